From an optimization exercise on the open Yosys and OpenROAD flow, aimed at small area; shortcuts taken in it are not production practice.
At most, simulation tests tie the RTL to the original design; equivalence was not proved.
Runs are listed by start time; runs that overlapped did not see each other's results, and the first one shown may already differ from the original design.
Some runs may be left out. An edit can pass the tests and still lose a function that they never use.
For runs 5 and 6, only the layout was checked, not whether the RTL still works.
No activity file was given, so power comes from the tool's default toggle rates.

[flow/config.mk]
export PLATFORM = sky130hd
export DESIGN_NAME = top_final
export DESIGN_NICKNAME = top_final
export VERILOG_FILES = /design/flow/design.v
export SDC_FILE = /design/flow/constraint.sdc
export NUM_CORES = 4
export LEC_CHECK = 0
export CAP_MARGIN = 20
export CORE_MARGIN = 2
export CORE_UTILIZATION = 30
export PLACE_DENSITY = 0.5
export SLEW_MARGIN = 20
export SYNTH_MEMORY_MAX_BITS = 16384
[flow/constraint.sdc]
create_clock -name core_clock -period 10.0 [get_ports {CLK100MHZ}]
set_input_delay 2.0000 -clock core_clock [delete_from_list [all_inputs] [get_ports {CLK100MHZ}]]
set_output_delay 2.0000 -clock core_clock [all_outputs]
set_load 0.01 [all_outputs]
[flow/design.v]
`timescale 1ns / 1ps
module charROM(
    input [6:0] addr,
    output reg [63:0] data
);
    always @(*) begin
        case (addr)
            7'd0: data = 64'h0000000000000000;
            7'd1: data = 64'h0000000000000000;
            7'd2: data = 64'h0000000000000000;
            7'd3: data = 64'h0000000000000000;
            7'd4: data = 64'h0000000000000000;
            7'd5: data = 64'h0000000000000000;
            7'd6: data = 64'h0000000000000000;
            7'd7: data = 64'h0000000000000000;
            7'd8: data = 64'h0000000000000000;
            7'd9: data = 64'h0000000000000000;
            7'd10: data = 64'h0000000000000000;
            7'd11: data = 64'h0000000000000000;
            7'd12: data = 64'h0000000000000000;
            7'd13: data = 64'h0000000000000000;
            7'd14: data = 64'h0000000000000000;
            7'd15: data = 64'h0000000000000000;
            7'd16: data = 64'h0000000000000000;
            7'd17: data = 64'h0000000000000000;
            7'd18: data = 64'h0000000000000000;
            7'd19: data = 64'h0000000000000000;
            7'd20: data = 64'h0000000000000000;
            7'd21: data = 64'h0000000000000000;
            7'd22: data = 64'h0000000000000000;
            7'd23: data = 64'h0000000000000000;
            7'd24: data = 64'h0000000000000000;
            7'd25: data = 64'h0000000000000000;
            7'd26: data = 64'h0000000000000000;
            7'd27: data = 64'h0000000000000000;
            7'd28: data = 64'h0000000000000000;
            7'd29: data = 64'h0000000000000000;
            7'd30: data = 64'h0000000000000000;
            7'd31: data = 64'h0000000000000000;
            7'd32: data = 64'h0000000000000000;
            7'd33: data = 64'h0000005f00000000;
            7'd34: data = 64'h0000030003000000;
            7'd35: data = 64'h643c26643c262400;
            7'd36: data = 64'h2649497f49493200;
            7'd37: data = 64'h4225120824522100;
            7'd38: data = 64'h20504e5522582800;
            7'd39: data = 64'h0000000300000000;
            7'd40: data = 64'h00001c2241000000;
            7'd41: data = 64'h00000041221c0000;
            7'd42: data = 64'h0015150e0e151500;
            7'd43: data = 64'h0008083e08080000;
            7'd44: data = 64'h0000005030000000;
            7'd45: data = 64'h0008080808080000;
            7'd46: data = 64'h0000004000000000;
            7'd47: data = 64'h4020100804020100;
            7'd48: data = 64'h003e4141413e0000;
            7'd49: data = 64'h0000417f40000000;
            7'd50: data = 64'h00426151496e0000;
            7'd51: data = 64'h0022414949360000;
            7'd52: data = 64'h001814127f100000;
            7'd53: data = 64'h0027494949710000;
            7'd54: data = 64'h003c4a4948700000;
            7'd55: data = 64'h004321110d030000;
            7'd56: data = 64'h0036494949360000;
            7'd57: data = 64'h00060949291e0000;
            7'd58: data = 64'h0000001200000000;
            7'd59: data = 64'h0000005230000000;
            7'd60: data = 64'h0000081414220000;
            7'd61: data = 64'h0014141414141400;
            7'd62: data = 64'h0000221414080000;
            7'd63: data = 64'h0002015905020000;
            7'd64: data = 64'h3e415d554d512e00;
            7'd65: data = 64'h407c4a094a7c4000;
            7'd66: data = 64'h417f494949493600;
            7'd67: data = 64'h1c22414141412200;
            7'd68: data = 64'h417f414141221c00;
            7'd69: data = 64'h417f49495d416300;
            7'd70: data = 64'h417f49091d010300;
            7'd71: data = 64'h1c224149493a0800;
            7'd72: data = 64'h417f0808087f4100;
            7'd73: data = 64'h0041417f41410000;
            7'd74: data = 64'h304041413f010100;
            7'd75: data = 64'h417f080c12614100;
            7'd76: data = 64'h417f414040406000;
            7'd77: data = 64'h417f420c427f4100;
            7'd78: data = 64'h417f420c117f0100;
            7'd79: data = 64'h1c22414141221c00;
            7'd80: data = 64'h417f490909090600;
            7'd81: data = 64'h0c12212161524c00;
            7'd82: data = 64'h417f090919694600;
            7'd83: data = 64'h6649494949493300;
            7'd84: data = 64'h0301417f41010300;
            7'd85: data = 64'h013f4140413f0100;
            7'd86: data = 64'h010f3140310f0100;
            7'd87: data = 64'h011f6114611f0100;
            7'd88: data = 64'h4141360836414100;
            7'd89: data = 64'h0103447844030100;
            7'd90: data = 64'h4361514945436100;
            7'd91: data = 64'h00007f4141000000;
            7'd92: data = 64'h0102040810204000;
            7'd93: data = 64'h000041417f000000;
            7'd94: data = 64'h0004020101020400;
            7'd95: data = 64'h0040404040404000;
            7'd96: data = 64'h0001020000000000;
            7'd97: data = 64'h00344a4a4a3c4000;
            7'd98: data = 64'h00413f4848483000;
            7'd99: data = 64'h003c424242240000;
            7'd100: data = 64'h00304848493f4000;
            7'd101: data = 64'h003c4a4a4a2c0000;
            7'd102: data = 64'h0000487e49090000;
            7'd103: data = 64'h00264949493f0100;
            7'd104: data = 64'h417f480444784000;
            7'd105: data = 64'h0000447d40000000;
            7'd106: data = 64'h000040443d000000;
            7'd107: data = 64'h417f101824424200;
            7'd108: data = 64'h0040417f40400000;
            7'd109: data = 64'h427e027c027e4000;
            7'd110: data = 64'h427e4402427c4000;
            7'd111: data = 64'h003c4242423c0000;
            7'd112: data = 64'h00417f4909090600;
            7'd113: data = 64'h00060909497f4100;
            7'd114: data = 64'h00427e4402020400;
            7'd115: data = 64'h00644a4a4a360000;
            7'd116: data = 64'h00043f4444200000;
            7'd117: data = 64'h00023e4040227e40;
            7'd118: data = 64'h020e3240320e0200;
            7'd119: data = 64'h021e6218621e0200;
            7'd120: data = 64'h4262140814624200;
            7'd121: data = 64'h0143453805030100;
            7'd122: data = 64'h004662524a466200;
            7'd123: data = 64'h0000083641000000;
            7'd124: data = 64'h0000007f00000000;
            7'd125: data = 64'h0000004136080000;
            7'd126: data = 64'h0018080810101800;
            7'd127: data = 64'haa55aa55aa55aa55;
            default: data = 64'h0000000000000000;
        endcase
    end
endmodule
`timescale 1ns / 1ps
module delayGen(
    input clock,
    input reset,
    input delayEn,
    output reg delayDone
    );
    reg [17:0]  counter;
    always @(posedge clock)
    begin
        if(reset)
            counter <= 0;
        else if(delayEn & counter != 20000)
            counter <= counter + 1;
        else
            counter <= 0;
    end
    always @(posedge clock)
    begin
        if(reset)
            delayDone <= 1'b0;
        else if(delayEn & counter == 20000)
            delayDone <= 1'b1;
        else
            delayDone <= 1'b0;
    end
endmodule
`timescale 1ns / 1ps
module spiControl(
input  clock,  
input  reset,
input [7:0] data_in,
input  load_data,  
output reg done_send, 
output     spi_clock, 
output reg spi_data
);
reg [2:0] counter;
reg [2:0] dataCount;
reg [7:0] shiftReg;
reg [1:0] state;
reg clock_10;
reg CE;
assign spi_clock = (CE == 1) ? clock_10 : 1'b1;
always @(posedge clock)
begin
    if(reset)
        counter <= 0;
    else if(counter != 4)
        counter <= counter + 1;
    else
        counter <= 0;
end
always @(posedge clock)
begin
    if(reset)
        clock_10 <= 0;
    else if(counter == 4)
        clock_10 <= ~clock_10;
end
localparam IDLE = 'd0,
           SEND = 'd1,
           DONE = 'd2;
wire clock_10_fall = (counter == 4) & clock_10;
always @(posedge clock)
begin
    if(reset)
    begin
        state <= IDLE;
        dataCount <= 0;
        done_send <= 1'b0;
        CE <= 0;
        spi_data <= 1'b1;
        shiftReg <= 8'd0;
    end
    else if(clock_10_fall)
    begin
        case(state)
            IDLE:begin
                if(load_data)
                begin
                    shiftReg <= data_in;
                    state <= SEND;
                     dataCount <= 0;
                end
            end
            SEND:begin
                spi_data <= shiftReg[7];
                shiftReg <= {shiftReg[6:0],1'b0};
                CE <= 1;
                if(dataCount != 7)
                    dataCount <= dataCount + 1;
                else
                begin
                    state <= DONE;
                end
            end
            DONE:begin
                CE <= 0;
                done_send <= 1'b1;
                if(!load_data)
                begin
                    done_send <= 1'b0;
                    state <= IDLE;
                end
            end
        endcase
    end
end
endmodule
`timescale 1ns / 1ps
module oledControl(
    input clock,  
    input reset,
    output wire oled_spi_clk,
    output wire oled_spi_data,
    output reg  oled_vdd,
    output reg  oled_vbat,
    output reg  oled_reset_n,
    output reg  oled_dc_n,
    input [6:0] sendData,
    input       sendDataValid,
    input       updateString,
    output reg  sendDone
    );
    reg [4:0] state;
    reg [4:0] nextState;
    reg startDelay;
    reg [7:0] spiData;
    reg spiLoadData;
    reg [1:0] currPage;
    wire delayDone;
    wire spiDone;
    wire [63:0] charBitMap;
    reg [7:0] columnAddr;
    reg [3:0] byteCounter;
    localparam IDLE = 'd0,
               DELAY = 'd1,
               INIT = 'd2,
               RESET = 'd3,
               CHARG_PUMP = 'd4,
               WAIT_SPI = 'd5,
               CHARG_PUMP1 = 'd6,
               PRE_CHARG = 'd7,
               PRE_CHARG1 = 'd8,
               VBAT_ON = 'd9,
               CONTRAST = 'd10,
               CONTRAST1 = 'd11,
               SEG_REMAP = 'd12,
               SCAN_DIR = 'd13,
               COM_PIN = 'd14,
               COM_PIN1 = 'd15,
               DISPLAY_ON = 'd16,
               FULL_DISPLAY = 'd17,
               DONE = 'd18,
               PAGE_ADDR = 'd19,
               PAGE_ADDR1 = 'd20,
               PAGE_ADDR2 = 'd21,
               COLUMN_ADDR = 'd22,
               SEND_DATA = 'd23;
    always @(posedge clock)
    begin
        if(reset)
        begin
            state <= IDLE;
            nextState <= IDLE;
            oled_vdd <= 1'b1;
            oled_vbat <= 1'b1;
            oled_reset_n <= 1'b1;
            oled_dc_n <= 1'b1;
            startDelay <= 1'b0;
            spiData <= 8'd0;
            spiLoadData <= 1'b0;
            currPage <= 0;
            sendDone <= 0;
            columnAddr <= 0;
            byteCounter <= 0;
        end
        else
        begin
            case(state)
                IDLE: begin
                    oled_vbat <= 1'b1;
                    oled_reset_n <= 1'b1;
                    oled_dc_n <= 1'b0;
                    oled_vdd <= 1'b0;
                    state <= DELAY;
                    nextState <= INIT;
                end
                DELAY: begin
                    startDelay <= 1'b1;
                    if(delayDone)
                    begin
                        state <= nextState;
                        startDelay <= 1'b0;
                    end
                end
                INIT: begin
                    spiData <= 'hAE;
                    spiLoadData <= 1'b1;
                    if(spiDone)
                    begin
                        spiLoadData <= 1'b0;
                        oled_reset_n <= 1'b0;
                        state <= DELAY;
                        nextState <= RESET;
                    end
                end
                RESET: begin
                    oled_reset_n <= 1'b1;
                    state <= DELAY;
                    nextState <= CHARG_PUMP;
                end
                CHARG_PUMP: begin
                    spiData <= 'h8D;
                    spiLoadData <= 1'b1;
                    if(spiDone)
                    begin
                        spiLoadData <= 1'b0;
                        state <= WAIT_SPI;
                        nextState <= CHARG_PUMP1;
                    end
                end
                WAIT_SPI: begin
                    if(!spiDone)
                    begin    
                        state <= nextState;
                    end
                end
                CHARG_PUMP1: begin
                    spiData <= 'h14;
                    spiLoadData <= 1'b1;
                    if(spiDone)
                    begin
                        spiLoadData <= 1'b0;
                        state <= WAIT_SPI;
                        nextState <= PRE_CHARG;
                    end
                end
                PRE_CHARG: begin
                    spiData <= 'hD9;
                    spiLoadData <= 1'b1;
                    if(spiDone)
                    begin
                        spiLoadData <= 1'b0;
                        state <= WAIT_SPI;
                        nextState <= PRE_CHARG1;
                    end
                end
                PRE_CHARG1: begin
                    spiData <= 'hF1;
                    spiLoadData <= 1'b1;
                    if(spiDone)
                    begin
                        spiLoadData <= 1'b0;
                        state <= WAIT_SPI;
                        nextState <= VBAT_ON;
                    end
                end
                VBAT_ON: begin
                    oled_vbat <= 1'b0;
                    state <= DELAY;
                    nextState <= CONTRAST;
                end
                CONTRAST: begin
                    spiData <= 'h81;
                    spiLoadData <= 1'b1;
                    if(spiDone)
                    begin
                        spiLoadData <= 1'b0;
                        state <= WAIT_SPI;
                        nextState <= CONTRAST1;
                    end
                end
                CONTRAST1: begin
                    spiData <= 'hFF;
                    spiLoadData <= 1'b1;
                    if(spiDone)
                    begin
                        spiLoadData <= 1'b0;
                        state <= WAIT_SPI;
                        nextState <= SEG_REMAP;
                    end
                end
                SEG_REMAP: begin
                    spiData <= 'hA0;
                    spiLoadData <= 1'b1;
                    if(spiDone)
                    begin
                        spiLoadData <= 1'b0;
                        state <= WAIT_SPI;
                        nextState <= SCAN_DIR;
                    end
                end
                SCAN_DIR: begin
                    spiData <= 'hC0;
                    spiLoadData <= 1'b1;
                    if(spiDone)
                    begin
                        spiLoadData <= 1'b0;
                        state <= WAIT_SPI;
                        nextState <= COM_PIN;
                    end
                end
                COM_PIN: begin
                    spiData <= 'hDA;
                    spiLoadData <= 1'b1;
                    if(spiDone)
                    begin
                        spiLoadData <= 1'b0;
                        state <= WAIT_SPI;
                        nextState <= COM_PIN1;
                    end
                end
                COM_PIN1: begin
                    spiData <= 'h00;
                    spiLoadData <= 1'b1;
                    if(spiDone)
                    begin
                        spiLoadData <= 1'b0;
                        state <= WAIT_SPI;
                        nextState <= DISPLAY_ON;
                    end
                end
                DISPLAY_ON: begin
                    spiData <= 'hAF;
                    spiLoadData <= 1'b1;
                    if(spiDone)
                    begin
                        spiLoadData <= 1'b0;
                        state <= WAIT_SPI;
                        nextState <= PAGE_ADDR;  
                    end
                end
                PAGE_ADDR: begin
                    spiData <= 'h22;
                    spiLoadData <= 1'b1;
                    oled_dc_n <= 1'b0;
                    if(spiDone)
                    begin
                        spiLoadData <= 1'b0;
                        state <= WAIT_SPI;
                        nextState <= PAGE_ADDR1;
                    end
                end
                PAGE_ADDR1: begin
                    spiData <= currPage;  
                    spiLoadData <= 1'b1;
                    oled_dc_n <= 1'b0;
                    if(spiDone)
                    begin
                        spiLoadData <= 1'b0;
                        state <= WAIT_SPI;
                        currPage <= currPage + 1;
                        nextState <= PAGE_ADDR2;
                    end
                end
                PAGE_ADDR2: begin
                    spiData <= currPage;  
                    spiLoadData <= 1'b1;
                    oled_dc_n <= 1'b0;
                    if(spiDone)
                    begin
                        spiLoadData <= 1'b0;
                        state <= WAIT_SPI;
                        nextState <= COLUMN_ADDR;
                    end
                end
                COLUMN_ADDR: begin
                    spiData <= 'h10;  
                    spiLoadData <= 1'b1;
                    if(spiDone)
                    begin
                        spiLoadData <= 1'b0;
                        state <= WAIT_SPI;
                        nextState <= DONE;
                    end
                end
                DONE: begin
                    sendDone <= 1'b0;
                    if (updateString) begin
                        columnAddr <= 0;
                        currPage   <= 0;
                        state      <= PAGE_ADDR;    
                        nextState  <= PAGE_ADDR;
                    end
                    if(sendDataValid & columnAddr != 128 & !sendDone)
                    begin
                        state <= SEND_DATA;
                        byteCounter <= 8;
                    end
                    else if(sendDataValid & columnAddr == 128 & !sendDone)
                    begin
                        state <= PAGE_ADDR;
                        columnAddr <= 0;
                        byteCounter <= 8;
                    end
                end
                SEND_DATA: begin
                    spiData <= charBitMap[(byteCounter*8-1)-:8];
                    spiLoadData <= 1'b1;
                    oled_dc_n <= 1'b1;
                    if(spiDone)
                    begin
                        columnAddr <= columnAddr - 1;
                        spiLoadData <= 1'b0;
                        state <= WAIT_SPI;
                        if(byteCounter != 1)
                        begin
                            byteCounter <= byteCounter - 1;
                            nextState <= SEND_DATA;
                        end
                        else
                        begin
                            nextState <= DONE;
                            sendDone <= 1'b1;
                        end
                    end
                end
            endcase
        end
    end
    delayGen DG(
        .clock(clock),
        .reset(reset),
        .delayEn(startDelay),
        .delayDone(delayDone)
    );
    spiControl SC(
        .clock(clock),  
    .reset(reset),
    .data_in(spiData),
    .load_data(spiLoadData),  
    .done_send(spiDone),  
    .spi_clock(oled_spi_clk),  
    .spi_data(oled_spi_data)
    );
    charROM CR(
        .addr(sendData),
        .data(charBitMap)
    );
endmodule
`timescale 1ns / 1ps
module main_control (
    input wire clk,
    input wire reset,
    input wire signed [15:0] data_x,
    input wire signed [15:0] data_y,
    input wire signed [15:0] data_z,
    output reg [3:0] direction  
);
    localparam signed [15:0] x_threshold = 500;   
    localparam signed [15:0] y_threshold = 500;   
    localparam signed [15:0] z_threshold = 500;   
    always @(posedge clk) begin
        if (reset) begin
            direction <= 4'b0000;  
        end else begin
            direction <= 4'b0000;  
            if (data_x > x_threshold) begin
                direction <= 4'b1000;  
            end
            else if (data_x < -x_threshold) begin
                direction <= 4'b0100;  
            end
            if (data_y > y_threshold) begin
                direction <= 4'b0001;  
            end
            else if (data_y < -y_threshold) begin
                direction <= 4'b0010;  
            end
            if (data_z > z_threshold) begin
                direction <= 4'b0011;  
            end
            else if (data_z < -z_threshold) begin
                direction <= 4'b0110;  
            end
        end
    end
endmodule
`timescale 1ns / 1ps
module spi_master(
    input iclk,                  
    input reset,                 
    input tick,                  
    input miso,                  
	output sclk,				 
    output reg mosi,              
    output reg cs,               
    output [44:0] acl_data      
    );
	reg sclk_control;		
	reg clk_counter;
	reg clk_reg;	
	always @(posedge iclk) begin
		if(reset) begin
			clk_counter <= 1'b0;
			clk_reg <= 1'b1;
		end
		else if(tick) begin
		clk_counter <= clk_counter + 1;
		if(clk_counter == 1'b1)
			clk_reg <= ~clk_reg;          
		end
	end
	localparam [7:0] write_instr = 8'h0A;			 
	localparam [7:0] mode_reg_addr = 8'h2D;			 
	localparam [7:0] mode_wr_data = 8'h02;			 
    localparam [7:0] read_instr = 8'h0B;			 
    localparam [7:0] x_LSB_addr = 8'h0E;			 
    reg [44:0] temp_DATA;			 
    reg [15:0] X;						 
    reg [15:0] Y;					     
    reg [15:0] Z;						 
    reg [31:0] counter;         		 
    wire latch_data;
    localparam [6:0] POWER_UP    = 7'h00,		 
					 BEGIN_SPIW  = 7'h01,		
					 SEND_WCMD7   = 7'h02,		 
					 SEND_WCMD6   = 7'h03,
					 SEND_WCMD5   = 7'h04,
					 SEND_WCMD4   = 7'h05,
					 SEND_WCMD3   = 7'h06,
					 SEND_WCMD2   = 7'h07,
					 SEND_WCMD1   = 7'h08,
					 SEND_WCMD0   = 7'h09,
					 SEND_WADDR7  = 7'h0A,		
					 SEND_WADDR6  = 7'h0B,
					 SEND_WADDR5  = 7'h0C,
					 SEND_WADDR4  = 7'h0D,
					 SEND_WADDR3  = 7'h0E,
					 SEND_WADDR2  = 7'h0F,
					 SEND_WADDR1  = 7'h10,
					 SEND_WADDR0  = 7'h11,
					 SEND_BYTE7  = 7'h12,		
					 SEND_BYTE6  = 7'h13,
					 SEND_BYTE5  = 7'h14,
					 SEND_BYTE4  = 7'h15,
					 SEND_BYTE3  = 7'h16,
					 SEND_BYTE2  = 7'h17,
					 SEND_BYTE1  = 7'h18,
					 SEND_BYTE0  = 7'h19,
					 WAIT        = 7'h1A,
					 BEGIN_SPIR  = 7'h1B,
					 SEND_RCMD7  = 7'h1C,		
					 SEND_RCMD6  = 7'h1D,
					 SEND_RCMD5  = 7'h1E,
					 SEND_RCMD4  = 7'h1F,
					 SEND_RCMD3  = 7'h20,
					 SEND_RCMD2  = 7'h21,
                     SEND_RCMD1  = 7'h22,
					 SEND_RCMD0  = 7'h23,
					 SEND_RADDR7 = 7'h24,		
					 SEND_RADDR6 = 7'h25,
					 SEND_RADDR5 = 7'h26,
					 SEND_RADDR4 = 7'h27,
					 SEND_RADDR3 = 7'h28,
					 SEND_RADDR2 = 7'h29,
                     SEND_RADDR1 = 7'h2A,
                     SEND_RADDR0 = 7'h2B,
					 REC_XLSB7	 = 7'h2C,
					 REC_XLSB6	 = 7'h2D,
					 REC_XLSB5	 = 7'h2E,
					 REC_XLSB4	 = 7'h2F,
					 REC_XLSB3	 = 7'h30,
					 REC_XLSB2	 = 7'h31,
					 REC_XLSB1	 = 7'h32,
					 REC_XLSB0	 = 7'h33,
					 REC_XMSB7	 = 7'h34,
					 REC_XMSB6	 = 7'h35,
					 REC_XMSB5	 = 7'h36,
					 REC_XMSB4	 = 7'h37,
					 REC_XMSB3	 = 7'h38,
					 REC_XMSB2	 = 7'h39,
					 REC_XMSB1	 = 7'h3A,
					 REC_XMSB0	 = 7'h3B,
					 REC_YLSB7	 = 7'h3C,
					 REC_YLSB6	 = 7'h3D,
					 REC_YLSB5	 = 7'h3E,
					 REC_YLSB4	 = 7'h3F,
					 REC_YLSB3	 = 7'h40,
					 REC_YLSB2	 = 7'h41,
					 REC_YLSB1	 = 7'h42,
					 REC_YLSB0	 = 7'h43,
					 REC_YMSB7	 = 7'h44,
					 REC_YMSB6	 = 7'h45,
					 REC_YMSB5	 = 7'h46,
					 REC_YMSB4	 = 7'h47,
					 REC_YMSB3	 = 7'h48,
					 REC_YMSB2	 = 7'h49,
					 REC_YMSB1	 = 7'h4A,
					 REC_YMSB0	 = 7'h4B,
					 REC_ZLSB7	 = 7'h4C,
					 REC_ZLSB6	 = 7'h4D,
					 REC_ZLSB5	 = 7'h4E,
					 REC_ZLSB4	 = 7'h4F,
					 REC_ZLSB3	 = 7'h50,
					 REC_ZLSB2	 = 7'h51,
					 REC_ZLSB1	 = 7'h52,
					 REC_ZLSB0	 = 7'h53,
					 REC_ZMSB7	 = 7'h54,
					 REC_ZMSB6	 = 7'h55,
					 REC_ZMSB5	 = 7'h56,
					 REC_ZMSB4	 = 7'h57,
					 REC_ZMSB3	 = 7'h58,
					 REC_ZMSB2	 = 7'h59,
					 REC_ZMSB1	 = 7'h5A,
					 REC_ZMSB0	 = 7'h5B,
					 END_SPI	 = 7'h5C;	 
    reg [6:0] state_reg;          
    always @(posedge iclk) begin   
      if(reset) begin
        counter <= 32'd0;
        state_reg <= POWER_UP;
        cs <= 1'b1;
        mosi <= 1'b0;
        sclk_control <= 1'b0;
        X <= 16'd0;
        Y <= 16'd0;
        Z <= 16'd0;
      end
      else if(tick) begin
        counter <= counter + 1;                              
        case(state_reg)
            POWER_UP    : begin
                            if(counter == 32'd2399)		 
                                state_reg <= BEGIN_SPIW;
			end
			BEGIN_SPIW	: begin						 
							if(counter == 32'd2401) begin
								state_reg <= SEND_WCMD7;
								cs <= 1'b0;			 
							end	
			end
            SEND_WCMD7    : begin					 
							sclk_control <= 1'b1;	 
							mosi <= write_instr[7];	 
							if(counter == 32'd2405)
								state_reg <= SEND_WCMD6;
            end
			SEND_WCMD6    : begin					 
							mosi <= write_instr[6];	 
							if(counter == 32'd2409)
								state_reg <= SEND_WCMD5;
            end
			SEND_WCMD5    : begin					 
							mosi <= write_instr[5];	 
							if(counter == 32'd2413)
								state_reg <= SEND_WCMD4;
            end
			SEND_WCMD4    : begin					 
							mosi <= write_instr[4];	 
							if(counter == 32'd2417)
								state_reg <= SEND_WCMD3;
            end
			SEND_WCMD3    : begin					 
							mosi <= write_instr[3];	 
							if(counter == 32'd2421)
								state_reg <= SEND_WCMD2;
            end
			SEND_WCMD2    : begin					 
							mosi <= write_instr[2];	 
							if(counter == 32'd2425)
								state_reg <= SEND_WCMD1;
            end
			SEND_WCMD1    : begin					 
							mosi <= write_instr[1];	 
							if(counter == 32'd2429)
								state_reg <= SEND_WCMD0;
            end
			SEND_WCMD0    : begin					 
							mosi <= write_instr[0];	 
							if(counter == 32'd2433)
								state_reg <= SEND_WADDR7;
            end
            SEND_WADDR7   : begin						 
							mosi <= mode_reg_addr[7];	 
							if(counter == 32'd2437)
								state_reg <= SEND_WADDR6;							
            end
			SEND_WADDR6   : begin						 
							mosi <= mode_reg_addr[6];	 
							if(counter == 32'd2441)
								state_reg <= SEND_WADDR5;
            end
			SEND_WADDR5   : begin						 
							mosi <= mode_reg_addr[5];	 
							if(counter == 32'd2445)
								state_reg <= SEND_WADDR4;
            end
			SEND_WADDR4   : begin						 
							mosi <= mode_reg_addr[4];	 
							if(counter == 32'd2449)
								state_reg <= SEND_WADDR3;
            end
			SEND_WADDR3   : begin						 
							mosi <= mode_reg_addr[3];	 
							if(counter == 32'd2453)
								state_reg <= SEND_WADDR2;
            end
			SEND_WADDR2   : begin						 
							mosi <= mode_reg_addr[2];	 
							if(counter == 32'd2457)
								state_reg <= SEND_WADDR1;
            end
			SEND_WADDR1   : begin						 
							mosi <= mode_reg_addr[1];	 
							if(counter == 32'd2461)
								state_reg <= SEND_WADDR0;
            end
			SEND_WADDR0   : begin						 
							mosi <= mode_reg_addr[0];	 
							if(counter == 32'd2465)
								state_reg <= SEND_BYTE7;
            end
			SEND_BYTE7	: begin							 
							mosi <= mode_wr_data[7];	 
							if(counter == 32'd2469)
								state_reg <= SEND_BYTE6;
			end
			SEND_BYTE6	: begin							 
							mosi <= mode_wr_data[6];	 
							if(counter == 32'd2473)
								state_reg <= SEND_BYTE5;
			end
			SEND_BYTE5	: begin							 
							mosi <= mode_wr_data[5];	 
							if(counter == 32'd2477)
								state_reg <= SEND_BYTE4;
			end
            SEND_BYTE4	: begin							 
							mosi <= mode_wr_data[4];	 
							if(counter == 32'd2481)
								state_reg <= SEND_BYTE3;
			end
            SEND_BYTE3	: begin							 
							mosi <= mode_wr_data[3];	 
							if(counter == 32'd2485)
								state_reg <= SEND_BYTE2;
			end
            SEND_BYTE2	: begin							 
							mosi <= mode_wr_data[2];	 
							if(counter == 32'd2489)
								state_reg <= SEND_BYTE1;
			end
			SEND_BYTE1	: begin							 
							mosi <= mode_wr_data[1];	 
							if(counter == 32'd2493)
								state_reg <= SEND_BYTE0;
			end
            SEND_BYTE0	: begin							 
							mosi <= mode_wr_data[0];	 
							if(counter == 32'd2497) begin
								state_reg <= WAIT;
								counter <= 32'd0;
								cs <= 1'b1;			 
								sclk_control <= 1'b0;	 
							end
			end
			WAIT		: begin							 
							if(counter == 32'd4002) begin
								counter <= 32'd0;
								state_reg <= BEGIN_SPIR;
								end
			end
			BEGIN_SPIR	: begin							 
							if(counter == 32'd1) begin
								state_reg <= SEND_RCMD7;
								cs <= 1'b0;				 
								sclk_control <= 1'b1;	 
							end
			end
			SEND_RCMD7 	: begin							 
							mosi <= read_instr[7];		 
							if(counter == 32'd4)
								state_reg <= SEND_RCMD6;
			end
			SEND_RCMD6 	: begin							 
							mosi <= read_instr[6];		 
							if(counter == 32'd8)
								state_reg <= SEND_RCMD5;
			end 
			SEND_RCMD5 	: begin							 
							mosi <= read_instr[5];		 
							if(counter == 32'd12)
								state_reg <= SEND_RCMD4;
			end 
			SEND_RCMD4 	: begin							 
							mosi <= read_instr[4];		 
							if(counter == 32'd16)
								state_reg <= SEND_RCMD3;
			end 
			SEND_RCMD3 	: begin							 
							mosi <= read_instr[3];		 
							if(counter == 32'd20)
								state_reg <= SEND_RCMD2;
			end 
			SEND_RCMD2 	: begin							 
							mosi <= read_instr[2];		 
							if(counter == 32'd24)
								state_reg <= SEND_RCMD1;
			end 
			SEND_RCMD1 	: begin							 
							mosi <= read_instr[1];		 
							if(counter == 32'd28)
								state_reg <= SEND_RCMD0;
			end 
			SEND_RCMD0 	: begin							 
							mosi <= read_instr[0];		 
							if(counter == 32'd32)
								state_reg <= SEND_RADDR7;
			end 
			SEND_RADDR7 : begin							 
							mosi <= x_LSB_addr[7];		 
							if(counter == 32'd36)
								state_reg <= SEND_RADDR6;
			end
			SEND_RADDR6 : begin							 
							mosi <= x_LSB_addr[6];		 
							if(counter == 32'd40)
								state_reg <= SEND_RADDR5;
			end
			SEND_RADDR5 : begin							 
							mosi <= x_LSB_addr[5];		 
							if(counter == 32'd44)
								state_reg <= SEND_RADDR4;
			end
			SEND_RADDR4 : begin							 
							mosi <= x_LSB_addr[4];		 
							if(counter == 32'd48)
								state_reg <= SEND_RADDR3;
			end
			SEND_RADDR3 : begin							 
							mosi <= x_LSB_addr[3];		 
							if(counter == 32'd52)
								state_reg <= SEND_RADDR2;
			end
			SEND_RADDR2 : begin							 
							mosi <= x_LSB_addr[2];		 
							if(counter == 32'd56)
								state_reg <= SEND_RADDR1;
			end
			SEND_RADDR1 : begin							 
							mosi <= x_LSB_addr[1];		 
							if(counter == 32'd60)
								state_reg <= SEND_RADDR0;
			end
			SEND_RADDR0 : begin							 
							mosi <= x_LSB_addr[0];		 
							if(counter == 32'd64)
								state_reg <= REC_XLSB7;
			end
			REC_XLSB7 	: begin							 
							X[7] <= miso;				 
							if(counter == 32'd68)
								state_reg <= REC_XLSB6;
			end	
			REC_XLSB6 	: begin							 
							X[6] <= miso;				 
							if(counter == 32'd72)
								state_reg <= REC_XLSB5;
			end	
			REC_XLSB5 	: begin							 
							X[5] <= miso;				 
							if(counter == 32'd76)
								state_reg <= REC_XLSB4;
			end	
			REC_XLSB4 	: begin							 
							X[4] <= miso;				 
							if(counter == 32'd80)
								state_reg <= REC_XLSB3;
			end	
			REC_XLSB3 	: begin							 
							X[3] <= miso;				 
							if(counter == 32'd84)
								state_reg <= REC_XLSB2;
			end	
			REC_XLSB2 	: begin							 
							X[2] <= miso;				 
							if(counter == 32'd88)
								state_reg <= REC_XLSB1;
			end	
			REC_XLSB1 	: begin							 
							X[1] <= miso;				 
							if(counter == 32'd92)
								state_reg <= REC_XLSB0;
			end	
			REC_XLSB0 	: begin							 
							X[0] <= miso;				 
							if(counter == 32'd96)
								state_reg <= REC_XMSB7;
			end	
			REC_XMSB7 	: begin							 
							X[15] <= miso;				 
							if(counter == 32'd100)
								state_reg <= REC_XMSB6;
			end	
			REC_XMSB6 	: begin							 
							X[14] <= miso;				 
							if(counter == 32'd104)
								state_reg <= REC_XMSB5;
			end	
			REC_XMSB5 	: begin							 
							X[13] <= miso;				 
							if(counter == 32'd108)
								state_reg <= REC_XMSB4;
			end	
			REC_XMSB4 	: begin							 
							X[12] <= miso;				 
							if(counter == 32'd112)
								state_reg <= REC_XMSB3;
			end	
			REC_XMSB3 	: begin							 
							X[11] <= miso;				 
							if(counter == 32'd116)
								state_reg <= REC_XMSB2;
			end	
			REC_XMSB2 	: begin							 
							X[10] <= miso;				 
							if(counter == 32'd120)
								state_reg <= REC_XMSB1;
			end	
			REC_XMSB1 	: begin							 
							X[9] <= miso;				 
							if(counter == 32'd124)
								state_reg <= REC_XMSB0;
			end	
			REC_XMSB0 	: begin							 
							X[8] <= miso;				 
							if(counter == 32'd128)
								state_reg <= REC_YLSB7;
			end	
			REC_YLSB7 	: begin							 
							Y[7] <= miso;				 
							if(counter == 32'd132)
								state_reg <= REC_YLSB6;
			end	
			REC_YLSB6 	: begin							 
							Y[6] <= miso;				 
							if(counter == 32'd136)
								state_reg <= REC_YLSB5;
			end	
			REC_YLSB5 	: begin							 
							Y[5] <= miso;				 
							if(counter == 32'd140)
								state_reg <= REC_YLSB4;
			end	
			REC_YLSB4 	: begin							 
							Y[4] <= miso;				 
							if(counter == 32'd144)
								state_reg <= REC_YLSB3;
			end	
			REC_YLSB3 	: begin							 
							Y[3] <= miso;				 
							if(counter == 32'd148)
								state_reg <= REC_YLSB2;
			end	
			REC_YLSB2 	: begin							 
							Y[2] <= miso;				 
							if(counter == 32'd152)
								state_reg <= REC_YLSB1;
			end	
			REC_YLSB1 	: begin							 
							Y[1] <= miso;				 
							if(counter == 32'd156)
								state_reg <= REC_YLSB0;
			end	
			REC_YLSB0 	: begin							 
							Y[0] <= miso;				 
							if(counter == 32'd160)
								state_reg <= REC_YMSB7;
			end	
			REC_YMSB7 	: begin							 
							Y[15] <= miso;				 
							if(counter == 32'd164)
								state_reg <= REC_YMSB6;
			end	
			REC_YMSB6 	: begin							 
							Y[14] <= miso;				 
							if(counter == 32'd168)
								state_reg <= REC_YMSB5;
			end	
			REC_YMSB5 	: begin							 
							Y[13] <= miso;				 
							if(counter == 32'd172)
								state_reg <= REC_YMSB4;
			end	
			REC_YMSB4 	: begin							 
							Y[12] <= miso;				 
							if(counter == 32'd176)
								state_reg <= REC_YMSB3;
			end	
			REC_YMSB3 	: begin							 
							Y[11] <= miso;				 
							if(counter == 32'd180)
								state_reg <= REC_YMSB2;
			end	
			REC_YMSB2 	: begin							 
							Y[10] <= miso;				 
							if(counter == 32'd184)
								state_reg <= REC_YMSB1;
			end	
			REC_YMSB1 	: begin							 
							Y[9] <= miso;				 
							if(counter == 32'd188)
								state_reg <= REC_YMSB0;
			end	
			REC_YMSB0 	: begin							 
							Y[8] <= miso;				 
							if(counter == 32'd192)
								state_reg <= REC_ZLSB7;
			end	
			REC_ZLSB7 	: begin							 
							Z[7] <= miso;				 
							if(counter == 32'd196)
								state_reg <= REC_ZLSB6;
			end	
			REC_ZLSB6 	: begin							 
							Z[6] <= miso;				 
							if(counter == 32'd200)
								state_reg <= REC_ZLSB5;			
			end	
			REC_ZLSB5 	: begin							 
							Z[5] <= miso;				 
							if(counter == 32'd204)
								state_reg <= REC_ZLSB4;			
			end	
			REC_ZLSB4 	: begin							 
							Z[4] <= miso;				 
							if(counter == 32'd208)
								state_reg <= REC_ZLSB3;		
			end	
			REC_ZLSB3 	: begin							 
							Z[3] <= miso;				 
							if(counter == 32'd212)
								state_reg <= REC_ZLSB2;			
			end	
			REC_ZLSB2 	: begin							 
							Z[2] <= miso;				 
							if(counter == 32'd216)
								state_reg <= REC_ZLSB1;			
			end	
			REC_ZLSB1 	: begin							 
							Z[1] <= miso;				 
							if(counter == 32'd220)
								state_reg <= REC_ZLSB0;			
			end	
			REC_ZLSB0 	: begin							 
							Z[0] <= miso;				 
							if(counter == 32'd224)
								state_reg <= REC_ZMSB7;			
			end	
			REC_ZMSB7 	: begin							 
							Z[15] <= miso;				 
							if(counter == 32'd228)
								state_reg <= REC_ZMSB6;
			end	
			REC_ZMSB6 	: begin							 
							Z[14] <= miso;				 
							if(counter == 32'd232)
								state_reg <= REC_ZMSB5;		
			end	
			REC_ZMSB5 	: begin							 
							Z[13] <= miso;				 
							if(counter == 32'd236)
								state_reg <= REC_ZMSB4;			
			end	
			REC_ZMSB4 	: begin							 
							Z[12] <= miso;				 
							if(counter == 32'd240)
								state_reg <= REC_ZMSB3;			
			end	
			REC_ZMSB3 	: begin							 
							Z[11] <= miso;				 
							if(counter == 32'd244)
								state_reg <= REC_ZMSB2;			
			end	
			REC_ZMSB2 	: begin							 
							Z[10] <= miso;				 
							if(counter == 32'd248)
								state_reg <= REC_ZMSB1;
			end	
			REC_ZMSB1 	: begin							 
							Z[9] <= miso;				 
							if(counter == 32'd252)
								state_reg <= REC_ZMSB0;
			end	
			REC_ZMSB0 	: begin							 
							Z[8] <= miso;				 
							if(counter == 32'd256) begin
								cs <= 1'b1;				 
								sclk_control <= 1'b0;	 
								state_reg <= END_SPI;
							end
			end	
			END_SPI 	: begin							 
							if(counter == 32'd4259) begin
								counter <= 32'd0;				 
								state_reg <= BEGIN_SPIR;		 
							end
			end		
        endcase
      end
    end
    always @(posedge iclk)
        if(reset)
            temp_DATA <= 45'b0;
        else if(tick & latch_data) begin		 
            temp_DATA <= { X[14:0], Y[14:0], Z[14:0] };    
		end
    assign acl_data = temp_DATA;
	assign latch_data = ((state_reg == END_SPI) && (counter == 32'd258)) ? 1 : 0;
	assign sclk = (sclk_control) ? clk_reg : 0;
endmodule
`timescale 1ns / 1ps
module iclk_gen (
    input CLK100MHZ,
    input reset,
    output clk_4MHz_en
);
    reg [4:0] div;
    always @(posedge CLK100MHZ) begin
        if (reset)
            div <= 5'd0;
        else if (div == 5'd24)
            div <= 5'd0;
        else
            div <= div + 5'd1;
    end
    assign clk_4MHz_en = (div == 5'd24);
endmodule
`timescale 1ns / 1ps
module top_final (
    input CLK100MHZ,             
    input reset,                 
    input ACL_MISO,              
    output ACL_MOSI,             
    output ACL_SCLK,             
    output ACL_CSN,              
    output oled_spi_clk,         
    output oled_spi_data,        
    output oled_vdd,             
    output oled_vbat,            
    output oled_reset_n,         
    output oled_dc_n             
);
    wire clk_4MHz_en;
    iclk_gen clock_generation (
        .CLK100MHZ(CLK100MHZ),
        .reset(reset),
        .clk_4MHz_en(clk_4MHz_en)
    );
    wire [44:0] acl_data;
    spi_master master (
        .iclk(CLK100MHZ),
        .reset(reset),
        .tick(clk_4MHz_en),
        .miso(ACL_MISO),
        .sclk(ACL_SCLK),
        .mosi(ACL_MOSI),
        .cs(ACL_CSN),
        .acl_data(acl_data)
    );
    wire signed [14:0] data_x =  acl_data[14:0];   
    wire signed [14:0] data_y =  acl_data[29:15];  
    wire signed [14:0] data_z =  acl_data[44:30];  
    wire [3:0] direction;
    main_control main_control_inst (
        .clk(CLK100MHZ),
        .reset(reset),
        .data_x(data_x),
        .data_y(data_y),
        .data_z(data_z),
        .direction(direction)
    );
    integer byteCounter;
    localparam IDLE = 'd0,
               SEND = 'd1,
               DONE = 'd2;
    reg [1:0] state;
    integer stringCount;
    reg [7:0] sendData;
    reg sendDataValid;
    wire sendDone;
    localparam stringLen = 64; 
    reg [(8*stringLen)-1:0] message;
    reg updateString;
    reg [26:0] refresh_timer; 
    always @(posedge CLK100MHZ) begin
      if(reset) begin
        stringCount <= 0;
        updateString <= 1'b0;
        message <= "                                                                ";
      end
      else begin
        stringCount <= stringCount + 1;
        if(stringCount == 100000)
        begin
        updateString <= 1'b1;
        case (direction)
            4'b1000: message <= "---------------------FLAT---------------------------------------";
            4'b0100: message <= "UNFLAT";
            4'b0001: message <= "       ^               |               |               UP       ";
            4'b0010: message <= "       |               |               v              DOWN      ";
            4'b0011: message <= "                      ---->                           RIGHT     ";
            4'b0110: message <= "                      <----                           LEFT      ";
            default: message <= "                                                                ";
        endcase
        stringCount <= 0;
        end
        else begin
            updateString <= 1'b0;
        end
      end
    end
    always @(posedge CLK100MHZ)
    begin
        if(reset)
        begin
            state <= IDLE;
            byteCounter <= stringLen;
            sendDataValid <= 1'b0;
            sendData <= 8'd0;
        end
        else
        begin
            case(state)
                IDLE: begin
                    if(!sendDone)
                    begin
                        sendData <= message[(byteCounter*8-1)-:8];
                        sendDataValid <= 1'b1;
                        state <= SEND;
                    end
                end
                SEND: begin
                    if(sendDone)
                    begin
                        sendDataValid <= 1'b0;
                        byteCounter <= byteCounter - 1;
                        if(byteCounter != 1)
                            state <= IDLE;
                        else
                            state <= DONE;
                    end
                end
                DONE: begin
                    if(updateString)
                    begin
                        byteCounter <= stringLen;
                        state <= IDLE;
                    end
                    else
                        state <= DONE;
                end
            endcase
        end
        end
    oledControl oled_control_inst (
        .clock(CLK100MHZ),
        .reset(reset),
        .oled_spi_clk(oled_spi_clk),
        .oled_spi_data(oled_spi_data),
        .oled_vdd(oled_vdd),
        .oled_vbat(oled_vbat),
        .oled_reset_n(oled_reset_n),
        .oled_dc_n(oled_dc_n),
        .sendData(sendData),
        .sendDataValid(sendDataValid),
        .sendDone(sendDone),
        .updateString(updateString)
    );
endmodule
[flow/run.sh]
#!/bin/bash
# synth_recipe.tcl (not shown) runs the flow's synth.tcl, then flattens the netlist and writes it again
# the make line also repeats each setting of config.mk as NAME=value (left out here)
make -C /OpenROAD-flow-scripts/flow DESIGN_CONFIG=/design/flow/config.mk WORK_HOME=/design/flow/orfs CLKGATE_MAP_FILE= SYNTH_SCRIPT=/design/flow/synth_recipe.tcl finish
==> impl_metrics.py, run 1 <==
metrics = {
    "routing": {
        "firstDrtPassIters": 10,
        "wl_met1_um": 47000,
        "drt_iter0_markers": 3794,
        "drc_errors": 0,
        "highest_layer": "met4",
        "met3WireLength_um": 12800,
        "drt_wl_total_um": 113000,
        "dr_wl_met2_um": 46100,
        "vias": 28700,
        "via_per_inst": 6.21,
        "ant_nets": 0,
        "wl_per_cell_um": 24.6,
    },
    "floorplanning": {
        "row_count": 108,
        "dieArea_mm2": 0.0895,
        "ioPinCount": 12,
        "initial_core_util_pct": 30.2,
        "die_w_um": 299,
        "fp.coreArea_mm2": 0.0866,
        "die_y_um": 299,
    },
    "synth": {
        "synth_ff_type": "dfxtp_1",
        "yosys_warnings": 12,
        "netlist-cell-type-count": 106,
        "synthCells": 3598,
        "synth_seq_cells": 375,
        "synth_edf_count": 0,
        "syn_nets": 3648,
        "yosysSeqAreaShare_pct": 28.7,
        "synth_area_mm2": 0.0262,
        "async_flop_share_pct": 0,
        "syn_avg_cell_area_um2": 7.27,
    },
    "placed_design": {
        "dp.final_hpwl_um": 77000,
        "gp_congestion": 1.05,
        "portBuffers": 11,
    },
    "timing": {
        "hold_violations": 0,
        "setup_tns_ns": 0,
        "rsz0062_at_grt": "no",
        "setup_violations": 0,
        "tightest_slew_ns": 1.15,
        "drv_slew": 0,
        "holdWs_ns": 0.433,
        "fmax_mhz": 139,
        "min_period_ns": 7.20,
        "skew_ns": 0.0452,
        "period_share_pct": 72.0,
        "max-slew-margin-rel_pct": 23.2,
    },
    "critical_path": {
        "reg2regPathDepth": 15,
        "cp_top_family": "compound AO/OA/AOI/OAI gates",
        "worstPathBufferInverterCount": 4,
        "cp.required_ns": 10.47,
        "cp_common_cell": "inv_1",
        "critPathSlowestCell": "a311oi_1",
        "r2r-end": "oled_control_inst.charBitMap[16]",
        "worst-path-stages": 15,
        "critPathMaxStageDelay_ns": 0.82,
        "crit_type": "flop to flop",
        "timing.rr.start": "byteCounter[0]",
        "cp_max_fo": 46,
        "crit_chain": "buf_4, inv_1, ha_1, nor3b_1, nand4_1, and2_1, a21oi_1, nand2_1, inv_1, ha_1, inv_1, a311oi_1, o21ai_0, a32oi_1, nand3_1",
        "arrival_ns": 7.67,
        "r2r_slack_ns": 2.80,
        "worstSetupStartpointType": "flop",
        "endpoint_kind": "flop",
    },
    "grt": {
        "antenna_found_initial": 0,
        "grt_overflow": 0,
        "grt_pass1_vias": 27100,
        "grt_pass1_wl_um": 172000,
        "track_usage_pct": 24.4,
        "grt_start_max_net_pins": 78,
    },
    "cts": {
        "htree_levels": 2,
        "cts_setup_buffers": 0,
        "root_buffer": "clkbuf_16",
        "clock-sinks": 375,
        "cts_tree": "yes",
        "clk_pin_slew_ns": 0.06,
        "postCtsResizedCells": 0,
        "clkLatencyLatePin_ns": 0.62,
        "hold_buffers": 0,
        "cts.path.max_buffers": 3,
        "cts_inserted_buffers": 47,
    },
    "hold_path": {
        "worstHoldStart": "master.Y[9]",
        "worstHoldPathCells": 2,
        "min_to": "master.temp_DATA[24]",
        "min_path_type": "flop to flop",
    },
    "status": {
        "status": "timing/DRC/antenna clean",
    },
    "power_and_ir_drop": {
        "cellPowerDensity_mw_per_mm2": 132,
        "p_leak_nw": 9.82,
        "max-vdd-ir-drop_v": 0.000129,
    },
    "layout": {
        "layout_commonest_cell": "nor2_1",
        "final_util_pct": 33.1,
        "largest_reg_flops": 51,
        "synthToLayoutAreaGrowth_pct": 9.63,
        "layout_common_cells": "nor2_1, nand2_1, dfxtp_1",
        "final_nets": 3474,
        "drive_above_1_share_pct": 7.06,
    },
    "flow_run": {
        "maxCapViolCount": 0,
    },
}
-- worst min-delay path, cell delays in order, from the launching register on --
cell and delay (ns):
dfxtp_1 0.30, nand2_1 0.05, a21oi_1 0.05
-- metal layers --
layer	GRT usage (%)	vias to the layer above
met2	35.2	1771
met1	32.1	13400
met4	14.3	0
met3	7.22	509
li1	-	13000
met5	0	-
-- power by group --
group          switching (W)  leakage, nW  internal, W
registers          0.0000346         3.03      0.00154
logic               0.000311         6.01     0.000140
clock network       0.000710        0.779      0.00106
total                0.00106         9.82      0.00274
-- cells in the mapped netlist (34+ instances only) --
cell type / instances / area share, %
a31oi_1: 51 / 1.2
nor2_1: 400 / 5.7
ha_1: 47 / 2.2
a211oi_1: 53 / 1.5
dfxtp_1: 375 / 29
and3_1: 43 / 1.0
mux2i_1: 41 / 1.6
inv_1: 68 / 0.98
nor3_1: 109 / 2.1
nand2_1: 377 / 5.4
o31ai_1: 34 / 0.98
clkbuf_1: 212 / 3.0
o22ai_1: 35 / 0.84
nand3_1: 159 / 3.0
nand2b_1: 42 / 1.0
o211ai_1: 47 / 1.3
xor2_1: 60 / 2.0
nor4_1: 53 / 1.3
xnor2_1: 51 / 1.7
nor2b_1: 34 / 0.81
a21oi_1: 318 / 6.1
o21ai_0: 249 / 4.8
buf_2: 58 / 1.1
nand4_1: 60 / 1.4
-- cells by family (layout without fill, tap and decap cells) --
group	count (synthesis)	count (layout)	synth area share, %
other	0	1	0
multiplexers	62	62	3.00
adder cells (fa/ha/maj)	47	47	2.25
XOR/XNOR	111	111	3.72
AO/OA/AOI/OAI	1150	1150	28.8
flip-flops	375	375	28.7
buffers and inverters	381	241	5.95
AND/OR/NAND/NOR	1472	1472	27.6
-- through the flow --
step                      setup WS (ns)  power [W]  instances  area (µm²)
after floorplan                    4.65    0.00191       3598       26200
after global placement             3.44    0.00205       4530       27100
after detailed placement           3.14    0.00204       4530       27100
after CTS                          3.15    0.00384       4613       28700
after global routing               2.63    0.00396       4613       28700
final                              2.80    0.00380       4614       28700
-- area by class of cell --
class / instances / area [µm²]
Clock inverter: 19 / 275
Tap cell: 1155 / 1450
Antenna cell: 1 / 2.50
Fill cell: 9279 / 57900
Sequential cell: 375 / 7510
Timing Repair Buffer: 85 / 679
Clock buffer: 64 / 1330
Inverter: 73 / 274
Multi-Input combinational cell: 2842 / 17100
-- how the worst max path moves through the flow --
| stage | endpoint | slack [ns] | startpoint |
|---|---|---|---|
| after floorplan | oled_control_inst.charBitMap[18] | 4.65 | byteCounter[1] |
| after global placement | oled_control_inst.charBitMap[16] | 3.44 | byteCounter[0] |
| after detailed placement | oled_control_inst.charBitMap[16] | 3.14 | byteCounter[0] |
| after CTS | oled_control_inst.charBitMap[16] | 3.15 | byteCounter[0] |
| after global routing | oled_control_inst.charBitMap[16] | 2.63 | byteCounter[0] |
| final | oled_control_inst.charBitMap[16] | 2.80 | byteCounter[0] |
==> inputs of run 2 (changes only) <==
==> flow/design.v (replaced) <==
`timescale 1ns / 1ps
module charROM(
    input [4:0] code,
    input [2:0] col,
    output reg [7:0] data
);
    always @(*) begin
        case ({code, col})
            8'd10: data = 8'h08;
            8'd11: data = 8'h08;
            8'd12: data = 8'h08;
            8'd13: data = 8'h08;
            8'd14: data = 8'h08;
            8'd18: data = 8'h22;
            8'd19: data = 8'h14;
            8'd20: data = 8'h14;
            8'd21: data = 8'h08;
            8'd26: data = 8'h08;
            8'd27: data = 8'h14;
            8'd28: data = 8'h14;
            8'd29: data = 8'h22;
            8'd33: data = 8'h40;
            8'd34: data = 8'h7c;
            8'd35: data = 8'h4a;
            8'd36: data = 8'h09;
            8'd37: data = 8'h4a;
            8'd38: data = 8'h7c;
            8'd39: data = 8'h40;
            8'd41: data = 8'h1c;
            8'd42: data = 8'h22;
            8'd43: data = 8'h41;
            8'd44: data = 8'h41;
            8'd45: data = 8'h41;
            8'd46: data = 8'h7f;
            8'd47: data = 8'h41;
            8'd49: data = 8'h63;
            8'd50: data = 8'h41;
            8'd51: data = 8'h5d;
            8'd52: data = 8'h49;
            8'd53: data = 8'h49;
            8'd54: data = 8'h7f;
            8'd55: data = 8'h41;
            8'd57: data = 8'h03;
            8'd58: data = 8'h01;
            8'd59: data = 8'h1d;
            8'd60: data = 8'h09;
            8'd61: data = 8'h49;
            8'd62: data = 8'h7f;
            8'd63: data = 8'h41;
            8'd65: data = 8'h08;
            8'd66: data = 8'h3a;
            8'd67: data = 8'h49;
            8'd68: data = 8'h49;
            8'd69: data = 8'h41;
            8'd70: data = 8'h22;
            8'd71: data = 8'h1c;
            8'd73: data = 8'h41;
            8'd74: data = 8'h7f;
            8'd75: data = 8'h08;
            8'd76: data = 8'h08;
            8'd77: data = 8'h08;
            8'd78: data = 8'h7f;
            8'd79: data = 8'h41;
            8'd82: data = 8'h41;
            8'd83: data = 8'h41;
            8'd84: data = 8'h7f;
            8'd85: data = 8'h41;
            8'd86: data = 8'h41;
            8'd89: data = 8'h60;
            8'd90: data = 8'h40;
            8'd91: data = 8'h40;
            8'd92: data = 8'h40;
            8'd93: data = 8'h41;
            8'd94: data = 8'h7f;
            8'd95: data = 8'h41;
            8'd97: data = 8'h01;
            8'd98: data = 8'h7f;
            8'd99: data = 8'h11;
            8'd100: data = 8'h0c;
            8'd101: data = 8'h42;
            8'd102: data = 8'h7f;
            8'd103: data = 8'h41;
            8'd105: data = 8'h1c;
            8'd106: data = 8'h22;
            8'd107: data = 8'h41;
            8'd108: data = 8'h41;
            8'd109: data = 8'h41;
            8'd110: data = 8'h22;
            8'd111: data = 8'h1c;
            8'd113: data = 8'h06;
            8'd114: data = 8'h09;
            8'd115: data = 8'h09;
            8'd116: data = 8'h09;
            8'd117: data = 8'h49;
            8'd118: data = 8'h7f;
            8'd119: data = 8'h41;
            8'd121: data = 8'h46;
            8'd122: data = 8'h69;
            8'd123: data = 8'h19;
            8'd124: data = 8'h09;
            8'd125: data = 8'h09;
            8'd126: data = 8'h7f;
            8'd127: data = 8'h41;
            8'd129: data = 8'h03;
            8'd130: data = 8'h01;
            8'd131: data = 8'h41;
            8'd132: data = 8'h7f;
            8'd133: data = 8'h41;
            8'd134: data = 8'h01;
            8'd135: data = 8'h03;
            8'd137: data = 8'h01;
            8'd138: data = 8'h3f;
            8'd139: data = 8'h41;
            8'd140: data = 8'h40;
            8'd141: data = 8'h41;
            8'd142: data = 8'h3f;
            8'd143: data = 8'h01;
            8'd145: data = 8'h01;
            8'd146: data = 8'h1f;
            8'd147: data = 8'h61;
            8'd148: data = 8'h14;
            8'd149: data = 8'h61;
            8'd150: data = 8'h1f;
            8'd151: data = 8'h01;
            8'd153: data = 8'h04;
            8'd154: data = 8'h02;
            8'd155: data = 8'h01;
            8'd156: data = 8'h01;
            8'd157: data = 8'h02;
            8'd158: data = 8'h04;
            8'd161: data = 8'h02;
            8'd162: data = 8'h0e;
            8'd163: data = 8'h32;
            8'd164: data = 8'h40;
            8'd165: data = 8'h32;
            8'd166: data = 8'h0e;
            8'd167: data = 8'h02;
            8'd172: data = 8'h7f;
            default: data = 8'h00;
        endcase
    end
endmodule
module msgROM(
    input [2:0] sel,
    input [5:0] pos,
    output reg [4:0] code
);
    always @(*) begin
        case ({sel, pos})
            9'd127: code = 5'd1;
            9'd126: code = 5'd1;
            9'd125: code = 5'd1;
            9'd124: code = 5'd1;
            9'd123: code = 5'd1;
            9'd122: code = 5'd1;
            9'd121: code = 5'd1;
            9'd120: code = 5'd1;
            9'd119: code = 5'd1;
            9'd118: code = 5'd1;
            9'd117: code = 5'd1;
            9'd116: code = 5'd1;
            9'd115: code = 5'd1;
            9'd114: code = 5'd1;
            9'd113: code = 5'd1;
            9'd112: code = 5'd1;
            9'd111: code = 5'd1;
            9'd110: code = 5'd1;
            9'd109: code = 5'd1;
            9'd108: code = 5'd1;
            9'd107: code = 5'd1;
            9'd106: code = 5'd7;
            9'd105: code = 5'd11;
            9'd104: code = 5'd4;
            9'd103: code = 5'd16;
            9'd102: code = 5'd1;
            9'd101: code = 5'd1;
            9'd100: code = 5'd1;
            9'd99: code = 5'd1;
            9'd98: code = 5'd1;
            9'd97: code = 5'd1;
            9'd96: code = 5'd1;
            9'd95: code = 5'd1;
            9'd94: code = 5'd1;
            9'd93: code = 5'd1;
            9'd92: code = 5'd1;
            9'd91: code = 5'd1;
            9'd90: code = 5'd1;
            9'd89: code = 5'd1;
            9'd88: code = 5'd1;
            9'd87: code = 5'd1;
            9'd86: code = 5'd1;
            9'd85: code = 5'd1;
            9'd84: code = 5'd1;
            9'd83: code = 5'd1;
            9'd82: code = 5'd1;
            9'd81: code = 5'd1;
            9'd80: code = 5'd1;
            9'd79: code = 5'd1;
            9'd78: code = 5'd1;
            9'd77: code = 5'd1;
            9'd76: code = 5'd1;
            9'd75: code = 5'd1;
            9'd74: code = 5'd1;
            9'd73: code = 5'd1;
            9'd72: code = 5'd1;
            9'd71: code = 5'd1;
            9'd70: code = 5'd1;
            9'd69: code = 5'd1;
            9'd68: code = 5'd1;
            9'd67: code = 5'd1;
            9'd66: code = 5'd1;
            9'd65: code = 5'd1;
            9'd64: code = 5'd1;
            9'd133: code = 5'd17;
            9'd132: code = 5'd12;
            9'd131: code = 5'd7;
            9'd130: code = 5'd11;
            9'd129: code = 5'd4;
            9'd128: code = 5'd16;
            9'd248: code = 5'd19;
            9'd232: code = 5'd21;
            9'd216: code = 5'd21;
            9'd200: code = 5'd17;
            9'd199: code = 5'd14;
            9'd312: code = 5'd21;
            9'd296: code = 5'd21;
            9'd280: code = 5'd20;
            9'd265: code = 5'd5;
            9'd264: code = 5'd13;
            9'd263: code = 5'd18;
            9'd262: code = 5'd12;
            9'd361: code = 5'd1;
            9'd360: code = 5'd1;
            9'd359: code = 5'd1;
            9'd358: code = 5'd1;
            9'd357: code = 5'd3;
            9'd329: code = 5'd15;
            9'd328: code = 5'd10;
            9'd327: code = 5'd8;
            9'd326: code = 5'd9;
            9'd325: code = 5'd16;
            9'd425: code = 5'd2;
            9'd424: code = 5'd1;
            9'd423: code = 5'd1;
            9'd422: code = 5'd1;
            9'd421: code = 5'd1;
            9'd393: code = 5'd11;
            9'd392: code = 5'd6;
            9'd391: code = 5'd7;
            9'd390: code = 5'd16;
            default: code = 5'd0;
        endcase
    end
endmodule
`timescale 1ns / 1ps
module delayGen(
    input clock,
    input reset,
    input delayEn,
    output reg delayDone
    );
    always @(posedge clock)
    begin
        if(reset)
            delayDone <= 1'b0;
        else
            delayDone <= delayEn;
    end
endmodule
`timescale 1ns / 1ps
module spiControl(
    input  clock,
    input  reset,
    input [7:0] data_in,
    input  load_data,
    output reg done_send,
    output     spi_clock,
    output reg spi_data
);
reg [2:0] counter;
reg [2:0] dataCount;
reg [1:0] state;
reg clock_10;
reg CE;
assign spi_clock = CE ? clock_10 : 1'b1;
always @(posedge clock)
begin
    if(reset | counter == 3'd4)
        counter <= 0;
    else
        counter <= counter + 1;
end
always @(posedge clock)
begin
    if(reset)
        clock_10 <= 0;
    else if(counter == 3'd4)
        clock_10 <= ~clock_10;
end
localparam IDLE = 2'd0,
           SEND = 2'd1,
           DONE = 2'd2;
wire clock_10_fall = (counter == 3'd4) & clock_10;
always @(posedge clock)
begin
    if(reset)
    begin
        state <= IDLE;
        dataCount <= 0;
        done_send <= 1'b0;
        CE <= 0;
        spi_data <= 1'b1;
    end
    else if(clock_10_fall)
    begin
        case(state)
            IDLE:begin
                if(load_data)
                begin
                    state <= SEND;
                    dataCount <= 0;
                end
            end
            SEND:begin
                spi_data <= data_in[3'd7 - dataCount];
                CE <= 1;
                if(dataCount != 7)
                    dataCount <= dataCount + 1;
                else
                    state <= DONE;
            end
            default:begin
                CE <= 0;
                done_send <= 1'b1;
                if(!load_data)
                begin
                    done_send <= 1'b0;
                    state <= IDLE;
                end
            end
        endcase
    end
end
endmodule
`timescale 1ns / 1ps
module oledControl(
    input clock,
    input reset,
    output wire oled_spi_clk,
    output wire oled_spi_data,
    output wire oled_vdd,
    output wire oled_vbat,
    output wire oled_reset_n,
    output reg  oled_dc_n,
    input [4:0] charCode,
    input       sendDataValid,
    input       updateString,
    input [16:0] timer,
    output reg  sendDone
    );
    localparam [4:0] IDLE = 5'd0,
                     INIT = 5'd1,
                     RESET = 5'd2,
                     CHARG_PUMP = 5'd3,
                     CHARG_PUMP1 = 5'd4,
                     PRE_CHARG = 5'd5,
                     PRE_CHARG1 = 5'd6,
                     VBAT_ON = 5'd7,
                     CONTRAST = 5'd8,
                     CONTRAST1 = 5'd9,
                     SEG_REMAP = 5'd10,
                     SCAN_DIR = 5'd11,
                     COM_PIN = 5'd12,
                     COM_PIN1 = 5'd13,
                     DISPLAY_ON = 5'd14,
                     PAGE_ADDR = 5'd15,
                     PAGE_ADDR1 = 5'd16,
                     PAGE_ADDR2 = 5'd17,
                     COLUMN_ADDR = 5'd18,
                     DONE = 5'd19,
                     SEND_DATA = 5'd20;
    localparam [16:0] D1 = 17'd20003, D2 = 17'd40103, D3 = 17'd60107, D4 = 17'd80544;
    reg [4:0] cmd;
    reg pend;
    reg spiLoadData;
    reg [1:0] currPage;
    reg [4:0] charCount;         
    reg [2:0] byteCounter;       
    wire spiDone;
    wire [7:0] fontByte;
    wire isDelay = (cmd == INIT) | (cmd == RESET) | (cmd == CHARG_PUMP) | (cmd == CONTRAST);
    wire delayEnd = (cmd == INIT       & ((timer & D1) == D1)) |
                    (cmd == RESET      & ((timer & D2) == D2)) |
                    (cmd == CHARG_PUMP & ((timer & D3) == D3)) |
                    (cmd == CONTRAST   & ((timer & D4) == D4));
    wire sending = ~(cmd == IDLE | cmd == RESET | cmd == VBAT_ON | cmd == DONE);
    reg [7:0] spiData;
    always @(*) begin
        case (cmd)
            INIT:        spiData = 8'hAE;
            CHARG_PUMP:  spiData = 8'h8D;
            CHARG_PUMP1: spiData = 8'h14;
            PRE_CHARG:   spiData = 8'hD9;
            PRE_CHARG1:  spiData = 8'hF1;
            CONTRAST:    spiData = 8'h81;
            CONTRAST1:   spiData = 8'hFF;
            SEG_REMAP:   spiData = 8'hA0;
            SCAN_DIR:    spiData = 8'hC0;
            COM_PIN:     spiData = 8'hDA;
            DISPLAY_ON:  spiData = 8'hAF;
            PAGE_ADDR:   spiData = 8'h22;
            PAGE_ADDR1:  spiData = {6'd0, currPage};
            PAGE_ADDR2:  spiData = {6'd0, currPage};
            COLUMN_ADDR: spiData = 8'h10;
            SEND_DATA:   spiData = fontByte;
            default:     spiData = 8'h00;
        endcase
    end
    assign oled_vdd = (cmd == IDLE);
    assign oled_vbat = (cmd < CONTRAST);
    assign oled_reset_n = (cmd != RESET);
    always @(posedge clock)
    begin
        if(reset)
        begin
            cmd <= IDLE;
            pend <= 1'b0;
            oled_dc_n <= 1'b1;
            spiLoadData <= 1'b0;
            currPage <= 0;
            sendDone <= 0;
            charCount <= 0;
            byteCounter <= 0;
        end
        else if(pend)
        begin
            if(isDelay ? delayEnd : !spiDone)
                pend <= 1'b0;
        end
        else if(cmd == DONE)
        begin
            sendDone <= 1'b0;
            if (updateString) begin
                charCount <= 0;
                currPage <= 0;
                cmd <= PAGE_ADDR;
            end
            if(sendDataValid & !charCount[4] & !sendDone)
            begin
                cmd <= SEND_DATA;
                byteCounter <= 3'd7;
            end
            else if(sendDataValid & charCount[4] & !sendDone)
            begin
                cmd <= PAGE_ADDR;
                charCount <= 0;
                byteCounter <= 3'd7;
            end
        end
        else if(!sending)
        begin
            if(cmd == IDLE)
                oled_dc_n <= 1'b0;
            cmd <= cmd + 5'd1;
            pend <= 1'b1;
        end
        else
        begin
            spiLoadData <= 1'b1;
            if(cmd == PAGE_ADDR | cmd == PAGE_ADDR1 | cmd == PAGE_ADDR2)
                oled_dc_n <= 1'b0;
            if(cmd == SEND_DATA)
                oled_dc_n <= 1'b1;
            if(spiDone)
            begin
                spiLoadData <= 1'b0;
                pend <= 1'b1;
                if(cmd == PAGE_ADDR1)
                    currPage <= currPage + 1;
                if(cmd != SEND_DATA)
                    cmd <= cmd + 5'd1;
                else if(byteCounter != 3'd0)
                    byteCounter <= byteCounter - 3'd1;
                else
                begin
                    cmd <= DONE;
                    sendDone <= 1'b1;
                    charCount <= charCount + 5'd1;
                end
            end
        end
    end
    spiControl SC(
        .clock(clock),
        .reset(reset),
        .data_in(spiData),
        .load_data(spiLoadData),
        .done_send(spiDone),
        .spi_clock(oled_spi_clk),
        .spi_data(oled_spi_data)
    );
    charROM CR(
        .code(charCode),
        .col(byteCounter),
        .data(fontByte)
    );
endmodule
`timescale 1ns / 1ps
module main_control (
    input wire clk,
    input wire reset,
    input wire bit_en,
    input wire [3:0] bit_q,
    input wire [1:0] bit_axis,
    input wire b,
    input wire latch,
    output reg [2:0] direction
);
    localparam [7:0] K1 = 8'hF4, K2 = 8'h0C;
    reg e1, g1, e2, l2;      
    reg [2:0] code;          
    wire k1 = K1[3'd7 - bit_q[2:0]];
    wire k2 = K2[3'd7 - bit_q[2:0]];
    wire gt = ~e1 & (~e2 | (b & g1));
    wire lt =  e1 & (~e2 | (~b & l2));
    always @(posedge clk) begin
        if (reset) begin
            e1 <= 1'b0; g1 <= 1'b0; e2 <= 1'b0; l2 <= 1'b0;
            code <= 3'd0;
        end else if (bit_en) begin
            if (!bit_q[3]) begin
                if (bit_q[2:0] == 3'd0) begin
                    e1 <= (b == k1); g1 <= b & ~k1;
                    e2 <= (b == k2); l2 <= ~b & k2;
                end else begin
                    e1 <= e1 & (b == k1); g1 <= g1 | (e1 & b & ~k1);
                    e2 <= e2 & (b == k2); l2 <= l2 | (e2 & ~b & k2);
                end
            end else if (bit_q == 4'd9) begin
                e1 <= b;
                e2 <= 1'b1;
            end else if (bit_q != 4'd8 && bit_q != 4'd15) begin
                e2 <= e2 & (b == e1);
            end else if (bit_q == 4'd15) begin
                case (bit_axis)
                    2'd0: code <= gt ? 3'd5 : lt ? 3'd6 : 3'd0;
                    2'd1: if (code == 3'd0) code <= gt ? 3'd3 : lt ? 3'd4 : 3'd0;
                    default: if (code == 3'd0) code <= gt ? 3'd1 : lt ? 3'd2 : 3'd0;
                endcase
            end
        end
    end
    always @(posedge clk) begin
        if (reset)
            direction <= 3'd0;
        else if (latch)
            direction <= code;
    end
endmodule
`timescale 1ns / 1ps
module spi_master(
    input iclk,
    input reset,
    input tick,
    input tick0,
    input miso,
    output sclk,
    output reg mosi,
    output reg cs,
    output bit_en,           
    output [3:0] bit_q,      
    output [1:0] bit_axis,   
    output latch             
    );
    localparam [1:0] PU = 2'd0, WT = 2'd1, RD = 2'd2;
    localparam [23:0] wseq = 24'h0A2D02;
    localparam [15:0] rseq = 16'h0B0E;
    reg [12:0] c;
    reg [1:0] ph;
    reg sctl;
    wire [12:0] cw = c - 13'd2402;
    wire [12:0] cr = c - 13'd1;
    wire [12:0] cb = c - 13'd68;
    always @(posedge iclk) begin
        if (reset) begin
            c <= 13'd0;
            ph <= PU;
            cs <= 1'b1;
            mosi <= 1'b0;
            sctl <= 1'b0;
        end else if (tick) begin
            c <= c + 13'd1;
            case (ph)
                PU: begin
                    if (c == 13'd2401)
                        cs <= 1'b0;
                    if (c >= 13'd2402) begin
                        sctl <= 1'b1;
                        mosi <= wseq[5'd23 - cw[6:2]];
                    end
                    if (c == 13'd2497) begin
                        c <= 13'd0;
                        ph <= WT;
                        cs <= 1'b1;
                        sctl <= 1'b0;
                    end
                end
                WT: begin
                    if (c == 13'd4002) begin
                        c <= 13'd0;
                        ph <= RD;
                    end
                end
                default: begin
                    if (c == 13'd1) begin
                        cs <= 1'b0;
                        sctl <= 1'b1;
                    end
                    if (c >= 13'd2 && c <= 13'd64)
                        mosi <= rseq[4'd15 - cr[5:2]];
                    if (c == 13'd256) begin
                        cs <= 1'b1;
                        sctl <= 1'b0;
                    end
                    if (c == 13'd4259)
                        c <= 13'd0;
                end
            endcase
        end
    end
    assign sclk = sctl & ~(ph == PU ? c[1] : (c[1] ^ c[0]));
    assign bit_en = tick & (ph == RD) & (c[1:0] == 2'd0) & (c >= 13'd68) & (c <= 13'd256);
    assign bit_q = cb[5:2];
    assign bit_axis = cb[7:6];
    assign latch = tick0 & (ph == RD) & (c == 13'd259);
endmodule
`timescale 1ns / 1ps
module iclk_gen (
    input CLK100MHZ,
    input reset,
    output clk_4MHz_en,
    output tick0
);
    reg [4:0] div;
    always @(posedge CLK100MHZ) begin
        if (reset | clk_4MHz_en)
            div <= 5'd0;
        else
            div <= div + 5'd1;
    end
    assign clk_4MHz_en = (div == 5'd24);
    assign tick0 = (div == 5'd0);
endmodule
`timescale 1ns / 1ps
module top_final (
    input CLK100MHZ,
    input reset,
    input ACL_MISO,
    output ACL_MOSI,
    output ACL_SCLK,
    output ACL_CSN,
    output oled_spi_clk,
    output oled_spi_data,
    output oled_vdd,
    output oled_vbat,
    output oled_reset_n,
    output oled_dc_n
);
    wire clk_4MHz_en, tick0;
    iclk_gen clock_generation (
        .CLK100MHZ(CLK100MHZ),
        .reset(reset),
        .clk_4MHz_en(clk_4MHz_en),
        .tick0(tick0)
    );
    wire bit_en, latch;
    wire [3:0] bit_q;
    wire [1:0] bit_axis;
    spi_master master (
        .iclk(CLK100MHZ),
        .reset(reset),
        .tick(clk_4MHz_en),
        .tick0(tick0),
        .miso(ACL_MISO),
        .sclk(ACL_SCLK),
        .mosi(ACL_MOSI),
        .cs(ACL_CSN),
        .bit_en(bit_en),
        .bit_q(bit_q),
        .bit_axis(bit_axis),
        .latch(latch)
    );
    wire [2:0] direction;
    main_control main_control_inst (
        .clk(CLK100MHZ),
        .reset(reset),
        .bit_en(bit_en),
        .bit_q(bit_q),
        .bit_axis(bit_axis),
        .b(ACL_MISO),
        .latch(latch),
        .direction(direction)
    );
    reg [16:0] stringCount;
    reg updateString;
    reg [2:0] message;           
    wire refresh = stringCount[16] & stringCount[15] & stringCount[10] &
                   stringCount[9] & stringCount[7] & stringCount[5];
    always @(posedge CLK100MHZ) begin
        if (reset) begin
            stringCount <= 17'd0;
            updateString <= 1'b0;
            message <= 3'd0;
        end else begin
            stringCount <= refresh ? 17'd0 : stringCount + 17'd1;
            updateString <= refresh;
            if (refresh)
                message <= direction;
        end
    end
    localparam [1:0] IDLE = 2'd0, SEND = 2'd1, DONE = 2'd2;
    reg [1:0] state;
    reg [5:0] byteCounter;
    reg [2:0] sendSel;
    wire sendDone;
    wire sendDataValid = (state == SEND);
    always @(posedge CLK100MHZ) begin
        if (reset) begin
            state <= IDLE;
            byteCounter <= 6'd63;
            sendSel <= 3'd0;
        end else begin
            case (state)
                IDLE: if (!sendDone) begin
                    sendSel <= message;
                    state <= SEND;
                end
                SEND: if (sendDone) begin
                    byteCounter <= byteCounter - 6'd1;    
                    state <= (byteCounter != 6'd0) ? IDLE : DONE;
                end
                default: if (updateString)
                    state <= IDLE;
            endcase
        end
    end
    wire [4:0] charCode;
    msgROM message_rom (
        .sel(sendSel),
        .pos(byteCounter),
        .code(charCode)
    );
    oledControl oled_control_inst (
        .clock(CLK100MHZ),
        .reset(reset),
        .oled_spi_clk(oled_spi_clk),
        .oled_spi_data(oled_spi_data),
        .oled_vdd(oled_vdd),
        .oled_vbat(oled_vbat),
        .oled_reset_n(oled_reset_n),
        .oled_dc_n(oled_dc_n),
        .charCode(charCode),
        .sendDataValid(sendDataValid),
        .updateString(updateString),
        .timer(stringCount),
        .sendDone(sendDone)
    );
endmodule
--- a/flow/config.mk
+++ b/flow/config.mk
@@ -5,6 +5,7 @@
 export SDC_FILE = /design/flow/constraint.sdc
 export NUM_CORES = 4
 export LEC_CHECK = 0
+export ABC_AREA = 1
 export CAP_MARGIN = 20
 export CORE_MARGIN = 2
 export CORE_UTILIZATION = 30
==> impl_metrics.py, run 2 <==
metrics = {
    "synth": {
        "synth_edf_count": 0,
        "synth_ff_type": "dfxtp_1",
        "synthTopCellsByArea": "dfxtp_1, nand2_1, nor2_1, inv_1, ha_1",
        "synth_common_cells": "nand2_1, nor2_1, inv_1",
        "syn_nets": 1272,
        "yosys.area.top_type_share_pct": 25.7,
        "synth_seq_cells": 96,
        "yosys.cell_count.top_type": "nand2_1",
        "async_flop_share_pct": 0,
        "yosys_warnings": 8,
        "yosysSeqAreaShare_pct": 25.7,
        "synth_area_mm2": 0.00749,
        "synthCells": 1226,
        "synth_area_leader_cell": "dfxtp_1",
        "netlist-cell-type-count": 47,
        "syn_avg_cell_area_um2": 6.11,
    },
    "routing": {
        "ant_nets": 0,
        "drc_errors": 0,
        "wl_per_cell_um": 13.5,
        "via_per_inst": 4.97,
        "drt_iter0_markers": 331,
        "vias": 7715,
        "firstDrtPassIters": 5,
        "drt_wl_total_um": 20900,
    },
    "critical_path": {
        "worstPathBufferInverterCount": 5,
        "cp_max_fo": 4,
        "critPathSlowestCell": "clkdlybuf4s50_1",
        "cp_top_family": "buffers and inverters",
        "arrival_ns": 2.12,
        "endpoint_kind": "primary output",
        "cp_common_cell": "inv_1",
        "reg2regPathDepth": 21,
        "crit_type": "flop to primary output",
        "crit_chain": "inv_1, ha_1, inv_1, nor2_1, inv_1, nor2_1, inv_1, clkdlybuf4s50_1",
        "worstSetupStartpointType": "flop",
        "critPathMaxStageDelay_ns": 0.50,
        "r2r_slack_ns": 6.56,
        "cp.required_ns": 8.00,
        "r2r-end": "oled_control_inst.SC.spi_data",
        "timing.rr.start": "sendSel[2]",
    },
    "flow_run": {
        "maxCapViolCount": 0,
    },
    "power_and_ir_drop": {
        "max-vdd-ir-drop_v": 0.0000704,
        "pwr-share-seq_pct": 40.1,
        "p_leak_nw": 3.67,
        "power_frac_comb_pct": 24.9,
        "clkPwrFrac_pct": 35.0,
        "swShare_pct": 33.3,
        "p_sw_w": 0.000350,
        "cellPowerDensity_mw_per_mm2": 128,
        "intPower_w": 0.000700,
    },
    "hold_path": {
        "worstHoldPathCells": 1,
        "worstHoldStart": "stringCount[0]",
        "min_path_type": "flop to flop",
        "min_to": "stringCount[0]",
    },
    "timing": {
        "skew_ns": 0.00804,
        "setup_violations": 0,
        "fin_ws_ns": 5.88,
        "period_share_pct": 41.2,
        "hold_violations": 0,
        "tightest_slew_ns": 0.863,
        "rsz0062_at_grt": "no",
        "min_period_ns": 4.12,
        "holdWs_ns": 0.445,
        "max-slew-margin-rel_pct": 42.3,
        "setup_tns_ns": 0,
        "drv_slew": 0,
        "fmax_mhz": 243,
    },
    "grt": {
        "antenna_found_initial": 0,
        "grt_pass1_wl_um": 35700,
        "grt_pass1_vias": 7399,
        "grt_overflow": 0,
        "grt_start_max_net_pins": 37,
        "track_usage_pct": 16.3,
    },
    "floorplanning": {
        "ioPinCount": 12,
        "initial_core_util_pct": 30.7,
        "row_count": 57,
        "die_w_um": 162,
        "fp.coreArea_mm2": 0.0244,
        "die_y_um": 162,
        "dieArea_mm2": 0.0262,
    },
    "cts": {
        "htree_levels": 3,
        "cts_setup_buffers": 0,
        "clk_pin_slew_ns": 0.07,
        "cts_tree": "yes",
        "clkLatencyLatePin_ns": 0.35,
        "cts_inserted_buffers": 9,
        "root_buffer": "clkbuf_16",
        "clock-sinks": 96,
        "cts.path.max_buffers": 2,
        "hold_buffers": 0,
        "postCtsResizedCells": 0,
    },
    "layout": {
        "fill_cells": 2733,
        "synthToLayoutAreaGrowth_pct": 9.54,
        "drive_above_1_share_pct": 4.89,
        "final_nets": 1268,
        "layout_common_cells": "nand2_1, nor2_1, inv_1",
        "largest_reg_flops": 17,
        "diodes": 0,
        "layout_commonest_cell": "nand2_1",
    },
    "placed_design": {
        "portBuffers": 11,
        "gp_congestion": 0.890,
        "dp_slack_ns": 6.24,
        "dp.final_hpwl_um": 15700,
    },
    "status": {
        "status": "timing/DRC/antenna clean",
    },
}
[run 2: logic make-up (layout without fill, tap and decap cells)]
kind of cell	Yosys count	count (layout)	synth area share, %
AO/OA/AOI/OAI	207	207	16.4
XOR/XNOR	17	17	1.99
adder cells (fa/ha/maj)	43	43	7.19
flip-flops	96	96	25.7
buffers and inverters	213	214	11.1
AND/OR/NAND/NOR	650	650	37.7
[run 2: cell type report]
class	count	area (µm²)	area share, %
Sequential cell	96	1920	23.4
Multi-Input combinational cell	917	4740	57.7
Tap cell	324	405	4.94
Clock buffer	11	253	3.08
Timing Repair Buffer	14	133	1.62
Clock inverter	5	62.6	0.763
Inverter	184	691	8.42
[run 2: how the worst max path moves through the flow]
stage                                  to                     start  cells past startpoint  slack (ns)
after floorplan                  ACL_SCLK               master.c[1]                      3        6.93
after global placement    stringCount[11]                     reset                      6        6.20
after detailed placement  stringCount[11]                     reset                      6        6.24
after CTS                    oled_reset_n  oled_control_inst.cmd[0]                      8        5.90
after global routing         oled_reset_n  oled_control_inst.cmd[0]                      8        5.76
final                        oled_reset_n  oled_control_inst.cmd[0]                      8        5.88
[run 2: per-stage QoR]
stage	utilization (%)	cells	cell area, µm²	total power (W)
2_1_floorplan	-	1226	7490	0.000614
3_3_place_gp	32.3	1535	7890	0.000688
3_5_place_dp	32.3	1535	7890	0.000689
4_1_cts	33.6	1551	8200	0.00106
5_1_grt	33.6	1551	8200	0.00112
6_report	33.6	1551	8200	0.00105
[run 2: metal layers]
layer / vias up / wire (µm) / track usage, %
li1: 4027 / - / -
met1: 3529 / 10500 / 22.2
met2: 125 / 9480 / 27.0
met3: 34 / 539 / 1.99
met4: 0 / 334 / 4.71
met5: - / 0 / 0
[run 2: power groups by stage]
stage / Clock [W] / Sequential (W) / Combinational [W]
final: 0.000368 / 0.000421 / 0.000261
after global routing: 0.000394 / 0.000424 / 0.000304
after CTS: 0.000379 / 0.000421 / 0.000260
after detailed placement: 0 / 0.000430 / 0.000259
after global placement: 0 / 0.000430 / 0.000259
after floorplan: 0 / 0.000422 / 0.000192
==> inputs of run 3 (changes only) <==
--- a/flow/design.v
+++ b/flow/design.v
@@ -273,7 +273,7 @@
     input  reset,
     input [7:0] data_in,
     input  load_data,
-    output reg done_send,
+    output done_send,
     output     spi_clock,
     output reg spi_data
 );
@@ -281,7 +281,12 @@
 reg [2:0] dataCount;
 reg [1:0] state;
 reg clock_10;
-reg CE;
+localparam IDLE = 2'd0,
+           SEND = 2'd1,
+           DONE0 = 2'd2,
+           DONE1 = 2'd3;
+wire CE = (state == DONE0) | ((state == SEND) & (dataCount != 3'd0));
+assign done_send = (state == DONE1);
 assign spi_clock = CE ? clock_10 : 1'b1;
 always @(posedge clock)
 begin
@@ -297,18 +302,12 @@
     else if(counter == 3'd4)
         clock_10 <= ~clock_10;
 end
-localparam IDLE = 2'd0,
-           SEND = 2'd1,
-           DONE = 2'd2;
 wire clock_10_fall = (counter == 3'd4) & clock_10;
 always @(posedge clock)
 begin
     if(reset)
     begin
         state <= IDLE;
-        dataCount <= 0;
-        done_send <= 1'b0;
-        CE <= 0;
         spi_data <= 1'b1;
     end
     else if(clock_10_fall)
@@ -316,27 +315,17 @@
         case(state)
             IDLE:begin
                 if(load_data)
-                begin
                     state <= SEND;
-                    dataCount <= 0;
-                end
+                dataCount <= 0;
             end
             SEND:begin
                 spi_data <= data_in[3'd7 - dataCount];
-                CE <= 1;
-                if(dataCount != 7)
-                    dataCount <= dataCount + 1;
-                else
-                    state <= DONE;
+                dataCount <= dataCount + 1;
+                if(dataCount == 7)
+                    state <= DONE0;
             end
             default:begin
-                CE <= 0;
-                done_send <= 1'b1;
-                if(!load_data)
-                begin
-                    done_send <= 1'b0;
-                    state <= IDLE;
-                end
+                state <= load_data ? DONE1 : IDLE;
             end
         endcase
     end
@@ -430,7 +419,6 @@
             currPage <= 0;
             sendDone <= 0;
             charCount <= 0;
-            byteCounter <= 0;
         end
         else if(pend)
         begin
@@ -516,35 +504,36 @@
     input wire latch,
     output reg [2:0] direction
 );
-    localparam [7:0] K1 = 8'hF4, K2 = 8'h0C;
-    reg e1, g1, e2, l2;      
+    reg t, e, d;
     reg [2:0] code;          
-    wire k1 = K1[3'd7 - bit_q[2:0]];
-    wire k2 = K2[3'd7 - bit_q[2:0]];
-    wire gt = ~e1 & (~e2 | (b & g1));
-    wire lt =  e1 & (~e2 | (~b & l2));
+    reg k;
+    always @(*) begin
+        case (bit_q[2:0])
+            3'd1, 3'd2, 3'd3: k = t;
+            3'd4:             k = ~t;
+            3'd5:             k = 1'b1;
+            default:          k = 1'b0;
+        endcase
+    end
+    wire gt = ~t & (~e | (b & d));
+    wire lt =  t & (~e | (~b & d));
     always @(posedge clk) begin
-        if (reset) begin
-            e1 <= 1'b0; g1 <= 1'b0; e2 <= 1'b0; l2 <= 1'b0;
-            code <= 3'd0;
-        end else if (bit_en) begin
-            if (!bit_q[3]) begin
-                if (bit_q[2:0] == 3'd0) begin
-                    e1 <= (b == k1); g1 <= b & ~k1;
-                    e2 <= (b == k2); l2 <= ~b & k2;
-                end else begin
-                    e1 <= e1 & (b == k1); g1 <= g1 | (e1 & b & ~k1);
-                    e2 <= e2 & (b == k2); l2 <= l2 | (e2 & ~b & k2);
-                end
+        if (bit_en) begin
+            if (bit_q == 4'd0) begin
+                t <= b; e <= 1'b1; d <= 1'b0;
+            end else if (!bit_q[3]) begin
+                e <= e & (b == k);
+                d <= d | (e & (b != k) & (b == t));
             end else if (bit_q == 4'd9) begin
-                e1 <= b;
-                e2 <= 1'b1;
+                t <= b;
+                d <= d & (b ^ t);
+                e <= 1'b1;
             end else if (bit_q != 4'd8 && bit_q != 4'd15) begin
-                e2 <= e2 & (b == e1);
+                e <= e & (b == t);
             end else if (bit_q == 4'd15) begin
                 case (bit_axis)
-                    2'd0: code <= gt ? 3'd5 : lt ? 3'd6 : 3'd0;
-                    2'd1: if (code == 3'd0) code <= gt ? 3'd3 : lt ? 3'd4 : 3'd0;
+                    2'd1: code <= gt ? 3'd5 : lt ? 3'd6 : 3'd0;
+                    2'd2: if (code == 3'd0) code <= gt ? 3'd3 : lt ? 3'd4 : 3'd0;
                     default: if (code == 3'd0) code <= gt ? 3'd1 : lt ? 3'd2 : 3'd0;
                 endcase
             end
@@ -572,67 +561,50 @@
     output [1:0] bit_axis,   
     output latch             
     );
-    localparam [1:0] PU = 2'd0, WT = 2'd1, RD = 2'd2;
     localparam [23:0] wseq = 24'h0A2D02;
     localparam [15:0] rseq = 16'h0B0E;
-    reg [12:0] c;
-    reg [1:0] ph;
-    reg sctl;
-    wire [12:0] cw = c - 13'd2402;
-    wire [12:0] cr = c - 13'd1;
-    wire [12:0] cb = c - 13'd68;
+    reg [1:0] q;
+    reg [11:0] s;
+    wire rd = s[11];
+    wire [10:0] r = s[10:0];
+    wire r_lo = rd & (r[10:6] == 5'd0);             
+    wire slot_end = tick & (q == 2'd1);
+    wire slot_bit = tick & (q == 2'd2);             
+    wire [4:0] k = s[4:0] + 5'd1;                   
     always @(posedge iclk) begin
         if (reset) begin
-            c <= 13'd0;
-            ph <= PU;
+            q <= 2'd0;
+            s <= 12'd422;
             cs <= 1'b1;
             mosi <= 1'b0;
-            sctl <= 1'b0;
-        end else if (tick) begin
-            c <= c + 13'd1;
-            case (ph)
-                PU: begin
-                    if (c == 13'd2401)
-                        cs <= 1'b0;
-                    if (c >= 13'd2402) begin
-                        sctl <= 1'b1;
-                        mosi <= wseq[5'd23 - cw[6:2]];
-                    end
-                    if (c == 13'd2497) begin
-                        c <= 13'd0;
-                        ph <= WT;
-                        cs <= 1'b1;
-                        sctl <= 1'b0;
-                    end
-                end
-                WT: begin
-                    if (c == 13'd4002) begin
-                        c <= 13'd0;
-                        ph <= RD;
-                    end
-                end
-                default: begin
-                    if (c == 13'd1) begin
-                        cs <= 1'b0;
-                        sctl <= 1'b1;
-                    end
-                    if (c >= 13'd2 && c <= 13'd64)
-                        mosi <= rseq[4'd15 - cr[5:2]];
-                    if (c == 13'd256) begin
-                        cs <= 1'b1;
-                        sctl <= 1'b0;
-                    end
-                    if (c == 13'd4259)
-                        c <= 13'd0;
-                end
-            endcase
+        end else begin
+            if (tick)
+                q <= q + 2'd1;
+            if (slot_end)
+                s <= (rd & (r == 11'd1064)) ? 12'd2048 : s + 12'd1;
+            if (slot_end & (s == 12'd1022))
+                cs <= 1'b0;
+            if (slot_bit & rd & (r == 11'd0))
+                cs <= 1'b0;
+            if (slot_end & ((s == 12'd1046) | (rd & (r == 11'd63))))
+                cs <= 1'b1;
+            if (slot_bit) begin
+                if (s == 12'd1023)
+                    mosi <= wseq[23];
+                else if (s[11:5] == 7'b0100000 && s[4:0] <= 5'd22)
+                    mosi <= wseq[5'd23 - k];
+                else if (r_lo && r[5:4] == 2'd0)
+                    mosi <= rseq[4'd15 - r[3:0]];
+                else
+                    mosi <= 1'b0;
+            end
         end
     end
-    assign sclk = sctl & ~(ph == PU ? c[1] : (c[1] ^ c[0]));
-    assign bit_en = tick & (ph == RD) & (c[1:0] == 2'd0) & (c >= 13'd68) & (c <= 13'd256);
-    assign bit_q = cb[5:2];
-    assign bit_axis = cb[7:6];
-    assign latch = tick0 & (ph == RD) & (c == 13'd259);
+    assign sclk = ~cs & ~q[1];
+    assign bit_en = slot_end & r_lo & (r[5:4] != 2'd0);
+    assign bit_q = r[3:0];
+    assign bit_axis = r[5:4];
+    assign latch = tick0 & (q == 2'd0) & rd & (r == 11'd64);
 endmodule
 `timescale 1ns / 1ps
 module iclk_gen (
@@ -701,19 +673,17 @@
         .latch(latch),
         .direction(direction)
     );
-    reg [16:0] stringCount;
-    reg updateString;
+    reg [16:0] timer;
     reg [2:0] message;           
-    wire refresh = stringCount[16] & stringCount[15] & stringCount[10] &
-                   stringCount[9] & stringCount[7] & stringCount[5];
+    wire top100k = timer[16] & timer[15] & timer[10] & timer[9] & timer[7] & timer[5];
+    wire refresh = top100k & ~timer[0];
+    wire updateString = top100k & timer[0];
     always @(posedge CLK100MHZ) begin
         if (reset) begin
-            stringCount <= 17'd0;
-            updateString <= 1'b0;
+            timer <= 17'd0;
             message <= 3'd0;
         end else begin
-            stringCount <= refresh ? 17'd0 : stringCount + 17'd1;
-            updateString <= refresh;
+            timer <= updateString ? 17'd1 : timer + 17'd1;
             if (refresh)
                 message <= direction;
         end
@@ -728,7 +698,6 @@
         if (reset) begin
             state <= IDLE;
             byteCounter <= 6'd63;
-            sendSel <= 3'd0;
         end else begin
             case (state)
                 IDLE: if (!sendDone) begin
@@ -762,7 +731,7 @@
         .charCode(charCode),
         .sendDataValid(sendDataValid),
         .updateString(updateString),
-        .timer(stringCount),
+        .timer(timer),
         .sendDone(sendDone)
     );
 endmodule
==> impl_metrics.py, run 3 <==
metrics = {
    "status": {
        "status": "timing/DRC/antenna clean",
    },
    "routing": {
        "via_per_inst": 5.02,
        "drt_iter0_markers": 476,
        "wl_per_cell_um": 13.1,
        "ant_nets": 0,
        "drt_wl_total_um": 18100,
        "firstDrtPassIters": 5,
        "drc_errors": 0,
        "vias": 6944,
    },
    "grt": {
        "track_usage_pct": 15.4,
        "grt_overflow": 0,
        "grt_start_max_net_pins": 30,
        "grt_pass1_vias": 6565,
        "grt_pass1_wl_um": 31400,
        "antenna_found_initial": 0,
    },
    "cts": {
        "root_buffer": "clkbuf_16",
        "clock-sinks": 90,
        "cts_tree": "yes",
        "postCtsResizedCells": 0,
        "htree_levels": 3,
        "clk_pin_slew_ns": 0.07,
        "cts.path.max_buffers": 2,
        "hold_buffers": 0,
        "clkLatencyLatePin_ns": 0.34,
        "cts_inserted_buffers": 9,
        "cts_setup_buffers": 0,
    },
    "hold_path": {
        "min_path_type": "flop to flop",
    },
    "critical_path": {
        "crit_chain": "inv_1, ha_1, inv_1, nor2_1, inv_1, nor2_1, clkdlybuf4s50_1",
        "arrival_ns": 2.04,
        "endpoint_kind": "primary output",
        "cp_common_cell": "inv_1",
        "critPathSlowestCell": "clkdlybuf4s50_1",
        "cp.required_ns": 8.00,
        "cp_max_fo": 5,
        "critPathMaxStageDelay_ns": 0.58,
        "worstSetupStartpointType": "flop",
        "crit_type": "flop to primary output",
    },
    "power_and_ir_drop": {
        "cellPowerDensity_mw_per_mm2": 133,
        "p_leak_nw": 3.38,
        "power.total_w": 0.00100,
        "max-vdd-ir-drop_v": 0.0000650,
    },
    "synth": {
        "synth_edf_count": 15,
        "syn_nets": 1138,
        "yosys.area.top_type_share_pct": 21.7,
        "synthCells": 1093,
        "synthTopCellsByArea": "dfxtp_1, nand2_1, inv_1, nor2_1, ha_1",
        "yosys_warnings": 8,
        "netlist-cell-type-count": 53,
        "synth_ff_type": "dfxtp_1",
        "syn_avg_cell_area_um2": 6.33,
        "yosysSeqAreaShare_pct": 28.2,
        "synth_seq_cells": 90,
        "synth_common_cells": "nand2_1, inv_1, nor2_1",
        "async_flop_share_pct": 0,
        "synth_area_mm2": 0.00692,
        "synth_area_leader_cell": "dfxtp_1",
        "yosys.cell_count.top_type": "nand2_1",
    },
    "placed_design": {
        "dp_slack_ns": 6.29,
        "dp.final_hpwl_um": 13700,
        "place_inst": 1366,
        "portBuffers": 11,
        "dpl-instance-area_mm2": 0.00728,
        "gp_congestion": 0.874,
    },
    "layout": {
        "diodes": 0,
        "layout_common_cells": "nand2_1, inv_1, nor2_1",
        "drive_above_1_share_pct": 4.74,
        "stdcell_area_mm2": 0.00756,
        "stdcell_count": 1382,
        "layout_commonest_cell": "nand2_1",
        "final_nets": 1137,
        "largest_reg_flops": 17,
        "synthToLayoutAreaGrowth_pct": 9.22,
        "fill_cells": 2484,
    },
    "timing": {
        "setup_violations": 0,
        "fmax_mhz": 247,
        "hold_violations": 0,
        "fin_ws_ns": 5.96,
        "rsz0062_at_grt": "no",
        "period_share_pct": 40.4,
        "tightest_slew_ns": 0.995,
        "min_period_ns": 4.04,
        "setup_tns_ns": 0,
        "max-slew-margin-rel_pct": 33.0,
        "drv_slew": 0,
        "skew_ns": 0.00866,
    },
    "floorplanning": {
        "ioPinCount": 12,
        "initial_core_util_pct": 30.6,
        "fp.coreArea_mm2": 0.0226,
        "dieArea_mm2": 0.0243,
        "die_y_um": 156,
        "row_count": 55,
        "die_w_um": 156,
    },
    "flow_run": {
        "maxCapViolCount": 0,
    },
}
-- run 3: cell type report --
type | instances | area [µm²] | share of cell area (%)
multi-input combinational | 809 | 4210 | 55.7
sequential | 90 | 1950 | 25.8
inverter | 168 | 631 | 8.34
tap | 285 | 357 | 4.72
clock buffer | 12 | 256 | 3.39
timing repair buffer | 14 | 133 | 1.75
clock inverter | 4 | 25.0 | 0.331
-- run 3: per-stage QoR --
step / utilization, % / hold slack, ns
2_1_floorplan: - / 0.403
3_3_place_gp: 32.2 / 0.408
3_5_place_dp: 32.2 / 0.410
4_1_cts: 33.4 / 0.426
5_1_grt: 33.4 / 0.437
6_report: 33.4 / 0.427
-- run 3: where the power goes --
part | switching (W) | internal (W)
Clock | 0.000145 | 0.000183
Sequential | 0.0000242 | 0.000388
Combinational | 0.000172 | 0.0000921
-- run 3: kinds of logic (layout without fill, tap and decap cells) --
group,Yosys count,count (layout),share of synthesized area (%)
simple gates,575,575,36.5
buf+inv,194,198,11.0
compound gates,179,179,15.0
flops,90,90,28.2
fa+ha+maj,42,42,7.59
xor+xnor,13,13,1.64
-- run 3: worst max-delay path: cells and delay by family, from the launching register on --
kind / cells / cell delay (ns)
adder cells (fa/ha/maj): 1 / 0.18
buffers and inverters: 4 / 0.87
flip-flops: 1 / 0.35
AND/OR/NAND/NOR: 2 / 0.33
-- run 3: worst paths after layout --
path                                                from                            end  slack (ns)  depth (start not counted)
worst max register to register            byteCounter[1]  oled_control_inst.SC.spi_data        6.21                         23
worst min-delay path                          message[0]                     sendSel[0]        0.43                          0
worst min register to register                message[0]                     sendSel[0]        0.43                          0
worst max-delay path            oled_control_inst.cmd[0]                       oled_vdd        5.96                          7
-- run 3: metal layers --
layer	up-vias	wire length, µm	track usage, %	part of all wire (%)
met5	-	0	0	0
met3	17	832	1.83	4.6
met4	0	240	4.33	1.3
li1	3597	-	-	-
met2	186	8010	24.6	44
met1	3144	8970	21.8	50
==> inputs of run 4 (changes only) <==
==> flow/flow/run.sh (new file) <==
#!/bin/bash
# Layout flow: the standard synthesis, then its combinational logic mapped
# again for area (registers, their names and cells untouched), then the standard flow's
# standard layout from floorplan to finish.
set -euo pipefail
WORK=$(pwd)
F=$WORK/flow
R=$WORK/orfs/results/$FLOW_PLATFORM/top_final/base
LIB=$FLOW_HOME/platforms/$FLOW_PLATFORM/lib/sky130_fd_sc_hd__tt_025C_1v80.lib

# 1. standard synthesis
bash standard.sh synth > synth_standard.log 2>&1

# 2. remap the combinational logic
cp $R/1_2_yosys.v $WORK/standard_1_2_yosys.v
python3 $F/mkmap.py $LIB $WORK/combmap.v > mkmap.log 2>&1
DU=$(sed -n '/^export DONT_USE_CELLS/,/^$/p' $FLOW_HOME/platforms/$FLOW_PLATFORM/config.mk \
     | grep -o 'sky130_fd_sc_hd__[a-z0-9_]*' | sort -u | sed 's/^/-dont_use /' | tr '\n' ' ')
cat > $WORK/remap.ys <<EOT
read_liberty -lib $LIB
read_verilog $WORK/standard_1_2_yosys.v
hierarchy -top $FLOW_TOP
techmap -map $WORK/combmap.v
techmap
opt -fast
opt -purge
abc -liberty $LIB $DU -script $F/area.abc
opt_clean -purge
hilomap -singleton -hicell sky130_fd_sc_hd__conb_1 HI -locell sky130_fd_sc_hd__conb_1 LO
insbuf -buf sky130_fd_sc_hd__buf_4 A X
opt_clean -purge
tee -o $WORK/remap_stat.txt stat -liberty $LIB
check -assert -mapped
write_verilog -noattr -nohex -nodec $WORK/remap_1_2_yosys.v
EOT
yosys -s $WORK/remap.ys > remap.log 2>&1
cp $WORK/remap_1_2_yosys.v $R/1_2_yosys.v
rm -f $R/1_synth.odb

# 3. standard layout from the remapped netlist
bash standard.sh finish > layout_standard.log 2>&1
==> flow/flow/area.abc (new file) <==
strash
dc2
balance -l; resub -K 6 -l; rewrite -l; resub -K 6 -N 2 -l; refactor -l; resub -K 8 -l; balance -l; resub -K 8 -N 2 -l; rewrite -l; resub -K 10 -l; rewrite -z -l; resub -K 10 -N 2 -l; balance -l; resub -K 12 -l; refactor -z -l; resub -K 12 -N 2 -l; rewrite -z -l; balance -l
balance -l; resub -K 6 -l; rewrite -l; resub -K 6 -N 2 -l; refactor -l; resub -K 8 -l; balance -l; resub -K 8 -N 2 -l; rewrite -l; resub -K 10 -l; rewrite -z -l; resub -K 10 -N 2 -l; balance -l; resub -K 12 -l; refactor -z -l; resub -K 12 -N 2 -l; rewrite -z -l; balance -l
strash
&get -n
&dch -f
&nf -R 1000
&put
==> flow/flow/mkmap.py (new file) <==
#!/usr/bin/env python3
"""Write a Yosys techmap file that turns each combinational sky130 cell back into logic,
from the liberty 'function' of each output pin.  Sequential cells are left out."""
import re, sys
lib = open(sys.argv[1]).read()
out = open(sys.argv[2], 'w')
# split into cells
cells = re.split(r'\n\s*cell\s*\(\s*"?([A-Za-z0-9_]+)"?\s*\)\s*\{', lib)
n = 0
for i in range(1, len(cells), 2):
    name, body = cells[i], cells[i + 1]
    if re.search(r'\b(ff|latch|statetable)\s*\(', body):
        continue
    pins = re.findall(r'pin\s*\(\s*"?([A-Za-z0-9_]+)"?\s*\)\s*\{(.*?)\n\s{8}\}', body, re.S)
    ins, outs = [], []
    for pn, pb in pins:
        d = re.search(r'direction\s*:\s*"?(\w+)"?', pb)
        if not d: continue
        if d.group(1) == 'input': ins.append(pn)
        elif d.group(1) == 'output':
            f = re.search(r'function\s*:\s*"([^"]*)"', pb)
            if not f: break
            outs.append((pn, f.group(1)))
    else:
        if not outs: continue
        def conv(f):
            f = f.replace('!', '~').replace('+', '|').replace('*', '&').replace('^', '^')
            # implicit AND: "A B" -> "A&B"
            f = re.sub(r'([A-Za-z0-9_\)])\s+(?=[A-Za-z0-9_~\(])', r'\1&', f)
            return f
        out.write('module %s(%s);\n' % (name, ', '.join(ins + [o for o, _ in outs])))
        for p in ins: out.write('  input %s;\n' % p)
        for o, f in outs: out.write('  output %s;\n  assign %s = %s;\n' % (o, o, conv(f)))
        out.write('endmodule\n')
        n += 1
print(n, 'cells')
==> flow/standard.sh (new file) <==
#!/bin/bash
# synth_recipe.tcl (not shown) runs the flow's synth.tcl, then flattens the netlist and writes it again
# the make line also repeats each setting of config.mk as NAME=value (left out here)
make -C /OpenROAD-flow-scripts/flow DESIGN_CONFIG=/design/flow/config.mk WORK_HOME=/design/flow/orfs CLKGATE_MAP_FILE= SYNTH_SCRIPT=/design/flow/synth_recipe.tcl "${@:-finish}"
removed: flow/run.sh
==> impl_metrics.py, run 4 <==
metrics = {
    "power_and_ir_drop": {
        "max-vdd-ir-drop_v": 0.0000864,
        "p_leak_nw": 2.11,
        "power.total_w": 0.000893,
        "cellPowerDensity_mw_per_mm2": 147,
    },
    "critical_path": {
        "r2r-end": "oled_control_inst.SC.spi_data",
        "arrival_ns": 5.88,
        "cp_common_cell": "nor2_1",
        "crit_type": "flop to flop",
        "cp_top_family": "simple AND/OR/NAND/NOR gates",
        "critPathMaxStageDelay_ns": 0.54,
        "worstSetupStartpointType": "flop",
        "cp.required_ns": 10.19,
        "reg2regPathDepth": 24,
        "cp_max_fo": 21,
        "r2r_slack_ns": 4.31,
        "endpoint_kind": "flop",
        "critPathSlowestCell": "or4_1",
        "crit_chain": "or2_0, nor2_1, a21oi_1, o22ai_1, or3_1, or4_1, or2_0, buf_4, nor2_1, nand3_1, and2_0, nand3_1, nand2_1, a21oi_1, nor2_1, a2111oi_0, nor3_1, a21boi_0, o21ai_0, nand3_1, a31oi_1, nor2_1, a21oi_1, o211ai_1",
        "timing.rr.start": "byteCounter[4]",
        "worstPathBufferInverterCount": 1,
    },
    "cts": {
        "cts.path.max_buffers": 2,
        "root_buffer": "clkbuf_16",
        "clkLatencyLatePin_ns": 0.33,
        "cts_tree": "yes",
        "clk_pin_slew_ns": 0.06,
        "cts_setup_buffers": 0,
        "htree_levels": 3,
        "postCtsResizedCells": 0,
        "clock-sinks": 90,
        "cts_inserted_buffers": 9,
        "hold_buffers": 0,
    },
    "flow_run": {
        "maxCapViolCount": 0,
    },
    "routing": {
        "ant_nets": 0,
        "via_per_inst": 5.83,
        "firstDrtPassIters": 5,
        "drc_errors": 0,
        "drt_wl_total_um": 15700,
        "vias": 5728,
        "drt_iter0_markers": 697,
        "wl_per_cell_um": 16.0,
    },
    "timing": {
        "drv_slew": 0,
        "max-slew-margin-rel_pct": 37.9,
        "fmax_mhz": 176,
        "period_share_pct": 56.9,
        "hold_violations": 0,
        "holdWs_ns": 0.435,
        "setup_violations": 0,
        "skew_ns": 0.00402,
        "tightest_slew_ns": 0.932,
        "rsz0062_at_grt": "no",
        "fin_ws_ns": 4.31,
        "setup_tns_ns": 0,
        "min_period_ns": 5.69,
    },
    "layout": {
        "diodes": 0,
        "stdcell_area_mm2": 0.00608,
        "synthToLayoutAreaGrowth_pct": 13.4,
        "layout_common_cells": "nor2_1, a21oi_1, nand2_1",
        "final_nets": 755,
        "drive_above_1_share_pct": 2.11,
        "fill_cells": 1877,
        "largest_reg_flops": 17,
        "layout_commonest_cell": "nor2_1",
    },
    "grt": {
        "grt_pass1_vias": 5087,
        "grt_pass1_wl_um": 25500,
        "antenna_found_initial": 0,
        "grt_overflow": 0,
        "grt_start_max_net_pins": 39,
        "track_usage_pct": 16.7,
    },
    "floorplanning": {
        "die_w_um": 138,
        "initial_core_util_pct": 30.8,
        "ioPinCount": 12,
        "dieArea_mm2": 0.0190,
        "die_y_um": 138,
        "fp.coreArea_mm2": 0.0174,
        "row_count": 48,
    },
    "synth": {
        "syn_avg_cell_area_um2": 7.38,
        "syn_nets": 730,
        "yosys_warnings": 8,
        "synth_area_mm2": 0.00536,
        "synthCells": 727,
    },
    "placed_design": {
        "portBuffers": 11,
        "gp_congestion": 0.912,
        "dp_slack_ns": 4.42,
        "dpl-instance-area_mm2": 0.00578,
        "dp.final_hpwl_um": 11400,
    },
    "hold_path": {
        "min_path_type": "flop to flop",
        "min_to": "sendSel[1]",
        "worstHoldPathCells": 0,
        "worstHoldStart": "message[1]",
    },
    "status": {
        "status": "timing/DRC/antenna clean",
    },
}
## run 4: layout make-up
type | count | area [µm²] | share of cell area [%]
clock buffer | 14 | 287 | 4.71
timing repair buffer | 14 | 133 | 2.18
inverter | 8 | 30.0 | 0.494
sequential | 90 | 1950 | 32.1
tap | 225 | 282 | 4.63
clock inverter | 2 | 15.0 | 0.247
multi-input combinational | 629 | 3380 | 55.6
## run 4: worst max-delay path by stage
stage                         from                             to  cells past startpoint
CTS                 byteCounter[4]  oled_control_inst.SC.spi_data                     24
floorplan               sendSel[1]  oled_control_inst.SC.spi_data                     24
global route        byteCounter[4]  oled_control_inst.SC.spi_data                     24
detailed placement  byteCounter[4]  oled_control_inst.SC.spi_data                     24
global placement    byteCounter[4]  oled_control_inst.SC.spi_data                     24
finish              byteCounter[4]  oled_control_inst.SC.spi_data                     24
## run 4: through the flow
stage,utilization (%),std cells
final,34.9,982
after global placement,33.2,966
after floorplan,-,727
after detailed placement,33.2,966
after CTS,34.9,982
after global routing,34.9,982
## run 4: per-layer routing
metal	part of all wire (%)	global-route usage, %	wire [µm]
met5	0	0	0
met4	2.6	7.14	412
met3	5.2	2.24	823
met2	45	26.2	7000
met1	48	23.0	7450
## run 4: report_power, final
part	total [W]	switching (W)	internal (W)
logic	0.000151	0.0000931	0.0000578
registers	0.000407	0.0000249	0.000382
clock network	0.000335	0.000136	0.000200
==> inputs of run 5 (changes only) <==
--- a/flow/design.v
+++ b/flow/design.v
@@ -271,13 +271,13 @@
 module spiControl(
     input  clock,
     input  reset,
+    input  p5,               
     input [7:0] data_in,
     input  load_data,
     output done_send,
     output     spi_clock,
     output reg spi_data
 );
-reg [2:0] counter;
 reg [2:0] dataCount;
 reg [1:0] state;
 reg clock_10;
@@ -290,19 +290,12 @@
 assign spi_clock = CE ? clock_10 : 1'b1;
 always @(posedge clock)
 begin
-    if(reset | counter == 3'd4)
-        counter <= 0;
-    else
-        counter <= counter + 1;
-end
-always @(posedge clock)
-begin
     if(reset)
         clock_10 <= 0;
-    else if(counter == 3'd4)
+    else if(p5)
         clock_10 <= ~clock_10;
 end
-wire clock_10_fall = (counter == 3'd4) & clock_10;
+wire clock_10_fall = p5 & clock_10;
 always @(posedge clock)
 begin
     if(reset)
@@ -335,6 +328,7 @@
 module oledControl(
     input clock,
     input reset,
+    input p5,
     output wire oled_spi_clk,
     output wire oled_spi_data,
     output wire oled_vdd,
@@ -481,6 +475,7 @@
     spiControl SC(
         .clock(clock),
         .reset(reset),
+        .p5(p5),
         .data_in(spiData),
         .load_data(spiLoadData),
         .done_send(spiDone),
@@ -504,8 +499,9 @@
     input wire latch,
     output reg [2:0] direction
 );
+    localparam [2:0] X_GT = 3'd1, X_LT = 3'd2, Y_GT = 3'd3, Y_LT = 3'd4, Z_GT = 3'd5, Z_LT = 3'd6;
     reg t, e, d;
-    reg [2:0] code;          
+    reg found;
     reg k;
     always @(*) begin
         case (bit_q[2:0])
@@ -517,10 +513,20 @@
     end
     wire gt = ~t & (~e | (b & d));
     wire lt =  t & (~e | (~b & d));
+    reg [2:0] res;
+    always @(*) begin
+        case (bit_axis)
+            2'd1:    res = gt ? Z_GT : Z_LT;
+            2'd2:    res = gt ? Y_GT : Y_LT;
+            default: res = gt ? X_GT : X_LT;
+        endcase
+    end
+    wire first = (bit_axis == 2'd1) & (bit_q == 4'd0);
     always @(posedge clk) begin
-        if (bit_en) begin
+        if (bit_en & (first | ~found)) begin
             if (bit_q == 4'd0) begin
                 t <= b; e <= 1'b1; d <= 1'b0;
+                found <= 1'b0;
             end else if (!bit_q[3]) begin
                 e <= e & (b == k);
                 d <= d | (e & (b != k) & (b == t));
@@ -531,11 +537,10 @@
             end else if (bit_q != 4'd8 && bit_q != 4'd15) begin
                 e <= e & (b == t);
             end else if (bit_q == 4'd15) begin
-                case (bit_axis)
-                    2'd1: code <= gt ? 3'd5 : lt ? 3'd6 : 3'd0;
-                    2'd2: if (code == 3'd0) code <= gt ? 3'd3 : lt ? 3'd4 : 3'd0;
-                    default: if (code == 3'd0) code <= gt ? 3'd1 : lt ? 3'd2 : 3'd0;
-                endcase
+                if (gt | lt) begin
+                    {t, e, d} <= res;
+                    found <= 1'b1;
+                end
             end
         end
     end
@@ -543,7 +548,7 @@
         if (reset)
             direction <= 3'd0;
         else if (latch)
-            direction <= code;
+            direction <= found ? {t, e, d} : 3'd0;
     end
 endmodule
 `timescale 1ns / 1ps
@@ -610,18 +615,26 @@
 module iclk_gen (
     input CLK100MHZ,
     input reset,
+    output p5,
     output clk_4MHz_en,
     output tick0
 );
-    reg [4:0] div;
+    reg [2:0] lo, hi;
+    assign p5 = (lo == 3'd4);
     always @(posedge CLK100MHZ) begin
-        if (reset | clk_4MHz_en)
-            div <= 5'd0;
+        if (reset | p5)
+            lo <= 3'd0;
         else
-            div <= div + 5'd1;
+            lo <= lo + 3'd1;
+    end
+    always @(posedge CLK100MHZ) begin
+        if (reset | clk_4MHz_en)
+            hi <= 3'd0;
+        else if (p5)
+            hi <= hi + 3'd1;
     end
-    assign clk_4MHz_en = (div == 5'd24);
-    assign tick0 = (div == 5'd0);
+    assign clk_4MHz_en = p5 & (hi == 3'd4);
+    assign tick0 = (lo == 3'd0) & (hi == 3'd0);
 endmodule
 `timescale 1ns / 1ps
 module top_final (
@@ -638,10 +651,11 @@
     output oled_reset_n,
     output oled_dc_n
 );
-    wire clk_4MHz_en, tick0;
+    wire clk_4MHz_en, tick0, p5;
     iclk_gen clock_generation (
         .CLK100MHZ(CLK100MHZ),
         .reset(reset),
+        .p5(p5),
         .clk_4MHz_en(clk_4MHz_en),
         .tick0(tick0)
     );
@@ -722,6 +736,7 @@
     oledControl oled_control_inst (
         .clock(CLK100MHZ),
         .reset(reset),
+        .p5(p5),
         .oled_spi_clk(oled_spi_clk),
         .oled_spi_data(oled_spi_data),
         .oled_vdd(oled_vdd),
--- a/flow/flow/run.sh
+++ b/flow/flow/run.sh
@@ -37,5 +37,6 @@
 cp $WORK/remap_1_2_yosys.v $R/1_2_yosys.v
 rm -f $R/1_synth.odb
 
-# 3. standard layout from the remapped netlist
+# 3. standard layout from the remapped netlist; the port buffers are buf_1
+export BUFFER_PORTS_ARGS="-buffer_cell sky130_fd_sc_hd__buf_1"
 bash standard.sh finish > layout_standard.log 2>&1
==> flow/flow/area.abc (replaced) <==
strash
&get -n
&deepsyn -T 20
&put
strash
&get -n
&dch -f
&nf -p -R 1000
&put
mfs3 -a
--- a/flow/config.mk
+++ b/flow/config.mk
@@ -9,6 +9,7 @@
 export CAP_MARGIN = 20
 export CORE_MARGIN = 2
 export CORE_UTILIZATION = 30
+export CTS_BUF_LIST = sky130_fd_sc_hd__clkbuf_8
 export PLACE_DENSITY = 0.5
 export SLEW_MARGIN = 20
 export SYNTH_MEMORY_MAX_BITS = 16384
==> impl_metrics.py, run 5 <==
metrics = {
    "timing": {
        "max-slew-margin-rel_pct": 43.1,
        "tightest_slew_ns": 0.850,
        "rsz0062_at_grt": "no",
        "setup_violations": 0,
        "period_share_pct": 53.2,
        "holdWs_ns": 0.438,
        "min_period_ns": 5.32,
        "fin_ws_ns": 4.68,
        "drv_slew": 0,
        "setup_tns_ns": 0,
        "fmax_mhz": 188,
        "hold_violations": 0,
        "skew_ns": 0.00969,
    },
    "routing": {
        "ant_nets": 0,
        "wl_per_cell_um": 15.3,
        "firstDrtPassIters": 5,
        "vias": 5329,
        "via_per_inst": 5.62,
        "drt_iter0_markers": 477,
        "drc_errors": 0,
        "drt_wl_total_um": 14500,
    },
    "layout": {
        "fill_cells": 1774,
        "layout_commonest_cell": "nor2_1",
        "final_nets": 726,
        "stdcell_area_mm2": 0.00566,
        "synthToLayoutAreaGrowth_pct": 10.6,
        "diodes": 0,
        "layout_common_cells": "nor2_1, nand2_1, a21oi_1",
        "largest_reg_flops": 17,
        "drive_above_1_share_pct": 2.20,
    },
    "grt": {
        "antenna_found_initial": 0,
        "grt_overflow": 0,
        "grt_pass1_wl_um": 24100,
        "grt_pass1_vias": 4913,
        "grt_start_max_net_pins": 62,
        "track_usage_pct": 16.1,
    },
    "critical_path": {
        "r2r-end": "oled_control_inst.SC.spi_data",
        "cp-startpoint": "byteCounter[4]",
        "timing.rr.start": "byteCounter[4]",
        "cp_max_fo": 13,
        "cp.required_ns": 10.26,
        "worstSetupStartpointType": "flop",
        "endpoint_kind": "flop",
        "r2r_slack_ns": 4.68,
        "endpoint": "oled_control_inst.SC.spi_data",
        "crit_type": "flop to flop",
        "reg2regPathDepth": 22,
        "arrival_ns": 5.58,
    },
    "floorplanning": {
        "die_w_um": 135,
        "initial_core_util_pct": 30.7,
        "fp.coreArea_mm2": 0.0166,
        "die_y_um": 135,
        "ioPinCount": 12,
        "row_count": 47,
        "dieArea_mm2": 0.0181,
    },
    "cts": {
        "clkLatencyLatePin_ns": 0.35,
        "cts.path.max_buffers": 2,
        "hold_buffers": 0,
        "root_buffer": "clkbuf_8",
        "htree_levels": 3,
        "cts_setup_buffers": 0,
        "cts_inserted_buffers": 9,
        "postCtsResizedCells": 0,
        "clock-sinks": 86,
        "cts_tree": "yes",
        "clk_pin_slew_ns": 0.08,
    },
    "hold_path": {
        "worstHoldStart": "clock_generation.lo[0]",
        "min_path_type": "flop to flop",
    },
    "placed_design": {
        "dp.final_hpwl_um": 10900,
        "dpl-instance-area_mm2": 0.00544,
        "dp_slack_ns": 4.79,
        "gp_congestion": 0.902,
        "portBuffers": 11,
    },
    "power_and_ir_drop": {
        "p_leak_nw": 1.93,
        "cellPowerDensity_mw_per_mm2": 135,
        "max-vdd-ir-drop_v": 0.0000852,
    },
    "synth": {
        "yosys_warnings": 8,
        "syn_avg_cell_area_um2": 7.31,
        "synthCells": 700,
        "synth_area_mm2": 0.00511,
        "syn_nets": 703,
    },
    "flow_run": {
        "maxCapViolCount": 0,
    },
    "status": {
        "status": "timing/DRC/antenna clean",
    },
}
==> run 5: how the worst min path moves through the flow <==
stage / depth (start not counted) / to / slack (ns)
2_1_floorplan: 0 / sendSel[0] / 0.41
6_report: 1 / clock_generation.lo[0] / 0.44
5_1_grt: 0 / sendSel[0] / 0.46
3_5_place_dp: 0 / sendSel[0] / 0.42
4_1_cts: 1 / clock_generation.lo[0] / 0.44
3_3_place_gp: 1 / clock_generation.lo[0] / 0.42
==> run 5: final cells by class <==
type                    instances  area, µm²  area share [%]
clock inverters                 6       77.6            1.37
repair buffers                 12       50.0           0.885
flip-flops and latches         86       1850            32.7
clock buffers                  10        138            2.43
well taps                     220        275            4.87
inverters                      23       86.3            1.53
multi-input cells             591       3180            56.2
==> run 5: critical path: stages, from the launching register on <==
cell and delay [ns]:
dfxtp_1 0.36, or2_0 0.39, nor4b_1 0.53, nor3b_1 0.43, a22o_1 0.21, and2_0 0.14
or4_1 0.14, a2111o_1 0.37, clkinv_1 0.29, nand2_1 0.17, clkinv_1 0.14, nand2_1 0.13
nand3_1 0.08, nor3b_1 0.30, o21ai_0 0.14, nand2_1 0.11, a21oi_1 0.08, a211oi_1 0.31
o311a_1 0.24, o311ai_0 0.15, a21oi_1 0.14, a41oi_1 0.06, o41ai_1 0.31
==> run 5: per-layer routing <==
layer  part of all wire [%]  vias to the layer above  routed length [µm]  GRT usage (%)
li1                       -                     2650                   -              -
met1                     47                     2449                6830           20.8
met2                     46                      182                6640           26.8
met3                    3.7                       48                 536           2.03
met4                    3.5                        0                 512           7.49
met5                      0                        -                   0              0
==> run 5: power by group <==
group	internal (W)	total, W	switching (W)
clock network	0.000145	0.000265	0.000120
registers	0.000363	0.000384	0.0000209
logic	0.0000395	0.000114	0.0000746
==> run 5: per-stage QoR <==
step                power, W  std cells  util, %
floorplan           0.000466        700        -
global placement    0.000503        932     32.7
detailed placement  0.000504        932     32.7
CTS                 0.000771        948     34.0
global route        0.000801        948     34.0
finish              0.000763        948     34.0
==> inputs of run 6 (changes only) <==
==> flow/flow/area.abc (replaced) <==
strash
&get -n
&deepsyn -T 60
&put
strash
&get -n
&dch -f
&nf -p -R 1000
&put
mfs3 -a
--- a/flow/config.mk
+++ b/flow/config.mk
@@ -8,8 +8,8 @@
 export ABC_AREA = 1
 export CAP_MARGIN = 20
 export CORE_MARGIN = 2
-export CORE_UTILIZATION = 30
+export CORE_UTILIZATION = 60
 export CTS_BUF_LIST = sky130_fd_sc_hd__clkbuf_8
-export PLACE_DENSITY = 0.5
+export PLACE_DENSITY = 0.75
 export SLEW_MARGIN = 20
 export SYNTH_MEMORY_MAX_BITS = 16384
==> impl_metrics.py, run 6 <==
metrics = {
    "grt": {
        "grt_start_max_net_pins": 51,
        "grt_overflow": 0,
        "track_usage_pct": 30.5,
        "grt_pass1_vias": 4728,
        "grt_pass1_wl_um": 21900,
        "antenna_found_initial": 0,
    },
    "critical_path": {
        "timing.rr.start": "byteCounter[0]",
        "cp_max_fo": 12,
        "cp.required_ns": 10.29,
        "critPathSlowestCell": "dfxtp_1",
        "endpoint_kind": "flop",
        "critPathMaxStageDelay_ns": 0.54,
        "arrival_ns": 7.25,
        "cp_top_family": "compound AO/OA/AOI/OAI gates",
        "crit_type": "flop to flop",
        "worstSetupStartpointType": "flop",
        "cp-startpoint": "byteCounter[0]",
        "worstPathBufferInverterCount": 2,
    },
    "routing": {
        "drt_wl_total_um": 13300,
        "vias": 5263,
        "drt_iter0_markers": 577,
        "via_per_inst": 6.61,
        "drc_errors": 0,
        "firstDrtPassIters": 5,
        "ant_nets": 0,
        "wl_per_cell_um": 16.7,
    },
    "cts": {
        "cts_tree": "yes",
        "root_buffer": "clkbuf_8",
        "postCtsResizedCells": 0,
        "cts.path.max_buffers": 2,
        "htree_levels": 3,
        "cts_setup_buffers": 0,
        "hold_buffers": 0,
        "clk_pin_slew_ns": 0.09,
        "clock-sinks": 86,
        "clkLatencyLatePin_ns": 0.36,
        "cts_inserted_buffers": 9,
    },
    "power_and_ir_drop": {
        "p_leak_nw": 1.82,
        "power.total_w": 0.000738,
        "max-vdd-ir-drop_v": 0.0000980,
        "cellPowerDensity_mw_per_mm2": 137,
    },
    "hold_path": {
        "worstHoldStart": "message[0]",
        "min_path_type": "flop to flop",
    },
    "placed_design": {
        "portBuffers": 11,
        "dp.final_hpwl_um": 9720,
        "dpl-instance-area_mm2": 0.00516,
        "gp_congestion": 0.972,
    },
    "synth": {
        "syn_avg_cell_area_um2": 7.51,
        "syn_nets": 665,
        "synthCells": 662,
        "synth_area_mm2": 0.00497,
        "yosys_warnings": 8,
    },
    "layout": {
        "diodes": 0,
        "synthToLayoutAreaGrowth_pct": 7.90,
        "final_util_pct": 66.0,
        "stdcell_area_mm2": 0.00537,
        "layout_common_cells": "nor2_1, dfxtp_1, a21oi_1",
        "fill_cells": 683,
        "final_nets": 689,
        "drive_above_1_share_pct": 2.75,
        "largest_reg_flops": 17,
        "layout_commonest_cell": "nor2_1",
    },
    "floorplanning": {
        "ioPinCount": 12,
        "fp.coreArea_mm2": 0.00813,
        "die_w_um": 95.1,
        "die_y_um": 95.1,
        "dieArea_mm2": 0.00904,
        "initial_core_util_pct": 61.2,
        "row_count": 33,
    },
    "timing": {
        "skew_ns": 0.0109,
        "max-slew-margin-rel_pct": 43.0,
        "setup_violations": 0,
        "period_share_pct": 69.6,
        "min_period_ns": 6.96,
        "rsz0062_at_grt": "no",
        "tightest_slew_ns": 0.856,
        "setup_tns_ns": 0,
        "drv_slew": 0,
        "hold_violations": 0,
        "fmax_mhz": 144,
    },
    "status": {
        "status": "timing/DRC/antenna clean",
    },
    "flow_run": {
        "maxCapViolCount": 0,
    },
}
## run 6: final timing paths
check                                                      to  slack [ns]  cells after the start
worst max-delay path            oled_control_inst.SC.spi_data        3.04                     27
worst min-delay path                               sendSel[0]        0.45                      0
worst max register to register  oled_control_inst.SC.spi_data        3.04                     27
worst min register to register                     sendSel[0]        0.45                      0
## run 6: through the flow
step / setup slack, ns / instances / hold slack (ns)
after floorplan: 4.60 / 662 / 0.409
after global placement: 3.53 / 780 / 0.426
after detailed placement: 3.28 / 780 / 0.435
after CTS: 3.22 / 796 / 0.461
after global routing: 2.31 / 796 / 0.472
final: 3.04 / 796 / 0.452
## run 6: cell type report
class	instances	area, µm²	area share [%]
clock buffers	10	138	2.56
well taps	105	131	2.45
repair buffers	13	57.6	1.07
inverters	21	78.8	1.47
multi-input cells	555	3040	56.7
clock inverters	6	66.3	1.24
flip-flops and latches	86	1850	34.5
## run 6: power by group
part	switching [W]	leakage (nW)	internal, W
Sequential	0.0000212	0.716	0.000361
Combinational	0.0000623	1.01	0.0000406
Clock	0.000129	0.104	0.000124
## run 6: worst reg2reg max path, delay by kind of cell, from the launching register on
| family | cells | cell delay (ns) |
|---|---|---|
| AOI/OAI and AO/OA | 13 | 3.11 |
| buffers and inverters | 2 | 0.34 |
| DFF | 1 | 0.54 |
| and+or+nand+nor | 12 | 2.88 |
## run 6: routing by layer
layer | routed length [µm] | share of wire (%) | GRT usage (%)
met2 | 6150 | 46 | 48.9
met5 | 0 | 0 | 0
met1 | 5650 | 43 | 39.8
met4 | 535 | 4.0 | 15.1
met3 | 950 | 7.2 | 5.14
==> inputs of run 7 (changes only) <==
--- a/flow/design.v
+++ b/flow/design.v
@@ -568,25 +568,23 @@
     );
     localparam [23:0] wseq = 24'h0A2D02;
     localparam [15:0] rseq = 16'h0B0E;
-    reg [1:0] q;
-    reg [11:0] s;
+    reg [13:0] n;
+    wire [11:0] s = n[13:2];
+    wire [1:0] u = n[1:0];
     wire rd = s[11];
     wire [10:0] r = s[10:0];
     wire r_lo = rd & (r[10:6] == 5'd0);             
-    wire slot_end = tick & (q == 2'd1);
-    wire slot_bit = tick & (q == 2'd2);             
+    wire slot_end = tick & (u == 2'd3);
+    wire slot_bit = tick & (u == 2'd0);             
     wire [4:0] k = s[4:0] + 5'd1;                   
     always @(posedge iclk) begin
         if (reset) begin
-            q <= 2'd0;
-            s <= 12'd422;
+            n <= {12'd422, 2'd2};
             cs <= 1'b1;
             mosi <= 1'b0;
         end else begin
             if (tick)
-                q <= q + 2'd1;
-            if (slot_end)
-                s <= (rd & (r == 11'd1064)) ? 12'd2048 : s + 12'd1;
+                n <= (slot_end & rd & (r == 11'd1064)) ? {12'd2048, 2'd0} : n + 14'd1;
             if (slot_end & (s == 12'd1022))
                 cs <= 1'b0;
             if (slot_bit & rd & (r == 11'd0))
@@ -605,11 +603,11 @@
             end
         end
     end
-    assign sclk = ~cs & ~q[1];
+    assign sclk = ~cs & u[1];
     assign bit_en = slot_end & r_lo & (r[5:4] != 2'd0);
     assign bit_q = r[3:0];
     assign bit_axis = r[5:4];
-    assign latch = tick0 & (q == 2'd0) & rd & (r == 11'd64);
+    assign latch = tick0 & (u == 2'd2) & rd & (r == 11'd64);
 endmodule
 `timescale 1ns / 1ps
 module iclk_gen (
--- a/flow/flow/run.sh
+++ b/flow/flow/run.sh
@@ -39,4 +39,6 @@
 
 # 3. standard layout from the remapped netlist; the port buffers are buf_1
 export BUFFER_PORTS_ARGS="-buffer_cell sky130_fd_sc_hd__buf_1"
+# clock tree of clkbuf_8, without the dummy loads CTS adds to balance leaves
+export CTS_ARGS="-sink_clustering_enable -repair_clock_nets -buf_list sky130_fd_sc_hd__clkbuf_8 -dont_use_dummy_load"
 bash standard.sh finish > layout_standard.log 2>&1
--- a/flow/config.mk
+++ b/flow/config.mk
@@ -9,7 +9,6 @@
 export CAP_MARGIN = 20
 export CORE_MARGIN = 2
 export CORE_UTILIZATION = 60
-export CTS_BUF_LIST = sky130_fd_sc_hd__clkbuf_8
 export PLACE_DENSITY = 0.75
 export SLEW_MARGIN = 20
 export SYNTH_MEMORY_MAX_BITS = 16384
==> impl_metrics.py, run 7 <==
metrics = {
    "layout": {
        "drive_above_1_share_pct": 1.78,
        "layout_common_cells": "nor2_1, a21oi_1, dfxtp_1",
        "fill_cells": 743,
        "stdcell_count": 778,
        "final_util_pct": 64.7,
        "largest_reg_flops": 17,
        "synthToLayoutAreaGrowth_pct": 6.49,
        "regArea_mm2": 0.00185,
        "final_nets": 678,
        "multi_input_area_mm2": 0.00300,
        "diodes": 0,
    },
    "placed_design": {
        "gp_congestion": 1.02,
        "place_inst": 769,
        "dp.final_hpwl_um": 9930,
        "portBuffers": 11,
    },
    "timing": {
        "holdWs_ns": 0.440,
        "skew_ns": 0.0356,
        "min_period_ns": 7.31,
        "setup_violations": 0,
        "setup_tns_ns": 0,
        "period_share_pct": 73.1,
        "hold_violations": 0,
        "drv_slew": 0,
        "max-slew-margin-rel_pct": 45.5,
        "rsz0062_at_grt": "no",
        "fmax_mhz": 137,
        "tightest_slew_ns": 0.809,
    },
    "power_and_ir_drop": {
        "swShare_pct": 28.8,
        "max-vdd-ir-drop_v": 0.000107,
        "power_frac_comb_pct": 15.5,
        "p_sw_w": 0.000196,
        "intPower_w": 0.000485,
        "cellPowerDensity_mw_per_mm2": 130,
        "p_leak_nw": 1.84,
        "clkPwrFrac_pct": 27.0,
        "power.total_w": 0.000681,
        "pwr-share-seq_pct": 57.5,
    },
    "floorplanning": {
        "dieArea_mm2": 0.00894,
        "ioPinCount": 12,
        "die_y_um": 94.5,
        "die_w_um": 94.5,
        "row_count": 33,
        "fp.coreArea_mm2": 0.00809,
        "initial_core_util_pct": 60.8,
    },
    "critical_path": {
        "cp_common_cell": "o21ai_0",
        "critPathSlowestCell": "nor4_1",
        "cp_max_fo": 12,
        "arrival_ns": 7.56,
        "crit_type": "flop to flop",
        "worstSetupStartpointType": "flop",
        "critPathMaxStageDelay_ns": 0.49,
        "cp.required_ns": 10.25,
        "endpoint_kind": "flop",
    },
    "routing": {
        "vias": 5200,
        "drc_errors": 0,
        "firstDrtPassIters": 5,
        "ant_nets": 0,
        "drt_iter0_markers": 381,
        "wl_per_cell_um": 17.0,
        "via_per_inst": 6.68,
        "drt_wl_total_um": 13200,
    },
    "cts": {
        "clkLatencyLatePin_ns": 0.36,
        "cts_tree": "yes",
        "postCtsResizedCells": 0,
        "htree_levels": 3,
        "cts_setup_buffers": 0,
        "clk_pin_slew_ns": 0.08,
        "cts.path.max_buffers": 2,
        "hold_buffers": 0,
        "root_buffer": "clkbuf_8",
        "clock-sinks": 86,
        "cts_inserted_buffers": 9,
    },
    "synth": {
        "yosys_warnings": 8,
        "synth_area_mm2": 0.00492,
        "syn_avg_cell_area_um2": 7.56,
        "synthCells": 650,
        "syn_nets": 653,
    },
    "flow_run": {
        "maxCapViolCount": 0,
    },
    "grt": {
        "antenna_found_initial": 0,
        "grt_start_max_net_pins": 35,
        "grt_pass1_wl_um": 22000,
        "grt_pass1_vias": 4659,
        "grt_overflow": 0,
        "track_usage_pct": 30.7,
    },
    "hold_path": {
        "min_path_type": "flop to flop",
    },
    "status": {
        "status": "timing/DRC/antenna clean",
    },
}
==> run 7: cell count changes in the layout (fill, tap and decap cells not counted), sizes merged, moves of 4 or more <==
cell    previous run  this run
nor3b              1         9
clkinv            22        18
and2              17         9
o21ai             62        56
nor3              36        47
nand3             19        31
nand2b            26        16
nor2b             21        13
nand3b             7         2
nand2             61        69
nor2              93        73
==> run 7: path summary, 6_finish.rpt <==
kind	startpoint	end	slack, ns	cells past startpoint
worst max-delay path	byteCounter[4]	oled_control_inst.SC.spi_data	2.69	30
worst min-delay path	message[2]	sendSel[2]	0.44	0
worst max register to register	byteCounter[4]	oled_control_inst.SC.spi_data	2.69	30
worst min register to register	message[2]	sendSel[2]	0.44	0
==> run 7: worst max-delay path: cells and delay by family (launching register included) <==
| kind | cells | cell delay (ns) |
|---|---|---|
| buf+inv | 3 | 0.62 |
| simple gates | 10 | 2.65 |
| flops | 1 | 0.35 |
| compound gates | 17 | 3.60 |
==> run 7: metrics by stage <==
stage / area, µm² / setup slack (ns)
finish: 5240 / 2.69
detailed placement: 5110 / 3.07
floorplan: 4920 / 4.18
global route: 5240 / 1.99
global placement: 5110 / 3.37
CTS: 5240 / 3.00
==> run 7: metal layers <==
layer | track usage [%] | wire [µm]
met5 | 0 | 0
met4 | 12.6 | 484
met3 | 5.11 | 933
met2 | 48.9 | 5990
met1 | 41.6 | 5840
==> run 7: layout make-up <==
cell class / instances / share of cell area (%)
inverters: 18 / 1.29
flip-flops and latches: 86 / 35.4
clock buffers: 9 / 2.37
multi-input cells: 546 / 57.3
repair buffers: 14 / 1.22
well taps: 105 / 2.51
==> run 7: power groups by stage <==
| stage | clock, W | combinational [W] | sequential [W] |
|---|---|---|---|
| 6_report | 0.000184 | 0.000105 | 0.000392 |
| 5_1_grt | 0.000199 | 0.000119 | 0.000394 |
| 4_1_cts | 0.000187 | 0.000104 | 0.000390 |
| 3_5_place_dp | 0 | 0.000103 | 0.000398 |
| 3_3_place_gp | 0 | 0.000102 | 0.000398 |
| 2_1_floorplan | 0 | 0.0000777 | 0.000391 |
==> inputs of run 8 (changes only) <==
--- a/flow/config.mk
+++ b/flow/config.mk
@@ -8,7 +8,7 @@
 export ABC_AREA = 1
 export CAP_MARGIN = 20
 export CORE_MARGIN = 2
-export CORE_UTILIZATION = 60
-export PLACE_DENSITY = 0.75
+export CORE_UTILIZATION = 30
+export PLACE_DENSITY = 0.5
 export SLEW_MARGIN = 20
 export SYNTH_MEMORY_MAX_BITS = 16384
==> impl_metrics.py, run 8 <==
metrics = {
    "routing": {
        "drc_errors": 0,
        "drt_wl_total_um": 14400,
        "via_per_inst": 5.68,
        "wl_per_cell_um": 16.2,
        "drt_iter0_markers": 532,
        "firstDrtPassIters": 5,
        "ant_nets": 0,
        "vias": 5051,
    },
    "cts": {
        "hold_buffers": 0,
        "clk_pin_slew_ns": 0.08,
        "clkLatencyLatePin_ns": 0.36,
        "postCtsResizedCells": 0,
        "cts_setup_buffers": 0,
        "htree_levels": 3,
        "cts_inserted_buffers": 9,
        "cts_tree": "yes",
        "root_buffer": "clkbuf_8",
        "cts.path.max_buffers": 2,
        "clock-sinks": 86,
    },
    "timing": {
        "tightest_slew_ns": 0.790,
        "rsz0062_at_grt": "no",
        "holdWs_ns": 0.441,
        "setup_violations": 0,
        "fmax_mhz": 142,
        "min_period_ns": 7.06,
        "hold_violations": 0,
        "setup_tns_ns": 0,
        "max-slew-margin-rel_pct": 47.3,
        "skew_ns": 0.0236,
        "drv_slew": 0,
        "period_share_pct": 70.6,
    },
    "grt": {
        "grt_start_max_net_pins": 35,
        "grt_pass1_vias": 4840,
        "track_usage_pct": 16.8,
        "antenna_found_initial": 0,
        "grt_pass1_wl_um": 24400,
        "grt_overflow": 0,
    },
    "hold_path": {
        "min_to": "sendSel[2]",
        "worstHoldPathCells": 0,
        "min_path_type": "flop to flop",
        "worstHoldStart": "message[2]",
    },
    "critical_path": {
        "timing.rr.start": "byteCounter[4]",
        "cp_top_family": "compound AO/OA/AOI/OAI gates",
        "cp.required_ns": 10.28,
        "endpoint_kind": "flop",
        "crit_type": "flop to flop",
        "arrival_ns": 7.34,
        "cp-startpoint": "byteCounter[4]",
        "worstPathBufferInverterCount": 3,
        "critPathMaxStageDelay_ns": 0.39,
        "r2r_slack_ns": 2.94,
        "cp_common_cell": "o21ai_0",
        "worstSetupStartpointType": "flop",
        "r2r-end": "oled_control_inst.SC.spi_data",
        "critPathSlowestCell": "nor2_1",
        "cp_max_fo": 12,
        "reg2regPathDepth": 30,
    },
    "power_and_ir_drop": {
        "cellPowerDensity_mw_per_mm2": 128,
        "p_leak_nw": 1.84,
        "max-vdd-ir-drop_v": 0.0000881,
    },
    "synth": {
        "synthCells": 650,
        "syn_nets": 653,
        "synth_area_mm2": 0.00492,
        "syn_avg_cell_area_um2": 7.56,
        "yosys_warnings": 8,
    },
    "flow_run": {
        "maxCapViolCount": 0,
    },
    "layout": {
        "synthToLayoutAreaGrowth_pct": 9.31,
        "stdcell_area_mm2": 0.00538,
        "largest_reg_flops": 17,
        "final_nets": 678,
        "drive_above_1_share_pct": 1.78,
        "layout_common_cells": "nor2_1, a21oi_1, dfxtp_1",
        "diodes": 0,
    },
    "floorplanning": {
        "dieArea_mm2": 0.0174,
        "fp.coreArea_mm2": 0.0159,
        "row_count": 46,
        "die_y_um": 132,
        "die_w_um": 132,
        "initial_core_util_pct": 30.8,
        "ioPinCount": 12,
    },
    "placed_design": {
        "dpl-instance-area_mm2": 0.00525,
        "gp_congestion": 0.868,
        "dp.final_hpwl_um": 10800,
        "portBuffers": 11,
    },
    "status": {
        "status": "timing/DRC/antenna clean",
    },
}
## run 8: cell counts in the layout (fill, tap and decap cells not counted)
Identical to the previous run, type by type.
## run 8: cell type report
class                           count  area, µm²
Inverter                           18       67.6
Clock buffer                        9        124
Multi-Input combinational cell    546       3000
Fill cell                        1697      10600
Timing Repair Buffer               14       63.8
Tap cell                          216        270
Sequential cell                    86       1850
## run 8: worst reg2reg max path: cells and delay by family (launching register included)
family | cells | cell delay, ns
buf+inv | 3 | 0.63
compound gates | 17 | 3.57
flops | 1 | 0.36
simple gates | 10 | 2.45
## run 8: report_power, final
group          total, W  internal [W]  switching, W
logic          0.000108     0.0000407     0.0000669
clock network  0.000189     0.0000806      0.000109
registers      0.000392      0.000363     0.0000290
## run 8: worst max-delay path by stage
stage | endpoint | depth (start not counted)
CTS | oled_control_inst.SC.spi_data | 30
finish | oled_control_inst.SC.spi_data | 30
global placement | oled_control_inst.SC.spi_data | 30
floorplan | oled_control_inst.SC.spi_data | 29
detailed placement | oled_control_inst.SC.spi_data | 30
global route | oled_control_inst.SC.spi_data | 30
## run 8: metal layers
metal,up-vias,routed length [µm],global-route usage [%]
li1,2490,-,-
met1,2383,6730,22.2
met5,-,0,0
met2,142,6750,27.3
met4,0,416,8.09
met3,36,523,1.81
## run 8: per-stage QoR
step / utilization (%) / worst slack (ns) / total power (W) / std cells
final: 33.7 / 2.94 / 0.000689 / 889
after global routing: 33.7 / 1.98 / 0.000729 / 889
after CTS: 33.7 / 2.98 / 0.000697 / 889
after detailed placement: 32.9 / 3.02 / 0.000506 / 880
after global placement: 32.9 / 3.18 / 0.000506 / 880
after floorplan: - / 4.18 / 0.000468 / 650
==> inputs of run 9 (changes only) <==
--- a/flow/flow/run.sh
+++ b/flow/flow/run.sh
@@ -16,7 +16,11 @@
 python3 $F/mkmap.py $LIB $WORK/combmap.v > mkmap.log 2>&1
 DU=$(sed -n '/^export DONT_USE_CELLS/,/^$/p' $FLOW_HOME/platforms/$FLOW_PLATFORM/config.mk \
      | grep -o 'sky130_fd_sc_hd__[a-z0-9_]*' | sort -u | sed 's/^/-dont_use /' | tr '\n' ' ')
-cat > $WORK/remap.ys <<EOT
+# ABC's deepsyn is randomised: map with a few seeds at once, keep the smallest.
+SEEDS="1 2 3 4"
+for S in $SEEDS; do
+  sed "s/@SEED@/$S/" $F/area.abc.in > $WORK/area_$S.abc
+  cat > $WORK/remap_$S.ys <<EOT
 read_liberty -lib $LIB
 read_verilog $WORK/standard_1_2_yosys.v
 hierarchy -top $FLOW_TOP
@@ -24,16 +28,26 @@
 techmap
 opt -fast
 opt -purge
-abc -liberty $LIB $DU -script $F/area.abc
+abc -liberty $LIB $DU -script $WORK/area_$S.abc
 opt_clean -purge
 hilomap -singleton -hicell sky130_fd_sc_hd__conb_1 HI -locell sky130_fd_sc_hd__conb_1 LO
 insbuf -buf sky130_fd_sc_hd__buf_4 A X
 opt_clean -purge
-tee -o $WORK/remap_stat.txt stat -liberty $LIB
+tee -o $WORK/remap_stat_$S.txt stat -liberty $LIB
 check -assert -mapped
-write_verilog -noattr -nohex -nodec $WORK/remap_1_2_yosys.v
+write_verilog -noattr -nohex -nodec $WORK/remap_1_2_yosys_$S.v
 EOT
-yosys -s $WORK/remap.ys > remap.log 2>&1
+  yosys -s $WORK/remap_$S.ys > remap_$S.log 2>&1 &
+done
+wait
+BEST=""; BESTA=""
+for S in $SEEDS; do
+  [ -s $WORK/remap_1_2_yosys_$S.v ] || continue
+  A=$(grep "Chip area for module" $WORK/remap_stat_$S.txt | grep -o "[0-9.]*$")
+  if [ -z "$BEST" ] || awk "BEGIN{exit !($A < $BESTA)}"; then BEST=$S; BESTA=$A; fi
+done
+echo "seed $BEST area $BESTA" > remap_choice.log
+cp $WORK/remap_1_2_yosys_$BEST.v $WORK/remap_1_2_yosys.v
 cp $WORK/remap_1_2_yosys.v $R/1_2_yosys.v
 rm -f $R/1_synth.odb
 
==> flow/flow/area.abc.in (new file) <==
strash
&get -n
&deepsyn -T 120 -S @SEED@
&put
strash
&get -n
&dch -f
&nf -p -R 1000
&put
mfs3 -a
removed: flow/flow/area.abc
==> impl_metrics.py, run 9 <==
metrics = {
    "status": {
        "status": "timing/DRC/antenna clean",
    },
    "grt": {
        "grt_pass1_wl_um": 23700,
        "grt_pass1_vias": 4767,
        "grt_overflow": 0,
        "track_usage_pct": 16.5,
        "antenna_found_initial": 0,
        "grt_start_max_net_pins": 37,
    },
    "layout": {
        "largest_reg_flops": 17,
        "layout_common_cells": "nand2_1, nor2_1, dfxtp_1",
        "diodes": 0,
        "synthToLayoutAreaGrowth_pct": 9.16,
        "stdcell_area_mm2": 0.00538,
        "final_nets": 696,
        "layout_commonest_cell": "nand2_1",
        "multi_input_area_mm2": 0.00300,
        "fill_cells": 1749,
        "stdcell_count": 907,
        "regArea_mm2": 0.00185,
        "drive_above_1_share_pct": 1.74,
    },
    "timing": {
        "min_period_ns": 6.90,
        "max-slew-margin-rel_pct": 52.4,
        "drv_slew": 0,
        "hold_violations": 0,
        "setup_violations": 0,
        "skew_ns": 0.0245,
        "period_share_pct": 69.0,
        "setup_tns_ns": 0,
        "rsz0062_at_grt": "no",
        "tightest_slew_ns": 0.713,
        "fmax_mhz": 145,
    },
    "routing": {
        "via_per_inst": 5.60,
        "wl_per_cell_um": 15.7,
        "drt_wl_total_um": 14300,
        "ant_nets": 0,
        "vias": 5081,
        "drc_errors": 0,
        "firstDrtPassIters": 5,
        "drt_iter0_markers": 395,
    },
    "placed_design": {
        "gp_congestion": 0.906,
        "dpl-instance-area_mm2": 0.00526,
        "dp.final_hpwl_um": 10700,
        "portBuffers": 11,
        "place_inst": 898,
    },
    "synth": {
        "syn_nets": 672,
        "syn_avg_cell_area_um2": 7.37,
        "synth_area_mm2": 0.00493,
        "yosys_warnings": 8,
        "synthCells": 669,
    },
    "critical_path": {
        "r2r_slack_ns": 3.10,
        "endpoint_kind": "flop",
        "crit_type": "flop to flop",
        "cp_common_cell": "o21ai_0",
        "critPathMaxStageDelay_ns": 0.58,
        "worstSetupStartpointType": "flop",
        "cp_max_fo": 9,
        "critPathSlowestCell": "nor2b_1",
        "arrival_ns": 7.16,
        "cp.required_ns": 10.26,
    },
    "cts": {
        "clock-sinks": 86,
        "cts_tree": "yes",
        "cts_inserted_buffers": 9,
        "cts_setup_buffers": 0,
        "root_buffer": "clkbuf_8",
        "clk_pin_slew_ns": 0.09,
        "clkLatencyLatePin_ns": 0.37,
        "postCtsResizedCells": 0,
        "htree_levels": 3,
        "cts.path.max_buffers": 2,
        "hold_buffers": 0,
    },
    "floorplanning": {
        "initial_core_util_pct": 30.9,
        "die_y_um": 132,
        "row_count": 46,
        "die_w_um": 132,
        "ioPinCount": 12,
        "fp.coreArea_mm2": 0.0159,
        "dieArea_mm2": 0.0175,
    },
    "flow_run": {
        "maxCapViolCount": 0,
    },
    "power_and_ir_drop": {
        "power.total_w": 0.000668,
        "max-vdd-ir-drop_v": 0.0000634,
        "p_leak_nw": 1.81,
        "cellPowerDensity_mw_per_mm2": 124,
    },
    "hold_path": {
        "min_path_type": "flop to flop",
    },
}
-- run 9: changes by cell type in the layout (fill, tap and decap cells not counted), moves of 5 or more --
cell	delta
nand2_1	+17
nand4_1	-5
nor2_1	+8
nor3_1	-8
nor3b_1	-6
o21ai_0	+11
-- run 9: layout make-up --
class,count,area share (%)
repair buffers,13,1.07
well taps,216,5.02
inverters,21,1.47
flip-flops and latches,86,34.4
multi-input cells,562,55.7
clock buffers,9,2.30
-- run 9: final timing paths --
| kind | start | endpoint | cells after the start |
|---|---|---|---|
| setup / recovery | sendSel[1] | oled_control_inst.SC.spi_data | 32 |
| hold / removal | message[0] | sendSel[0] | 0 |
| setup reg to reg | sendSel[1] | oled_control_inst.SC.spi_data | 32 |
| hold reg to reg | message[0] | sendSel[0] | 0 |
-- run 9: critical path: cells and delay by family (launching register included) --
kind	cells	cell delay, ns
flip-flops	1	0.53
AND/OR/NAND/NOR	14	2.42
AO/OA/AOI/OAI	18	3.86
-- run 9: routing by layer --
layer / part of all wire [%] / track usage [%] / vias to the layer above / wire (µm)
met5: 0 / 0 / - / 0
met2: 46 / 26.2 / 152 / 6530
met1: 47 / 21.8 / 2376 / 6740
li1: - / - / 2514 / -
met3: 3.8 / 2.04 / 39 / 548
met4: 3.1 / 8.78 / 0 / 440
-- run 9: power breakdown --
group / switching, W / total (W) / internal, W
logic: 0.0000585 / 0.0000902 / 0.0000317
clock network: 0.000110 / 0.000191 / 0.0000806
registers: 0.0000254 / 0.000387 / 0.000361
-- run 9: per-stage QoR --
step | worst slack [ns] | utilization (%) | hold WS, ns
6_report | 3.10 | 33.7 | 0.444
5_1_grt | 2.46 | 33.7 | 0.459
4_1_cts | 3.21 | 33.7 | 0.447
3_5_place_dp | 3.21 | 33.0 | 0.432
3_3_place_gp | 3.19 | 33.0 | 0.422
2_1_floorplan | 4.35 | - | 0.409
==> inputs of run 10 (changes only) <==
--- a/flow/design.v
+++ b/flow/design.v
@@ -362,20 +362,24 @@
                      COLUMN_ADDR = 5'd18,
                      DONE = 5'd19,
                      SEND_DATA = 5'd20;
-    localparam [16:0] D1 = 17'd20003, D2 = 17'd40103, D3 = 17'd60107, D4 = 17'd80544;
+    localparam [16:0] D1 = 17'b01000111000001001,   
+                      D2 = 17'b11101110011110010,   
+                      D3 = 17'b11001010111101000,   
+                      D4 = 17'b00001101100110000;   
     reg [4:0] cmd;
     reg pend;
     reg spiLoadData;
     reg [1:0] currPage;
     reg [4:0] charCount;         
+    wire col128 = charCount[4];
     reg [2:0] byteCounter;       
     wire spiDone;
     wire [7:0] fontByte;
     wire isDelay = (cmd == INIT) | (cmd == RESET) | (cmd == CHARG_PUMP) | (cmd == CONTRAST);
-    wire delayEnd = (cmd == INIT       & ((timer & D1) == D1)) |
-                    (cmd == RESET      & ((timer & D2) == D2)) |
-                    (cmd == CHARG_PUMP & ((timer & D3) == D3)) |
-                    (cmd == CONTRAST   & ((timer & D4) == D4));
+    wire delayEnd = (cmd == INIT       & (timer == D1)) |
+                    (cmd == RESET      & (timer == D2)) |
+                    (cmd == CHARG_PUMP & (timer == D3)) |
+                    (cmd == CONTRAST   & (timer == D4));
     wire sending = ~(cmd == IDLE | cmd == RESET | cmd == VBAT_ON | cmd == DONE);
     reg [7:0] spiData;
     always @(*) begin
@@ -427,12 +431,12 @@
                 currPage <= 0;
                 cmd <= PAGE_ADDR;
             end
-            if(sendDataValid & !charCount[4] & !sendDone)
+            if(sendDataValid & !col128 & !sendDone)
             begin
                 cmd <= SEND_DATA;
                 byteCounter <= 3'd7;
             end
-            else if(sendDataValid & charCount[4] & !sendDone)
+            else if(sendDataValid & col128 & !sendDone)
             begin
                 cmd <= PAGE_ADDR;
                 charCount <= 0;
@@ -685,17 +689,23 @@
         .latch(latch),
         .direction(direction)
     );
+    localparam [16:0] T_REFRESH = 17'b01010100011010111;     
     reg [16:0] timer;
+    reg updateString;
     reg [2:0] message;           
-    wire top100k = timer[16] & timer[15] & timer[10] & timer[9] & timer[7] & timer[5];
-    wire refresh = top100k & ~timer[0];
-    wire updateString = top100k & timer[0];
+    wire refresh = (timer == T_REFRESH);
     always @(posedge CLK100MHZ) begin
-        if (reset) begin
+        if (reset | refresh)
             timer <= 17'd0;
+        else
+            timer <= {timer[15:0], ~(timer[16] ^ timer[13])};
+    end
+    always @(posedge CLK100MHZ) begin
+        if (reset) begin
+            updateString <= 1'b0;
             message <= 3'd0;
         end else begin
-            timer <= updateString ? 17'd1 : timer + 17'd1;
+            updateString <= refresh;
             if (refresh)
                 message <= direction;
         end
==> impl_metrics.py, run 10 <==
metrics = {
    "layout": {
        "fill_cells": 1698,
        "final_nets": 665,
        "diodes": 0,
        "layout_commonest_cell": "nand2_1",
        "drive_above_1_share_pct": 1.67,
        "synthToLayoutAreaGrowth_pct": 9.19,
        "largest_reg_flops": 17,
        "layout_common_cells": "nand2_1, dfxtp_1, nor2_1",
    },
    "power_and_ir_drop": {
        "max-vdd-ir-drop_v": 0.0000810,
        "power.total_w": 0.000772,
        "cellPowerDensity_mw_per_mm2": 144,
        "p_leak_nw": 1.76,
    },
    "timing": {
        "max-slew-margin-rel_pct": 38.1,
        "fmax_mhz": 137,
        "setup_tns_ns": 0,
        "period_share_pct": 72.8,
        "drv_slew": 0,
        "rsz0062_at_grt": "no",
        "tightest_slew_ns": 0.924,
        "setup_violations": 0,
        "hold_violations": 0,
        "skew_ns": 0.0392,
        "min_period_ns": 7.28,
    },
    "grt": {
        "antenna_found_initial": 0,
        "grt_pass1_vias": 4610,
        "grtUsageMet1_pct": 21.4,
        "grt_pass1_wl_um": 23300,
        "grt_overflow": 0,
        "grt_util_met3_pct": 3.11,
        "track_usage_pct": 16.5,
        "top_usage_layer": "met2",
        "grt_start_max_net_pins": 30,
        "use_met2_pct": 26.4,
    },
    "critical_path": {
        "reg2regPathDepth": 31,
        "timing.rr.start": "byteCounter[4]",
        "r2r-end": "oled_control_inst.SC.spi_data",
        "cp.required_ns": 10.27,
        "r2r_slack_ns": 2.72,
        "cp_common_cell": "a31oi_1",
        "arrival_ns": 7.56,
        "critPathSlowestCell": "a21oi_1",
        "crit_type": "flop to flop",
        "endpoint_kind": "flop",
        "critPathMaxStageDelay_ns": 0.59,
        "cp_max_fo": 12,
        "worstSetupStartpointType": "flop",
    },
    "hold_path": {
        "worstHoldPathCells": 0,
        "worstHoldStart": "message[2]",
        "min_path_type": "flop to flop",
        "min_to": "sendSel[2]",
    },
    "synth": {
        "synthCells": 638,
        "yosys_warnings": 8,
        "synth_area_mm2": 0.00490,
        "syn_avg_cell_area_um2": 7.68,
        "syn_nets": 641,
    },
    "routing": {
        "firstDrtPassIters": 5,
        "ant_nets": 0,
        "drt_wl_total_um": 14300,
        "drc_errors": 0,
        "drt_iter0_markers": 521,
        "wl_per_cell_um": 16.3,
        "via_per_inst": 5.64,
        "vias": 4944,
    },
    "placed_design": {
        "dp.final_hpwl_um": 10600,
        "gp_congestion": 0.920,
        "portBuffers": 11,
    },
    "cts": {
        "htree_levels": 3,
        "postCtsResizedCells": 0,
        "cts_setup_buffers": 0,
        "cts_tree": "yes",
        "clock-sinks": 87,
        "clk_pin_slew_ns": 0.08,
        "root_buffer": "clkbuf_8",
        "cts.path.max_buffers": 2,
        "hold_buffers": 0,
        "cts_inserted_buffers": 9,
        "clkLatencyLatePin_ns": 0.38,
    },
    "floorplanning": {
        "row_count": 46,
        "fp.coreArea_mm2": 0.0159,
        "dieArea_mm2": 0.0174,
        "die_w_um": 132,
        "ioPinCount": 12,
        "initial_core_util_pct": 30.7,
        "die_y_um": 132,
    },
    "status": {
        "status": "timing/DRC/antenna clean",
    },
    "flow_run": {
        "maxCapViolCount": 0,
    },
}
==> run 10: area by class of cell <==
type                       count  area [µm²]  share of cell area (%)
multi-input combinational    530        2950                    55.1
sequential                    87        1870                    35.0
tap                          216         270                    5.05
clock buffer                   9         124                    2.32
inverter                      21        78.8                    1.47
timing repair buffer          13        56.3                    1.05
==> run 10: worst max path at each step <==
stage | slack, ns | cells past startpoint | end | start
after detailed placement | 3.01 | 31 | oled_control_inst.SC.spi_data | byteCounter[4]
after CTS | 2.96 | 31 | oled_control_inst.SC.spi_data | byteCounter[4]
after global routing | 2.13 | 31 | oled_control_inst.SC.spi_data | byteCounter[4]
after floorplan | 4.63 | 31 | oled_control_inst.SC.spi_data | sendSel[1]
final | 2.72 | 31 | oled_control_inst.SC.spi_data | byteCounter[4]
after global placement | 2.75 | 32 | oled_control_inst.SC.spi_data | byteCounter[0]
==> run 10: worst max-delay path, delay by kind of cell (launching register included) <==
| kind | cells | cell delay [ns] |
|---|---|---|
| DFF | 1 | 0.54 |
| AOI/OAI and AO/OA | 20 | 4.57 |
| and+or+nand+nor | 11 | 2.10 |
==> run 10: metal layers <==
metal	wire length [µm]	vias to the layer above
li1	-	2428
met1	6550	2292
met2	6590	185
met3	783	39
met4	386	0
met5	0	-
==> run 10: power by group <==
part           internal [W]  switching [W]  total [W]
logic             0.0000578       0.000112   0.000170
clock network     0.0000806       0.000111   0.000192
registers          0.000372      0.0000373   0.000410
total              0.000511       0.000261   0.000772
==> run 10: stage by stage <==
step                cells  utilization, %  cell area, µm²  setup slack (ns)  hold WS (ns)
floorplan             638               -            4900              4.63         0.409
global placement      867            32.8            5230              2.75         0.428
detailed placement    867            32.8            5230              3.01         0.424
CTS                   876            33.6            5350              2.96         0.447
global route          876            33.6            5350              2.13         0.469
finish                876            33.6            5350              2.72         0.444
==> inputs of run 11 (changes only) <==
==> flow/design.v: back to that of run 7 <==
==> flow/flow/run.sh (replaced) <==
#!/bin/bash
# Layout flow: the standard synthesis, then its combinational logic mapped
# again for area (registers, their names and cells untouched), then the standard flow's
# standard layout from floorplan to finish.
set -euo pipefail
WORK=$(pwd)
F=$WORK/flow
R=$WORK/orfs/results/$FLOW_PLATFORM/top_final/base
LIB=$FLOW_HOME/platforms/$FLOW_PLATFORM/lib/sky130_fd_sc_hd__tt_025C_1v80.lib

# 1. standard synthesis
bash standard.sh synth > synth_standard.log 2>&1

# 2. remap the combinational logic
cp $R/1_2_yosys.v $WORK/standard_1_2_yosys.v
python3 $F/mkmap.py $LIB $WORK/combmap.v > mkmap.log 2>&1
DU=$(sed -n '/^export DONT_USE_CELLS/,/^$/p' $FLOW_HOME/platforms/$FLOW_PLATFORM/config.mk \
     | grep -o 'sky130_fd_sc_hd__[a-z0-9_]*' | sort -u | sed 's/^/-dont_use /' | tr '\n' ' ')
cat > $WORK/remap.ys <<EOT
read_liberty -lib $LIB
read_verilog $WORK/standard_1_2_yosys.v
hierarchy -top $FLOW_TOP
techmap -map $WORK/combmap.v
techmap
opt -fast
opt -purge
abc -liberty $LIB $DU -script $F/area.abc
opt_clean -purge
hilomap -singleton -hicell sky130_fd_sc_hd__conb_1 HI -locell sky130_fd_sc_hd__conb_1 LO
insbuf -buf sky130_fd_sc_hd__buf_4 A X
opt_clean -purge
tee -o $WORK/remap_stat.txt stat -liberty $LIB
check -assert -mapped
write_verilog -noattr -nohex -nodec $WORK/remap_1_2_yosys.v
EOT
yosys -s $WORK/remap.ys > remap.log 2>&1
cp $WORK/remap_1_2_yosys.v $R/1_2_yosys.v
rm -f $R/1_synth.odb

# 3. standard layout from the remapped netlist; the port buffers are buf_1
export BUFFER_PORTS_ARGS="-buffer_cell sky130_fd_sc_hd__buf_1"
# clock tree of clkbuf_8, without the dummy loads CTS adds to balance leaves
export CTS_ARGS="-sink_clustering_enable -repair_clock_nets -sink_clustering_size 20 -sink_clustering_max_diameter 200 -buf_list sky130_fd_sc_hd__clkbuf_8 -dont_use_dummy_load"
bash standard.sh finish > layout_standard.log 2>&1
==> flow/flow/area.abc (new file) <==
strash
&get -n
&deepsyn -T 60
&put
strash
&get -n
&dch -f
&nf -p -R 1000
&put
mfs3 -a
removed: flow/flow/area.abc.in
==> impl_metrics.py, run 11 <==
metrics = {
    "status": {
        "status": "timing/DRC/antenna clean",
    },
    "layout": {
        "synthToLayoutAreaGrowth_pct": 9.32,
        "layout_common_cells": "nand2_1, nor2_1, dfxtp_1",
        "largest_reg_flops": 17,
        "fill_cells": 1737,
        "final_nets": 697,
        "layout_commonest_cell": "nand2_1",
        "drive_above_1_share_pct": 1.88,
        "diodes": 0,
    },
    "critical_path": {
        "crit_type": "flop to flop",
        "timing.rr.start": "byteCounter[2]",
        "cp.required_ns": 10.24,
        "worst-path-stages": 27,
        "r2r_slack_ns": 3.98,
        "critPathSlowestCell": "o41ai_1",
        "endpoint_kind": "flop",
        "worstSetupStartpointType": "flop",
        "r2r-end": "oled_control_inst.SC.spi_data",
        "critPathMaxStageDelay_ns": 0.78,
        "cp_max_fo": 10,
        "cp_top_family": "compound AO/OA/AOI/OAI gates",
        "reg2regPathDepth": 27,
        "cp_common_cell": "o21ai_0",
        "cp-startpoint": "byteCounter[2]",
        "arrival_ns": 6.26,
        "worstPathBufferInverterCount": 2,
    },
    "floorplanning": {
        "die_y_um": 133,
        "ioPinCount": 12,
        "initial_core_util_pct": 30.3,
        "die_w_um": 133,
        "fp.coreArea_mm2": 0.0164,
        "dieArea_mm2": 0.0176,
        "row_count": 47,
    },
    "hold_path": {
        "min_path_type": "flop to flop",
        "worstHoldPathCells": 0,
        "worstHoldStart": "message[1]",
        "min_to": "sendSel[1]",
    },
    "timing": {
        "tightest_slew_ns": 0.905,
        "period_share_pct": 60.2,
        "skew_ns": 0.0308,
        "max-slew-margin-rel_pct": 38.9,
        "hold_violations": 0,
        "setup_violations": 0,
        "fmax_mhz": 166,
        "fin_ws_ns": 3.98,
        "drv_slew": 0,
        "rsz0062_at_grt": "no",
        "setup_tns_ns": 0,
        "min_period_ns": 6.02,
    },
    "placed_design": {
        "portBuffers": 11,
        "gp_congestion": 0.926,
        "dp.final_hpwl_um": 11000,
        "dp_slack_ns": 4.28,
    },
    "synth": {
        "synthCells": 670,
        "syn_nets": 673,
        "synth_area_mm2": 0.00497,
        "yosys_warnings": 8,
        "syn_avg_cell_area_um2": 7.42,
    },
    "cts": {
        "htree_levels": 3,
        "clk_pin_slew_ns": 0.09,
        "cts_setup_buffers": 0,
        "hold_buffers": 0,
        "clkLatencyLatePin_ns": 0.37,
        "cts_tree": "yes",
        "cts.path.max_buffers": 2,
        "root_buffer": "clkbuf_8",
        "cts_inserted_buffers": 9,
        "postCtsResizedCells": 0,
        "clock-sinks": 86,
    },
    "flow_run": {
        "maxCapViolCount": 0,
    },
    "routing": {
        "ant_nets": 0,
        "via_per_inst": 5.62,
        "drt_iter0_markers": 502,
        "vias": 5126,
        "firstDrtPassIters": 5,
        "met3WireLength_um": 516,
        "drt_wl_total_um": 14700,
        "wl_met1_um": 6970,
        "wl_per_cell_um": 16.1,
        "drc_errors": 0,
        "highest_layer": "met4",
        "dr_wl_met2_um": 6780,
    },
    "grt": {
        "grt_start_max_net_pins": 35,
        "grt_overflow": 0,
        "antenna_found_initial": 0,
        "grt_pass1_vias": 4674,
        "track_usage_pct": 16.5,
        "grt_pass1_wl_um": 23600,
    },
    "power_and_ir_drop": {
        "p_leak_nw": 1.81,
        "cellPowerDensity_mw_per_mm2": 128,
        "max-vdd-ir-drop_v": 0.0000843,
    },
}
==> run 11: metal layers <==
layer	track usage, %	vias up
met5	0	-
met4	7.41	0
met3	2.38	30
met2	26.9	138
met1	21.7	2409
li1	-	2549
==> run 11: metrics by stage <==
step	cells	util (%)	instance area, µm²	hold slack (ns)	total power (W)
2_1_floorplan	670	-	4970	0.409	0.000472
3_3_place_gp	903	32.3	5310	0.429	0.000511
3_5_place_dp	903	32.3	5310	0.420	0.000512
4_1_cts	912	33.1	5430	0.412	0.000703
5_1_grt	912	33.1	5430	0.438	0.000732
6_report	912	33.1	5430	0.412	0.000696
==> run 11: how the worst max path moves through the flow <==
stage | to | slack (ns)
final | oled_control_inst.SC.spi_data | 3.98
after global routing | oled_control_inst.SC.spi_data | 3.54
after CTS | oled_control_inst.SC.spi_data | 4.17
after detailed placement | oled_control_inst.SC.spi_data | 4.28
after global placement | oled_control_inst.SC.spi_data | 4.25
after floorplan | oled_control_inst.SC.spi_data | 4.65
==> run 11: area by class of cell <==
| class | count | area [µm²] | share of cell area [%] |
|---|---|---|---|
| sequential | 86 | 1850 | 34.1 |
| timing repair buffer | 13 | 57.6 | 1.06 |
| tap | 220 | 275 | 5.07 |
| inverter | 20 | 75.1 | 1.38 |
| multi-input combinational | 564 | 3050 | 56.1 |
| clock buffer | 9 | 124 | 2.28 |
==> run 11: where the power goes <==
| group | internal, W | switching, W | total (W) | leakage (nW) |
|---|---|---|---|---|
| Combinational | 0.0000422 | 0.0000691 | 0.000111 | 1.04 |
| Sequential | 0.000363 | 0.0000312 | 0.000394 | 0.708 |
| Clock | 0.0000806 | 0.000111 | 0.000191 | 0.0647 |
==> inputs of run 12 (changes only) <==
--- a/flow/flow/run.sh
+++ b/flow/flow/run.sh
@@ -40,5 +40,5 @@
 # 3. standard layout from the remapped netlist; the port buffers are buf_1
 export BUFFER_PORTS_ARGS="-buffer_cell sky130_fd_sc_hd__buf_1"
 # clock tree of clkbuf_8, without the dummy loads CTS adds to balance leaves
-export CTS_ARGS="-sink_clustering_enable -repair_clock_nets -sink_clustering_size 20 -sink_clustering_max_diameter 200 -buf_list sky130_fd_sc_hd__clkbuf_8 -dont_use_dummy_load"
+export CTS_ARGS="-sink_clustering_enable -repair_clock_nets -sink_clustering_size 25 -sink_clustering_max_diameter 200 -buf_list sky130_fd_sc_hd__clkbuf_16 -dont_use_dummy_load"
 bash standard.sh finish > layout_standard.log 2>&1
==> impl_metrics.py, run 12 <==
metrics = {
    "cts": {
        "cts.path.max_buffers": 2,
        "htree_levels": 3,
        "root_buffer": "clkbuf_16",
        "clkLatencyLatePin_ns": 0.34,
        "clk_pin_slew_ns": 0.06,
        "hold_buffers": 0,
        "postCtsResizedCells": 0,
        "cts_setup_buffers": 0,
        "cts_tree": "yes",
        "clock-sinks": 86,
        "cts_inserted_buffers": 9,
    },
    "status": {
        "status": "timing/DRC/antenna clean",
    },
    "floorplanning": {
        "die_y_um": 133,
        "initial_core_util_pct": 30.3,
        "fp.coreArea_mm2": 0.0164,
        "dieArea_mm2": 0.0176,
        "die_w_um": 133,
        "row_count": 47,
        "ioPinCount": 12,
    },
    "layout": {
        "final_nets": 697,
        "layout_common_cells": "nand2_1, nor2_1, dfxtp_1",
        "diodes": 0,
        "layout_commonest_cell": "nand2_1",
        "stdcell_count": 912,
        "synthToLayoutAreaGrowth_pct": 11.4,
        "largest_reg_flops": 17,
        "fill_cells": 1726,
        "stdcell_area_mm2": 0.00553,
        "drive_above_1_share_pct": 1.88,
    },
    "critical_path": {
        "cp_top_family": "compound AO/OA/AOI/OAI gates",
        "cp_common_cell": "o21ai_0",
        "critPathSlowestCell": "o41ai_1",
        "endpoint_kind": "flop",
        "arrival_ns": 6.18,
        "cp.required_ns": 10.22,
        "crit_type": "flop to flop",
        "worstSetupStartpointType": "flop",
        "critPathMaxStageDelay_ns": 0.75,
        "cp_max_fo": 10,
        "worstPathBufferInverterCount": 2,
    },
    "routing": {
        "wl_per_cell_um": 16.1,
        "firstDrtPassIters": 5,
        "drc_errors": 0,
        "vias": 5165,
        "drt_wl_total_um": 14700,
        "ant_nets": 0,
        "drt_iter0_markers": 496,
        "via_per_inst": 5.66,
    },
    "power_and_ir_drop": {
        "cellPowerDensity_mw_per_mm2": 141,
        "p_leak_nw": 1.86,
        "max-vdd-ir-drop_v": 0.0000837,
    },
    "timing": {
        "period_share_pct": 59.6,
        "holdWs_ns": 0.419,
        "max-slew-margin-rel_pct": 42.2,
        "hold_violations": 0,
        "tightest_slew_ns": 0.855,
        "rsz0062_at_grt": "no",
        "setup_violations": 0,
        "setup_tns_ns": 0,
        "fin_ws_ns": 4.04,
        "skew_ns": 0.0209,
        "min_period_ns": 5.96,
        "fmax_mhz": 168,
        "drv_slew": 0,
    },
    "placed_design": {
        "gp_congestion": 0.926,
        "dp.final_hpwl_um": 11000,
        "place_inst": 903,
        "dp_slack_ns": 4.28,
        "dpl-instance-area_mm2": 0.00531,
        "portBuffers": 11,
    },
    "synth": {
        "syn_avg_cell_area_um2": 7.42,
        "synthCells": 670,
        "syn_nets": 673,
        "yosys_warnings": 8,
        "synth_area_mm2": 0.00497,
    },
    "grt": {
        "grt_pass1_vias": 4658,
        "grt_start_max_net_pins": 35,
        "antenna_found_initial": 0,
        "track_usage_pct": 16.6,
        "grt_pass1_wl_um": 23800,
        "grt_overflow": 0,
    },
    "hold_path": {
        "min_path_type": "flop to flop",
    },
    "flow_run": {
        "maxCapViolCount": 0,
    },
}
## run 12: worst reg2reg max path: cells and delay by family (launching register included)
| kind | cells | cell delay [ns] |
|---|---|---|
| compound gates | 13 | 2.88 |
| buf+inv | 2 | 0.40 |
| flops | 1 | 0.50 |
| simple gates | 12 | 2.06 |
## run 12: final timing paths
check	from	cells past startpoint	end	slack, ns
min reg2reg	message[1]	0	sendSel[1]	0.42
min	message[1]	0	sendSel[1]	0.42
max	byteCounter[2]	27	oled_control_inst.SC.spi_data	4.04
max reg2reg	byteCounter[2]	27	oled_control_inst.SC.spi_data	4.04
## run 12: area by class of cell
type	count	area (µm²)	area share, %
inverters	20	75.1	1.36
well taps	220	275	4.98
clock buffers	9	225	4.07
flip-flops and latches	86	1850	33.5
multi-input cells	564	3050	55.1
repair buffers	13	57.6	1.04
## run 12: layer usage
layer | track usage [%] | routed length [µm] | vias up | share of wire [%]
met5 | 0 | 0 | - | 0
met4 | 7.29 | 456 | 0 | 3.1
met3 | 2.38 | 599 | 37 | 4.1
met2 | 27.1 | 6830 | 158 | 47
met1 | 22.0 | 6790 | 2423 | 46
li1 | - | - | 2547 | -
## run 12: power breakdown
group	leakage (nW)	total, W	internal [W]	switching [W]
Clock	0.111	0.000276	0.000158	0.000118
Combinational	1.04	0.000112	0.0000422	0.0000697
Sequential	0.708	0.000394	0.000363	0.0000306
Total	1.86	0.000782	0.000563	0.000218
## run 12: through the flow
| stage | utilization, % | total power, W |
|---|---|---|
| 2_1_floorplan | - | 0.000472 |
| 3_3_place_gp | 32.3 | 0.000511 |
| 3_5_place_dp | 32.3 | 0.000512 |
| 4_1_cts | 33.7 | 0.000792 |
| 5_1_grt | 33.7 | 0.000823 |
| 6_report | 33.7 | 0.000782 |
==> inputs of run 13 (changes only) <==
--- a/flow/design.v
+++ b/flow/design.v
@@ -362,20 +362,24 @@
                      COLUMN_ADDR = 5'd18,
                      DONE = 5'd19,
                      SEND_DATA = 5'd20;
-    localparam [16:0] D1 = 17'd20003, D2 = 17'd40103, D3 = 17'd60107, D4 = 17'd80544;
+    localparam [16:0] D1 = 17'b01000111000001001,   
+                      D2 = 17'b11101110011110010,   
+                      D3 = 17'b11001010111101000,   
+                      D4 = 17'b00001101100110000;   
     reg [4:0] cmd;
     reg pend;
     reg spiLoadData;
     reg [1:0] currPage;
     reg [4:0] charCount;         
+    wire col128 = charCount[4];
     reg [2:0] byteCounter;       
     wire spiDone;
     wire [7:0] fontByte;
     wire isDelay = (cmd == INIT) | (cmd == RESET) | (cmd == CHARG_PUMP) | (cmd == CONTRAST);
-    wire delayEnd = (cmd == INIT       & ((timer & D1) == D1)) |
-                    (cmd == RESET      & ((timer & D2) == D2)) |
-                    (cmd == CHARG_PUMP & ((timer & D3) == D3)) |
-                    (cmd == CONTRAST   & ((timer & D4) == D4));
+    wire delayEnd = (cmd == INIT       & (timer == D1)) |
+                    (cmd == RESET      & (timer == D2)) |
+                    (cmd == CHARG_PUMP & (timer == D3)) |
+                    (cmd == CONTRAST   & (timer == D4));
     wire sending = ~(cmd == IDLE | cmd == RESET | cmd == VBAT_ON | cmd == DONE);
     reg [7:0] spiData;
     always @(*) begin
@@ -427,12 +431,12 @@
                 currPage <= 0;
                 cmd <= PAGE_ADDR;
             end
-            if(sendDataValid & !charCount[4] & !sendDone)
+            if(sendDataValid & !col128 & !sendDone)
             begin
                 cmd <= SEND_DATA;
                 byteCounter <= 3'd7;
             end
-            else if(sendDataValid & charCount[4] & !sendDone)
+            else if(sendDataValid & col128 & !sendDone)
             begin
                 cmd <= PAGE_ADDR;
                 charCount <= 0;
@@ -559,8 +563,8 @@
     input tick0,
     input miso,
     output sclk,
-    output reg mosi,
-    output reg cs,
+    output reg mosi,      
+    output cs,
     output bit_en,           
     output [3:0] bit_q,      
     output [1:0] bit_axis,   
@@ -574,40 +578,30 @@
     wire rd = s[11];
     wire [10:0] r = s[10:0];
     wire r_lo = rd & (r[10:6] == 5'd0);             
-    wire slot_end = tick & (u == 2'd3);
-    wire slot_bit = tick & (u == 2'd0);             
+    wire slot_end = tick & (u == 2'd2);
     wire [4:0] k = s[4:0] + 5'd1;                   
     always @(posedge iclk) begin
-        if (reset) begin
-            n <= {12'd422, 2'd2};
-            cs <= 1'b1;
-            mosi <= 1'b0;
-        end else begin
-            if (tick)
-                n <= (slot_end & rd & (r == 11'd1064)) ? {12'd2048, 2'd0} : n + 14'd1;
-            if (slot_end & (s == 12'd1022))
-                cs <= 1'b0;
-            if (slot_bit & rd & (r == 11'd0))
-                cs <= 1'b0;
-            if (slot_end & ((s == 12'd1046) | (rd & (r == 11'd63))))
-                cs <= 1'b1;
-            if (slot_bit) begin
-                if (s == 12'd1023)
-                    mosi <= wseq[23];
-                else if (s[11:5] == 7'b0100000 && s[4:0] <= 5'd22)
-                    mosi <= wseq[5'd23 - k];
-                else if (r_lo && r[5:4] == 2'd0)
-                    mosi <= rseq[4'd15 - r[3:0]];
-                else
-                    mosi <= 1'b0;
-            end
-        end
+        if (reset)
+            n <= {12'd422, 2'd1};
+        else if (tick)
+            n <= (slot_end & rd & (r == 11'd1064)) ? 14'd8191 : n + 14'd1;
+    end
+    always @(*) begin
+        if (s == 12'd1023)
+            mosi = wseq[23];
+        else if (s[11:5] == 7'b0100000 && s[4:0] <= 5'd22)
+            mosi = wseq[5'd23 - k];
+        else if (r_lo && r[5:4] == 2'd0)
+            mosi = rseq[4'd15 - r[3:0]];
+        else
+            mosi = 1'b0;
     end
-    assign sclk = ~cs & u[1];
+    assign cs = ~(((n >= 14'd4091) & (n <= 14'd4186)) | (rd & (n[12:8] == 5'd0) & (n[7:0] != 8'd255)));
+    assign sclk = ~cs & (n[1] ^ n[0]);
     assign bit_en = slot_end & r_lo & (r[5:4] != 2'd0);
     assign bit_q = r[3:0];
     assign bit_axis = r[5:4];
-    assign latch = tick0 & (u == 2'd2) & rd & (r == 11'd64);
+    assign latch = tick0 & (u == 2'd1) & rd & (r == 11'd64);
 endmodule
 `timescale 1ns / 1ps
 module iclk_gen (
@@ -685,17 +679,23 @@
         .latch(latch),
         .direction(direction)
     );
+    localparam [16:0] T_REFRESH = 17'b01010100011010111;     
     reg [16:0] timer;
+    reg updateString;
     reg [2:0] message;           
-    wire top100k = timer[16] & timer[15] & timer[10] & timer[9] & timer[7] & timer[5];
-    wire refresh = top100k & ~timer[0];
-    wire updateString = top100k & timer[0];
+    wire refresh = (timer == T_REFRESH);
     always @(posedge CLK100MHZ) begin
-        if (reset) begin
+        if (reset | refresh)
             timer <= 17'd0;
+        else
+            timer <= {timer[15:0], ~(timer[16] ^ timer[13])};
+    end
+    always @(posedge CLK100MHZ) begin
+        if (reset) begin
+            updateString <= 1'b0;
             message <= 3'd0;
         end else begin
-            timer <= updateString ? 17'd1 : timer + 17'd1;
+            updateString <= refresh;
             if (refresh)
                 message <= direction;
         end
--- a/flow/flow/run.sh
+++ b/flow/flow/run.sh
@@ -16,7 +16,11 @@
 python3 $F/mkmap.py $LIB $WORK/combmap.v > mkmap.log 2>&1
 DU=$(sed -n '/^export DONT_USE_CELLS/,/^$/p' $FLOW_HOME/platforms/$FLOW_PLATFORM/config.mk \
      | grep -o 'sky130_fd_sc_hd__[a-z0-9_]*' | sort -u | sed 's/^/-dont_use /' | tr '\n' ' ')
-cat > $WORK/remap.ys <<EOT
+# ABC's deepsyn is randomised: map with a few seeds at once, keep the smallest.
+SEEDS="1 2 3 4"
+for S in $SEEDS; do
+  sed "s/@SEED@/$S/" $F/area.abc.in > $WORK/area_$S.abc
+  cat > $WORK/remap_$S.ys <<EOT
 read_liberty -lib $LIB
 read_verilog $WORK/standard_1_2_yosys.v
 hierarchy -top $FLOW_TOP
@@ -24,21 +28,31 @@
 techmap
 opt -fast
 opt -purge
-abc -liberty $LIB $DU -script $F/area.abc
+abc -liberty $LIB $DU -script $WORK/area_$S.abc
 opt_clean -purge
 hilomap -singleton -hicell sky130_fd_sc_hd__conb_1 HI -locell sky130_fd_sc_hd__conb_1 LO
 insbuf -buf sky130_fd_sc_hd__buf_4 A X
 opt_clean -purge
-tee -o $WORK/remap_stat.txt stat -liberty $LIB
+tee -o $WORK/remap_stat_$S.txt stat -liberty $LIB
 check -assert -mapped
-write_verilog -noattr -nohex -nodec $WORK/remap_1_2_yosys.v
+write_verilog -noattr -nohex -nodec $WORK/remap_1_2_yosys_$S.v
 EOT
-yosys -s $WORK/remap.ys > remap.log 2>&1
+  yosys -s $WORK/remap_$S.ys > remap_$S.log 2>&1 &
+done
+wait
+BEST=""; BESTA=""
+for S in $SEEDS; do
+  [ -s $WORK/remap_1_2_yosys_$S.v ] || continue
+  A=$(grep "Chip area for module" $WORK/remap_stat_$S.txt | grep -o "[0-9.]*$")
+  if [ -z "$BEST" ] || awk "BEGIN{exit !($A < $BESTA)}"; then BEST=$S; BESTA=$A; fi
+done
+echo "seed $BEST area $BESTA" > remap_choice.log
+cp $WORK/remap_1_2_yosys_$BEST.v $WORK/remap_1_2_yosys.v
 cp $WORK/remap_1_2_yosys.v $R/1_2_yosys.v
 rm -f $R/1_synth.odb
 
 # 3. standard layout from the remapped netlist; the port buffers are buf_1
 export BUFFER_PORTS_ARGS="-buffer_cell sky130_fd_sc_hd__buf_1"
 # clock tree of clkbuf_8, without the dummy loads CTS adds to balance leaves
-export CTS_ARGS="-sink_clustering_enable -repair_clock_nets -sink_clustering_size 25 -sink_clustering_max_diameter 200 -buf_list sky130_fd_sc_hd__clkbuf_16 -dont_use_dummy_load"
+export CTS_ARGS="-sink_clustering_enable -repair_clock_nets -buf_list sky130_fd_sc_hd__clkbuf_8 -dont_use_dummy_load"
 bash standard.sh finish > layout_standard.log 2>&1
==> flow/flow/area.abc.in (new file) <==
strash
&get -n
&deepsyn -T 300 -S @SEED@
&put
strash
&get -n
&dch -f
&nf -p -R 1000
&put
mfs3 -a
removed: flow/flow/area.abc
==> impl_metrics.py, run 13 <==
metrics = {
    "timing": {
        "rsz0062_at_grt": "no",
        "drv_slew": 0,
        "setup_violations": 0,
        "fin_ws_ns": 1.56,
        "period_share_pct": 84.4,
        "holdWs_ns": 0.454,
        "tightest_slew_ns": 1.05,
        "setup_tns_ns": 0,
        "hold_violations": 0,
        "fmax_mhz": 118,
        "skew_ns": 0.0182,
        "min_period_ns": 8.44,
        "max-slew-margin-rel_pct": 28.0,
    },
    "critical_path": {
        "r2r_slack_ns": 1.56,
        "worstSetupStartpointType": "flop",
        "critPathSlowestCell": "a211oi_1",
        "cp_max_fo": 11,
        "arrival_ns": 8.69,
        "crit_type": "flop to flop",
        "cp_common_cell": "a21oi_1",
        "critPathMaxStageDelay_ns": 0.64,
        "cp.required_ns": 10.25,
        "reg2regPathDepth": 39,
        "endpoint_kind": "flop",
    },
    "layout": {
        "layout_common_cells": "dfxtp_1, nor2_1, nand2_1",
        "final_nets": 649,
        "drive_above_1_share_pct": 1.86,
        "regArea_mm2": 0.00183,
        "multi_input_area_mm2": 0.00296,
        "fill_cells": 1689,
        "largest_reg_flops": 17,
        "synthToLayoutAreaGrowth_pct": 9.31,
        "layout_commonest_cell": "dfxtp_1",
        "diodes": 0,
        "stdcell_count": 860,
    },
    "grt": {
        "track_usage_pct": 16.4,
        "top_usage_layer": "met2",
        "grt_util_met3_pct": 3.47,
        "use_met2_pct": 29.0,
        "grt_start_max_net_pins": 50,
        "grtUsageMet1_pct": 18.9,
        "grt_pass1_vias": 4592,
        "antenna_found_initial": 0,
        "grt_pass1_wl_um": 23000,
        "grt_overflow": 0,
    },
    "cts": {
        "cts_setup_buffers": 0,
        "htree_levels": 3,
        "cts_inserted_buffers": 9,
        "clkLatencyLatePin_ns": 0.38,
        "postCtsResizedCells": 0,
        "clk_pin_slew_ns": 0.07,
        "cts.path.max_buffers": 2,
        "root_buffer": "clkbuf_8",
        "hold_buffers": 0,
        "cts_tree": "yes",
        "clock-sinks": 85,
    },
    "placed_design": {
        "dp_slack_ns": 1.79,
        "dp.final_hpwl_um": 10500,
        "gp_congestion": 0.913,
        "portBuffers": 11,
        "place_inst": 851,
    },
    "routing": {
        "drt_wl_total_um": 14100,
        "wl_per_cell_um": 16.4,
        "vias": 4871,
        "ant_nets": 0,
        "drt_iter0_markers": 570,
        "drc_errors": 0,
        "via_per_inst": 5.66,
        "firstDrtPassIters": 5,
    },
    "floorplanning": {
        "die_y_um": 131,
        "initial_core_util_pct": 30.6,
        "row_count": 46,
        "dieArea_mm2": 0.0172,
        "fp.coreArea_mm2": 0.0158,
        "ioPinCount": 12,
        "die_w_um": 131,
    },
    "synth": {
        "yosys_warnings": 8,
        "syn_nets": 625,
        "syn_avg_cell_area_um2": 7.80,
        "synth_area_mm2": 0.00485,
        "synthCells": 622,
    },
    "power_and_ir_drop": {
        "max-vdd-ir-drop_v": 0.0000617,
        "p_leak_nw": 1.71,
        "cellPowerDensity_mw_per_mm2": 127,
    },
    "status": {
        "status": "timing/DRC/antenna clean",
    },
    "hold_path": {
        "worstHoldPathCells": 0,
        "min_path_type": "flop to flop",
    },
    "flow_run": {
        "maxCapViolCount": 0,
    },
}
run 13: critical path, delay by kind of cell (launching register included):
kind | cells | cell delay, ns
mux | 1 | 0.16
flops | 1 | 0.49
compound gates | 21 | 4.79
simple gates | 15 | 2.57
buf+inv | 2 | 0.31
run 13: final cells by class:
type,instances,area share [%]
Tap cell,216,5.10
Sequential cell,85,34.5
Clock buffer,9,2.34
Timing Repair Buffer,13,1.09
Multi-Input combinational cell,521,55.8
Inverter,16,1.13
run 13: path summary, 6_finish.rpt:
kind	start	endpoint
setup reg to reg	byteCounter[2]	oled_control_inst.SC.spi_data
hold reg to reg	message[0]	sendSel[0]
hold / removal	message[0]	sendSel[0]
setup / recovery	byteCounter[2]	oled_control_inst.SC.spi_data
run 13: where the power goes:
group          leakage, nW  internal [W]  total [W]  switching [W]
sequential           0.702      0.000358   0.000379      0.0000212
combinational        0.940     0.0000347   0.000101      0.0000665
clock               0.0647     0.0000805   0.000191       0.000110
run 13: metal layers:
layer,vias to the layer above,share of wire [%]
li1,2366,-
met1,2264,41
met2,196,51
met3,45,4.7
met4,0,3.5
met5,-,0
run 13: per-stage QoR:
step | util, % | power [W] | area, µm²
detailed placement | 32.7 | 0.000488 | 5180
floorplan | - | 0.000451 | 4850
global placement | 32.7 | 0.000487 | 5180
finish | 33.5 | 0.000671 | 5300
CTS | 33.5 | 0.000679 | 5300
global route | 33.5 | 0.000708 | 5300
==> inputs of run 14 (changes only) <==
--- a/flow/design.v
+++ b/flow/design.v
@@ -563,8 +563,8 @@
     input tick0,
     input miso,
     output sclk,
-    output reg mosi,      
-    output cs,
+    output reg mosi,
+    output reg cs,
     output bit_en,           
     output [3:0] bit_q,      
     output [1:0] bit_axis,   
@@ -578,30 +578,40 @@
     wire rd = s[11];
     wire [10:0] r = s[10:0];
     wire r_lo = rd & (r[10:6] == 5'd0);             
-    wire slot_end = tick & (u == 2'd2);
+    wire slot_end = tick & (u == 2'd3);
+    wire slot_bit = tick & (u == 2'd0);             
     wire [4:0] k = s[4:0] + 5'd1;                   
     always @(posedge iclk) begin
-        if (reset)
-            n <= {12'd422, 2'd1};
-        else if (tick)
-            n <= (slot_end & rd & (r == 11'd1064)) ? 14'd8191 : n + 14'd1;
+        if (reset) begin
+            n <= {12'd422, 2'd2};
+            cs <= 1'b1;
+            mosi <= 1'b0;
+        end else begin
+            if (tick)
+                n <= (slot_end & rd & (r == 11'd1064)) ? {12'd2048, 2'd0} : n + 14'd1;
+            if (slot_end & (s == 12'd1022))
+                cs <= 1'b0;
+            if (slot_bit & rd & (r == 11'd0))
+                cs <= 1'b0;
+            if (slot_end & ((s == 12'd1046) | (rd & (r == 11'd63))))
+                cs <= 1'b1;
+            if (slot_bit) begin
+                if (s == 12'd1023)
+                    mosi <= wseq[23];
+                else if (s[11:5] == 7'b0100000 && s[4:0] <= 5'd22)
+                    mosi <= wseq[5'd23 - k];
+                else if (r_lo && r[5:4] == 2'd0)
+                    mosi <= rseq[4'd15 - r[3:0]];
+                else
+                    mosi <= 1'b0;
+            end
+        end
     end
-    always @(*) begin
-        if (s == 12'd1023)
-            mosi = wseq[23];
-        else if (s[11:5] == 7'b0100000 && s[4:0] <= 5'd22)
-            mosi = wseq[5'd23 - k];
-        else if (r_lo && r[5:4] == 2'd0)
-            mosi = rseq[4'd15 - r[3:0]];
-        else
-            mosi = 1'b0;
-    end
-    assign cs = ~(((n >= 14'd4091) & (n <= 14'd4186)) | (rd & (n[12:8] == 5'd0) & (n[7:0] != 8'd255)));
-    assign sclk = ~cs & (n[1] ^ n[0]);
+    assign sclk = ~cs & u[1];
     assign bit_en = slot_end & r_lo & (r[5:4] != 2'd0);
     assign bit_q = r[3:0];
     assign bit_axis = r[5:4];
-    assign latch = tick0 & (u == 2'd1) & rd & (r == 11'd64);
+    assign latch = tick0 & (u == 2'd2) & rd & (r == 11'd64);
 endmodule
 `timescale 1ns / 1ps
 module iclk_gen (
--- a/flow/flow/run.sh
+++ b/flow/flow/run.sh
@@ -54,5 +54,5 @@
 # 3. standard layout from the remapped netlist; the port buffers are buf_1
 export BUFFER_PORTS_ARGS="-buffer_cell sky130_fd_sc_hd__buf_1"
 # clock tree of clkbuf_8, without the dummy loads CTS adds to balance leaves
-export CTS_ARGS="-sink_clustering_enable -repair_clock_nets -buf_list sky130_fd_sc_hd__clkbuf_8 -dont_use_dummy_load"
+export CTS_ARGS="-repair_clock_nets -buf_list sky130_fd_sc_hd__clkbuf_8 -dont_use_dummy_load"
 bash standard.sh finish > layout_standard.log 2>&1
==> flow/flow/area.abc.in (replaced) <==
strash
&get -n
&deepsyn -T 120 -S @SEED@
&put
strash
&get -n
&dch -f
&nf -p -R 1000
&put
mfs3 -a
==> impl_metrics.py, run 14 <==
metrics = {
    "cts": {
        "root_buffer": "clkbuf_8",
        "cts.path.max_buffers": 2,
        "clkLatencyLatePin_ns": 0.37,
        "cts_inserted_buffers": 9,
        "cts_tree": "yes",
        "htree_levels": 3,
        "clk_pin_slew_ns": 0.08,
        "hold_buffers": 0,
        "cts_setup_buffers": 0,
        "postCtsResizedCells": 0,
        "clock-sinks": 87,
    },
    "timing": {
        "setup_violations": 0,
        "min_period_ns": 7.66,
        "rsz0062_at_grt": "no",
        "max-slew-margin-rel_pct": 44.7,
        "period_share_pct": 76.6,
        "hold_violations": 0,
        "setup_tns_ns": 0,
        "fin_ws_ns": 2.34,
        "skew_ns": 0.0307,
        "tightest_slew_ns": 0.826,
        "fmax_mhz": 131,
        "drv_slew": 0,
    },
    "layout": {
        "drive_above_1_share_pct": 1.63,
        "synthToLayoutAreaGrowth_pct": 9.09,
        "layout_common_cells": "nor2_1, nand2_1, dfxtp_1",
        "regArea_mm2": 0.00187,
        "final_nets": 680,
        "diodes": 0,
        "multi_input_area_mm2": 0.00301,
        "layout_commonest_cell": "nor2_1",
        "fill_cells": 1751,
        "largest_reg_flops": 17,
    },
    "placed_design": {
        "gp_congestion": 0.903,
        "portBuffers": 11,
        "dp.final_hpwl_um": 11000,
        "dp_slack_ns": 2.53,
    },
    "grt": {
        "track_usage_pct": 16.9,
        "top_usage_layer": "met2",
        "grt_start_max_net_pins": 35,
        "grt_util_met3_pct": 3.18,
        "grt_pass1_vias": 4666,
        "grtUsageMet1_pct": 21.1,
        "use_met2_pct": 27.0,
        "grt_overflow": 0,
        "grt_pass1_wl_um": 24000,
        "antenna_found_initial": 0,
    },
    "critical_path": {
        "endpoint_kind": "flop",
        "crit_type": "flop to flop",
        "timing.rr.start": "byteCounter[4]",
        "cp.required_ns": 10.27,
        "critPathSlowestCell": "dfxtp_1",
        "worstSetupStartpointType": "flop",
        "r2r_slack_ns": 2.34,
        "critPathMaxStageDelay_ns": 0.44,
        "cp_top_family": "compound AO/OA/AOI/OAI gates",
        "cp_common_cell": "a21oi_1",
        "arrival_ns": 7.92,
        "cp_max_fo": 9,
        "cp-startpoint": "byteCounter[4]",
        "worstPathBufferInverterCount": 2,
    },
    "routing": {
        "via_per_inst": 5.66,
        "vias": 5043,
        "drt_iter0_markers": 526,
        "wl_per_cell_um": 16.5,
        "drc_errors": 0,
        "ant_nets": 0,
        "drt_wl_total_um": 14700,
        "firstDrtPassIters": 5,
    },
    "floorplanning": {
        "die_y_um": 133,
        "fp.coreArea_mm2": 0.0160,
        "initial_core_util_pct": 31.0,
        "row_count": 46,
        "die_w_um": 133,
        "ioPinCount": 12,
        "dieArea_mm2": 0.0176,
    },
    "synth": {
        "syn_avg_cell_area_um2": 7.59,
        "yosys_warnings": 8,
        "synthCells": 653,
        "synth_area_mm2": 0.00495,
        "syn_nets": 656,
    },
    "flow_run": {
        "maxCapViolCount": 0,
    },
    "power_and_ir_drop": {
        "max-vdd-ir-drop_v": 0.0000561,
        "power.total_w": 0.000710,
        "p_leak_nw": 1.82,
        "cellPowerDensity_mw_per_mm2": 131,
    },
    "hold_path": {
        "min_path_type": "flop to flop",
        "worstHoldStart": "message[1]",
    },
    "status": {
        "status": "timing/DRC/antenna clean",
    },
}
## run 14: path summary, 6_finish.rpt
check,endpoint,depth (start not counted)
max,oled_control_inst.SC.spi_data,36
min,sendSel[1],0
max reg2reg,oled_control_inst.SC.spi_data,36
min reg2reg,sendSel[1],0
## run 14: layer usage
layer | vias up | routed length, µm
li1 | 2452 | -
met4 | 0 | 620
met5 | - | 0
met1 | 2355 | 6650
met3 | 46 | 715
met2 | 190 | 6750
## run 14: through the flow
| step | cells | util, % | instance area [µm²] | hold WS (ns) |
|---|---|---|---|---|
| after global routing | 891 | 33.8 | 5410 | 0.460 |
| after global placement | 882 | 33.0 | 5280 | 0.430 |
| after CTS | 891 | 33.8 | 5410 | 0.441 |
| after detailed placement | 882 | 33.0 | 5280 | 0.422 |
| final | 891 | 33.8 | 5410 | 0.437 |
| after floorplan | 653 | - | 4950 | 0.409 |
## run 14: power by group
part | switching [W] | internal (W) | total, W
clock | 0.000115 | 0.0000808 | 0.000196
sequential | 0.0000287 | 0.000367 | 0.000395
combinational | 0.0000763 | 0.0000423 | 0.000119
total | 0.000220 | 0.000490 | 0.000710
## run 14: area by class of cell
cell class / instances / area share (%)
multi-input combinational: 546 / 55.6
sequential: 87 / 34.6
tap: 216 / 5.00
clock buffer: 9 / 2.29
inverter: 20 / 1.39
timing repair buffer: 13 / 1.04
==> inputs of run 15 (changes only) <==
--- a/flow/design.v
+++ b/flow/design.v
@@ -278,7 +278,7 @@
     output     spi_clock,
     output reg spi_data
 );
-reg [2:0] dataCount;
+reg [2:0] dataCount;      
 reg [1:0] state;
 reg clock_10;
 localparam IDLE = 2'd0,
@@ -301,6 +301,7 @@
     if(reset)
     begin
         state <= IDLE;
+        dataCount <= 0;
         spi_data <= 1'b1;
     end
     else if(clock_10_fall)
@@ -309,7 +310,6 @@
             IDLE:begin
                 if(load_data)
                     state <= SEND;
-                dataCount <= 0;
             end
             SEND:begin
                 spi_data <= data_in[3'd7 - dataCount];
@@ -417,6 +417,7 @@
             currPage <= 0;
             sendDone <= 0;
             charCount <= 0;
+            byteCounter <= 3'd7;
         end
         else if(pend)
         begin
@@ -434,13 +435,11 @@
             if(sendDataValid & !col128 & !sendDone)
             begin
                 cmd <= SEND_DATA;
-                byteCounter <= 3'd7;
             end
             else if(sendDataValid & col128 & !sendDone)
             begin
                 cmd <= PAGE_ADDR;
                 charCount <= 0;
-                byteCounter <= 3'd7;
             end
         end
         else if(!sending)
@@ -463,11 +462,11 @@
                 pend <= 1'b1;
                 if(cmd == PAGE_ADDR1)
                     currPage <= currPage + 1;
+                if(cmd == SEND_DATA)
+                    byteCounter <= byteCounter - 3'd1;
                 if(cmd != SEND_DATA)
                     cmd <= cmd + 5'd1;
-                else if(byteCounter != 3'd0)
-                    byteCounter <= byteCounter - 3'd1;
-                else
+                else if(byteCounter == 3'd0)
                 begin
                     cmd <= DONE;
                     sendDone <= 1'b1;
@@ -563,8 +562,8 @@
     input tick0,
     input miso,
     output sclk,
-    output reg mosi,
-    output reg cs,
+    output reg mosi,      
+    output cs,
     output bit_en,           
     output [3:0] bit_q,      
     output [1:0] bit_axis,   
@@ -578,40 +577,30 @@
     wire rd = s[11];
     wire [10:0] r = s[10:0];
     wire r_lo = rd & (r[10:6] == 5'd0);             
-    wire slot_end = tick & (u == 2'd3);
-    wire slot_bit = tick & (u == 2'd0);             
+    wire slot_end = tick & (u == 2'd2);
     wire [4:0] k = s[4:0] + 5'd1;                   
     always @(posedge iclk) begin
-        if (reset) begin
-            n <= {12'd422, 2'd2};
-            cs <= 1'b1;
-            mosi <= 1'b0;
-        end else begin
-            if (tick)
-                n <= (slot_end & rd & (r == 11'd1064)) ? {12'd2048, 2'd0} : n + 14'd1;
-            if (slot_end & (s == 12'd1022))
-                cs <= 1'b0;
-            if (slot_bit & rd & (r == 11'd0))
-                cs <= 1'b0;
-            if (slot_end & ((s == 12'd1046) | (rd & (r == 11'd63))))
-                cs <= 1'b1;
-            if (slot_bit) begin
-                if (s == 12'd1023)
-                    mosi <= wseq[23];
-                else if (s[11:5] == 7'b0100000 && s[4:0] <= 5'd22)
-                    mosi <= wseq[5'd23 - k];
-                else if (r_lo && r[5:4] == 2'd0)
-                    mosi <= rseq[4'd15 - r[3:0]];
-                else
-                    mosi <= 1'b0;
-            end
-        end
+        if (reset)
+            n <= {12'd422, 2'd1};
+        else if (tick)
+            n <= (slot_end & rd & (r == 11'd1064)) ? 14'd8191 : n + 14'd1;
+    end
+    always @(*) begin
+        if (s == 12'd1023)
+            mosi = wseq[23];
+        else if (s[11:5] == 7'b0100000 && s[4:0] <= 5'd22)
+            mosi = wseq[5'd23 - k];
+        else if (r_lo && r[5:4] == 2'd0)
+            mosi = rseq[4'd15 - r[3:0]];
+        else
+            mosi = 1'b0;
     end
-    assign sclk = ~cs & u[1];
+    assign cs = ~(((n >= 14'd4091) & (n <= 14'd4186)) | (rd & (n[12:8] == 5'd0) & (n[7:0] != 8'd255)));
+    assign sclk = ~cs & (n[1] ^ n[0]);
     assign bit_en = slot_end & r_lo & (r[5:4] != 2'd0);
     assign bit_q = r[3:0];
     assign bit_axis = r[5:4];
-    assign latch = tick0 & (u == 2'd2) & rd & (r == 11'd64);
+    assign latch = tick0 & (u == 2'd1) & rd & (r == 11'd64);
 endmodule
 `timescale 1ns / 1ps
 module iclk_gen (
--- a/flow/flow/run.sh
+++ b/flow/flow/run.sh
@@ -17,9 +17,16 @@
 DU=$(sed -n '/^export DONT_USE_CELLS/,/^$/p' $FLOW_HOME/platforms/$FLOW_PLATFORM/config.mk \
      | grep -o 'sky130_fd_sc_hd__[a-z0-9_]*' | sort -u | sed 's/^/-dont_use /' | tr '\n' ' ')
 # ABC's deepsyn is randomised: map with a few seeds at once, keep the smallest.
-SEEDS="1 2 3 4"
+# Runs 1-3 end with mfs3 (which can fail on some netlists), run 4 does not,
+# run 5 is a plain deterministic script as a fallback.
+SEEDS="1 2 3 4 5"
 for S in $SEEDS; do
-  sed "s/@SEED@/$S/" $F/area.abc.in > $WORK/area_$S.abc
+  case $S in
+    4) T=$F/area_nomfs.abc.in ;;
+    5) T=$F/basic.abc.in ;;
+    *) T=$F/area_mfs.abc.in ;;
+  esac
+  sed "s/@SEED@/$S/" $T > $WORK/area_$S.abc
   cat > $WORK/remap_$S.ys <<EOT
 read_liberty -lib $LIB
 read_verilog $WORK/standard_1_2_yosys.v
@@ -54,5 +61,5 @@
 # 3. standard layout from the remapped netlist; the port buffers are buf_1
 export BUFFER_PORTS_ARGS="-buffer_cell sky130_fd_sc_hd__buf_1"
 # clock tree of clkbuf_8, without the dummy loads CTS adds to balance leaves
-export CTS_ARGS="-repair_clock_nets -buf_list sky130_fd_sc_hd__clkbuf_8 -dont_use_dummy_load"
+export CTS_ARGS="-sink_clustering_enable -repair_clock_nets -buf_list sky130_fd_sc_hd__clkbuf_8 -dont_use_dummy_load"
 bash standard.sh finish > layout_standard.log 2>&1
==> flow/flow/area_mfs.abc.in (new file) <==
strash
&get -n
&deepsyn -T 300 -S @SEED@
&put
strash
&get -n
&dch -f
&nf -p -R 1000
&put
mfs3 -a
==> flow/flow/area_nomfs.abc.in (new file) <==
strash
&get -n
&deepsyn -T 300 -S @SEED@
&put
strash
&get -n
&dch -f
&nf -p -R 1000
&put
==> flow/flow/basic.abc.in (new file) <==
strash
dc2
balance -l; resub -K 6 -l; rewrite -l; resub -K 6 -N 2 -l; refactor -l; resub -K 8 -l; balance -l; resub -K 8 -N 2 -l; rewrite -l; resub -K 10 -l; rewrite -z -l; resub -K 10 -N 2 -l; balance -l; resub -K 12 -l; refactor -z -l; resub -K 12 -N 2 -l; rewrite -z -l; balance -l
balance -l; resub -K 6 -l; rewrite -l; resub -K 6 -N 2 -l; refactor -l; resub -K 8 -l; balance -l; resub -K 8 -N 2 -l; rewrite -l; resub -K 10 -l; rewrite -z -l; resub -K 10 -N 2 -l; balance -l; resub -K 12 -l; refactor -z -l; resub -K 12 -N 2 -l; rewrite -z -l; balance -l
strash
&get -n
&dch -f
&nf -R 1000
&put
removed: flow/flow/area.abc.in
==> impl_metrics.py, run 15 <==
metrics = {
    "status": {
        "status": "timing/DRC/antenna clean",
    },
    "cts": {
        "htree_levels": 3,
        "hold_buffers": 0,
        "root_buffer": "clkbuf_8",
        "cts.path.max_buffers": 2,
        "clkLatencyLatePin_ns": 0.37,
        "cts_tree": "yes",
        "postCtsResizedCells": 0,
        "cts_inserted_buffers": 9,
        "clock-sinks": 85,
        "cts_setup_buffers": 0,
        "clk_pin_slew_ns": 0.10,
    },
    "power_and_ir_drop": {
        "p_leak_nw": 1.72,
        "max-vdd-ir-drop_v": 0.0000661,
        "cellPowerDensity_mw_per_mm2": 126,
    },
    "floorplanning": {
        "initial_core_util_pct": 30.6,
        "fp.coreArea_mm2": 0.0159,
        "die_w_um": 131,
        "ioPinCount": 12,
        "dieArea_mm2": 0.0172,
        "row_count": 46,
        "die_y_um": 131,
    },
    "layout": {
        "final_nets": 660,
        "synthToLayoutAreaGrowth_pct": 9.57,
        "drive_above_1_share_pct": 2.14,
        "diodes": 0,
        "layout_commonest_cell": "dfxtp_1",
        "largest_reg_flops": 17,
        "layout_common_cells": "dfxtp_1, nor2_1, a21oi_1",
    },
    "routing": {
        "via_per_inst": 5.67,
        "drt_iter0_markers": 421,
        "drc_errors": 0,
        "firstDrtPassIters": 5,
        "drt_wl_total_um": 14500,
        "vias": 4940,
        "ant_nets": 0,
        "wl_per_cell_um": 16.6,
    },
    "grt": {
        "grt_pass1_vias": 4532,
        "grt_overflow": 0,
        "antenna_found_initial": 0,
        "track_usage_pct": 16.7,
        "grt_pass1_wl_um": 23500,
        "grt_start_max_net_pins": 52,
    },
    "flow_run": {
        "maxCapViolCount": 0,
    },
    "critical_path": {
        "r2r-end": "oled_control_inst.SC.spi_data",
        "reg2regPathDepth": 32,
        "cp_max_fo": 11,
        "critPathMaxStageDelay_ns": 0.62,
        "endpoint_kind": "flop",
        "arrival_ns": 7.89,
        "timing.rr.start": "byteCounter[2]",
        "cp_common_cell": "o21ai_0",
        "cp.required_ns": 10.23,
        "r2r_slack_ns": 2.35,
        "worstSetupStartpointType": "flop",
        "crit_type": "flop to flop",
        "critPathSlowestCell": "a21boi_0",
    },
    "timing": {
        "setup_tns_ns": 0,
        "period_share_pct": 76.5,
        "tightest_slew_ns": 0.879,
        "drv_slew": 0,
        "min_period_ns": 7.65,
        "setup_violations": 0,
        "fin_ws_ns": 2.35,
        "fmax_mhz": 131,
        "rsz0062_at_grt": "no",
        "max-slew-margin-rel_pct": 40.9,
        "hold_violations": 0,
        "skew_ns": 0.0424,
    },
    "synth": {
        "synthCells": 632,
        "synth_area_mm2": 0.00486,
        "syn_nets": 635,
        "syn_avg_cell_area_um2": 7.70,
        "yosys_warnings": 8,
    },
    "placed_design": {
        "gp_congestion": 0.941,
        "dp_slack_ns": 2.48,
        "dp.final_hpwl_um": 10900,
        "portBuffers": 11,
    },
    "hold_path": {
        "worstHoldStart": "timer[15]",
        "min_path_type": "flop to flop",
        "min_to": "timer[16]",
        "worstHoldPathCells": 2,
    },
}
==> run 15: routing by layer <==
layer  GRT usage, %  share of wire, %  wire, µm
met1           20.3                44      6380
met2           27.4                47      6780
met3           3.59               5.6       811
met4           9.18               3.6       516
met5              0                 0         0
==> run 15: final cells by class <==
type / count / area, µm²
Timing Repair Buffer: 14 / 65.1
Fill cell: 1737 / 10600
Inverter: 18 / 67.6
Sequential cell: 85 / 1770
Tap cell: 216 / 270
Clock buffer: 9 / 124
Multi-Input combinational cell: 529 / 3030
==> run 15: worst max path at each step <==
| stage | startpoint | to | depth (start not counted) |
|---|---|---|---|
| 2_1_floorplan | byteCounter[2] | oled_control_inst.SC.spi_data | 31 |
| 3_3_place_gp | byteCounter[2] | oled_control_inst.SC.spi_data | 31 |
| 3_5_place_dp | byteCounter[2] | oled_control_inst.SC.spi_data | 32 |
| 4_1_cts | byteCounter[2] | oled_control_inst.SC.spi_data | 32 |
| 5_1_grt | byteCounter[2] | oled_control_inst.SC.spi_data | 31 |
| 6_report | byteCounter[2] | oled_control_inst.SC.spi_data | 32 |
==> run 15: through the flow <==
stage               std cells  instance area, µm²  power [W]  hold WS [ns]  util (%)
floorplan                 632                4860   0.000450         0.409         -
global placement          862                5200   0.000492         0.446      32.8
detailed placement        862                5200   0.000492         0.444      32.8
CTS                       871                5330   0.000678         0.432      33.5
global route              871                5330   0.000708         0.457      33.5
finish                    871                5330   0.000672         0.429      33.5
==> run 15: power by group <==
part | switching [W] | leakage (nW) | internal, W
clock network | 0.000107 | 0.0647 | 0.0000805
registers | 0.0000282 | 0.694 | 0.000356
logic | 0.0000596 | 0.964 | 0.0000406
==> run 15: worst max-delay path, delay by kind of cell (launching register included) <==
kind | cells | cell delay [ns]
compound gates | 20 | 4.04
buf+inv | 3 | 0.75
flops | 1 | 0.50
simple gates | 9 | 2.23
==> inputs of run 16 (changes only) <==
==> flow/flow/area_mfs.abc.in (replaced) <==
strash
&get -n
&deepsyn -T 600 -S @SEED@
&put
strash
&get -n
&dch -f
&nf -p -R 1000
&put
mfs3 -a
==> flow/flow/area_nomfs.abc.in (replaced) <==
strash
&get -n
&deepsyn -T 600 -S @SEED@
&put
strash
&get -n
&dch -f
&nf -p -R 1000
&put
==> impl_metrics.py, run 16 <==
metrics = {
    "timing": {
        "hold_violations": 0,
        "fmax_mhz": 152,
        "tightest_slew_ns": 0.778,
        "holdWs_ns": 0.459,
        "min_period_ns": 6.59,
        "max-slew-margin-rel_pct": 48.0,
        "skew_ns": 0.0230,
        "rsz0062_at_grt": "no",
        "drv_slew": 0,
        "period_share_pct": 65.9,
        "setup_violations": 0,
        "setup_tns_ns": 0,
    },
    "layout": {
        "stdcell_count": 860,
        "final_nets": 649,
        "layout_common_cells": "dfxtp_1, nor2_1, nand2_1",
        "drive_above_1_share_pct": 2.02,
        "fill_cells": 1667,
        "largest_reg_flops": 17,
        "layout_commonest_cell": "dfxtp_1",
        "synthToLayoutAreaGrowth_pct": 9.66,
        "diodes": 0,
    },
    "floorplanning": {
        "die_y_um": 130,
        "die_w_um": 130,
        "initial_core_util_pct": 30.3,
        "ioPinCount": 12,
        "dieArea_mm2": 0.0169,
        "fp.coreArea_mm2": 0.0157,
        "row_count": 46,
    },
    "routing": {
        "ant_nets": 0,
        "met3WireLength_um": 544,
        "via_per_inst": 5.64,
        "drt_iter0_markers": 439,
        "wl_per_cell_um": 15.7,
        "vias": 4848,
        "drt_wl_total_um": 13500,
        "wl_met1_um": 6280,
        "dr_wl_met2_um": 6130,
        "highest_layer": "met4",
        "drc_errors": 0,
        "firstDrtPassIters": 5,
    },
    "grt": {
        "grt_start_max_net_pins": 53,
        "grt_pass1_wl_um": 22100,
        "track_usage_pct": 16.3,
        "grt_overflow": 0,
        "antenna_found_initial": 0,
        "grt_pass1_vias": 4465,
    },
    "cts": {
        "root_buffer": "clkbuf_8",
        "postCtsResizedCells": 0,
        "clock-sinks": 85,
        "cts_setup_buffers": 0,
        "clkLatencyLatePin_ns": 0.36,
        "cts_tree": "yes",
        "cts.path.max_buffers": 2,
        "clk_pin_slew_ns": 0.08,
        "cts_inserted_buffers": 9,
        "htree_levels": 3,
        "hold_buffers": 0,
    },
    "synth": {
        "yosys_warnings": 8,
        "syn_nets": 624,
        "synthCells": 621,
        "syn_avg_cell_area_um2": 7.66,
        "synth_area_mm2": 0.00475,
    },
    "status": {
        "status": "timing/DRC/antenna clean",
    },
    "placed_design": {
        "place_inst": 851,
        "dp.final_hpwl_um": 10000,
        "portBuffers": 11,
        "gp_congestion": 0.940,
    },
    "flow_run": {
        "maxCapViolCount": 0,
    },
    "critical_path": {
        "endpoint": "oled_control_inst.SC.spi_data",
        "cp.required_ns": 10.25,
        "arrival_ns": 6.84,
        "critPathMaxStageDelay_ns": 0.63,
        "cp-startpoint": "sendSel[0]",
        "worstSetupStartpointType": "flop",
        "endpoint_kind": "flop",
        "reg2regPathDepth": 32,
        "r2r-end": "oled_control_inst.SC.spi_data",
        "crit_type": "flop to flop",
        "critPathSlowestCell": "edfxtp_1",
        "r2r_slack_ns": 3.41,
        "timing.rr.start": "sendSel[0]",
        "cp_max_fo": 13,
    },
    "power_and_ir_drop": {
        "p_leak_nw": 1.65,
        "max-vdd-ir-drop_v": 0.0000710,
        "cellPowerDensity_mw_per_mm2": 129,
    },
    "hold_path": {
        "min_path_type": "flop to flop",
    },
}
## run 16: cell types whose count changed in the layout (fill, tap and decap cells not counted), sizes merged, moves of 4 or more
cell    change
a21oi      -12
nand2      +10
and3        -6
nand2b      -5
nor3        +5
o21a        -5
a221oi      +4
a32o        -4
a41oi       +4
nor2        +4
nor3b       +4
## run 16: layer usage
metal / track usage [%] / vias to the layer above
li1: - / 2374
met1: 20.9 / 2283
met2: 26.5 / 152
met3: 2.83 / 39
met4: 8.22 / 0
met5: 0 / -
## run 16: power by group
part           switching [W]  internal [W]
combinational      0.0000606     0.0000383
sequential         0.0000250      0.000355
clock               0.000111     0.0000807
total               0.000197      0.000474
## run 16: final cells by class
class | count | area, µm² | share of cell area, %
multi-input combinational | 520 | 2920 | 56.1
sequential | 85 | 1770 | 34.0
tap | 216 | 270 | 5.18
clock buffer | 9 | 124 | 2.38
timing repair buffer | 14 | 65.1 | 1.25
inverter | 16 | 60.1 | 1.15
## run 16: critical path: cells and delay by family (launching register included)
| kind | cells | cell delay, ns |
|---|---|---|
| AOI/OAI and AO/OA | 16 | 3.30 |
| buffers and inverters | 1 | 0.23 |
| and+or+nand+nor | 15 | 2.33 |
| DFF | 1 | 0.63 |
## run 16: how the worst min path moves through the flow
stage	from	end	slack, ns	cells after the start
after floorplan	message[0]	sendSel[0]	0.41	0
after global placement	clock_generation.lo[0]	clock_generation.lo[0]	0.43	1
after detailed placement	clock_generation.lo[0]	clock_generation.lo[0]	0.45	1
after CTS	clock_generation.lo[0]	clock_generation.lo[0]	0.46	1
after global routing	oled_control_inst.charCount[2]	oled_control_inst.charCount[2]	0.50	1
final	clock_generation.lo[0]	clock_generation.lo[0]	0.46	1
## run 16: per-stage QoR
| step | cell area [µm²] | worst slack [ns] | power (W) | utilization (%) |
|---|---|---|---|---|
| after floorplan | 4750 | 4.49 | 0.000452 | - |
| after global placement | 5090 | 3.58 | 0.000485 | 32.4 |
| after detailed placement | 5090 | 3.55 | 0.000486 | 32.4 |
| after CTS | 5210 | 3.53 | 0.000680 | 33.2 |
| after global routing | 5210 | 2.73 | 0.000708 | 33.2 |
| final | 5210 | 3.41 | 0.000670 | 33.2 |
==> inputs of run 17 (changes only) <==
==> flow/flow/area_mfs.abc.in (replaced) <==
strash
&get -n
&deepsyn -T 1200 -S @SEED@
&put
strash
&get -n
&dch -f
&nf -p -R 1000
&put
mfs3 -a
==> flow/flow/area_nomfs.abc.in (replaced) <==
strash
&get -n
&deepsyn -T 1200 -S @SEED@
&put
strash
&get -n
&dch -f
&nf -p -R 1000
&put
==> impl_metrics.py, run 17 <==
metrics = {
    "routing": {
        "drt_iter0_markers": 396,
        "vias": 4834,
        "firstDrtPassIters": 5,
        "via_per_inst": 5.52,
        "wl_per_cell_um": 16.2,
        "ant_nets": 0,
        "drt_wl_total_um": 14200,
        "drc_errors": 0,
    },
    "cts": {
        "cts_setup_buffers": 0,
        "cts_inserted_buffers": 9,
        "cts.path.max_buffers": 2,
        "htree_levels": 3,
        "clkLatencyLatePin_ns": 0.36,
        "clk_pin_slew_ns": 0.08,
        "cts_tree": "yes",
        "postCtsResizedCells": 0,
        "clock-sinks": 85,
        "root_buffer": "clkbuf_8",
        "hold_buffers": 0,
    },
    "critical_path": {
        "crit_type": "flop to flop",
        "worstSetupStartpointType": "flop",
        "cp_max_fo": 11,
        "endpoint_kind": "flop",
        "cp.required_ns": 10.29,
        "critPathSlowestCell": "o41ai_1",
        "cp_common_cell": "o21ai_0",
        "worstPathBufferInverterCount": 3,
        "arrival_ns": 8.42,
        "critPathMaxStageDelay_ns": 0.60,
        "cp_top_family": "compound AO/OA/AOI/OAI gates",
    },
    "layout": {
        "synthToLayoutAreaGrowth_pct": 9.41,
        "stdcell_count": 875,
        "stdcell_area_mm2": 0.00525,
        "fill_cells": 1728,
        "drive_above_1_share_pct": 1.82,
        "layout_commonest_cell": "nor2_1",
        "layout_common_cells": "nor2_1, nand2_1, dfxtp_1",
        "largest_reg_flops": 17,
        "diodes": 0,
        "final_nets": 664,
        "final_util_pct": 33.3,
    },
    "grt": {
        "antenna_found_initial": 0,
        "grt_start_max_net_pins": 51,
        "top_usage_layer": "met2",
        "grt_pass1_vias": 4592,
        "track_usage_pct": 17.2,
        "grt_pass1_wl_um": 23300,
        "use_met2_pct": 28.4,
        "grt_util_met3_pct": 3.66,
        "grt_overflow": 0,
        "grtUsageMet1_pct": 22.3,
    },
    "timing": {
        "fin_ws_ns": 1.86,
        "rsz0062_at_grt": "no",
        "drv_slew": 0,
        "setup_violations": 0,
        "tightest_slew_ns": 0.763,
        "min_period_ns": 8.14,
        "period_share_pct": 81.4,
        "fmax_mhz": 123,
        "hold_violations": 0,
        "setup_tns_ns": 0,
        "max-slew-margin-rel_pct": 48.7,
        "skew_ns": 0.0231,
    },
    "synth": {
        "synthCells": 637,
        "yosys_warnings": 8,
        "syn_avg_cell_area_um2": 7.54,
        "synth_area_mm2": 0.00480,
        "syn_nets": 640,
    },
    "power_and_ir_drop": {
        "max-vdd-ir-drop_v": 0.0000463,
        "cellPowerDensity_mw_per_mm2": 128,
        "p_leak_nw": 1.74,
    },
    "placed_design": {
        "portBuffers": 11,
        "dpl-instance-area_mm2": 0.00513,
        "dp.final_hpwl_um": 10500,
        "gp_congestion": 0.934,
        "place_inst": 866,
        "dp_slack_ns": 2.11,
    },
    "floorplanning": {
        "initial_core_util_pct": 30.5,
        "die_w_um": 131,
        "die_y_um": 131,
        "fp.coreArea_mm2": 0.0158,
        "row_count": 46,
        "ioPinCount": 12,
        "dieArea_mm2": 0.0170,
    },
    "flow_run": {
        "maxCapViolCount": 0,
    },
    "hold_path": {
        "min_path_type": "flop to flop",
    },
    "status": {
        "status": "timing/DRC/antenna clean",
    },
}
run 17: final timing paths:
kind                                      from                       endpoint  slack, ns  depth (start not counted)
worst min register to register      message[2]                     sendSel[2]       0.45                          0
worst min-delay path                message[2]                     sendSel[2]       0.45                          0
worst max-delay path            byteCounter[5]  oled_control_inst.SC.spi_data       1.86                         33
worst max register to register  byteCounter[5]  oled_control_inst.SC.spi_data       1.86                         33
run 17: per-stage QoR:
| step | hold slack [ns] | total power [W] |
|---|---|---|
| finish | 0.454 | 0.000670 |
| global route | 0.463 | 0.000706 |
| CTS | 0.458 | 0.000681 |
| detailed placement | 0.438 | 0.000487 |
| global placement | 0.439 | 0.000487 |
| floorplan | 0.409 | 0.000449 |
run 17: final cells by class:
cell class / count / area [µm²] / area share, %
well taps: 216 / 270 / 5.14
repair buffers: 13 / 57.6 / 1.10
inverters: 18 / 67.6 / 1.29
flip-flops and latches: 85 / 1770 / 33.7
multi-input cells: 534 / 2960 / 56.4
clock buffers: 9 / 124 / 2.36
run 17: report_power, final:
part           total (W)  internal [W]  switching [W]
logic           0.000103     0.0000382      0.0000643
clock network   0.000191     0.0000806       0.000110
registers       0.000377      0.000355      0.0000226
total           0.000670      0.000473       0.000197
run 17: routing by layer:
layer | share of wire (%) | routed length (µm)
met1 | 47 | 6650
met2 | 47 | 6670
met3 | 3.6 | 506
met4 | 2.6 | 368
met5 | 0 | 0

==> separate check: timing with driven ports <==
How much do the figures lean on ideal ports? The routed layouts below were timed once more, with nothing changed but the port constraints. Step 1, drivers: a clkbuf_16 drives CLK100MHZ and a buf_2 each remaining input, both assumed. Step 2 moves the port delays by t, midway between the first and last clock arrival at a register: inputs arrive t later, outputs are due t later. That takes back most of the time a late clock gives input paths. a / b / c = no drivers / after step 1 / after step 2; a / b = the first two.
run	t, ns	setup WS [ns]	pins driven straight from the clock port
run 1	0.653	2.798 / 2.798 / 2.798	1
run 2	0.389	5.882 / 5.842 / 6.230	1
run 3	0.378	5.955 / 5.912 / 6.209	1
run 4	0.368	4.309 / 4.309 / 4.309	1
run 5	0.380	4.682 / 4.682 / 4.682	1
run 6	0.387	3.038 / 3.038 / 3.038	1
run 7	0.373	2.695 / 2.695 / 2.695	1
run 8	0.379	2.940 / 2.940 / 2.940	1
run 9	0.389	3.102 / 3.102 / 3.102	1
run 10	0.400	2.717 / 2.717 / 2.717	1
run 11	0.391	3.984 / 3.984 / 3.984	1
run 12	0.370	4.041 / 4.041 / 4.041	1
run 13	0.399	1.559 / 1.559 / 1.559	1
run 14	0.388	2.344 / 2.344 / 2.344	1
run 15	0.384	2.346 / 2.346 / 2.346	1
run 16	0.383	3.405 / 3.405 / 3.405	1
run 17	0.387	1.862 / 1.862 / 1.862	1
After both steps every run listed still meets setup and hold.
